This design comes from an exercise in tuning for small area, a short achievable clock period and few clock cycles on the open sky130 flow, not from production work.
RTL that was checked went through simulation tests only; none was proved equivalent to the original.
The runs stand in the order in which they began. Some may have run side by side, so a run need not build on the results above it, and the first need not be the original design.
Some runs may be left out. An edit can pass the tests and still lose a function that they never use.
The RTL of runs 5 to 11, 14, 21 and 23 was laid out without a check of its function.
Power is estimated from default activity; no workload was simulated.

**flow/run.sh**
```bash
#!/bin/bash
# synth_recipe.tcl (not shown) runs the flow's synth.tcl, then flattens the netlist and writes it again
# the make line also repeats each setting of config.mk as NAME=value (left out here)
make -C /OpenROAD-flow-scripts/flow DESIGN_CONFIG=/design/flow/config.mk WORK_HOME=/design/flow/orfs CLKGATE_MAP_FILE= SYNTH_SCRIPT=/design/flow/synth_recipe.tcl finish
```
**flow/constraint.sdc**
```tcl
create_clock -name core_clock -period 12.0 [get_ports {CLK}]
set_input_delay 2.4000 -clock core_clock [delete_from_list [all_inputs] [get_ports {CLK}]]
set_output_delay 2.4000 -clock core_clock [all_outputs]
set_load 0.01 [all_outputs]
```
**flow/config.mk**
```make
export PLATFORM = sky130hd
export DESIGN_NAME = Processor
export DESIGN_NICKNAME = Processor
export VERILOG_FILES = /design/flow/design.v
export SDC_FILE = /design/flow/constraint.sdc
export NUM_CORES = 4
export LEC_CHECK = 0
export CAP_MARGIN = 20
export CORE_MARGIN = 2
export CORE_UTILIZATION = 40
export SLEW_MARGIN = 20
```
**flow/design.v**
```verilog
`default_nettype none 
module ALU (
    input [31:0] SrcAE,
    input [31:0] SrcBE,
    input [3:0] ALUControlE,
    output reg [31:0] ALUResultE,
    output reg ZeroE
);
    always @(*) begin
        ZeroE = 0;
        ALUResultE = 0;
            case (ALUControlE) 
                4'b0000 : ALUResultE = SrcAE + SrcBE;  
                4'b0001 : ALUResultE = SrcAE - SrcBE;  
                4'b0101 : ALUResultE = ($signed(SrcAE) < $signed(SrcBE)) ? 32'b1 : 32'b0;  
                4'b0100 : ALUResultE = ($unsigned(SrcAE) < $unsigned(SrcBE)) ? 32'b1 : 32'b0;  
                4'b0110 : ALUResultE = SrcAE ^ SrcBE;  
                4'b0011 : ALUResultE = SrcAE | SrcBE;  
                4'b0010 : ALUResultE = SrcAE & SrcBE;  
                4'b0111 : ALUResultE = SrcAE << SrcBE[4:0];  
                4'b1000 : ALUResultE = SrcAE >> SrcBE[4:0];  
                4'b1001 : ALUResultE = $signed(SrcAE) >>> SrcBE[4:0];  
                4'b1010 : ZeroE = (SrcAE == SrcBE) ? 1 : 0;  
                4'b1011 : ZeroE = (SrcAE != SrcBE) ? 1 : 0;  
                4'b1100 : ZeroE = ($signed(SrcAE) < $signed(SrcBE)) ? 1 : 0;  
                4'b1101 : ZeroE = ($signed(SrcAE) >= $signed(SrcBE)) ? 1 : 0;  
                4'b1110 : ZeroE = ($unsigned(SrcAE) < $unsigned(SrcBE)) ? 1 : 0;  
                4'b1111 : ZeroE = ($unsigned(SrcAE) >= $unsigned(SrcBE)) ? 1 : 0;  
                default : begin
                    ALUResultE = 32'b0;
                    ZeroE = 0;
                end
            endcase
    end
endmodule
`default_nettype none
module ALU_Decoder(
    input opcode_bit5,
    input [2:0] funct3,
    input funct7_bit5,
    input [1:0] ALUOp,
    output reg [3:0] ALUControlD
);
always @(*) begin
    case (ALUOp)
        2'b00 : ALUControlD = 4'b0000;  
        2'b01 : begin
                case (funct3)
                    3'b000: ALUControlD = 4'b1010;  
                    3'b001: ALUControlD = 4'b1011;  
                    3'b100: ALUControlD = 4'b1100;  
                    3'b101: ALUControlD = 4'b1101;  
                    3'b110: ALUControlD = 4'b1110;  
                    3'b111: ALUControlD = 4'b1111;  
                    default: ALUControlD = 4'b0000;  
                endcase
        end
        2'b10: begin
            case (funct3)
                3'b000: ALUControlD = (opcode_bit5 && funct7_bit5) ? 4'b0001 : 4'b0000;  
                3'b010: ALUControlD = 4'b0101;  
                3'b011: ALUControlD = 4'b0100;  
                3'b100: ALUControlD = 4'b0110;  
                3'b110: ALUControlD = 4'b0011;  
                3'b111: ALUControlD = 4'b0010;  
                3'b001: ALUControlD = 4'b0111;  
                3'b101: ALUControlD = funct7_bit5 ? 4'b1001 : 4'b1000;  
                default: ALUControlD = 4'b0000;
            endcase
        end
        default: ALUControlD = 4'b0000;
    endcase
end
endmodule
`default_nettype none
module Control_unit (
    input [6:0] opcode,
    input [4:0] Des_Reg,
    output reg RegWriteD,
    output reg [2:0] ImmSrcD,
    output reg ALUSrcD,
    output reg [1:0] ResultSrcD,
    output reg MemWriteD,
    output reg JumpD,
    output reg BranchD,
    output reg [1:0] ALUOp,
    output reg JalSrcD,
    output reg USrcD,
    output reg UOControlD
);
always @(*) begin
            RegWriteD  = 1'b0;
            ImmSrcD    = 3'b000;
            ALUSrcD    = 1'b0;
            ResultSrcD = 2'b00;
            MemWriteD  = 1'b0;
            BranchD    = 1'b0;
            ALUOp      = 2'b00;
            JumpD      = 1'b0;
            JalSrcD    = 1'b0;
            USrcD      = 1'b0;
            UOControlD = 1'b0;
    case (opcode)
        7'b0110011 : begin  
            RegWriteD = 1'b1;
            ALUSrcD = 0;
            MemWriteD = 0;
            ResultSrcD = 2'b00;
            BranchD = 0;
            ALUOp = 2'b10;
            JumpD = 0;
        end
        7'b0010011 : begin  
            RegWriteD = (Des_Reg != 5'b0) ? 1 : 0;   
            ImmSrcD = 3'b000;
            ALUSrcD = 1'b1;
            MemWriteD = 0;
            ResultSrcD = 2'b00;
            BranchD = 0;
            ALUOp = 2'b10;
            JumpD = 0;
            USrcD = 0;
        end
        7'b0000011 : begin  
            RegWriteD = 1'b1;
            ImmSrcD = 3'b000;
            ALUSrcD = 1'b1;
            MemWriteD = 0;
            ResultSrcD = 2'b01;
            BranchD = 0;
            ALUOp = 2'b00;
            JumpD = 0;
            USrcD = 0;
        end
        7'b0100011 : begin  
            RegWriteD = 1'b0;
            ImmSrcD = 3'b001;
            ALUSrcD = 1;
            MemWriteD = 1;
            BranchD = 0;
            ALUOp = 2'b00;
            JumpD = 0;
            USrcD = 0;
        end
        7'b1100011 : begin  
            RegWriteD = 1'b0;
            ImmSrcD = 3'b010;
            ALUSrcD = 0;
            MemWriteD = 0;
            BranchD = 1;
            ALUOp = 2'b01;
            JumpD = 0;
            JalSrcD = 0;
            USrcD = 0;
        end
        7'b1101111 : begin  
            RegWriteD = 1'b1;
            ImmSrcD = 3'b011;
            MemWriteD = 0;
            ResultSrcD = 2'b10;
            BranchD = 0;
            JumpD = 1;
            JalSrcD = 0;
            USrcD = 0;
        end
        7'b1100111 : begin  
            RegWriteD = 1'b1;
            ImmSrcD = 3'b000;
            MemWriteD = 0;
            ResultSrcD = 2'b10;
            BranchD = 0;
            JumpD = 1;
            JalSrcD = 1;
            USrcD = 0;
        end
        7'b0110111 : begin  
            RegWriteD = 1'b1;
            ImmSrcD = 3'b100;
            MemWriteD = 0;
            ResultSrcD = 2'b11;
            BranchD = 0;
            JumpD = 0;
            UOControlD = 1;
        end
        7'b0010111 : begin  
            RegWriteD = 1'b1;
            ImmSrcD = 3'b100;
            MemWriteD = 0;
            ResultSrcD = 2'b11;
            BranchD = 0;
            JumpD = 0;
            JalSrcD = 0;
            USrcD = 1;
            UOControlD = 0;
        end
        default : begin
            RegWriteD = 1'b0;
            ImmSrcD = 3'b000;
            ALUSrcD = 0;
            MemWriteD = 0;
            ResultSrcD = 2'b00;
            BranchD = 0;
            ALUOp = 2'b00;
            JumpD = 0;
            JalSrcD = 0;
            USrcD = 0;
            UOControlD = 0;
        end
    endcase
end
endmodule
`default_nettype none
module Decode_Reg (
    input reset,             
    input CLR,               
    input CLK,               
    input EN,                
    input [31:0] Instr,
    input [31:0] PCF,
    input [31:0] PCPlus4F,
    output reg [31:0] InstrD,
    output reg [31:0] PCD,
    output reg [31:0] PCPlus4D
);
always @(posedge CLK or posedge reset) begin
    if (reset) begin
        InstrD <= 32'b0;
        PCD <= 32'b0;
        PCPlus4D <= 32'b0;
    end
    else if (CLR) begin
        InstrD <= 32'b0;
        PCD <= 32'b0;
        PCPlus4D <= 32'b0;
    end
    else if (EN) begin
    InstrD <= Instr;
    PCD <= PCF;
    PCPlus4D <= PCPlus4F;
    end
end
endmodule
`default_nettype none
module Execute_Reg (
    input reset,             
    input CLR,               
    input CLK,               
    input ZeroE,
    input RegWriteD,
    input ALUSrcD,
    input [1:0] ResultSrcD,
    input MemWriteD,
    input JumpD,
    input BranchD,
    input [3:0] ALUControlD,
    input [31:0] RD1D,        
    input [31:0] RD2D,        
    input [31:0] PCD,
    input [31:0] PCPlus4D,
    input [4:0] Rs1D,
    input [4:0] Rs2D,
    input [4:0] RdD,
    input [31:0] ImmExtD,
    input JalSrcD,
    input USrcD,
    input UOControlD,
    output reg RegWriteE,
    output reg ALUSrcE,
    output reg [1:0] ResultSrcE,
    output reg MemWriteE,
    output reg JumpE,
    output reg BranchE,
    output reg [3:0] ALUControlE,
    output reg [31:0] RD1E,        
    output reg [31:0] RD2E,        
    output reg [31:0] PCE,
    output reg [31:0] PCPlus4E,
    output reg [4:0] Rs1E,
    output reg [4:0] Rs2E,
    output reg [4:0] RdE,
    output reg [31:0] ImmExtE,
    output reg JalSrcE,
    output reg USrcE,
    output reg UOControlE
);
always @(posedge CLK or posedge reset) begin
    if (reset) begin
        RegWriteE    <= 1'b0;
        ALUSrcE      <= 1'b0;
        ResultSrcE   <= 2'b00;
        MemWriteE    <= 1'b0;
        JumpE        <= 1'b0;
        BranchE      <= 1'b0;
        ALUControlE  <= 4'b0000;
        RD1E         <= 32'b0;
        RD2E         <= 32'b0;
        PCE          <= 32'b0;
        PCPlus4E     <= 32'b0;
        Rs1E         <= 5'b00000;
        Rs2E         <= 5'b00000;
        RdE          <= 5'b00000;
        ImmExtE      <= 32'b0;
        JalSrcE      <= 1'b0;
        USrcE        <= 1'b0;
        UOControlE   <= 1'b0;
    end
    else if (CLR) begin
        RegWriteE    <= 1'b0;
        ALUSrcE      <= 1'b0;
        ResultSrcE   <= 2'b00;
        MemWriteE    <= 1'b0;
        JumpE        <= 1'b0;
        BranchE      <= 1'b0;
        ALUControlE  <= 4'b0000;
        RD1E         <= 32'b0;
        RD2E         <= 32'b0;
        PCE          <= 32'b0;
        PCPlus4E     <= 32'b0;
        Rs1E         <= 5'b00000;
        Rs2E         <= 5'b00000;
        RdE          <= 5'b00000;
        ImmExtE      <= 32'b0;
        JalSrcE      <= 1'b0;
        USrcE        <= 1'b0;
        UOControlE   <= 1'b0;
    end 
    else begin
        RegWriteE <= RegWriteD;
        ResultSrcE <= ResultSrcD;
        MemWriteE <= MemWriteD;
        JumpE <= JumpD;
        BranchE <= BranchD;
        ALUControlE <= ALUControlD;
        ALUSrcE <= ALUSrcD;
        JalSrcE <= JalSrcD;
        USrcE <= USrcD;
        UOControlE <= UOControlD;
        RD1E <= RD1D;
        RD2E <= RD2D;
        PCE <= PCD;
        Rs1E <= Rs1D;
        Rs2E <= Rs2D;
        RdE <= RdD;
        ImmExtE <= ImmExtD;
        PCPlus4E <= PCPlus4D;
    end
end
endmodule
`default_nettype none
module Hazard_Unit(
    input  [4:0] Rs1E,
    input  [4:0] Rs2E,
    input  [4:0] RdE,
    input  [4:0] RdM,
    input  [4:0] RdW,
    input  [4:0] Rs1D,
    input  [4:0] Rs2D,
    input PCSrcE,
    input [1:0] ResultSrcE,
    input RegWriteM,
    input RegWriteW,
    output reg StallF,
    output reg StallD,
    output reg FlushD,
    output reg FlushE,
    output reg [1:0] ForwardAE,
    output reg [1:0] ForwardBE
);
    reg lwStall;
    always @(*) begin
        lwStall = (ResultSrcE == 2'b01) && ((Rs1D == RdE && Rs1D != 5'b0) || (Rs2D == RdE && Rs2D != 5'b0));
        StallF = lwStall;
        StallD = lwStall;
        FlushD = PCSrcE;
        FlushE = lwStall || PCSrcE;
        if ((Rs1E == RdM) && RegWriteM && (Rs1E != 5'b0))
            ForwardAE = 2'b10;   
        else if ((Rs1E == RdW) && RegWriteW && (Rs1E != 5'b0))
            ForwardAE = 2'b01;   
        else
            ForwardAE = 2'b00;   
        if ((Rs2E == RdM) && RegWriteM && (Rs2E != 5'b0))
            ForwardBE = 2'b10;   
        else if ((Rs2E == RdW) && RegWriteW && (Rs2E != 5'b0))
            ForwardBE = 2'b01;   
        else
            ForwardBE = 2'b00;   
    end
endmodule
`default_nettype none
module Mem_Reg (
    input CLK,               
    input reset,             
    input RegWriteE,
    input [1:0] ResultSrcE,
    input MemWriteE,
    input [31:0] PCPlus4E,
    input [4:0] RdE,
    input [31:0] UOutE,
    input [31:0] WriteDataE,
    input [31:0] ALUResultE,
    output reg RegWriteM,
    output reg [1:0] ResultSrcM,
    output reg MemWriteM,
    output reg [31:0] WriteDataM,       
    output reg [31:0] ALUResultM,       
    output reg [31:0] PCPlus4M,
    output reg [4:0] RdM,
    output reg [31:0] UOutM
);
always @(posedge CLK or posedge reset) begin
    if (reset) begin
        RegWriteM <= 0;
        ResultSrcM <= 0;
        MemWriteM <= 0;
        ALUResultM <= 0;
        WriteDataM <= 0;
        UOutM <= 0;
        RdM <= 0;
        PCPlus4M <= 0;
    end else begin
    RegWriteM <= RegWriteE;
    ResultSrcM <= ResultSrcE;
    MemWriteM <= MemWriteE;
    ALUResultM <= ALUResultE;
    WriteDataM <= WriteDataE;
    UOutM <= UOutE;
    RdM <= RdE;
    PCPlus4M <= PCPlus4E;
    end
end
endmodule
`default_nettype none
module PC (
    input wire CLK,                       
    input reset,                          
    input wire EN,                        
    input PCSrcE,
    output wire [31:0] PCFI,              
    input wire [31:0] PCTargetE,          
    input wire [31:0] PCPlus4F,           
    output reg [31:0] PCF                 
);
    assign PCFI = PCSrcE ? PCTargetE : PCPlus4F;
    always @(posedge CLK or posedge reset) begin
        if (reset)
            PCF <= 32'b0;             
        else if (EN)
            PCF <= PCFI;              
    end
endmodule
`default_nettype none
module Registers (
    input CLK,
    input [4:0] A1,            
    input [4:0] A2,              
    input [4:0] A3,              
    input WE3,                   
    input [31:0] WD3,            
    output [31:0] RD1,           
    output [31:0] RD2            
);
    reg [31:0] reg_file [1:15];
    assign RD1 = (A1[3:0] == 4'b0) ? 32'b0 : reg_file[A1[3:0]];
    assign RD2 = (A2[3:0] == 4'b0) ? 32'b0 : reg_file[A2[3:0]];
    always @(negedge CLK) begin
    if (WE3 && A3[3:0] != 0) begin
        reg_file[A3[3:0]] <= WD3;
    end
end
endmodule
`default_nettype none
module Writeback_Reg (
    input CLK,               
    input reset,             
    input RegWriteM,
    input [1:0] ResultSrcM,
    input [31:0] PCPlus4M,
    input [4:0] RdM,
    input [31:0] UOutM,
    input [31:0] ReadDataM,
    input [31:0] ALUResultM,
    output reg RegWriteW,
    output reg [1:0] ResultSrcW,
    output reg [31:0] ReadDataW,        
    output reg [31:0] ALUResultW,        
    output reg [31:0] PCPlus4W,
    output reg [4:0] RdW,
    output reg [31:0] UOutW
);
always @(posedge CLK or posedge reset) begin
    if (reset) begin
        RegWriteW <= 0;
        ResultSrcW <= 0;
        ALUResultW <= 0;
        ReadDataW <= 0;
        UOutW <= 0;
        RdW <= 0;
        PCPlus4W <= 0;
    end else begin
    RegWriteW <= RegWriteM;
    ResultSrcW <= ResultSrcM;
    ALUResultW <= ALUResultM;
    ReadDataW <= ReadDataM;
    UOutW <= UOutM;
    RdW <= RdM;
    PCPlus4W <= PCPlus4M;
    end
end
endmodule
`default_nettype none
module immediate (
    input wire [31:7] InstrD,
    input wire [2:0] ImmSrcD,
    output reg [31:0] ImmExtD
);
always @(*) begin
    case (ImmSrcD)
        3'b000 : ImmExtD = {{20{InstrD[31]}}, InstrD[31:20]};  
        3'b001 : ImmExtD = {{20{InstrD[31]}}, InstrD[31:25], InstrD[11:7]};  
        3'b010 : ImmExtD = {{20{InstrD[31]}}, InstrD[7], InstrD[30:25], InstrD[11:8], 1'b0};  
        3'b011 : ImmExtD = {{12{InstrD[31]}}, InstrD[19:12], InstrD[20], InstrD[30:21], 1'b0};  
        3'b100 : ImmExtD = {InstrD[31:12], 12'b0};  
        default : ImmExtD = 32'b0;
    endcase
end
endmodule
`default_nettype none
module Processor (
    input CLK,
    input reset,
    output [31:0] imem_addr,
    input  [31:0] imem_rdata,
    output [31:0] dmem_addr,
    output [31:0] dmem_wdata,
    output        dmem_we,
    output        dmem_re,
    input  [31:0] dmem_rdata
);
    wire StallF, StallD, FlushD, FlushE;
    wire [1:0] ForwardAE, ForwardBE;
    wire RegWriteD, RegWriteE, RegWriteM, RegWriteW;
    wire MemWriteD, MemWriteE;
    wire JumpD, JumpE;
    wire BranchD, BranchE;
    wire ALUSrcD, ALUSrcE;
    wire JalSrcD, JalSrcE;
    wire USrcD, USrcE;
    wire UOControlD, UOControlE;
    wire [1:0] ResultSrcD, ResultSrcE, ResultSrcM, ResultSrcW, ALUOp;
    wire [2:0] ImmSrcD;
    wire [3:0] ALUControlD, ALUControlE;
    wire PCSrcE;
    wire [31:0] PCFI, PCF, PCD, PCE, PCPlus4F, PCPlus4D, PCPlus4E, PCPlus4M, PCPlus4W;
    wire [31:0] Instr, InstrD;
    wire ZeroE;
    wire [31:0] RD1D, RD1E, RD2D, RD2E;
    wire [4:0] Rs1E, Rs2E, RdE, RdM, RdW;
    wire [31:0] ImmExtD, ImmExtE;
    wire [31:0] ALUResultE, ALUResultW;
    wire [31:0] ReadDataM, ReadDataW;
    wire [31:0] UOutM, UOutW;
    wire [31:0] ALUResultM; 
    wire MemWriteM;
    wire [31:0] WriteDataM;
    reg [31:0] SrcAE, SrcBE;
    reg [31:0] PCTargetE, UOutE, WriteDataE;
    reg [31:0] ResultW;
    reg [31:0] ResultM;
    PC pc_module (  
        .CLK(CLK),
        .reset(reset),
        .EN(~StallF),
        .PCFI(PCFI),
        .PCF(PCF),
        .PCTargetE(PCTargetE),
        .PCPlus4F(PCPlus4F),
        .PCSrcE(PCSrcE)
    );
    assign PCPlus4F = PCF + 4;
    assign imem_addr = PCF;
    assign Instr = imem_rdata;
    Decode_Reg decode_module(
        .reset(reset),
        .CLR(FlushD),
        .CLK(CLK),            
        .EN(~StallD),
        .Instr(Instr),
        .PCF(PCF),
        .PCPlus4F(PCPlus4F),
        .InstrD(InstrD),
        .PCD(PCD),
        .PCPlus4D(PCPlus4D)
);
    Hazard_Unit Hazard_module(
        .Rs1E(Rs1E),
        .Rs2E(Rs2E),
        .RdE(RdE),
        .RdM(RdM),
        .RdW(RdW),
        .Rs1D(InstrD[19:15]),
        .Rs2D(InstrD[24:20]),
        .PCSrcE(PCSrcE),
        .ResultSrcE(ResultSrcE),
        .RegWriteM(RegWriteM),
        .RegWriteW(RegWriteW),
        .StallF(StallF),
        .StallD(StallD),
        .FlushD(FlushD),
        .FlushE(FlushE),
        .ForwardAE(ForwardAE),
        .ForwardBE(ForwardBE)
    );
    Control_unit CU_module( 
        .opcode(InstrD[6:0]),
        .Des_Reg(InstrD[11:7]),
        .RegWriteD(RegWriteD),
        .ImmSrcD(ImmSrcD),
        .ALUSrcD(ALUSrcD),
        .ResultSrcD(ResultSrcD),
        .MemWriteD(MemWriteD),
        .JumpD(JumpD),
        .BranchD(BranchD),
        .ALUOp(ALUOp),
        .JalSrcD(JalSrcD),
        .USrcD(USrcD),
        .UOControlD(UOControlD)
    );
    ALU_Decoder ALUDecode_module(
        .opcode_bit5(InstrD[5]),
        .funct3(InstrD[14:12]),
        .funct7_bit5(InstrD[30]),
        .ALUOp(ALUOp),
        .ALUControlD(ALUControlD)
    );
    immediate immediate_module ( 
        .InstrD(InstrD[31:7]),
        .ImmSrcD(ImmSrcD),
        .ImmExtD(ImmExtD)
    );
    Registers register_module ( 
        .CLK(CLK),
        .A1(InstrD[19:15]),
        .A2(InstrD[24:20]),
        .A3(RdW),
        .WE3(RegWriteW),
        .WD3(ResultW),
        .RD1(RD1D),
        .RD2(RD2D)
    );
   Execute_Reg execute_module(
        .CLK(CLK),
        .reset(reset),
        .CLR(FlushE),
        .ZeroE(ZeroE),
        .RegWriteD(RegWriteD),
        .ALUSrcD(ALUSrcD),
        .ResultSrcD(ResultSrcD),
        .MemWriteD(MemWriteD),
        .JumpD(JumpD),
        .BranchD(BranchD),
        .ALUControlD(ALUControlD),
        .RD1D(RD1D),
        .RD2D(RD2D),
        .PCD(PCD),
        .PCPlus4D(PCPlus4D),
        .Rs1D(InstrD[19:15]),
        .Rs2D(InstrD[24:20]),
        .RdD(InstrD[11:7]),
        .ImmExtD(ImmExtD),
        .JalSrcD(JalSrcD),
        .USrcD(USrcD),
        .UOControlD(UOControlD),
        .RegWriteE(RegWriteE),
        .ALUSrcE(ALUSrcE),
        .ResultSrcE(ResultSrcE),
        .MemWriteE(MemWriteE),
        .JumpE(JumpE),
        .BranchE(BranchE),
        .ALUControlE(ALUControlE),
        .RD1E(RD1E),
        .RD2E(RD2E),
        .PCE(PCE),
        .PCPlus4E(PCPlus4E),
        .Rs1E(Rs1E),
        .Rs2E(Rs2E),
        .RdE(RdE),
        .ImmExtE(ImmExtE),
        .JalSrcE(JalSrcE),
        .USrcE(USrcE),
        .UOControlE(UOControlE)
   );
   assign PCSrcE = ((ZeroE && BranchE) || JumpE);
   reg [31:0] Imm, Add1, Add2;
   always @(*) begin 
        case (ForwardAE)
        2'b00 : SrcAE = RD1E;
        2'b01 : SrcAE = ResultW;
        2'b10 : SrcAE = ResultM;
        default : SrcAE = RD1E;
        endcase
        case (ForwardBE)
        2'b00 : WriteDataE = RD2E;
        2'b01 : WriteDataE = ResultW;
        2'b10 : WriteDataE = ResultM;
        default : WriteDataE = RD2E;
        endcase
        SrcBE = (ALUSrcE == 1) ? ImmExtE : WriteDataE;
        Add1 = (JalSrcE == 1) ? SrcAE : PCE;
        Add2 = (USrcE == 1) ? (ImmExtE) : ImmExtE;
        PCTargetE = Add1 + Add2;
        UOutE = (UOControlE == 1) ? (ImmExtE) : PCTargetE;
   end
    ALU ALU_module(   
        .SrcAE(SrcAE),
        .SrcBE(SrcBE),
        .ALUControlE(ALUControlE),
        .ALUResultE(ALUResultE),
        .ZeroE(ZeroE)
    );
    Mem_Reg Mem_module (
        .CLK(CLK),
        .reset(reset),
        .RegWriteE(RegWriteE),
        .ResultSrcE(ResultSrcE),
        .MemWriteE(MemWriteE),
        .PCPlus4E(PCPlus4E),
        .RdE(RdE),
        .UOutE(UOutE),
        .WriteDataE(WriteDataE),
        .ALUResultE(ALUResultE),
        .RegWriteM(RegWriteM),
        .ResultSrcM(ResultSrcM),
        .MemWriteM(MemWriteM),
        .WriteDataM(WriteDataM),
        .ALUResultM(ALUResultM),
        .PCPlus4M(PCPlus4M),
        .RdM(RdM),
        .UOutM(UOutM)
    );
    assign dmem_addr = ALUResultM;
    assign dmem_wdata = WriteDataM;
    assign dmem_we = MemWriteM;
    assign dmem_re = (ResultSrcM == 2'b01);
    assign ReadDataM = dmem_rdata;
    always @(*) begin
        case (ResultSrcM)
            2'b10 : ResultM = PCPlus4M;
            2'b11 : ResultM = UOutM;
            default : ResultM = ALUResultM;
        endcase
    end
    Writeback_Reg Writeback_module (
        .CLK(CLK),
        .reset(reset),
        .RegWriteM(RegWriteM),
        .ResultSrcM(ResultSrcM),
        .PCPlus4M(PCPlus4M),
        .RdM(RdM),
        .UOutM(UOutM),
        .ReadDataM(ReadDataM),
        .ALUResultM(ALUResultM),
        .RegWriteW(RegWriteW),
        .ResultSrcW(ResultSrcW),
        .ReadDataW(ReadDataW),
        .ALUResultW(ALUResultW),
        .PCPlus4W(PCPlus4W),
        .RdW(RdW),
        .UOutW(UOutW)
    );
    always @(*) begin
        case (ResultSrcW)
            2'b00 : ResultW = ALUResultW;
            2'b01 : ResultW = ReadDataW;
            2'b10 : ResultW = PCPlus4W;
            2'b11 : ResultW = UOutW;
        endcase
    end
endmodule
```
==> impl_metrics.env, run 1 <==
export IMPL_drc_errors=0
export IMPL_path_max_fanout=71
export IMPL_required_ns=12.55
export IMPL_clock_sinks=1065
export IMPL_slew_headroom=0.187
export IMPL_portBuffers=163
export IMPL_ys_seq_elements=1065
export IMPL_power_density_nw_per_um2=197
export IMPL_first_iter_violations=6192
export IMPL_synthesis_nets=4963
export IMPL_grt_antenna_before_repair=18
export IMPL_drt_pass1_iterations=8
export IMPL_fin_worst_skew_ns=0.0574
export IMPL_nets=5500
export IMPL_num_rows=136
export IMPL_finalHoldViolCount=0
export IMPL_p_clk_frac=0.340
export IMPL_grt_pass1_wl_um=312000
export IMPL_peakVddDrop_uv=143
export IMPL_drt_total_wl_um=221000
export IMPL_hp_class="flop to flop"
export IMPL_gr_total_overflow=0
export IMPL_htreeDepth=3
export IMPL_min_delay_start="execute_module.PCPlus4E[2]"
export IMPL_max_cap_viol_count=0
export IMPL_vias=44800
export IMPL_max_stage_delay_ns=0.93
export IMPL_largest_reg_flops=480
export IMPL_drive_gt1_frac=0.132
export IMPL_tns_ns=0
export IMPL_syn_area_per_cell_um2=11.6
export IMPL_status="finished clean"
export IMPL_synthFlopType="dfrtp_1"
export IMPL_cts_tree="built"
export IMPL_area_growth_pct=17.5
export IMPL_cp_startpoint="Writeback_module.ResultSrcW[0]"
export IMPL_synth_edf_count=480
export IMPL_die_h_um=376
export IMPL_gp_congestion=1.03
export IMPL_hpwl_um=150000
export IMPL_wl_per_cell_um=30.8
export IMPL_maxSlewViolCount=0
export IMPL_vias_per_cell=6.23
export IMPL_stdcell_count=7190
export IMPL_cp_cell_sequence="buf_4, mux4_2, nand3_1, a311oi_4, nor2_4, inv_2, ha_1, fa_1, nand2b_1, a21oi_1, o21a_1, o21ai_0, buf_4, o211a_1, a22oi_1, mux2i_1, o21ai_0, a41o_4, nand2b_4, buf_4, a2111oi_0"
export IMPL_p_comb_frac=0.250
export IMPL_start_util=0.403
export IMPL_p_sw_frac=0.369
export IMPL_grt_max_degree=174
export IMPL_rsz0062_at_grt="no"
export IMPL_grt_pass1_vias=42600
export IMPL_coreArea_um2=137000
export IMPL_period_minus_slack_ns=8.91
export IMPL_postCtsSetupBuffers=0
export IMPL_tightest_slew_ns=1.21
export IMPL_arrival_ns=9.46
export IMPL_crit_type="flop to flop"
export IMPL_critPathMostFrequentCell="buf_4"
export IMPL_ys_types=88
export IMPL_postCtsResizedCells=0
export IMPL_cts_root_buf="clkbuf_16"
export IMPL_cts_buffers=114
export IMPL_io_pins=164
export IMPL_yosysWarnings=12
export IMPL_setup_violations=0
export IMPL_seqPwrFrac=0.410
export IMPL_cp_top_family="compound AO/OA/AOI/OAI gates"
export IMPL_crit_path_end_kind="flop"
export IMPL_syn_cell_area_um2=55300
export IMPL_dieWidth_um=376
export IMPL_die_area_um2=141000
export IMPL_async_flop_share=0.549
export IMPL_start_kind="flop"
export IMPL_clk_latency_ns=0.77
export IMPL_seq_area_frac_synth=0.525
export IMPL_drtAntennaViolNets=0
export IMPL_clk_transition_reported_paths_ns=0.07
export IMPL_p_int_mw=8.08
export IMPL_slowest_stage="nand2b_4"
export IMPL_dp_cells=6496
export IMPL_grtUsageTotal=0.308
export IMPL_crit_buf_inv=4
export IMPL_r2r_start="Writeback_module.ResultSrcW[0]"
export IMPL_synthesis_instances=4760
export IMPL_hold_buffers=0
export IMPL_clockBufferDepth=3
export IMPL_fmax_ghz=0.112
export IMPL_p_switching_mw=4.72
export IMPL_power_leakage_nw=26.4
export IMPL_period_share=0.743
==> worst reg2reg max path, cell delays in order, from the launching register on <==
cell,delay (ns)
dfrtp_2,0.69
buf_4,0.38
mux4_2,0.55
nand3_1,0.26
a311oi_4,0.29
nor2_4,0.80
inv_2,0.63
ha_1,0.42
fa_1,0.48
nand2b_1,0.20
a21oi_1,0.18
o21a_1,0.18
o21ai_0,0.09
buf_4,0.18
o211a_1,0.34
a22oi_1,0.36
mux2i_1,0.12
o21ai_0,0.26
a41o_4,0.68
nand2b_4,1.00
buf_4,0.46
a2111oi_0,0.12
==> cell type report <==
cell class / count / area (µm²)
tap: 1794 / 2240
antenna: 6 / 15.0
inverter: 129 / 488
clock inverter: 538 / 2510
clock buffer: 151 / 3210
fill: 12300 / 72300
sequential: 1065 / 29100
multi-input combinational: 3205 / 24700
timing repair buffer: 302 / 2740
==> layout by cell type (no fill, tap or decap), drive strengths merged, types with 56 or more instances in the layout <==
cell and n:
and2 89, clkbuf 151, nand2 417, mux2 89, nor2 310, a2111oi 70, edfxtp 480, o22ai 56
xnor2 74, a211oi 125, nor3 67, o21ai 271, clkdlybuf4s50 163, nand3 95, dfrtp 585, mux4 201
inv 621, buf 139, mux2i 306, a21oi 338, ha 134
==> worst paths after layout <==
| path | end | slack, ns | cells past startpoint |
|---|---|---|---|
| setup / recovery | execute_module.RD2E[20] | 3.09 | 21 |
| hold / removal | Mem_module.PCPlus4M[2] | 0.32 | 0 |
| setup reg to reg | execute_module.RD2E[20] | 3.09 | 21 |
| hold reg to reg | Mem_module.PCPlus4M[2] | 0.32 | 0 |
| max in group asynchronous | decode_module.InstrD[4] | 7.73 | 4 |
| min in group asynchronous | Writeback_module.ReadDataW[15] | 2.08 | 2 |
==> metrics by stage <==
stage                     worst slack, ns   util  hold WS [ns]  power, mW  instance area (µm²)
after floorplan                      1.63      -         0.331       6.99                55300
after global placement               3.44  0.432         0.335       8.58                59300
after detailed placement             3.38  0.432         0.335       8.59                59300
after CTS                            3.36  0.473         0.332       12.7                65000
after global routing                 2.90  0.473         0.353       13.3                65000
final                                3.09  0.473         0.322       12.8                65000
==> power by group through the flow <==
stage / Combinational (mW) / Clock (mW) / Sequential [mW]
after floorplan: 1.83 / 0.237 / 4.93
after global placement: 3.07 / 0.237 / 5.28
after detailed placement: 3.08 / 0.237 / 5.27
after CTS: 3.10 / 4.36 / 5.22
after global routing: 3.39 / 4.64 / 5.28
final: 3.21 / 4.35 / 5.25
==> synthesized netlist by cell type (37+ instances only) <==
master	n	share of area
a21oi_1	338	0.031
mux2i_1	306	0.055
ha_1	134	0.030
dfrtp_1	585	0.26
o21ai_0	252	0.023
nand3_1	95	0.0086
buf_1	38	0.0026
clkbuf_1	288	0.020
edfxtp_1	480	0.26
a211oi_1	125	0.017
and2_1	89	0.010
o22ai_1	56	0.0063
a2111oi_0	70	0.011
inv_1	126	0.0086
mux4_2	201	0.082
xnor2_1	74	0.012
a31oi_1	41	0.0046
mux2_2	89	0.018
nor3_1	67	0.0061
nor2_1	308	0.021
nand2_1	417	0.028
o211ai_1	37	0.0050
nand2b_1	41	0.0046
==> layer usage <==
metal,vias up,share of wire,GRT usage
li1,19000,-,-
met1,22400,0.40,0.427
met2,2918,0.42,0.438
met3,525,0.13,0.100
met4,10,0.052,0.138
met5,-,0.00031,0
==> logic make-up after synthesis <==
family | Yosys count | share of synthesized area
AO/OA/AOI/OAI | 1227 | 0.144
AND/OR/NAND/NOR | 1150 | 0.0946
flip-flops | 1065 | 0.525
multiplexers | 596 | 0.155
buffers and inverters | 490 | 0.0343
adder cells (fa/ha/maj) | 137 | 0.0314
XOR/XNOR | 95 | 0.0150
Testbench counts, summed over its fixed seeds: cycles 131,165.
==> inputs of run 2 (changes only) <==
==> flow/design.v (replaced) <==
`default_nettype none
module Processor (
    input CLK,
    input reset,
    output [31:0] imem_addr,
    input  [31:0] imem_rdata,
    output [31:0] dmem_addr,
    output [31:0] dmem_wdata,
    output        dmem_we,
    output        dmem_re,
    input  [31:0] dmem_rdata
);
    reg [31:0] pc;
    wire [31:0] ins = imem_rdata;
    wire [6:0] op = ins[6:0];
    wire [2:0] f3 = ins[14:12];
    wire is_r    = (op == 7'b0110011);
    wire is_i    = (op == 7'b0010011);
    wire is_ld   = (op == 7'b0000011);
    wire is_st   = (op == 7'b0100011);
    wire is_br   = (op == 7'b1100011);
    wire is_jal  = (op == 7'b1101111);
    wire is_jalr = (op == 7'b1100111);
    wire is_lui  = (op == 7'b0110111);
    wire is_aui  = (op == 7'b0010111);
    reg [31:0] rf [1:15];
    wire [3:0] ra1 = ins[18:15];
    wire [3:0] ra2 = ins[23:20];
    wire [3:0] rd  = ins[10:7];
    wire [31:0] rs1 = (ra1 == 4'd0) ? 32'd0 : rf[ra1];
    wire [31:0] rs2 = (ra2 == 4'd0) ? 32'd0 : rf[ra2];
    wire [31:0] imm_i = {{20{ins[31]}}, ins[31:20]};
    wire [31:0] imm_s = {{20{ins[31]}}, ins[31:25], ins[11:7]};
    wire [31:0] imm_b = {{20{ins[31]}}, ins[7], ins[30:25], ins[11:8], 1'b0};
    wire [31:0] imm_j = {{12{ins[31]}}, ins[19:12], ins[20], ins[30:21], 1'b0};
    wire [31:0] imm_u = {ins[31:12], 12'b0};
    wire [31:0] srcb = is_r ? rs2 : imm_i;
    wire sub = is_r & ins[30];
    wire [31:0] sum = rs1 + (sub ? ~srcb : srcb) + {31'd0, sub};
    wire lt  = ($signed(rs1) < $signed(srcb));
    wire ltu = (rs1 < srcb);
    wire [31:0] sra = $signed(rs1) >>> srcb[4:0];
    reg [31:0] alu;
    always @(*) begin
        case (f3)
            3'b000: alu = sum;
            3'b001: alu = rs1 << srcb[4:0];
            3'b010: alu = {31'd0, lt};
            3'b011: alu = {31'd0, ltu};
            3'b100: alu = rs1 ^ srcb;
            3'b101: alu = ins[30] ? sra : (rs1 >> srcb[4:0]);
            3'b110: alu = rs1 | srcb;
            default: alu = rs1 & srcb;
        endcase
    end
    wire beq = (rs1 == rs2);
    wire blt = ($signed(rs1) < $signed(rs2));
    wire bltu = (rs1 < rs2);
    reg cond;
    always @(*) begin
        case (f3)
            3'b000: cond = beq;
            3'b001: cond = ~beq;
            3'b100: cond = blt;
            3'b101: cond = ~blt;
            3'b110: cond = bltu;
            3'b111: cond = ~bltu;
            default: cond = 1'b0;
        endcase
    end
    wire [31:0] pc4 = pc + 32'd4;
    wire [31:0] tgt = (is_jalr ? rs1 : pc) + (is_jalr ? imm_i : is_jal ? imm_j : imm_b);
    wire taken = is_jal | is_jalr | (is_br & cond);
    assign imem_addr = pc;
    assign dmem_addr = rs1 + (is_st ? imm_s : imm_i);
    assign dmem_wdata = rs2;
    assign dmem_we = is_st & ~reset;
    assign dmem_re = is_ld;
    reg [31:0] wd;
    always @(*) begin
        if (is_ld) wd = dmem_rdata;
        else if (is_jal | is_jalr) wd = pc4;
        else if (is_lui) wd = imm_u;
        else if (is_aui) wd = pc + imm_u;
        else wd = alu;
    end
    wire we = (is_r | is_i | is_ld | is_jal | is_jalr | is_lui | is_aui) && (rd != 4'd0);
    always @(posedge CLK) begin
        if (we) rf[rd] <= wd;
    end
    always @(posedge CLK or posedge reset) begin
        if (reset) pc <= 32'd0;
        else pc <= taken ? tgt : pc4;
    end
endmodule
==> run 2 against run 1 <==
  * Register-to-register slack better by 2.3 ns
  * Sequential share of layout area is 10 points lower
  * Critical path type is now input pin to primary output
  * Combinational power is 25% lower
  * Global-route usage is 0.12 points lower
  * Utilization is 1.2 points lower
  * Sequential power is 58% lower
  * Clock skew is 0.022 ns higher
  * Synthesized cell count is 25% lower
  * Critical path depth is 3 lower
  * Routed wire length is 30% lower
  * Non-clock buffer count is 1 higher
  * Highest routed layer unchanged
  * Setup slack worse by 2.3 ns
==> impl_metrics.env, run 2 <==
export IMPL_coreArea_um2=95300
export IMPL_layout_commonest_cell="edfxtp_1"
export IMPL_cts_root_buf="clkbuf_16"
export IMPL_synthesis_instances=3562
export IMPL_htreeDepth=2
export IMPL_dieWidth_um=315
export IMPL_tightest_slew_ns=1.22
export IMPL_synth_top_area_share=0.374
export IMPL_gp_congestion=1.03
export IMPL_fin_worst_skew_ns=0.0797
export IMPL_area_growth_pct=14.1
export IMPL_vias=32200
export IMPL_first_iter_violations=3831
export IMPL_drc_errors=0
export IMPL_synthFlopType="edfxtp_1"
export IMPL_synth_most_common_cell="edfxtp_1"
export IMPL_slew_headroom=0.184
export IMPL_yosysTopAreaCell="edfxtp_1"
export IMPL_syn_cell_area_um2=38600
export IMPL_gr_total_overflow=0
export IMPL_crit_type="input pin to primary output"
export IMPL_start_util=0.405
export IMPL_yosysWarnings=1
export IMPL_grt_antenna_before_repair=9
export IMPL_status="finished clean"
export IMPL_synthesis_nets=3873
export IMPL_wl_per_cell_um=31.0
export IMPL_seq_area_frac_synth=0.394
export IMPL_max_stage_delay_ns=0.57
export IMPL_synth_area_leaders="edfxtp_1 (37%), mux4_2 (11%), ha_1 (7.8%)"
export IMPL_final_cell_mix="edfxtp_1 (480), a21oi_1 (320), nor2_1 (285), ha_1 (241), nand2_1 (230)"
export IMPL_die_area_um2=98900
export IMPL_grtUsageTotal=0.306
export IMPL_drive_gt1_frac=0.154
export IMPL_period_minus_slack_ns=11.22
export IMPL_setup_violations=0
export IMPL_async_flop_share=0.0625
export IMPL_power_density_nw_per_um2=145
export IMPL_arrival_ns=8.82
export IMPL_hold_buffers=0
export IMPL_ys_types=86
export IMPL_rsz0062_at_grt="no"
export IMPL_path_max_fanout=45
export IMPL_holdWs_ns=0.675
export IMPL_vias_per_cell=6.43
export IMPL_fmax_ghz=0.0892
export IMPL_synthTopCellsByCount="edfxtp_1 (480), a21oi_1 (320), nor2_1 (301)"
export IMPL_critPathMostFrequentCell="a21oi_1"
export IMPL_tns_ns=0
export IMPL_drt_pass1_iterations=5
export IMPL_clockBufferDepth=3
export IMPL_cts_tree="built"
export IMPL_period_share=0.935
export IMPL_max_cap_viol_count=0
export IMPL_portBuffers=163
export IMPL_hp_class="flop to flop"
export IMPL_syn_area_per_cell_um2=10.8
export IMPL_cts_buffers=56
export IMPL_clk_latency_ns=0.69
export IMPL_die_h_um=315
export IMPL_crit_path_end_kind="primary output"
export IMPL_drt_total_wl_um=155000
export IMPL_nets=4007
export IMPL_start_kind="input pin"
export IMPL_slowest_stage="mux4_2"
export IMPL_grt_pass1_wl_um=220000
export IMPL_synth_edf_count=480
export IMPL_hpwl_um=110000
export IMPL_clock_sinks=512
export IMPL_peakVddDrop_uv=116
export IMPL_drtAntennaViolNets=0
export IMPL_ys_seq_elements=512
export IMPL_postCtsSetupBuffers=0
export IMPL_grt_pass1_vias=30700
export IMPL_io_pins=164
export IMPL_required_ns=9.60
export IMPL_maxSlewViolCount=0
export IMPL_cp_cell_sequence="clkbuf_8, mux4_2, mux2_2, a22oi_1, inv_1, ha_1, a21oi_1, o21bai_1, a21boi_0, o311ai_0, a21oi_1, o211ai_1, a211oi_1, o21ai_0, a31o_2, a21oi_1, xnor2_1, clkdlybuf4s50_1"
export IMPL_postCtsResizedCells=0
export IMPL_num_rows=113
export IMPL_largest_reg_flops=480
export IMPL_power_leakage_nw=16.3
export IMPL_clk_transition_reported_paths_ns=0.05
export IMPL_largest_registers="rf: 480 flops, pc: 32 flops"
export IMPL_grt_max_degree=90
export IMPL_finalHoldViolCount=0
-- run 2: cell types whose count changed after synthesis, sizes merged, moves of 44 or more --
cell     before  now
and2         89   29
nand2       417  230
o21ai       271  186
clkbuf      288  133
a21o         25   69
ha          134  241
dfrtp       585   32
a2111oi      70    4
mux2i       306  221
a211oi      125   62
-- run 2: logic make-up after synthesis --
family,share of synthesized area
AO/OA/AOI/OAI,0.164
XOR/XNOR,0.0347
adder cells (fa/ha/maj),0.0803
buffers and inverters,0.0384
flip-flops,0.394
multiplexers,0.191
AND/OR/NAND/NOR,0.0978
-- run 2: through the flow --
stage                      util  worst slack, ns  cells  area (µm²)  power, mW
after floorplan               -             2.51   3562       38600       3.67
after global placement    0.442            0.957   4903       42100       4.58
after detailed placement  0.442            0.810   4903       42100       4.58
after CTS                 0.462            0.788   5005       44000       6.36
after global routing      0.462            0.484   5005       44000       6.66
final                     0.462            0.784   5006       44000       6.39
-- run 2: per-layer routing --
layer  vias up  routed length [µm]  GRT usage
li1      14000                   -          -
met1     16100               62200      0.414
met2      1787               69700      0.478
met3       342               14800     0.0533
met4         2                8320      0.147
met5         -                  13          0
-- run 2: path summary, 6_finish.rpt --
path,startpoint,endpoint,slack [ns],cells after the start
worst max-delay path,imem_rdata[15],dmem_addr[31],0.78,18
worst min-delay path,pc[1],pc[1],0.67,1
worst max register to register,rf[12][2],rf[2][30],5.36,18
worst min register to register,pc[1],pc[1],0.67,1
max in group asynchronous,reset,pc[1],9.40,3
min in group asynchronous,reset,pc[29],2.21,3
-- run 2: final cells by class --
type | count | area [µm²]
clock buffer | 64 | 1430
multi-input combinational | 2697 | 22100
timing repair buffer | 303 | 2680
sequential | 512 | 15200
fill | 8833 | 51300
inverter | 126 | 475
antenna | 1 | 2.50
tap | 1265 | 1580
clock inverter | 38 | 484
-- run 2: power by group --
part | total (mW) | internal, mW | switching [mW]
Sequential | 2.19 | 2.07 | 0.117
Clock | 1.79 | 1.04 | 0.748
Combinational | 2.42 | 0.971 | 1.45
Total | 6.39 | 4.08 | 2.31
-- run 2: critical path: cells and delay by family --
family / cells / cell delay [ns]
AOI/OAI and AO/OA: 11 / 3.65
xor gates and xnor gates: 1 / 0.14
adders and majority gates: 1 / 0.40
buffers and inverters: 3 / 1.32
muxes: 2 / 0.85
Testbench counts for the RTL of run 2, summed over its fixed seeds: cycles 98,442.
==> inputs of run 3 (changes only) <==
==> flow/design.v (replaced) <==
`default_nettype none
module Processor (
    input CLK,
    input reset,
    output [31:0] imem_addr,
    input  [31:0] imem_rdata,
    output [31:0] dmem_addr,
    output [31:0] dmem_wdata,
    output        dmem_we,
    output        dmem_re,
    input  [31:0] dmem_rdata
);
    reg        we_e, st_e, ld_e, jalr_e, br_e;
    reg        pt_e;
    reg [3:0]  rd_e;
    reg [2:0]  f3_e;
    reg        sub_e, sra_e, useb_e, selalt_e;
    reg [31:0] a_e, b_e;
    reg [31:0] alt_e;      
    reg [11:0] imm_e;
    wire [31:0] immx_e = {{20{imm_e[11]}}, imm_e};
    wire [31:0] srcb = useb_e ? b_e : immx_e;
    wire [32:0] sum = {1'b0, a_e} + {1'b0, sub_e ? ~srcb : srcb} + {32'd0, sub_e};
    wire eq  = (sum[31:0] == 32'd0);
    wire ltu = ~sum[32];
    wire lt  = (a_e[31] ^ srcb[31]) ? a_e[31] : sum[31];
    wire left = ~f3_e[2];
    reg [31:0] a_rev;
    integer i;
    always @(*) for (i = 0; i < 32; i = i + 1) a_rev[i] = a_e[31 - i];
    wire [31:0] sh_in = left ? a_rev : a_e;
    wire fill = sra_e & a_e[31] & ~left;
    wire [63:0] sh_w = {{32{fill}}, sh_in} >> srcb[4:0];
    reg [31:0] sh_rev;
    always @(*) for (i = 0; i < 32; i = i + 1) sh_rev[i] = sh_w[31 - i];
    wire [31:0] shres = left ? sh_rev : sh_w[31:0];
    reg [31:0] alu;
    always @(*) begin
        case (f3_e)
            3'b000: alu = sum[31:0];
            3'b001: alu = shres;
            3'b010: alu = {31'd0, lt};
            3'b011: alu = {31'd0, ltu};
            3'b100: alu = a_e ^ srcb;
            3'b101: alu = shres;
            3'b110: alu = a_e | srcb;
            default: alu = a_e & srcb;
        endcase
    end
    wire [31:0] res_e = ld_e ? dmem_rdata : selalt_e ? alt_e : alu;
    reg cond;
    always @(*) begin
        case (f3_e)
            3'b000: cond = eq;
            3'b001: cond = ~eq;
            3'b100: cond = lt;
            3'b101: cond = ~lt;
            3'b110: cond = ltu;
            3'b111: cond = ~ltu;
            default: cond = 1'b0;
        endcase
    end
    wire mispred = br_e & (cond ^ pt_e);
    wire redirect = mispred | jalr_e;
    wire [31:0] rtgt = jalr_e ? sum[31:0] : alt_e;
    assign dmem_addr = sum[31:0];
    assign dmem_wdata = b_e;
    assign dmem_we = st_e;
    assign dmem_re = ld_e;
    reg [31:0] rf [1:15];
    always @(posedge CLK) begin
        if (we_e) rf[rd_e] <= res_e;
    end
    reg [31:0] pc;
    wire [31:0] ins = imem_rdata;
    wire [6:0] op = ins[6:0];
    wire [2:0] f3 = ins[14:12];
    wire is_r    = (op == 7'b0110011);
    wire is_i    = (op == 7'b0010011);
    wire is_ld   = (op == 7'b0000011);
    wire is_st   = (op == 7'b0100011);
    wire is_br   = (op == 7'b1100011);
    wire is_jal  = (op == 7'b1101111);
    wire is_jalr = (op == 7'b1100111);
    wire is_lui  = (op == 7'b0110111);
    wire is_aui  = (op == 7'b0010111);
    wire [3:0] ra1 = ins[18:15];
    wire [3:0] ra2 = ins[23:20];
    wire [3:0] rd  = ins[10:7];
    wire [31:0] rf1 = (ra1 == 4'd0) ? 32'd0 : rf[ra1];
    wire [31:0] rf2 = (ra2 == 4'd0) ? 32'd0 : rf[ra2];
    wire [31:0] rs1 = (we_e && rd_e == ra1) ? res_e : rf1;
    wire [31:0] rs2 = (we_e && rd_e == ra2) ? res_e : rf2;
    wire [31:0] imm_b = {{20{ins[31]}}, ins[7], ins[30:25], ins[11:8], 1'b0};
    wire [31:0] imm_j = {{12{ins[31]}}, ins[19:12], ins[20], ins[30:21], 1'b0};
    wire [31:0] imm_u = {ins[31:12], 12'b0};
    wire [31:0] pc4 = pc + 32'd4;
    wire [31:0] imm_t = ins[3] ? imm_j : ~ins[6] ? imm_u : imm_b;
    wire [31:0] tgt = pc + imm_t;
    wire pt = is_jal | (is_br & ins[31]);
    assign imem_addr = pc;
    always @(posedge CLK or posedge reset) begin
        if (reset) pc <= 32'd0;
        else if (redirect) pc <= rtgt;
        else if (pt) pc <= tgt;
        else pc <= pc4;
    end
    wire kill = redirect;    
    always @(posedge CLK or posedge reset) begin
        if (reset) begin
            we_e <= 1'b0; st_e <= 1'b0; ld_e <= 1'b0; jalr_e <= 1'b0; br_e <= 1'b0;
        end else begin
            we_e   <= ~kill & (is_r | is_i | is_ld | is_jal | is_jalr | is_lui | is_aui) & (rd != 4'd0);
            st_e   <= ~kill & is_st;
            ld_e   <= ~kill & is_ld;
            jalr_e <= ~kill & is_jalr;
            br_e   <= ~kill & is_br;
        end
    end
    always @(posedge CLK) begin
        pt_e     <= pt;
        rd_e     <= rd;
        f3_e     <= (is_r | is_i | is_br) ? f3 : 3'b000;
        sub_e    <= (is_r & ins[30] & (f3 == 3'b000)) | ((is_r | is_i) & (f3[2:1] == 2'b01)) | is_br;
        sra_e    <= ins[30];
        useb_e   <= is_r | is_br;
        selalt_e <= is_jal | is_jalr | is_lui | is_aui;
        a_e      <= rs1;
        b_e      <= rs2;
        imm_e    <= is_st ? {ins[31:25], ins[11:7]} : ins[31:20];
        alt_e    <= is_lui ? imm_u : (is_aui | (is_br & ~pt)) ? tgt : pc4;
    end
endmodule
==> run 3 against run 2 <==
  * Maximum frequency rose by 35%
  * Non-clock buffer count decreased by 34
  * Clock-buffer cell count up 29
  * Via count down 6.5%
==> impl_metrics.env, run 3 <==
export IMPL_slew_headroom=0.212
export IMPL_synthTopCellsByCount="edfxtp_1 (480), a21oi_1 (246), nand2_1 (246)"
export IMPL_hp_class="flop to flop"
export IMPL_synth_top_area_share=0.379
export IMPL_wl_per_cell_um=31.1
export IMPL_yosysTopAreaCell="edfxtp_1"
export IMPL_gr_total_overflow=0
export IMPL_drc_errors=0
export IMPL_p_clk_frac=0.307
export IMPL_cp_startpoint="useb_e"
export IMPL_syn_area_per_cell_um2=11.7
export IMPL_grt_pass1_wl_um=208000
export IMPL_synthFlopType="edfxtp_1"
export IMPL_portBuffers=163
export IMPL_vias=30100
export IMPL_finalPower_mw=7.47
export IMPL_cts_tree="built"
export IMPL_syn_cell_area_um2=38100
export IMPL_crit_cells=12
export IMPL_ys_seq_elements=636
export IMPL_dp_cells=4550
export IMPL_gp_congestion=1.01
export IMPL_arrival_ns=5.90
export IMPL_seq_area_frac_synth=0.466
export IMPL_fin_worst_skew_ns=0.0491
export IMPL_drt_pass1_iterations=6
export IMPL_num_fill_cells=8603
export IMPL_synth_most_common_cell="edfxtp_1"
export IMPL_max_cap_viol_count=0
export IMPL_p_int_mw=4.91
export IMPL_crit_buf_inv=3
export IMPL_required_ns=9.60
export IMPL_wl_met3_um=14200
export IMPL_p_comb_frac=0.302
export IMPL_synthesis_instances=3253
export IMPL_crit_path_end_kind="primary output"
export IMPL_stdcell_count=4686
export IMPL_nets=3555
export IMPL_clockBufferDepth=3
export IMPL_max_stage_delay_ns=0.96
export IMPL_die_area_um2=97700
export IMPL_htreeDepth=3
export IMPL_m1WireLength_um=58100
export IMPL_p_sw_frac=0.343
export IMPL_r2r_start="useb_e"
export IMPL_setup_violations=0
export IMPL_tightest_slew_ns=1.17
export IMPL_grt_pass1_vias=28700
export IMPL_r2r_cells=17
export IMPL_finalHoldViolCount=0
export IMPL_grt_max_degree=87
export IMPL_grt_antenna_before_repair=3
export IMPL_clk_transition_reported_paths_ns=0.06
export IMPL_slowest_stage="dfxtp_2"
export IMPL_cts_buffers=71
export IMPL_cts_root_buf="clkbuf_16"
export IMPL_synth_area_leaders="edfxtp_1 (38%), mux4_2 (13%), dfxtp_1 (6.3%)"
export IMPL_power_density_nw_per_um2=170
export IMPL_rsz0062_at_grt="no"
export IMPL_postCtsSetupBuffers=0
export IMPL_drtAntennaViolNets=0
export IMPL_crit_type="flop to primary output"
export IMPL_start_util=0.402
export IMPL_synthesis_nets=3449
export IMPL_fmax_ghz=0.121
export IMPL_top_layer_used="met5"
export IMPL_dieWidth_um=313
export IMPL_synth_edf_count=480
export IMPL_tns_ns=0
export IMPL_start_kind="flop"
export IMPL_yosysWarnings=1
export IMPL_critPathMostFrequentCell="o211ai_1"
export IMPL_io_pins=164
export IMPL_p_switching_mw=2.57
export IMPL_hpwl_um=99200
export IMPL_vias_per_cell=6.43
export IMPL_power_leakage_nw=15.8
export IMPL_clk_latency_ns=0.65
export IMPL_period_share=0.691
export IMPL_ys_types=89
export IMPL_period_minus_slack_ns=8.30
export IMPL_area_growth_pct=15.2
export IMPL_cp_top_family="compound AO/OA/AOI/OAI gates"
export IMPL_r2r_end="ld_e"
export IMPL_path_max_fanout=33
export IMPL_largest_reg_flops=480
export IMPL_rrSetupSlack_ns=5.16
export IMPL_postCtsResizedCells=0
export IMPL_final_cell_mix="edfxtp_1 (480), nand2_1 (246), a21oi_1 (246), nor2_1 (218), mux4_2 (216)"
export IMPL_hold_buffers=0
export IMPL_coreArea_um2=94700
export IMPL_maxSlewViolCount=0
export IMPL_cp_cell_sequence="mux2i_2, buf_4, xnor2_1, inv_1, fa_1, nor2b_1, o311a_1, o211ai_1, a211oi_1, o211ai_1, a21boi_0, clkdlybuf4s50_1"
export IMPL_layout_commonest_cell="edfxtp_1"
export IMPL_die_h_um=313
export IMPL_met2_length_um=65800
export IMPL_drive_gt1_frac=0.176
export IMPL_cp_endpoint="dmem_addr[28]"
export IMPL_num_rows=113
export IMPL_drt_total_wl_um=146000
export IMPL_status="finished clean"
export IMPL_seqPwrFrac=0.391
export IMPL_clock_sinks=636
export IMPL_first_iter_violations=4030
export IMPL_peakVddDrop_uv=117
export IMPL_grtUsageTotal=0.293
export IMPL_async_flop_share=0.0582
## run 3: cell count changes after synthesis, moves of 39 or more
cell | previous run | this run
o21ai_0 | 177 | 132
nor2_1 | 301 | 231
o22ai_1 | 20 | 59
buf_2 | 50 | 7
mux2i_1 | 220 | 142
clkbuf_1 | 133 | 183
nand2b_1 | 60 | 15
a21oi_1 | 320 | 246
dfxtp_1 | 0 | 119
a221o_1 | 4 | 69
ha_1 | 241 | 128
## run 3: cell families after synthesis
group                      Yosys count  share of synthesized area
AOI/OAI and AO/OA                  836                      0.148
xor gates and xnor gates           116                     0.0267
adders and majority gates          130                     0.0431
buffers and inverters              360                     0.0366
DFF                                636                      0.466
muxes                              451                      0.193
and+or+nand+nor                    724                     0.0868
## run 3: cell type report
type | instances | area (µm²) | share of cell area
clock buffers | 93 | 1950 | 0.0444
flip-flops and latches | 636 | 17700 | 0.404
clock inverters | 38 | 520 | 0.0119
multi-input cells | 2257 | 19200 | 0.437
well taps | 1265 | 1580 | 0.0361
repair buffers | 269 | 2440 | 0.0557
diodes | 4 | 10.0 | 0.000228
inverters | 124 | 465 | 0.0106
## run 3: worst min path at each step
stage	end	cells after the start	from
floorplan	pc[0]	2	alt_e[0]
global placement	alt_e[0]	1	pc[0]
detailed placement	pc[26]	2	alt_e[26]
CTS	pc[26]	2	alt_e[26]
global route	pc[26]	2	alt_e[26]
finish	pc[26]	2	alt_e[26]
## run 3: power by group through the flow
stage	clock [mW]	sequential (mW)	combinational, mW
2_1_floorplan	0	2.84	1.32
3_3_place_gp	0	2.96	2.21
3_5_place_dp	0	2.95	2.21
4_1_cts	2.31	2.91	2.22
5_1_grt	2.41	2.93	2.42
6_report	2.29	2.92	2.26
## run 3: worst register-to-register path, delay by kind of cell, from the launching register on
kind            cells  cell delay (ns)
flops               1             0.96
fa+ha+maj           1             0.40
buf+inv             2             0.46
simple gates        6             1.50
mux                 1             0.30
compound gates      6             2.91
xor+xnor            1             0.19
## run 3: stage by stage
stage | hold WS, ns | setup slack (ns) | cell area [µm²] | util
floorplan | 0.462 | 5.40 | 38100 | -
global placement | 0.513 | 4.59 | 41300 | 0.436
detailed placement | 0.507 | 4.52 | 41400 | 0.437
CTS | 0.480 | 3.84 | 43800 | 0.463
global route | 0.504 | 3.61 | 43900 | 0.463
finish | 0.468 | 3.70 | 43900 | 0.463
## run 3: routing by layer
layer | up-vias | GRT usage
met5 | - | 0
li1 | 12800 | -
met1 | 15100 | 0.391
met2 | 1820 | 0.455
met3 | 363 | 0.0618
met4 | 2 | 0.143
Testbench counts for the RTL of run 3, summed over its fixed seeds: cycles 108,335.
==> inputs of run 4 (changes only) <==
--- a/flow/config.mk
+++ b/flow/config.mk
@@ -10,2 +10,3 @@
 export CORE_UTILIZATION = 40
+export SETUP_SLACK_MARGIN = 5
 export SLEW_MARGIN = 20
==> run 4 against run 3 <==
  * Still clean on timing, DRC and antenna
  * Sequential cell count is the same
  * Register-to-register slack better by 0.76 ns
  * Utilization increased by 0.25 points
  * Sequential share of layout area decreased by 0.20 points
  * Maximum frequency increased by 19%
  * Setup slack improved by 1.3 ns
  * Clock skew down 0.0045 ns
  * Cell area rose by 0.53%
  * Sequential power about the same
  * First-iteration DRC count shrank 0.32%
  * Routed wire length grew 0.27%
  * Largest cell class unchanged
  * Largest power group unchanged
==> impl_metrics.env, run 4 <==
export IMPL_status="finished clean"
export IMPL_period_minus_slack_ns=6.97
export IMPL_vias_per_cell=6.42
export IMPL_required_ns=9.60
export IMPL_coreArea_um2=94700
export IMPL_largest_reg_flops=480
export IMPL_crit_type="flop to primary output"
export IMPL_grt_pass1_wl_um=208000
export IMPL_power_density_nw_per_um2=170
export IMPL_hpwl_um=99200
export IMPL_synth_compound_area_frac=0.148
export IMPL_power_leakage_nw=15.8
export IMPL_dp_cells=4550
export IMPL_max_cap_viol_count=0
export IMPL_synth_edf_count=480
export IMPL_dieWidth_um=313
export IMPL_critPathMostFrequentCell="nand2_1"
export IMPL_die_h_um=313
export IMPL_first_iter_violations=4017
export IMPL_peakVddDrop_uv=116
export IMPL_layout_commonest_cell="edfxtp_1"
export IMPL_crit_path_end_kind="primary output"
export IMPL_placed_area_um2=41400
export IMPL_wl_per_cell_um=31.1
export IMPL_finalHoldViolCount=0
export IMPL_synthesis_instances=3253
export IMPL_slowest_stage="clkdlybuf4s50_1"
export IMPL_r2r_end="ld_e"
export IMPL_grt_pass1_vias=28900
export IMPL_htreeDepth=3
export IMPL_drtAntennaViolNets=0
export IMPL_synth_most_common_cell="edfxtp_1"
export IMPL_min_delay_start="alt_e[26]"
export IMPL_hp_class="flop to flop"
export IMPL_die_area_um2=97700
export IMPL_cts_buffers=71
export IMPL_synth_xor_area_share=0.0267
export IMPL_fmax_ghz=0.143
export IMPL_clk_transition_reported_paths_ns=0.06
export IMPL_drive_gt1_frac=0.184
export IMPL_setup_violations=0
export IMPL_synthesis_nets=3449
export IMPL_yosysWarnings=1
export IMPL_period_share=0.581
export IMPL_tns_ns=0
export IMPL_num_rows=113
export IMPL_r2r_start="useb_e"
export IMPL_gp_congestion=1.01
export IMPL_synth_adder_area_share=0.0431
export IMPL_io_pins=164
export IMPL_stdcell_count=4694
export IMPL_clk_latency_ns=0.65
export IMPL_num_fill_cells=8600
export IMPL_drc_errors=0
export IMPL_cts_tree="built"
export IMPL_area_growth_pct=15.8
export IMPL_synth_area_leaders="edfxtp_1 (38%), mux4_2 (13%), dfxtp_1 (6.3%)"
export IMPL_drt_pass1_iterations=8
export IMPL_synthSimpleGateAreaFrac=0.0868
export IMPL_rsz0062_at_grt="yes"
export IMPL_muxShareOfSynthArea=0.193
export IMPL_syn_area_per_cell_um2=11.7
export IMPL_rrSetupSlack_ns=5.92
export IMPL_clock_sinks=636
export IMPL_clockBufferDepth=3
export IMPL_yosysTopAreaCell="edfxtp_1"
export IMPL_max_stage_delay_ns=0.68
export IMPL_grt_antenna_before_repair=3
export IMPL_hold_depth=2
export IMPL_gr_total_overflow=0
export IMPL_r2r_cells=17
export IMPL_arrival_ns=4.57
export IMPL_start_kind="flop"
export IMPL_nets=3562
export IMPL_syn_cell_area_um2=38100
export IMPL_cts_root_buf="clkbuf_16"
export IMPL_min_to="pc[26]"
export IMPL_synthFlopType="edfxtp_1"
export IMPL_grtUsageTotal=0.294
export IMPL_maxSlewViolCount=0
export IMPL_portBuffers=163
export IMPL_ys_seq_elements=636
export IMPL_drt_total_wl_um=146000
export IMPL_start_util=0.402
export IMPL_seq_area_frac_synth=0.466
export IMPL_final_cell_mix="edfxtp_1 (480), nand2_1 (246), a21oi_1 (240), mux4_2 (216), nor2_1 (215)"
export IMPL_synthTopCellsByCount="edfxtp_1 (480), a21oi_1 (246), nand2_1 (246)"
export IMPL_tightest_slew_ns=1.17
export IMPL_ys_types=89
export IMPL_path_max_fanout=16
export IMPL_cp_top_family="compound AO/OA/AOI/OAI gates"
export IMPL_synth_top_area_share=0.379
export IMPL_vias=30100
export IMPL_crit_buf_inv=3
export IMPL_synth_top_family_by_area="multiplexers"
export IMPL_slew_headroom=0.215
export IMPL_fin_worst_skew_ns=0.0446
export IMPL_grt_max_degree=87
export IMPL_holdWs_ns=0.472
export IMPL_finalPower_mw=7.50
export IMPL_async_flop_share=0.0582
export IMPL_final_cell_area_um2=44100
export IMPL_cp_cell_sequence="buf_12, buf_8, mux2i_2, xnor2_1, ha_1, a21oi_1, nand2_1, o2111ai_1, nand2_1, o21a_1, o211ai_1, clkdlybuf4s50_1"
-- run 4: cell counts after synthesis --
No cell type changed its count.
-- run 4: logic make-up after synthesis --
group	count (synthesis)
adders and majority gates	130
buffers and inverters	360
xor gates and xnor gates	116
and+or+nand+nor	724
muxes	451
DFF	636
AOI/OAI and AO/OA	836
-- run 4: layout make-up --
class                           count  area (µm²)  area share
Tap cell                         1265        1580      0.0359
Clock inverter                     38         520      0.0118
Timing Repair Buffer              276        2540      0.0577
Multi-Input combinational cell   2257       19300       0.437
Sequential cell                   636       17700       0.402
Inverter                          124         465      0.0106
Antenna cell                        5        12.5    0.000284
Clock buffer                       93        1950      0.0442
-- run 4: routing by layer --
metal / wire length (µm) / vias to the layer above / global-route usage / part of all wire
met5: 0 / - / 0 / 0
met4: 7570 / 0 / 0.143 / 0.052
li1: - / 12900 / - / -
met2: 66200 / 1777 / 0.456 / 0.45
met3: 14000 / 350 / 0.0646 / 0.096
met1: 58400 / 15200 / 0.391 / 0.40
-- run 4: worst max path at each step --
stage | from | endpoint | slack [ns] | cells after the start
after global routing | useb_e | dmem_addr[30] | 4.92 | 13
after floorplan | imem_rdata[20] | pc[28] | 5.40 | 16
final | useb_e | dmem_addr[24] | 5.03 | 12
after detailed placement | useb_e | dmem_addr[28] | 4.52 | 11
after CTS | useb_e | dmem_addr[30] | 5.00 | 12
after global placement | useb_e | dmem_addr[22] | 4.59 | 11
-- run 4: power by group --
group | internal [mW] | switching [mW] | total (mW)
combinational | 0.896 | 1.38 | 2.28
clock | 1.36 | 0.936 | 2.29
sequential | 2.67 | 0.256 | 2.92
total | 4.92 | 2.58 | 7.50
-- run 4: repair_timing --
item | 4_1_cts | 5_1_grt
resized for setup | 14 | 22
hold buffers | 0 | 0
buffers inserted | 4 | 3
pin swaps | 0 | 5
setup endpoints to repair | 24 | 11
gates cloned | 0 | 0
-- run 4: stage by stage --
stage               utilization  worst slack [ns]
floorplan                     -              5.40
CTS                       0.464              5.00
global placement          0.436              4.59
detailed placement        0.437              4.52
global route              0.465              4.92
finish                    0.466              5.03
-- run 4: worst min-delay path: stages (launching register included) --
cell	delay, ns
dfxtp_1	0.31
nand2_1	0.06
o221ai_1	0.09
==> inputs of run 5 (changes only) <==
--- a/flow/design.v
+++ b/flow/design.v
@@ -64,4 +64,5 @@
     wire redirect = mispred | jalr_e;
-    wire [31:0] rtgt = jalr_e ? sum[31:0] : alt_e;
-    assign dmem_addr = sum[31:0];
+    wire [31:0] addr = a_e + immx_e;
+    wire [31:0] rtgt = jalr_e ? addr : alt_e;
+    assign dmem_addr = addr;
     assign dmem_wdata = b_e;
==> flow/flow/run.sh (new file) <==
#!/bin/bash
export SETUP_SLACK_MARGIN=6
export BUFFER_PORTS_ARGS="-buffer_cell sky130_fd_sc_hd__buf_2"
bash standard.sh > standard.log 2>&1
==> flow/standard.sh (new file) <==
#!/bin/bash
# synth_recipe.tcl (not shown) runs the flow's synth.tcl, then flattens the netlist and writes it again
# the make line also repeats each setting of config.mk as NAME=value (left out here)
make -C /OpenROAD-flow-scripts/flow DESIGN_CONFIG=/design/flow/config.mk WORK_HOME=/design/flow/orfs CLKGATE_MAP_FILE= SYNTH_SCRIPT=/design/flow/synth_recipe.tcl "${@:-finish}"
--- a/flow/config.mk
+++ b/flow/config.mk
@@ -10,3 +10,2 @@
 export CORE_UTILIZATION = 40
-export SETUP_SLACK_MARGIN = 5
 export SLEW_MARGIN = 20
removed: flow/run.sh
==> run 5 against run 4 <==
  * Still clean
  * Global-route usage fell by 0.67 points
  * Utilization is 0.56 points lower
  * Sequential power about the same
  * Maximum frequency increased by 6.6%
  * Via count rose by 4.9%
  * Critical path depth up 4
  * Largest power group unchanged
==> impl_metrics.env, run 5 <==
export IMPL_synth_top_area_share=0.366
export IMPL_slew_headroom=0.226
export IMPL_gr_total_overflow=0
export IMPL_synthFlopType="edfxtp_1"
export IMPL_dp_cells=4735
export IMPL_finalHoldViolCount=0
export IMPL_wl_per_cell_um=30.4
export IMPL_cp_cell_sequence="ha_4, inv_2, fa_2, nor2b_1, o21ai_1, a21boi_2, or2_4, a311o_1, o211a_1, a31o_4, o41a_1, a31oi_4, o21bai_1, a21oi_2, xnor2_2, buf_2"
export IMPL_clk_latency_ns=0.63
export IMPL_area_growth_pct=14.5
export IMPL_die_area_um2=101000
export IMPL_setup_slack_ns=5.46
export IMPL_seq_area_frac_synth=0.450
export IMPL_ys_seq_elements=636
export IMPL_grtUsageTotal=0.287
export IMPL_clock_sinks=636
export IMPL_path_max_fanout=3
export IMPL_grt_pass1_vias=30200
export IMPL_layout_commonest_cell="edfxtp_1"
export IMPL_largest_reg_flops=480
export IMPL_peakVddDrop_uv=102
export IMPL_maxSlewViolCount=0
export IMPL_fin_worst_skew_ns=0.0252
export IMPL_portBuffers=163
export IMPL_synth_edf_count=480
export IMPL_grt_max_degree=96
export IMPL_place_ws_ns=5.20
export IMPL_htreeDepth=3
export IMPL_max_stage_delay_ns=0.38
export IMPL_slowest_stage="o41a_1"
export IMPL_start_kind="flop"
export IMPL_start_util=0.402
export IMPL_crit_type="flop to primary output"
export IMPL_placed_area_um2=41800
export IMPL_tightest_slew_ns=1.16
export IMPL_yosysTopAreaCell="edfxtp_1"
export IMPL_yosysWarnings=1
export IMPL_synthesis_nets=3671
export IMPL_num_fill_cells=8869
export IMPL_vias_per_cell=6.43
export IMPL_status="finished clean"
export IMPL_gp_congestion=0.999
export IMPL_synthTopCellsByCount="edfxtp_1 (480), a21oi_1 (265), nand2_1 (265)"
export IMPL_power_leakage_nw=16.7
export IMPL_cts_root_buf="clkbuf_16"
export IMPL_die_h_um=318
export IMPL_clk_transition_reported_paths_ns=0.06
export IMPL_drt_total_wl_um=149000
export IMPL_clockBufferDepth=3
export IMPL_async_flop_share=0.0582
export IMPL_syn_cell_area_um2=39400
export IMPL_arrival_ns=4.14
export IMPL_max_cap_viol_count=0
export IMPL_first_iter_violations=4351
export IMPL_power_density_nw_per_um2=166
export IMPL_drive_gt1_frac=0.237
export IMPL_hpwl_um=103000
export IMPL_period_share=0.545
export IMPL_final_cell_area_um2=45100
export IMPL_num_rows=115
export IMPL_cts_tree="built"
export IMPL_ys_types=97
export IMPL_grt_antenna_before_repair=4
export IMPL_hold_buffers=0
export IMPL_period_minus_slack_ns=6.54
export IMPL_tns_ns=0
export IMPL_synth_area_leaders="edfxtp_1 (37%), mux4_2 (13%), dfxtp_1 (6.1%)"
export IMPL_synth_most_common_cell="edfxtp_1"
export IMPL_cts_buffers=71
export IMPL_coreArea_um2=98000
export IMPL_setup_violations=0
export IMPL_synthesis_instances=3443
export IMPL_grt_pass1_wl_um=213000
export IMPL_rsz0062_at_grt="yes"
export IMPL_required_ns=9.60
export IMPL_io_pins=164
export IMPL_holdWs_ns=0.557
export IMPL_drtAntennaViolNets=0
export IMPL_dieWidth_um=318
export IMPL_vias=31600
export IMPL_crit_path_end_kind="primary output"
export IMPL_nets=3799
export IMPL_final_cell_mix="edfxtp_1 (480), nand2_1 (265), a21oi_1 (259), nor2_1 (228), mux4_2 (219)"
export IMPL_hp_class="flop to flop"
export IMPL_drc_errors=0
export IMPL_fmax_ghz=0.153
export IMPL_stdcell_count=4917
export IMPL_syn_area_per_cell_um2=11.4
export IMPL_drt_pass1_iterations=6
run 5: changes by cell type after synthesis, moves of 9 or more:
cell,delta
o21ai_0,+67
clkbuf_1,+10
a311o_1,-12
xnor2_1,+37
mux2_2,-11
nor4_1,-9
a21oi_1,+19
nand2_1,+19
ha_1,+31
o311ai_2,+18
inv_1,+18
nor2_1,+12
a22oi_1,-10
run 5: final cells by class:
class	instances	area, µm²	share of cell area
well taps	1287	1610	0.0357
diodes	1	2.50	0.0000555
repair buffers	301	1990	0.0442
clock inverters	46	526	0.0117
flip-flops and latches	636	17800	0.394
clock buffers	85	1890	0.0420
inverters	137	517	0.0115
multi-input cells	2424	20800	0.461
run 5: kinds of logic after synthesis:
family                   after synthesis  synth area share
AO/OA/AOI/OAI                        925             0.157
XOR/XNOR                             148            0.0329
adder cells (fa/ha/maj)              162            0.0521
buffers and inverters                384            0.0377
flip-flops                           636             0.450
multiplexers                         436             0.183
AND/OR/NAND/NOR                      752            0.0863
run 5: timing repair:
item / in CTS / in global routing
setup endpoints to repair: 85 / 66
pin swaps: 26 / 11
resized for setup: 61 / 43
setup buffers: 29 / 19
hold endpoints to repair: 0 / 0
cloned: 1 / 0
run 5: worst paths after layout:
check | start | end | slack (ns) | depth (start not counted)
max | imm_e[0] | dmem_addr[28] | 5.46 | 16
min | alt_e[3] | pc[3] | 0.56 | 2
max reg2reg | useb_e | pc[12] | 6.25 | 20
min reg2reg | alt_e[3] | pc[3] | 0.56 | 2
max in group asynchronous | reset | jalr_e | 9.71 | 3
min in group asynchronous | reset | pc[8] | 1.90 | 3
run 5: through the flow:
stage | utilization | total power [mW]
after floorplan | - | 4.23
after global placement | 0.426 | 5.11
after detailed placement | 0.426 | 5.12
after CTS | 0.456 | 7.40
after global routing | 0.460 | 7.76
final | 0.460 | 7.50
run 5: layer usage:
metal  GRT usage  part of all wire  up-vias
li1            -                 -    13500
met1       0.379              0.39    15900
met2       0.448              0.45     1883
met3      0.0604             0.098      352
met4       0.144             0.055        4
met5           0           0.00019        -
run 5: worst max-delay path: cells and delay by family, from the launching register on:
| family | cells | cell delay, ns |
|---|---|---|
| adder cells (fa/ha/maj) | 2 | 0.36 |
| AO/OA/AOI/OAI | 9 | 2.07 |
| AND/OR/NAND/NOR | 2 | 0.29 |
| flip-flops | 1 | 0.36 |
| buffers and inverters | 2 | 0.25 |
| XOR/XNOR | 1 | 0.20 |
run 5: where the power goes:
part / switching [mW] / internal (mW) / leakage, nW
clock: 0.938 / 1.32 / 1.19
combinational: 1.46 / 0.851 / 9.70
sequential: 0.275 / 2.66 / 5.76
==> inputs of run 6 (changes only) <==
==> flow/flow/run.sh (replaced) <==
#!/bin/bash
export SETUP_SLACK_MARGIN=7
export BUFFER_PORTS_ARGS="-buffer_cell sky130_fd_sc_hd__buf_2"
bash standard.sh > standard.log 2>&1
==> run 6 against run 5 <==
  * Non-clock buffer count increased by 124
  * Highest routed layer unchanged
  * Total power is 4.2% higher
  * Register-to-register slack better by 0.52 ns
  * Clock skew increased by 0.014 ns
  * Still clean on timing, DRC and antenna
==> impl_metrics.env, run 6 <==
export IMPL_grt_util_met3=0.0679
export IMPL_yosysWarnings=1
export IMPL_final_cell_mix="edfxtp_1 (480), nand2_1 (258), mux4_2 (219), a21oi_1 (216), nor2_1 (215)"
export IMPL_hp_class="flop to flop"
export IMPL_crit_path_end_kind="primary output"
export IMPL_final_cell_area_um2=48300
export IMPL_clk_transition_reported_paths_ns=0.06
export IMPL_vias_per_cell=6.46
export IMPL_drt_total_wl_um=155000
export IMPL_first_iter_violations=4120
export IMPL_synthesis_nets=3671
export IMPL_cts_buffers=70
export IMPL_rsz0062_at_grt="yes"
export IMPL_layout_commonest_cell="edfxtp_1"
export IMPL_muxShareOfSynthArea=0.183
export IMPL_seq_area_frac_synth=0.450
export IMPL_io_pins=164
export IMPL_cts_root_buf="clkbuf_16"
export IMPL_synth_area_leaders="edfxtp_1 (37%), mux4_2 (13%), dfxtp_1 (6.1%)"
export IMPL_async_flop_share=0.0582
export IMPL_path_max_fanout=6
export IMPL_tns_ns=0
export IMPL_period_share=0.544
export IMPL_fin_worst_skew_ns=0.0391
export IMPL_drc_errors=0
export IMPL_synthSimpleGateAreaFrac=0.0863
export IMPL_final_util=0.493
export IMPL_synthFlopType="edfxtp_1"
export IMPL_drt_pass1_iterations=8
export IMPL_ys_seq_elements=636
export IMPL_status="finished clean"
export IMPL_htreeDepth=3
export IMPL_yosysTopAreaCell="edfxtp_1"
export IMPL_tightest_slew_ns=1.21
export IMPL_max_cap_viol_count=0
export IMPL_die_area_um2=101000
export IMPL_wl_per_cell_um=30.7
export IMPL_power_leakage_nw=17.8
export IMPL_synth_top_area_share=0.366
export IMPL_dp_cells=4736
export IMPL_start_util=0.402
export IMPL_stdcell_count=5038
export IMPL_maxSlewViolCount=0
export IMPL_setup_slack_ns=5.47
export IMPL_num_rows=115
export IMPL_portBuffers=163
export IMPL_clock_sinks=636
export IMPL_syn_area_per_cell_um2=11.4
export IMPL_coreArea_um2=98000
export IMPL_dieWidth_um=318
export IMPL_cts_tree="built"
export IMPL_synth_compound_area_frac=0.157
export IMPL_hpwl_um=103000
export IMPL_grt_pass1_wl_um=218000
export IMPL_syn_cell_area_um2=39400
export IMPL_period_minus_slack_ns=6.53
export IMPL_use_met2=0.460
export IMPL_clockBufferDepth=3
export IMPL_setup_violations=0
export IMPL_fmax_ghz=0.153
export IMPL_die_h_um=318
export IMPL_synth_top_family_by_area="multiplexers"
export IMPL_synth_edf_count=480
export IMPL_power_density_nw_per_um2=162
export IMPL_num_fill_cells=8527
export IMPL_drtAntennaViolNets=0
export IMPL_largest_reg_flops=480
export IMPL_grt_max_degree=65
export IMPL_clk_latency_ns=0.62
export IMPL_placed_area_um2=41900
export IMPL_use_met1=0.377
export IMPL_busiest_layer="met2"
export IMPL_synth_xor_area_share=0.0329
export IMPL_drive_gt1_frac=0.317
export IMPL_slew_headroom=0.184
export IMPL_ys_types=97
export IMPL_grt_antenna_before_repair=4
export IMPL_synth_adder_area_share=0.0521
export IMPL_arrival_ns=4.13
export IMPL_place_ws_ns=5.16
export IMPL_required_ns=9.60
export IMPL_area_growth_pct=22.7
export IMPL_vias=32500
export IMPL_synth_most_common_cell="edfxtp_1"
export IMPL_grt_pass1_vias=31300
export IMPL_start_kind="flop"
export IMPL_finalHoldViolCount=0
export IMPL_synthesis_instances=3443
export IMPL_synthTopCellsByCount="edfxtp_1 (480), a21oi_1 (265), nand2_1 (265)"
export IMPL_gp_congestion=1.02
export IMPL_crit_type="flop to primary output"
export IMPL_gr_total_overflow=0
export IMPL_nets=3924
export IMPL_peakVddDrop_uv=84.8
export IMPL_grtUsageTotal=0.294
-- run 6: cell counts after synthesis --
Identical to the previous run, type by type.
-- run 6: report_power, final --
group	leakage (nW)	switching, mW	total, mW	internal, mW
combinational	11.0	1.62	2.75	1.14
clock	1.07	0.898	2.12	1.22
sequential	5.76	0.282	2.95	2.66
total	17.8	2.80	7.82	5.02
-- run 6: cell type report --
class	count	area, µm²	area share
timing repair buffer	425	3550	0.0734
tap	1287	1610	0.0333
antenna	1	2.50	0.0000518
multi-input combinational	2426	22600	0.468
sequential	636	17800	0.368
clock buffer	97	1940	0.0401
inverter	137	524	0.0109
clock inverter	29	290	0.00601
-- run 6: final timing paths --
kind	depth (start not counted)	start	slack [ns]	end
max reg2reg	25	useb_e	6.77	pc[18]
min reg2reg	2	alt_e[27]	0.53	pc[27]
min in group asynchronous	3	reset	1.92	pc[4]
max in group asynchronous	3	reset	9.66	jalr_e
max	16	a_e[2]	5.47	dmem_addr[30]
min	2	alt_e[27]	0.53	pc[27]
-- run 6: layer usage --
metal	routed length (µm)	vias to the layer above	part of all wire
met3	16100	458	0.10
met1	58400	16200	0.38
li1	-	13800	-
met2	69900	2025	0.45
met5	28	-	0.00018
met4	10100	4	0.065
-- run 6: stage by stage --
stage	power, mW	hold WS, ns
5_1_grt	8.08	0.551
3_3_place_gp	5.14	0.535
2_1_floorplan	4.27	0.461
3_5_place_dp	5.14	0.540
6_report	7.82	0.534
4_1_cts	7.52	0.535
-- run 6: what timing repair did --
action                     CTS  global route
hold buffers                 0             0
pin swaps                  112           101
setup endpoints to repair  614           342
gates cloned                12             5
hold endpoints to repair     0             0
setup buffers              107            51
resized for setup          318           186
-- run 6: cells by family after synthesis --
group / Yosys count
buffers and inverters: 384
flip-flops: 636
adder cells (fa/ha/maj): 162
AO/OA/AOI/OAI: 925
multiplexers: 436
XOR/XNOR: 148
AND/OR/NAND/NOR: 752
-- run 6: critical path: stages, from the launching register on --
cell	delay, ns
dfxtp_4	0.47
ha_4	0.25
nor2b_1	0.13
o21ai_2	0.14
a21boi_2	0.08
or2_4	0.24
a311o_1	0.37
o211a_1	0.28
a31o_4	0.25
o41a_1	0.38
a31oi_4	0.21
nor2_1	0.08
nor2_2	0.14
xor2_2	0.18
buf_6	0.14
inv_1	0.04
buf_2	0.13
==> inputs of run 7 (changes only) <==
--- a/flow/design.v
+++ b/flow/design.v
@@ -1,2 +1,27 @@
 `default_nettype none
+module skl_add #(parameter W = 32) (
+    input  [W-1:0] a,
+    input  [W-1:0] b,
+    input          cin,
+    output [W-1:0] s,
+    output         cout
+);
+    wire [W-1:0] g0 = a & b;
+    wire [W-1:0] p0 = a ^ b;
+    reg [W-1:0] g, p;
+    integer i, l;
+    always @(*) begin
+        g = g0;
+        p = p0;
+        g[0] = g0[0] | (p0[0] & cin);
+        for (l = 0; (1 << l) < W; l = l + 1)
+            for (i = W - 1; i >= 0; i = i - 1)
+                if (((i >> l) & 1) == 1) begin
+                    g[i] = g[i] | (p[i] & g[((i >> l) << l) - 1]);
+                    p[i] = p[i] & p[((i >> l) << l) - 1];
+                end
+    end
+    assign s = p0 ^ {g[W-2:0], cin};
+    assign cout = g[W-1];
+endmodule
 module Processor (
@@ -22,3 +47,4 @@
     wire [31:0] srcb = useb_e ? b_e : immx_e;
-    wire [32:0] sum = {1'b0, a_e} + {1'b0, sub_e ? ~srcb : srcb} + {32'd0, sub_e};
+    wire [32:0] sum;
+    skl_add #(32) u_sum (.a(a_e), .b(sub_e ? ~srcb : srcb), .cin(sub_e), .s(sum[31:0]), .cout(sum[32]));
     wire eq  = (sum[31:0] == 32'd0);
@@ -64,3 +90,5 @@
     wire redirect = mispred | jalr_e;
-    wire [31:0] addr = a_e + immx_e;
+    wire [31:0] addr;
+    wire addr_co;
+    skl_add #(32) u_addr (.a(a_e), .b(immx_e), .cin(1'b0), .s(addr), .cout(addr_co));
     wire [31:0] rtgt = jalr_e ? addr : alt_e;
@@ -90,4 +118,12 @@
     wire [3:0] rd  = ins[10:7];
-    wire [31:0] rf1 = (ra1 == 4'd0) ? 32'd0 : rf[ra1];
-    wire [31:0] rf2 = (ra2 == 4'd0) ? 32'd0 : rf[ra2];
+    reg [31:0] rf1, rf2;
+    integer k;
+    always @(*) begin
+        rf1 = 32'd0;
+        rf2 = 32'd0;
+        for (k = 1; k < 16; k = k + 1) begin
+            rf1 = rf1 | ({32{ra1 == k}} & rf[k]);
+            rf2 = rf2 | ({32{ra2 == k}} & rf[k]);
+        end
+    end
     wire [31:0] rs1 = (we_e && rd_e == ra1) ? res_e : rf1;
@@ -97,5 +133,10 @@
     wire [31:0] imm_u = {ins[31:12], 12'b0};
-    wire [31:0] pc4 = pc + 32'd4;
+    wire [31:0] pc4;
+    wire pc4_co;
+    skl_add #(30) u_pc4 (.a(pc[31:2]), .b(30'd1), .cin(1'b0), .s(pc4[31:2]), .cout(pc4_co));
+    assign pc4[1:0] = pc[1:0];
     wire [31:0] imm_t = ins[3] ? imm_j : ~ins[6] ? imm_u : imm_b;
-    wire [31:0] tgt = pc + imm_t;
+    wire [31:0] tgt;
+    wire tgt_co;
+    skl_add #(32) u_tgt (.a(pc), .b(imm_t), .cin(1'b0), .s(tgt), .cout(tgt_co));
     wire pt = is_jal | (is_br & ins[31]);
==> flow/run.sh (new file) <==
#!/bin/bash
# synth_recipe.tcl (not shown) runs the flow's synth.tcl, then flattens the netlist and writes it again
# the make line also repeats each setting of config.mk as NAME=value (left out here)
make -C /OpenROAD-flow-scripts/flow DESIGN_CONFIG=/design/flow/config.mk WORK_HOME=/design/flow/orfs CLKGATE_MAP_FILE= SYNTH_SCRIPT=/design/flow/synth_recipe.tcl finish
--- a/flow/config.mk
+++ b/flow/config.mk
@@ -10,2 +10,3 @@
 export CORE_UTILIZATION = 40
+export SETUP_SLACK_MARGIN = 5
 export SLEW_MARGIN = 20
removed: flow/flow/run.sh
removed: flow/standard.sh
==> run 7 against run 6 <==
  * Still clean
  * Worst hold slack got worse by 0.062 ns
  * Sequential share of layout area rose by 5.6 points
  * Register-to-register slack worse by 1.5 ns
  * Via count down 4.1%
  * Synthesized cell count shrank 1.5%
  * Cell area fell by 13%
  * Critical endpoint is now dmem_addr[31]
  * Largest cell class is now flip-flops and latches
==> impl_metrics.env, run 7 <==
export IMPL_htreeDepth=3
export IMPL_seq_area_frac_synth=0.492
export IMPL_gr_total_overflow=0
export IMPL_final_cell_mix="edfxtp_1 (480), a22oi_1 (302), nand2_1 (249), a21oi_1 (225), nor2_1 (164)"
export IMPL_synth_area_leaders="edfxtp_1 (40%), dfxtp_1 (6.6%), a22oi_1 (6.3%)"
export IMPL_hp_class="flop to flop"
export IMPL_cts_buffers=69
export IMPL_hpwl_um=95800
export IMPL_gp_congestion=1.00
export IMPL_max_cap_viol_count=0
export IMPL_grt_pass1_wl_um=217000
export IMPL_fin_worst_skew_ns=0.0345
export IMPL_cts_root_buf="clkbuf_16"
export IMPL_synth_edf_count=480
export IMPL_grt_max_degree=62
export IMPL_clockBufferDepth=3
export IMPL_largest_reg_flops=480
export IMPL_slew_headroom=0.223
export IMPL_nets=3743
export IMPL_setup_violations=0
export IMPL_period_share=0.572
export IMPL_clock_sinks=636
export IMPL_holdWs_ns=0.473
export IMPL_first_iter_violations=4983
export IMPL_wl_per_cell_um=32.6
export IMPL_synthFlopType="edfxtp_1"
export IMPL_arrival_ns=4.46
export IMPL_multi_input_area_um2=17300
export IMPL_max_stage_delay_ns=0.61
export IMPL_coreArea_um2=89600
export IMPL_slowest_stage="clkdlybuf4s50_1"
export IMPL_stdcell_count=4738
export IMPL_async_flop_share=0.0582
export IMPL_r2r_end="pc[30]"
export IMPL_maxSlewViolCount=0
export IMPL_crit_buf_inv=2
export IMPL_clk_transition_reported_paths_ns=0.06
export IMPL_num_fill_cells=8153
export IMPL_drc_errors=0
export IMPL_dieWidth_um=304
export IMPL_yosysTopAreaCell="edfxtp_1"
export IMPL_area_growth_pct=16.2
export IMPL_crit_cells=14
export IMPL_ys_types=79
export IMPL_peakVddDrop_uv=113
export IMPL_grt_antenna_before_repair=4
export IMPL_start_util=0.402
export IMPL_path_max_fanout=8
export IMPL_clk_latency_ns=0.64
export IMPL_register_area_um2=17700
export IMPL_synth_top_area_share=0.400
export IMPL_crit_type="flop to primary output"
export IMPL_fmax_ghz=0.146
export IMPL_tightest_slew_ns=1.16
export IMPL_finalHoldViolCount=0
export IMPL_die_area_um2=92500
export IMPL_vias=31200
export IMPL_crit_path_end_kind="primary output"
export IMPL_layout_commonest_cell="edfxtp_1"
export IMPL_yosysWarnings=3
export IMPL_vias_per_cell=6.59
export IMPL_num_rows=110
export IMPL_cts_tree="built"
export IMPL_syn_area_per_cell_um2=10.6
export IMPL_rsz0062_at_grt="no"
export IMPL_use_met2=0.505
export IMPL_rrSetupSlack_ns=5.22
export IMPL_cp_top_family="compound AO/OA/AOI/OAI gates"
export IMPL_drive_gt1_frac=0.100
export IMPL_power_leakage_nw=15.1
export IMPL_ys_seq_elements=636
export IMPL_synthesis_nets=3630
export IMPL_hold_buffers=0
export IMPL_synthesis_instances=3391
export IMPL_use_met1=0.404
export IMPL_portBuffers=163
export IMPL_synthTopCellsByCount="edfxtp_1 (480), a22oi_1 (302), nand2_1 (249)"
export IMPL_syn_cell_area_um2=36000
export IMPL_cp_cell_sequence="buf_4, ha_1, a21o_1, a21o_1, a21o_1, a21oi_2, a31oi_1, a221o_1, a31o_2, nand2_1, o21ai_1, a31o_2, xnor2_2, clkdlybuf4s50_1"
export IMPL_drt_pass1_iterations=9
export IMPL_min_delay_start="alt_e[29]"
export IMPL_busiest_layer="met2"
export IMPL_die_h_um=304
export IMPL_tns_ns=0
export IMPL_critPathMostFrequentCell="a21o_1"
export IMPL_min_to="pc[29]"
export IMPL_grt_pass1_vias=29800
export IMPL_grtUsageTotal=0.323
export IMPL_hold_depth=2
export IMPL_power_density_nw_per_um2=174
export IMPL_synth_most_common_cell="edfxtp_1"
export IMPL_drt_total_wl_um=154000
export IMPL_drtAntennaViolNets=0
export IMPL_required_ns=9.60
export IMPL_io_pins=164
export IMPL_start_kind="flop"
export IMPL_grt_util_met3=0.0860
export IMPL_status="finished clean"
export IMPL_dp_cells=4600
export IMPL_r2r_cells=21
export IMPL_r2r_start="sub_e"
export IMPL_period_minus_slack_ns=6.86
==> run 7: cell count changes after synthesis, moves of 54 or more <==
cell      change
a221o_1      -57
a222oi_1     +62
a22oi_1     +296
mux2_2       -54
mux4_2      -196
nand3_1      +87
nor3_1       +64
o21ai_0      -82
o22ai_1      -62
==> run 7: cell families after synthesis <==
logic type                 synth area share
AOI/OAI and AO/OA                     0.212
and+or+nand+nor                       0.107
DFF                                   0.492
buffers and inverters                0.0404
adders and majority gates            0.0630
muxes                                0.0520
xor gates and xnor gates             0.0330
==> run 7: metal layers <==
metal  vias up  part of all wire
li1      13300                 -
met1     14900              0.36
met2      2392              0.45
met3       533              0.13
met4         2             0.066
met5         -          0.000065
==> run 7: what timing repair did <==
| item | in CTS | in global routing |
|---|---|---|
| setup buffers | 1 | 7 |
| gates resized for setup | 13 | 13 |
| pin swaps | 0 | 1 |
| cloned | 0 | 1 |
| endpoints found under the setup margin | 44 | 24 |
==> run 7: stage by stage <==
stage                     power (mW)  setup WS [ns]  instance area [µm²]   util
after floorplan                 4.11           5.56                36000      -
after global placement          5.06           4.41                39400  0.439
after detailed placement        5.07           4.24                39400  0.439
after CTS                       7.23           5.03                41700  0.466
after global routing            7.54           5.01                41800  0.467
final                           7.29           5.14                41900  0.467
==> run 7: report_power, final <==
| group | switching, mW | total, mW | leakage [nW] | internal (mW) |
|---|---|---|---|---|
| clock network | 0.940 | 2.18 | 1.11 | 1.24 |
| registers | 0.237 | 2.92 | 5.74 | 2.68 |
| logic | 1.34 | 2.18 | 8.26 | 0.841 |
| total | 2.52 | 7.29 | 15.1 | 4.77 |
==> run 7: how the worst max path moves through the flow <==
stage	endpoint	start
floorplan	pc[30]	imem_rdata[6]
global placement	pc[30]	imem_rdata[6]
detailed placement	pc[15]	useb_e
CTS	pc[30]	imem_rdata[6]
global route	dmem_addr[31]	a_e[0]
finish	dmem_addr[31]	a_e[8]
==> run 7: worst reg2reg max path, cell delays in order, from the launching register on <==
cell,delay (ns)
dfxtp_2,1.10
a21oi_1,0.26
fa_1,0.51
nand2b_1,0.21
a211oi_1,0.42
o21ai_1,0.29
and2_1,0.26
inv_1,0.14
fa_1,0.47
nor2_1,0.11
nand4_1,0.10
nor2_1,0.09
and4_1,0.19
o221a_2,0.18
o2111ai_1,0.11
nor4_1,0.21
and4_1,0.33
mux2i_2,0.43
mux2i_4,0.33
buf_12,0.28
mux2_1,0.35
mux2_2,0.26
==> run 7: layout make-up <==
type	count	area share
diodes	2	0.000120
clock buffers	81	0.0428
clock inverters	46	0.0127
inverters	143	0.0128
multi-input cells	2383	0.413
flip-flops and latches	636	0.424
well taps	1176	0.0352
repair buffers	271	0.0592
==> inputs of run 8 (changes only) <==
==> flow/flow/run.sh (new file) <==
#!/bin/bash
export SETUP_SLACK_MARGIN=6
export BUFFER_PORTS_ARGS="-buffer_cell sky130_fd_sc_hd__buf_2"
bash standard.sh > standard.log 2>&1
==> flow/standard.sh (new file) <==
#!/bin/bash
# synth_recipe.tcl (not shown) runs the flow's synth.tcl, then flattens the netlist and writes it again
# the make line also repeats each setting of config.mk as NAME=value (left out here)
make -C /OpenROAD-flow-scripts/flow DESIGN_CONFIG=/design/flow/config.mk WORK_HOME=/design/flow/orfs CLKGATE_MAP_FILE= SYNTH_SCRIPT=/design/flow/synth_recipe.tcl "${@:-finish}"
--- a/flow/config.mk
+++ b/flow/config.mk
@@ -10,3 +10,2 @@
 export CORE_UTILIZATION = 40
-export SETUP_SLACK_MARGIN = 5
 export SLEW_MARGIN = 20
removed: flow/run.sh
==> run 8 against run 7 <==
  * Still clean on timing, DRC and antenna
  * Synthesized area stayed put
  * Cell area up 0.35%
  * Clock power hardly changed
  * Synthesized cell count stayed put
  * Maximum frequency is 13% higher
  * Critical path depth grew 10
  * Setup slack better by 0.81 ns
  * Die area did not move
  * Critical path type is now flop to flop
==> impl_metrics.env, run 8 <==
export IMPL_tightest_slew_ns=1.04
export IMPL_power_density_nw_per_um2=173
export IMPL_rsz0062_at_grt="yes"
export IMPL_slowest_stage="fa_1"
export IMPL_cts_root_buf="clkbuf_16"
export IMPL_arrival_ns=6.58
export IMPL_cp_top_family="multiplexers"
export IMPL_synthFlopType="edfxtp_1"
export IMPL_hp_class="flop to flop"
export IMPL_die_area_um2=92500
export IMPL_r2r_end="pc[10]"
export IMPL_synth_edf_count=480
export IMPL_setup_violations=0
export IMPL_largest_reg_flops=480
export IMPL_grt_pass1_wl_um=220000
export IMPL_tns_ns=0
export IMPL_holdWs_ns=0.467
export IMPL_final_cell_area_um2=42000
export IMPL_clk_transition_reported_paths_ns=0.06
export IMPL_area_growth_pct=16.6
export IMPL_drtAntennaViolNets=0
export IMPL_cp_endpoint="pc[10]"
export IMPL_syn_area_per_cell_um2=10.6
export IMPL_crit_type="flop to flop"
export IMPL_placed_area_um2=38500
export IMPL_r2r_start="useb_e"
export IMPL_cp_startpoint="useb_e"
export IMPL_stdcell_count=4773
export IMPL_start_kind="flop"
export IMPL_finalHoldViolCount=0
export IMPL_die_h_um=304
export IMPL_nets=3780
export IMPL_synth_area_leaders="edfxtp_1 (40%), dfxtp_1 (6.6%), a22oi_1 (6.3%)"
export IMPL_seq_area_frac_synth=0.492
export IMPL_period_minus_slack_ns=6.05
export IMPL_drive_gt1_frac=0.171
export IMPL_crit_cells=24
export IMPL_grtUsageTotal=0.326
export IMPL_synthesis_instances=3391
export IMPL_portBuffers=163
export IMPL_syn_cell_area_um2=36000
export IMPL_synthTopCellsByCount="edfxtp_1 (480), a22oi_1 (302), nand2_1 (249)"
export IMPL_num_rows=110
export IMPL_drt_total_wl_um=156000
export IMPL_cts_buffers=70
export IMPL_grt_antenna_before_repair=10
export IMPL_rrSetupSlack_ns=5.95
export IMPL_async_flop_share=0.0582
export IMPL_status="finished clean"
export IMPL_crit_path_end_kind="flop"
export IMPL_period_share=0.504
export IMPL_fmax_ghz=0.165
export IMPL_coreArea_um2=89600
export IMPL_dp_cells=4590
export IMPL_wl_per_cell_um=32.8
export IMPL_slew_headroom=0.306
export IMPL_crit_buf_inv=4
export IMPL_synthesis_nets=3630
export IMPL_start_util=0.402
export IMPL_clk_latency_ns=0.65
export IMPL_maxSlewViolCount=0
export IMPL_clockBufferDepth=3
export IMPL_r2r_cells=24
export IMPL_final_cell_mix="edfxtp_1 (480), a22oi_1 (302), nand2_1 (247), a21oi_1 (218), nor2_1 (166)"
export IMPL_grt_max_degree=62
export IMPL_gr_total_overflow=0
export IMPL_ys_seq_elements=636
export IMPL_finalPower_mw=7.25
export IMPL_yosysWarnings=3
export IMPL_vias=31800
export IMPL_io_pins=164
export IMPL_grt_pass1_vias=30300
export IMPL_first_iter_violations=5331
export IMPL_yosysTopAreaCell="edfxtp_1"
export IMPL_htreeDepth=3
export IMPL_clock_sinks=636
export IMPL_synth_top_area_share=0.400
export IMPL_vias_per_cell=6.67
export IMPL_max_stage_delay_ns=0.48
export IMPL_fin_worst_skew_ns=0.0514
export IMPL_ys_types=79
export IMPL_power_leakage_nw=15.5
export IMPL_cp_cell_sequence="buf_12, mux2i_4, buf_12, a21oi_1, fa_1, nand2b_2, a211oi_4, o21ai_4, and2_4, inv_1, fa_1, nor2_1, nand4_1, nor2_1, and4_1, o221a_2, o2111ai_1, nor4_1, and4_2, mux2i_4, mux2i_4, buf_12, mux2_2, mux2_2"
export IMPL_dieWidth_um=304
export IMPL_cts_tree="built"
export IMPL_drc_errors=0
export IMPL_max_cap_viol_count=0
export IMPL_peakVddDrop_uv=139
export IMPL_layout_commonest_cell="edfxtp_1"
export IMPL_path_max_fanout=8
export IMPL_drt_pass1_iterations=9
export IMPL_gp_congestion=1.01
export IMPL_hpwl_um=95700
export IMPL_synth_most_common_cell="edfxtp_1"
export IMPL_required_ns=12.54
run 8: cell counts after synthesis:
No cell type changed its count.
run 8: area by class of cell:
cell class | count | area [µm²]
Antenna cell | 2 | 5.00
Clock buffer | 99 | 1990
Clock inverter | 27 | 369
Tap cell | 1176 | 1470
Timing Repair Buffer | 308 | 2170
Inverter | 143 | 537
Fill cell | 8200 | 47600
Multi-Input combinational cell | 2382 | 17700
Sequential cell | 636 | 17800
run 8: worst min-delay path by stage:
stage	slack [ns]	cells after the start	end	from
floorplan	0.44	2	pc[3]	alt_e[3]
finish	0.47	2	pc[25]	alt_e[25]
CTS	0.48	2	pc[25]	alt_e[25]
detailed placement	0.47	2	pc[25]	alt_e[25]
global route	0.49	2	pc[12]	alt_e[12]
global placement	0.47	2	pc[12]	alt_e[12]
run 8: cell families after synthesis:
group | count (synthesis) | share of synthesized area
AOI/OAI and AO/OA | 1082 | 0.212
and+or+nand+nor | 838 | 0.107
DFF | 636 | 0.492
buffers and inverters | 373 | 0.0404
adders and majority gates | 173 | 0.0630
muxes | 155 | 0.0520
xor gates and xnor gates | 134 | 0.0330
run 8: where the power goes:
group / switching [mW] / total (mW) / internal, mW / leakage, nW
sequential: 0.245 / 2.93 / 2.69 / 5.75
combinational: 1.37 / 2.14 / 0.775 / 8.62
clock: 0.934 / 2.18 / 1.25 / 1.14
total: 2.55 / 7.25 / 4.71 / 15.5
run 8: routing by layer:
metal,share of wire,global-route usage,up-vias
li1,-,-,13400
met1,0.36,0.415,15400
met2,0.44,0.500,2461
met3,0.13,0.0810,561
met4,0.068,0.203,2
met5,0.000070,0.00207,-
run 8: what timing repair did:
action	4_1_cts	5_1_grt
hold buffers	0	0
pin swaps	21	9
buffers inserted	34	14
gates resized for setup	84	43
setup endpoints to repair	60	50
cloned	4	3
run 8: per-stage QoR:
stage | utilization | setup WS [ns]
2_1_floorplan | - | 5.94
3_3_place_gp | 0.429 | 4.60
3_5_place_dp | 0.430 | 4.50
4_1_cts | 0.464 | 5.99
5_1_grt | 0.469 | 5.84
6_report | 0.469 | 5.95
run 8: worst min-delay path, cell delays in order (launching register included):
cell and delay, ns:
dfxtp_1 0.31, nand2_1 0.05, a31oi_1 0.07
==> inputs of run 9 (changes only) <==
==> flow/flow/run.sh (replaced) <==
#!/bin/bash
export SETUP_SLACK_MARGIN=7
export BUFFER_PORTS_ARGS="-buffer_cell sky130_fd_sc_hd__buf_2"
bash standard.sh > standard.log 2>&1
==> run 9 against run 8 <==
  * Clock skew is 0.022 ns lower
  * Critical path type is now flop to primary output
  * Cell area rose by 4.0%
  * Combinational power is 11% higher
  * Utilization increased by 1.9 points
  * Clock-buffer cell count down 14
  * Synthesized cell count unchanged
==> impl_metrics.env, run 9 <==
export IMPL_dieWidth_um=304
export IMPL_crit_path_end_kind="primary output"
export IMPL_synth_most_common_cell="edfxtp_1"
export IMPL_status="finished clean"
export IMPL_hold_buffers=0
export IMPL_htreeDepth=3
export IMPL_hp_class="flop to flop"
export IMPL_dp_cells=4582
export IMPL_stdcell_count=4850
export IMPL_synthTopCellsByCount="edfxtp_1 (480), a22oi_1 (302), nand2_1 (249)"
export IMPL_p_int_mw=4.88
export IMPL_tightest_slew_ns=1.05
export IMPL_grt_pass1_vias=30900
export IMPL_portBuffers=163
export IMPL_power_density_nw_per_um2=172
export IMPL_num_rows=110
export IMPL_drt_pass1_iterations=10
export IMPL_crit_type="flop to primary output"
export IMPL_nets=3856
export IMPL_grt_antenna_before_repair=6
export IMPL_synth_top_area_share=0.400
export IMPL_period_share=0.505
export IMPL_clk_transition_reported_paths_ns=0.07
export IMPL_vias=32700
export IMPL_power_leakage_nw=16.1
export IMPL_synthFlopType="edfxtp_1"
export IMPL_wl_per_cell_um=32.7
export IMPL_grt_pass1_wl_um=223000
export IMPL_synthesis_nets=3630
export IMPL_num_fill_cells=7937
export IMPL_seqPwrFrac=0.393
export IMPL_gr_total_overflow=0
export IMPL_synth_area_leaders="edfxtp_1 (40%), dfxtp_1 (6.6%), a22oi_1 (6.3%)"
export IMPL_ys_types=79
export IMPL_final_cell_mix="edfxtp_1 (480), a22oi_1 (302), nand2_1 (237), a21oi_1 (198), buf_4 (166)"
export IMPL_drc_errors=0
export IMPL_drt_total_wl_um=158000
export IMPL_drtAntennaViolNets=0
export IMPL_syn_cell_area_um2=36000
export IMPL_fmax_ghz=0.165
export IMPL_finalPower_mw=7.52
export IMPL_first_iter_violations=5390
export IMPL_grtUsageTotal=0.330
export IMPL_layout_commonest_cell="edfxtp_1"
export IMPL_slew_headroom=0.295
export IMPL_hpwl_um=95100
export IMPL_peakVddDrop_uv=97.5
export IMPL_gp_congestion=1.01
export IMPL_largest_reg_flops=480
export IMPL_area_growth_pct=21.2
export IMPL_seq_area_frac_synth=0.492
export IMPL_cts_tree="built"
export IMPL_cts_buffers=69
export IMPL_required_ns=9.60
export IMPL_die_area_um2=92500
export IMPL_p_clk_frac=0.293
export IMPL_start_util=0.402
export IMPL_synth_edf_count=480
export IMPL_final_util=0.487
export IMPL_cts_root_buf="clkbuf_16"
export IMPL_die_h_um=304
export IMPL_holdWs_ns=0.501
export IMPL_max_cap_viol_count=0
export IMPL_grt_max_degree=62
export IMPL_multi_input_area_um2=18500
export IMPL_r2r_cells=29
export IMPL_finalHoldViolCount=0
export IMPL_register_area_um2=17800
export IMPL_vias_per_cell=6.74
export IMPL_drive_gt1_frac=0.221
export IMPL_path_max_fanout=3
export IMPL_synthesis_instances=3391
export IMPL_p_switching_mw=2.64
export IMPL_period_minus_slack_ns=6.06
export IMPL_p_comb_frac=0.315
export IMPL_io_pins=164
export IMPL_arrival_ns=3.66
export IMPL_rsz0062_at_grt="yes"
export IMPL_coreArea_um2=89600
export IMPL_clockBufferDepth=3
export IMPL_yosysWarnings=3
export IMPL_clock_sinks=636
export IMPL_syn_area_per_cell_um2=10.6
export IMPL_ys_seq_elements=636
export IMPL_hold_depth=2
export IMPL_setup_violations=0
export IMPL_start_kind="flop"
export IMPL_clk_latency_ns=0.63
export IMPL_fin_worst_skew_ns=0.0294
export IMPL_maxSlewViolCount=0
export IMPL_yosysTopAreaCell="edfxtp_1"
export IMPL_p_sw_frac=0.351
export IMPL_tns_ns=0
export IMPL_async_flop_share=0.0582
[run 9: cell counts after synthesis]
No cell type changed its count.
[run 9: worst max-delay path, cell delays in order (launching register included)]
cell	delay (ns)
dfxtp_4	0.39
ha_1	0.23
a21o_1	0.18
a21o_1	0.15
a21o_1	0.26
a21oi_4	0.25
a31oi_1	0.15
a221o_1	0.41
a31o_4	0.25
nand2_4	0.08
o21ai_4	0.07
a31o_4	0.25
xnor2_4	0.22
buf_6	0.14
[run 9: cell families (layout without fill, tap and decap cells)]
group	Yosys count	count (layout)	share of synthesized area
buffers and inverters	373	651	0.0404
xor gates and xnor gates	134	134	0.0330
muxes	155	156	0.0520
DFF	636	636	0.492
AOI/OAI and AO/OA	1082	1082	0.212
adders and majority gates	173	173	0.0630
and+or+nand+nor	838	840	0.107
other	0	2	0
[run 9: stage by stage]
stage | instance area (µm²) | setup WS [ns]
after global placement | 38600 | 4.20
final | 43700 | 5.94
after CTS | 43000 | 6.10
after detailed placement | 38600 | 4.06
after floorplan | 36300 | 6.49
after global routing | 43700 | 5.87
[run 9: routing by layer]
metal | track usage | wire length [µm]
met3 | 0.0938 | 21700
met1 | 0.407 | 55500
met4 | 0.211 | 12100
met2 | 0.508 | 69200
met5 | 0 | 10
[run 9: what timing repair did]
action	4_1_cts	5_1_grt
buffers inserted	95	30
cloned	14	1
endpoints found under the setup margin	619	272
pin swaps	82	44
gates resized for setup	226	89
[run 9: final timing paths]
kind,startpoint,to,slack (ns)
min in group asynchronous,reset,pc[9],1.89
setup / recovery,a_e[7],dmem_addr[31],5.94
max in group asynchronous,reset,ld_e,9.71
hold reg to reg,alt_e[12],pc[12],0.50
setup reg to reg,imm_e[11],ld_e,6.06
hold / removal,alt_e[12],pc[12],0.50
[run 9: power groups by stage]
stage / logic, mW / clock network, mW / registers (mW)
final: 2.37 / 2.20 / 2.95
after global routing: 2.52 / 2.30 / 2.95
after CTS: 2.18 / 2.21 / 2.94
after detailed placement: 1.98 / 0 / 2.98
after global placement: 1.97 / 0 / 2.99
after floorplan: 1.28 / 0 / 2.87
[run 9: cell type report]
type / count / area share
Antenna cell: 2 / 0.000115
Sequential cell: 636 / 0.408
Inverter: 143 / 0.0128
Clock buffer: 85 / 0.0416
Timing Repair inverter: 1 / 0.000143
Timing Repair Buffer: 381 / 0.0691
Tap cell: 1176 / 0.0337
Clock inverter: 41 / 0.0115
Multi-Input combinational cell: 2385 / 0.423
==> inputs of run 10 (changes only) <==
--- a/flow/design.v
+++ b/flow/design.v
@@ -41,4 +41,5 @@
     reg [2:0]  f3_e;
-    reg        sub_e, sra_e, useb_e, selalt_e;
-    reg [31:0] a_e, b_e;
+    reg        sub_e, sra_e, selalt_e;
+    reg [31:0] a_e;
+    reg [31:0] b_e;        
     reg [31:0] alt_e;      
@@ -46,8 +47,7 @@
     wire [31:0] immx_e = {{20{imm_e[11]}}, imm_e};
-    wire [31:0] srcb = useb_e ? b_e : immx_e;
     wire [32:0] sum;
-    skl_add #(32) u_sum (.a(a_e), .b(sub_e ? ~srcb : srcb), .cin(sub_e), .s(sum[31:0]), .cout(sum[32]));
-    wire eq  = (sum[31:0] == 32'd0);
+    skl_add #(32) u_sum (.a(a_e), .b(b_e), .cin(sub_e), .s(sum[31:0]), .cout(sum[32]));
+    wire eq  = &(a_e ^ b_e);
     wire ltu = ~sum[32];
-    wire lt  = (a_e[31] ^ srcb[31]) ? a_e[31] : sum[31];
+    wire lt  = (a_e[31] == b_e[31]) ? a_e[31] : sum[31];
     wire left = ~f3_e[2];
@@ -58,6 +58,14 @@
     wire fill = sra_e & a_e[31] & ~left;
-    wire [63:0] sh_w = {{32{fill}}, sh_in} >> srcb[4:0];
+    reg [31:0] sh_w;
+    always @(*) begin
+        sh_w = sh_in;
+        if (b_e[0]) sh_w = {{1{fill}}, sh_w[31:1]};
+        if (b_e[1]) sh_w = {{2{fill}}, sh_w[31:2]};
+        if (b_e[2]) sh_w = {{4{fill}}, sh_w[31:4]};
+        if (b_e[3]) sh_w = {{8{fill}}, sh_w[31:8]};
+        if (b_e[4]) sh_w = {{16{fill}}, sh_w[31:16]};
+    end
     reg [31:0] sh_rev;
     always @(*) for (i = 0; i < 32; i = i + 1) sh_rev[i] = sh_w[31 - i];
-    wire [31:0] shres = left ? sh_rev : sh_w[31:0];
+    wire [31:0] shres = left ? sh_rev : sh_w;
     reg [31:0] alu;
@@ -69,6 +77,6 @@
             3'b011: alu = {31'd0, ltu};
-            3'b100: alu = a_e ^ srcb;
+            3'b100: alu = a_e ^ b_e;
             3'b101: alu = shres;
-            3'b110: alu = a_e | srcb;
-            default: alu = a_e & srcb;
+            3'b110: alu = a_e | b_e;
+            default: alu = a_e & b_e;
         endcase
@@ -142,2 +150,4 @@
     wire pt = is_jal | (is_br & ins[31]);
+    wire sub_f = (is_r & ins[30] & (f3 == 3'b000)) | ((is_r | is_i) & (f3[2:1] == 2'b01)) | is_br;
+    wire [31:0] srcb_f = (is_r | is_br | is_st) ? rs2 : {{20{ins[31]}}, ins[31:20]};
     assign imem_addr = pc;
@@ -165,8 +175,7 @@
         f3_e     <= (is_r | is_i | is_br) ? f3 : 3'b000;
-        sub_e    <= (is_r & ins[30] & (f3 == 3'b000)) | ((is_r | is_i) & (f3[2:1] == 2'b01)) | is_br;
+        sub_e    <= sub_f;
         sra_e    <= ins[30];
-        useb_e   <= is_r | is_br;
         selalt_e <= is_jal | is_jalr | is_lui | is_aui;
         a_e      <= rs1;
-        b_e      <= rs2;
+        b_e      <= srcb_f ^ {32{sub_f}};
         imm_e    <= is_st ? {ins[31:25], ins[11:7]} : ins[31:20];
==> run 10 against run 9 <==
  * Die area increased by 2.4%
  * Utilization decreased by 1.2 points
  * Worst hold slack got worse by 0.028 ns
  * Clock-buffer cell count unchanged
  * Routed wire length increased by 7.6%
  * Critical path type unchanged
  * Still clean on timing, DRC and antenna
  * Register-to-register slack improved by 0.93 ns
  * Combinational power about the same
  * Global-route usage increased by 1.9 points
  * Clock skew increased by 0.0093 ns
  * Clock power about the same
==> impl_metrics.env, run 10 <==
export IMPL_vias=33700
export IMPL_coreArea_um2=91500
export IMPL_drtAntennaViolNets=0
export IMPL_tns_ns=0
export IMPL_clk_transition_reported_paths_ns=0.06
export IMPL_clock_sinks=635
export IMPL_fin_worst_skew_ns=0.0387
export IMPL_syn_cell_area_um2=36900
export IMPL_slew_headroom=0.244
export IMPL_async_flop_share=0.0583
export IMPL_r2r_end="b_e[4]"
export IMPL_fmax_ghz=0.171
export IMPL_placed_area_um2=39500
export IMPL_die_h_um=308
export IMPL_grt_max_degree=58
export IMPL_cts_buffers=71
export IMPL_drt_total_wl_um=170000
export IMPL_synth_most_common_cell="edfxtp_1"
export IMPL_power_density_nw_per_um2=172
export IMPL_arrival_ns=3.44
export IMPL_grt_pass1_vias=31800
export IMPL_crit_type="flop to primary output"
export IMPL_maxSlewViolCount=0
export IMPL_vias_per_cell=6.94
export IMPL_rrSetupSlack_ns=6.99
export IMPL_max_cap_viol_count=0
export IMPL_final_util=0.475
export IMPL_syn_area_per_cell_um2=10.8
export IMPL_clk_latency_ns=0.65
export IMPL_min_delay_start="alt_e[19]"
export IMPL_first_iter_violations=6018
export IMPL_tightest_slew_ns=1.12
export IMPL_yosysTopAreaCell="edfxtp_1"
export IMPL_cts_root_buf="clkbuf_16"
export IMPL_hold_depth=2
export IMPL_peakVddDrop_uv=96.8
export IMPL_min_to="pc[19]"
export IMPL_hp_class="flop to flop"
export IMPL_start_kind="flop"
export IMPL_hpwl_um=105000
export IMPL_drive_gt1_frac=0.217
export IMPL_rsz0062_at_grt="yes"
export IMPL_clockBufferDepth=3
export IMPL_period_share=0.487
export IMPL_gp_congestion=1.10
export IMPL_drc_errors=0
export IMPL_io_pins=164
export IMPL_drt_pass1_iterations=8
export IMPL_synthFlopType="edfxtp_1"
export IMPL_crit_path_end_kind="primary output"
export IMPL_portBuffers=163
export IMPL_dieWidth_um=308
export IMPL_num_rows=111
export IMPL_power_leakage_nw=15.8
export IMPL_wl_per_cell_um=35.1
export IMPL_area_growth_pct=17.8
export IMPL_grt_antenna_before_repair=5
export IMPL_finalHoldViolCount=0
export IMPL_start_util=0.403
export IMPL_grt_pass1_wl_um=236000
export IMPL_layout_commonest_cell="edfxtp_1"
export IMPL_period_minus_slack_ns=5.84
export IMPL_r2r_start="f3_e[2]"
export IMPL_synthesis_instances=3422
export IMPL_largest_reg_flops=480
export IMPL_diodes=0
export IMPL_seq_area_frac_synth=0.480
export IMPL_final_cell_mix="edfxtp_1 (480), a22oi_1 (294), nand2_1 (223), nor2_1 (181), buf_4 (166)"
export IMPL_cts_tree="built"
export IMPL_r2r_cells=14
export IMPL_grtUsageTotal=0.349
export IMPL_required_ns=9.60
export IMPL_final_cell_area_um2=43500
export IMPL_synthTopCellsByCount="edfxtp_1 (480), a22oi_1 (294), nand2_1 (224)"
export IMPL_ys_seq_elements=635
export IMPL_die_area_um2=94700
export IMPL_gr_total_overflow=0
export IMPL_yosysWarnings=3
export IMPL_synth_edf_count=480
export IMPL_synth_top_area_share=0.390
export IMPL_synth_area_leaders="edfxtp_1 (39%), dfxtp_1 (6.4%), a22oi_1 (6.0%)"
export IMPL_path_max_fanout=3
export IMPL_setup_violations=0
export IMPL_ys_types=90
export IMPL_htreeDepth=3
export IMPL_status="finished clean"
export IMPL_nets=3828
export IMPL_synthesis_nets=3632
export IMPL_hold_buffers=0
run 10: changes by cell type in the layout (fill, tap and decap cells not counted), moves of 17 or more:
cell | previous run | this run
a21oi_1 | 198 | 160
a221oi_1 | 49 | 66
nor2_1 | 157 | 181
nand3_1 | 131 | 114
nor3_1 | 86 | 63
ha_1 | 150 | 112
mux2i_1 | 88 | 65
mux2_2 | 24 | 45
and3_1 | 18 | 35
mux4_2 | 23 | 65
o31ai_1 | 1 | 20
o21ai_0 | 103 | 133
run 10: layout make-up:
cell class,count,area (µm²)
fill,8302,48000
multi-input combinational,2414,18900
sequential,635,17700
timing repair buffer,362,2540
clock buffer,85,1870
tap,1186,1480
inverter,134,507
clock inverter,40,450
run 10: how the worst max path moves through the flow:
| stage | to | depth (start not counted) | startpoint | slack (ns) |
|---|---|---|---|---|
| final | dmem_addr[23] | 14 | a_e[0] | 6.16 |
| after global routing | dmem_addr[23] | 14 | a_e[0] | 6.11 |
| after CTS | dmem_addr[23] | 13 | a_e[0] | 6.29 |
| after detailed placement | dmem_addr[31] | 13 | a_e[0] | 6.08 |
| after global placement | pc[23] | 14 | imem_rdata[3] | 6.25 |
| after floorplan | pc[21] | 14 | imem_rdata[3] | 6.78 |
run 10: power breakdown:
| group | total (mW) | switching, mW | leakage (nW) | internal, mW |
|---|---|---|---|---|
| registers | 2.92 | 0.253 | 5.74 | 2.66 |
| logic | 2.35 | 1.42 | 8.94 | 0.925 |
| clock network | 2.22 | 0.942 | 1.13 | 1.28 |
| total | 7.48 | 2.62 | 15.8 | 4.86 |
run 10: cell families (layout without fill, tap and decap cells):
group / after synthesis / in the layout / synth area share
muxes: 180 / 180 / 0.0725
adders and majority gates: 144 / 144 / 0.0519
buffers and inverters: 375 / 621 / 0.0404
and+or+nand+nor: 878 / 880 / 0.115
xor gates and xnor gates: 112 / 112 / 0.0266
AOI/OAI and AO/OA: 1098 / 1098 / 0.214
DFF: 635 / 635 / 0.480
run 10: critical path, cell delays in order (launching register included):
cell and delay, ns:
dfxtp_4 0.36, ha_4 0.12, inv_2 0.03, fa_2 0.37, nor2b_4 0.13, o211ai_1 0.13
nand3_1 0.16, nand4_1 0.19, a21o_1 0.25, a21oi_2 0.21, buf_4 0.15, o21ai_2 0.06
o21bai_2 0.16, xor2_2 0.28, buf_2 0.20
run 10: metal layers:
layer,share of wire,up-vias,track usage
met4,0.075,6,0.220
met3,0.13,630,0.0983
met5,0.00021,-,0
met2,0.44,2778,0.542
met1,0.35,16400,0.428
li1,-,13800,-
run 10: stage by stage:
| stage | power, mW | setup WS, ns | std cells | hold WS, ns |
|---|---|---|---|---|
| 2_1_floorplan | 4.14 | 6.78 | 3422 | 0.438 |
| 3_3_place_gp | 4.98 | 6.25 | 4645 | 0.465 |
| 3_5_place_dp | 4.99 | 6.08 | 4645 | 0.472 |
| 4_1_cts | 7.31 | 6.29 | 4826 | 0.476 |
| 5_1_grt | 7.72 | 6.11 | 4856 | 0.502 |
| 6_report | 7.48 | 6.16 | 4856 | 0.473 |
run 10: what timing repair did:
item                                    4_1_cts  5_1_grt
buffers inserted                             55       29
cloned                                        1        1
pin swaps                                    51       52
endpoints found under the setup margin       40      131
resized for setup                           124       73
==> inputs of run 11 (changes only) <==
==> flow/flow/run.sh (replaced) <==
#!/bin/bash
export SETUP_SLACK_MARGIN=6
export BUFFER_PORTS_ARGS="-buffer_cell sky130_fd_sc_hd__buf_2"
bash standard.sh > standard.log 2>&1
==> run 11 against run 10 <==
  * Total power decreased by 3.4%
  * Still clean on timing, DRC and antenna
  * Highest routed layer unchanged
  * Synthesized cell count unchanged
  * Die area unchanged
  * Final cell count decreased by 1.6%
==> impl_metrics.env, run 11 <==
export IMPL_period_minus_slack_ns=5.96
export IMPL_required_ns=9.60
export IMPL_placed_area_um2=39500
export IMPL_max_cap_viol_count=0
export IMPL_path_max_fanout=5
export IMPL_yosysWarnings=3
export IMPL_p_switching_mw=2.52
export IMPL_gp_congestion=1.04
export IMPL_crit_path_end_kind="primary output"
export IMPL_synthTopCellsByCount="edfxtp_1 (480), a22oi_1 (294), nand2_1 (224)"
export IMPL_start_kind="flop"
export IMPL_final_cell_area_um2=42100
export IMPL_start_util=0.403
export IMPL_finalHoldViolCount=0
export IMPL_vias=33100
export IMPL_synth_top_area_share=0.390
export IMPL_layout_commonest_cell="edfxtp_1"
export IMPL_crit_type="flop to primary output"
export IMPL_final_cell_mix="edfxtp_1 (480), a22oi_1 (294), nand2_1 (224), nor2_1 (190), a21oi_1 (175)"
export IMPL_seq_area_frac_synth=0.480
export IMPL_grt_antenna_before_repair=11
export IMPL_cts_tree="built"
export IMPL_drc_errors=0
export IMPL_clockBufferDepth=3
export IMPL_setup_violations=0
export IMPL_drive_gt1_frac=0.176
export IMPL_async_flop_share=0.0583
export IMPL_vias_per_cell=6.93
export IMPL_cts_root_buf="clkbuf_16"
export IMPL_slew_headroom=0.275
export IMPL_cp_cell_sequence="buf_8, ha_2, and4_2, and2_1, a221oi_4, o221ai_2, nor2_4, nor2b_4, a21o_1, xor2_1, buf_2"
export IMPL_grt_pass1_vias=31200
export IMPL_clk_latency_ns=0.66
export IMPL_portBuffers=163
export IMPL_p_comb_frac=0.291
export IMPL_p_sw_frac=0.348
export IMPL_tns_ns=0
export IMPL_status="finished clean"
export IMPL_max_stage_delay_ns=0.40
export IMPL_drtAntennaViolNets=0
export IMPL_arrival_ns=3.56
export IMPL_seqPwrFrac=0.404
export IMPL_wl_per_cell_um=34.5
export IMPL_grt_pass1_wl_um=231000
export IMPL_syn_area_per_cell_um2=10.8
export IMPL_die_h_um=308
export IMPL_die_area_um2=94700
export IMPL_first_iter_violations=5930
export IMPL_coreArea_um2=91500
export IMPL_p_clk_frac=0.305
export IMPL_cts_buffers=69
export IMPL_synthesis_instances=3422
export IMPL_synth_area_leaders="edfxtp_1 (39%), dfxtp_1 (6.4%), a22oi_1 (6.0%)"
export IMPL_yosysTopAreaCell="edfxtp_1"
export IMPL_fmax_ghz=0.168
export IMPL_power_leakage_nw=15.2
export IMPL_ys_seq_elements=635
export IMPL_synth_edf_count=480
export IMPL_htreeDepth=3
export IMPL_hpwl_um=102000
export IMPL_gr_total_overflow=0
export IMPL_period_share=0.497
export IMPL_maxSlewViolCount=0
export IMPL_syn_cell_area_um2=36900
export IMPL_fin_worst_skew_ns=0.0450
export IMPL_hp_class="flop to flop"
export IMPL_tightest_slew_ns=1.09
export IMPL_synth_most_common_cell="edfxtp_1"
export IMPL_drt_total_wl_um=165000
export IMPL_synthFlopType="edfxtp_1"
export IMPL_io_pins=164
export IMPL_area_growth_pct=14.1
export IMPL_dieWidth_um=308
export IMPL_peakVddDrop_uv=92.3
export IMPL_rsz0062_at_grt="yes"
export IMPL_drt_pass1_iterations=9
export IMPL_clk_transition_reported_paths_ns=0.06
export IMPL_largest_reg_flops=480
export IMPL_grt_max_degree=52
export IMPL_nets=3747
export IMPL_p_int_mw=4.71
export IMPL_num_rows=111
export IMPL_clock_sinks=635
export IMPL_ys_types=90
export IMPL_power_density_nw_per_um2=172
export IMPL_slowest_stage="xor2_1"
export IMPL_synthesis_nets=3632
export IMPL_grtUsageTotal=0.338
[run 11: power by group through the flow]
stage / Combinational (mW) / Sequential, mW / Clock [mW]
after floorplan: 1.27 / 2.85 / 0
after global placement: 1.99 / 2.95 / 0
after detailed placement: 2.00 / 2.95 / 0
after CTS: 2.02 / 2.91 / 2.22
after global routing: 2.24 / 2.92 / 2.32
final: 2.10 / 2.92 / 2.20
[run 11: layout make-up]
| cell class | count | area [µm²] |
|---|---|---|
| fill | 8400 | 49400 |
| sequential | 635 | 17700 |
| clock buffer | 90 | 1870 |
| multi-input combinational | 2412 | 18300 |
| timing repair buffer | 285 | 1760 |
| tap | 1186 | 1480 |
| inverter | 134 | 503 |
| clock inverter | 32 | 488 |
| antenna | 4 | 10.0 |
[run 11: kinds of logic after synthesis]
kind of cell | share of synthesized area
adder cells (fa/ha/maj) | 0.0519
buffers and inverters | 0.0404
AO/OA/AOI/OAI | 0.214
multiplexers | 0.0725
flip-flops | 0.480
XOR/XNOR | 0.0266
AND/OR/NAND/NOR | 0.115
[run 11: timing repair]
action	in CTS	in global routing
setup endpoints to repair	18	13
setup buffers	1	5
gates cloned	0	1
pin swaps	3	13
gates resized for setup	24	31
hold buffers	0	0
[run 11: metal layers]
layer	wire, µm	GRT usage	up-vias	part of all wire
met5	64	0	-	0.00039
met4	12600	0.217	10	0.076
met3	20600	0.0919	684	0.13
met2	72100	0.518	2693	0.44
met1	59300	0.422	16100	0.36
li1	-	-	13700	-
[run 11: through the flow]
stage / util / cells / setup WS [ns] / total power, mW / hold WS, ns
2_1_floorplan: - / 3422 / 6.35 / 4.12 / 0.438
3_3_place_gp: 0.431 / 4642 / 5.88 / 4.94 / 0.471
3_5_place_dp: 0.431 / 4644 / 5.85 / 4.96 / 0.481
4_1_cts: 0.458 / 4767 / 5.95 / 7.15 / 0.486
5_1_grt: 0.460 / 4774 / 5.97 / 7.48 / 0.513
6_report: 0.460 / 4778 / 6.04 / 7.23 / 0.479
[run 11: final timing paths]
path | from | end | slack, ns | cells past startpoint
hold / removal | alt_e[13] | pc[13] | 0.48 | 2
hold reg to reg | alt_e[13] | pc[13] | 0.48 | 2
setup / recovery | a_e[14] | dmem_addr[27] | 6.04 | 11
min in group asynchronous | reset | pc[2] | 1.88 | 3
setup reg to reg | b_e[1] | rf[2][16] | 6.61 | 12
max in group asynchronous | reset | we_e | 9.67 | 3
[run 11: critical path, delay by kind of cell, from the launching register on]
family | cells | cell delay, ns
fa+ha+maj | 1 | 0.31
flops | 1 | 0.39
buf+inv | 2 | 0.38
xor+xnor | 1 | 0.40
simple gates | 4 | 0.72
compound gates | 3 | 0.70
==> inputs of run 12 (changes only) <==
--- a/flow/design.v
+++ b/flow/design.v
@@ -45,4 +45,2 @@
     reg [31:0] alt_e;      
-    reg [11:0] imm_e;
-    wire [31:0] immx_e = {{20{imm_e[11]}}, imm_e};
     wire [32:0] sum;
@@ -98,8 +96,5 @@
     wire redirect = mispred | jalr_e;
-    wire [31:0] addr;
-    wire addr_co;
-    skl_add #(32) u_addr (.a(a_e), .b(immx_e), .cin(1'b0), .s(addr), .cout(addr_co));
-    wire [31:0] rtgt = jalr_e ? addr : alt_e;
-    assign dmem_addr = addr;
-    assign dmem_wdata = b_e;
+    wire [31:0] rtgt = jalr_e ? sum[31:0] : alt_e;
+    assign dmem_addr = sum[31:0];
+    assign dmem_wdata = alt_e;
     assign dmem_we = st_e;
@@ -151,3 +146,3 @@
     wire sub_f = (is_r & ins[30] & (f3 == 3'b000)) | ((is_r | is_i) & (f3[2:1] == 2'b01)) | is_br;
-    wire [31:0] srcb_f = (is_r | is_br | is_st) ? rs2 : {{20{ins[31]}}, ins[31:20]};
+    wire [31:0] srcb_f = (is_r | is_br) ? rs2 : {{20{ins[31]}}, ins[31:25], is_st ? ins[11:7] : ins[24:20]};
     assign imem_addr = pc;
@@ -180,4 +175,3 @@
         b_e      <= srcb_f ^ {32{sub_f}};
-        imm_e    <= is_st ? {ins[31:25], ins[11:7]} : ins[31:20];
-        alt_e    <= is_lui ? imm_u : (is_aui | (is_br & ~pt)) ? tgt : pc4;
+        alt_e    <= is_st ? rs2 : is_lui ? imm_u : (is_aui | (is_br & ~pt)) ? tgt : pc4;
     end
==> run 12 against run 11 <==
  * Critical path depth fell by 2
  * Combinational power rose by about 20%
  * Die area barely moved
  * Critical endpoint is now dmem_addr[23]
==> impl_metrics.env, run 12 <==
export IMPL_status="finished clean"
export IMPL_finalHoldViolCount=0
export IMPL_r2r_start="b_e[0]"
export IMPL_synth_area_leaders="edfxtp_1 (39%), a22oi_1 (6.3%), dfxtp_1 (5.8%)"
export IMPL_htreeDepth=3
export IMPL_clockBufferDepth=3
export IMPL_drc_errors=0
export IMPL_hp_class="flop to flop"
export IMPL_io_pins=164
export IMPL_grt_max_degree=69
export IMPL_tns_ns=0
export IMPL_area_growth_pct=13.5
export IMPL_power_density_nw_per_um2=182
export IMPL_drt_pass1_iterations=10
export IMPL_first_iter_violations=6995
export IMPL_wl_per_cell_um=36.0
export IMPL_yosysTopAreaCell="edfxtp_1"
export IMPL_slowest_stage="dfxtp_2"
export IMPL_ys_seq_elements=624
export IMPL_vias_per_cell=7.19
export IMPL_power_leakage_nw=14.9
export IMPL_gr_total_overflow=0
export IMPL_cts_root_buf="clkbuf_16"
export IMPL_hpwl_um=111000
export IMPL_r2r_cells=10
export IMPL_async_flop_share=0.0593
export IMPL_grtUsageTotal=0.353
export IMPL_vias=34500
export IMPL_largest_reg_flops=480
export IMPL_portBuffers=163
export IMPL_coreArea_um2=91500
export IMPL_cp_cell_sequence="inv_1, ha_1, and4_1, and2_1, o211a_1, a211o_1, o41ai_4, xnor2_2, buf_2"
export IMPL_max_cap_viol_count=0
export IMPL_clk_latency_ns=0.64
export IMPL_clock_sinks=624
export IMPL_cts_tree="built"
export IMPL_stdcell_count=4798
export IMPL_syn_area_per_cell_um2=10.7
export IMPL_seq_area_frac_synth=0.473
export IMPL_crit_path_end_kind="primary output"
export IMPL_tightest_slew_ns=1.26
export IMPL_start_util=0.404
export IMPL_clk_transition_reported_paths_ns=0.06
export IMPL_synthTopCellsByCount="edfxtp_1 (480), a22oi_1 (310), nand2_1 (227)"
export IMPL_grt_pass1_wl_um=240000
export IMPL_dieWidth_um=308
export IMPL_hold_buffers=0
export IMPL_cp_endpoint="dmem_addr[23]"
export IMPL_drt_total_wl_um=173000
export IMPL_drtAntennaViolNets=0
export IMPL_start_kind="flop"
export IMPL_grt_antenna_before_repair=9
export IMPL_final_cell_mix="edfxtp_1 (480), a22oi_1 (310), nand2_1 (227), nor2_1 (175), buf_2 (163)"
export IMPL_cts_buffers=69
export IMPL_holdWs_ns=0.541
export IMPL_max_stage_delay_ns=0.66
export IMPL_ys_types=104
export IMPL_yosysWarnings=3
export IMPL_dp_cells=4657
export IMPL_layout_commonest_cell="edfxtp_1"
export IMPL_period_share=0.498
export IMPL_maxSlewViolCount=0
export IMPL_grt_pass1_vias=32200
export IMPL_nets=3724
export IMPL_cp_startpoint="a_e[16]"
export IMPL_crit_type="flop to primary output"
export IMPL_synth_top_area_share=0.390
export IMPL_die_h_um=308
export IMPL_synthesis_instances=3458
export IMPL_peakVddDrop_uv=111
export IMPL_slew_headroom=0.156
export IMPL_synth_edf_count=480
export IMPL_fin_worst_skew_ns=0.0522
export IMPL_synthesis_nets=3633
export IMPL_synthFlopType="edfxtp_1"
export IMPL_period_minus_slack_ns=5.97
export IMPL_num_rows=111
export IMPL_syn_cell_area_um2=36900
export IMPL_rrSetupSlack_ns=6.41
export IMPL_required_ns=9.60
export IMPL_synth_most_common_cell="edfxtp_1"
export IMPL_drive_gt1_frac=0.178
export IMPL_gp_congestion=1.08
export IMPL_rsz0062_at_grt="no"
export IMPL_setup_violations=0
export IMPL_path_max_fanout=9
export IMPL_r2r_end="b_e[19]"
export IMPL_die_area_um2=94800
export IMPL_fmax_ghz=0.167
export IMPL_arrival_ns=3.57
[run 12: cell types whose count changed after synthesis, sizes merged, moves of 20 or more]
| cell | change |
|---|---|
| o211ai | +27 |
| and2 | +20 |
| ha | -30 |
| nor2 | -25 |
| mux2i | -29 |
| a21oi | -21 |
[run 12: power breakdown]
| part | leakage (nW) | switching (mW) | internal, mW |
|---|---|---|---|
| sequential | 5.65 | 0.310 | 2.67 |
| clock | 1.10 | 0.930 | 1.18 |
| combinational | 8.14 | 1.65 | 0.883 |
| total | 14.9 | 2.89 | 4.74 |
[run 12: per-stage QoR]
stage	util	total power, mW	setup WS (ns)	instance area [µm²]
global placement	0.430	5.38	5.78	39300
floorplan	-	4.30	6.15	36900
finish	0.458	7.63	6.03	41900
CTS	0.456	7.50	6.00	41800
detailed placement	0.430	5.38	5.71	39300
global route	0.458	7.83	6.00	41900
[run 12: cell type report]
class,count,area (µm²)
Timing Repair Buffer,285,1810
Inverter,124,473
Fill cell,8499,49600
Clock buffer,83,1810
Clock inverter,44,429
Antenna cell,7,17.5
Tap cell,1186,1480
Timing Repair inverter,1,5.00
Sequential cell,624,17500
Multi-Input combinational cell,2444,18400
[run 12: logic make-up after synthesis]
group,after synthesis,synth area share
AOI/OAI and AO/OA,1142,0.227
xor gates and xnor gates,104,0.0247
adders and majority gates,109,0.0390
buffers and inverters,390,0.0441
DFF,624,0.473
muxes,150,0.0655
and+or+nand+nor,939,0.126
[run 12: worst min-delay path by stage]
stage / start / endpoint / slack (ns) / depth (start not counted)
2_1_floorplan: alt_e[2] / pc[2] / 0.52 / 2
3_3_place_gp: pc[0] / alt_e[0] / 0.54 / 2
3_5_place_dp: pc[0] / alt_e[0] / 0.53 / 2
4_1_cts: alt_e[2] / pc[2] / 0.54 / 2
5_1_grt: alt_e[7] / pc[7] / 0.56 / 2
6_report: alt_e[2] / pc[2] / 0.54 / 2
[run 12: what timing repair did]
| item | in CTS | in global routing |
|---|---|---|
| resized for setup | 44 | 27 |
| pin swaps | 4 | 6 |
| setup buffers | 3 | 2 |
| gates cloned | 2 | 0 |
| setup endpoints to repair | 28 | 19 |
[run 12: layer usage]
metal	up-vias	track usage	part of all wire	wire [µm]
met1	16600	0.449	0.35	61200
met4	2	0.223	0.075	13000
met3	786	0.112	0.15	26100
li1	13900	-	-	-
met2	3255	0.518	0.42	72500
met5	-	0	0.000087	15
[run 12: worst max-delay path, delay by kind of cell (launching register included)]
family	cells	cell delay, ns
AO/OA/AOI/OAI	3	0.80
flip-flops	1	0.66
AND/OR/NAND/NOR	2	0.55
adder cells (fa/ha/maj)	1	0.39
buffers and inverters	2	0.31
XOR/XNOR	1	0.25
Testbench counts for the RTL of run 12, summed over its fixed seeds: cycles 108,335.
==> inputs of run 13 (changes only) <==
==> flow/flow/run.sh (replaced) <==
#!/bin/bash
export SETUP_SLACK_MARGIN=6.5
export BUFFER_PORTS_ARGS="-buffer_cell sky130_fd_sc_hd__buf_2"
bash standard.sh > standard.log 2>&1
--- a/flow/config.mk
+++ b/flow/config.mk
@@ -10,2 +10,3 @@
 export CORE_UTILIZATION = 40
+export CTS_BUF_LIST = sky130_fd_sc_hd__clkbuf_8
 export SLEW_MARGIN = 20
==> run 13 against run 12 <==
  * Still clean on timing, DRC and antenna
  * Critical endpoint is now dmem_addr[17]
  * Sequential cell count is the same
  * Largest cell class unchanged
  * Largest power group unchanged
  * Clock power shrank 6%
  * Clock skew shrank 0.0058 ns
  * Worst hold slack gained 0.023 ns
  * Combinational power grew 12%
  * Die area is the same
==> impl_metrics.env, run 13 <==
export IMPL_status="finished clean"
export IMPL_synth_edf_count=480
export IMPL_async_flop_share=0.0593
export IMPL_grt_pass1_wl_um=252000
export IMPL_htreeDepth=3
export IMPL_finalHoldViolCount=0
export IMPL_ys_types=104
export IMPL_clock_sinks=624
export IMPL_slew_headroom=0.147
export IMPL_fmax_ghz=0.170
export IMPL_drtAntennaViolNets=0
export IMPL_setup_violations=0
export IMPL_placed_area_um2=39400
export IMPL_rsz0062_at_grt="yes"
export IMPL_crit_path_end_kind="primary output"
export IMPL_drive_gt1_frac=0.230
export IMPL_gr_total_overflow=0
export IMPL_die_area_um2=94800
export IMPL_final_cell_area_um2=43500
export IMPL_drc_errors=0
export IMPL_area_growth_pct=17.9
export IMPL_synthesis_nets=3633
export IMPL_drt_total_wl_um=182000
export IMPL_crit_buf_inv=3
export IMPL_slowest_stage="fa_2"
export IMPL_peakVddDrop_uv=98.0
export IMPL_first_iter_violations=6738
export IMPL_min_delay_start="alt_e[8]"
export IMPL_dieWidth_um=308
export IMPL_portBuffers=163
export IMPL_hold_buffers=0
export IMPL_gp_congestion=1.10
export IMPL_largest_reg_flops=480
export IMPL_hpwl_um=115000
export IMPL_cts_buffers=100
export IMPL_cts_root_buf="clkbuf_8"
export IMPL_seq_area_frac_synth=0.473
export IMPL_path_max_fanout=5
export IMPL_tightest_slew_ns=1.28
export IMPL_synthTopCellsByCount="edfxtp_1 (480), a22oi_1 (310), nand2_1 (227)"
export IMPL_setup_slack_ns=6.12
export IMPL_yosysTopAreaCell="edfxtp_1"
export IMPL_die_h_um=308
export IMPL_arrival_ns=3.48
export IMPL_clockBufferDepth=3
export IMPL_start_util=0.404
export IMPL_synth_most_common_cell="edfxtp_1"
export IMPL_grt_pass1_vias=33300
export IMPL_synthesis_instances=3458
export IMPL_period_share=0.490
export IMPL_cp_startpoint="a_e[0]"
export IMPL_synthFlopType="edfxtp_1"
export IMPL_max_cap_viol_count=0
export IMPL_io_pins=164
export IMPL_num_rows=111
export IMPL_grt_antenna_before_repair=19
export IMPL_cp_cell_sequence="fa_2, fa_2, nand3_4, a21oi_4, o21ai_4, buf_6, buf_6, nand2_8, fa_2, xor2_4, buf_2"
export IMPL_synth_area_leaders="edfxtp_1 (39%), a22oi_1 (6.3%), dfxtp_1 (5.8%)"
export IMPL_hp_class="flop to flop"
export IMPL_clk_transition_reported_paths_ns=0.06
export IMPL_power_leakage_nw=15.7
export IMPL_drt_pass1_iterations=9
export IMPL_coreArea_um2=91500
export IMPL_vias=35500
export IMPL_yosysWarnings=3
export IMPL_ys_seq_elements=624
export IMPL_period_minus_slack_ns=5.88
export IMPL_place_ws_ns=5.94
export IMPL_layout_commonest_cell="edfxtp_1"
export IMPL_grtUsageTotal=0.373
export IMPL_syn_area_per_cell_um2=10.7
export IMPL_maxSlewViolCount=0
export IMPL_cp_top_family="adder cells"
export IMPL_r2r_start="f3_e[2]"
export IMPL_crit_type="flop to primary output"
export IMPL_power_density_nw_per_um2=179
export IMPL_required_ns=9.60
export IMPL_clk_latency_ns=0.76
export IMPL_vias_per_cell=7.17
export IMPL_synth_top_area_share=0.390
export IMPL_nets=3842
export IMPL_final_cell_mix="edfxtp_1 (480), a22oi_1 (310), nand2_1 (226), buf_4 (184), nor2_1 (169)"
export IMPL_final_util=0.476
export IMPL_cts_tree="built"
export IMPL_wl_per_cell_um=36.8
export IMPL_critPathMostFrequentCell="fa_2"
export IMPL_tns_ns=0
export IMPL_syn_cell_area_um2=36900
export IMPL_max_stage_delay_ns=0.39
export IMPL_start_kind="flop"
export IMPL_fin_worst_skew_ns=0.0464
export IMPL_grt_max_degree=68
## run 13: cell counts after synthesis
Identical to the previous run, type by type.
## run 13: path summary, 6_finish.rpt
path	to	cells past startpoint	slack [ns]
max	dmem_addr[17]	11	6.12
max in group asynchronous	ld_e	3	9.71
min	pc[8]	2	0.56
min reg2reg	pc[8]	2	0.56
max reg2reg	b_e[4]	9	6.52
min in group asynchronous	pc[16]	3	1.81
## run 13: metal layers
layer | vias up | share of wire | track usage
li1 | 14200 | - | -
met1 | 17100 | 0.35 | 0.472
met2 | 3385 | 0.41 | 0.542
met3 | 820 | 0.15 | 0.123
met4 | 16 | 0.083 | 0.250
met5 | - | 0.00057 | 0
## run 13: power breakdown
| part | total [mW] | switching, mW | internal, mW |
|---|---|---|---|
| clock network | 1.98 | 0.928 | 1.06 |
| logic | 2.83 | 1.77 | 1.06 |
| registers | 2.97 | 0.295 | 2.67 |
## run 13: worst reg2reg max path, cell delays in order (launching register included)
cell	delay, ns
dfxtp_2	0.68
buf_4	0.74
nand3_1	0.69
mux2_2	0.50
mux4_2	0.51
o221a_1	0.35
o221ai_4	0.62
o22ai_1	0.35
a21oi_1	0.34
xnor2_1	0.50
## run 13: area by class of cell
class | count | area (µm²)
Inverter | 124 | 473
Clock buffer | 111 | 1530
Multi-Input combinational cell | 2444 | 19100
Timing Repair Buffer | 373 | 2720
Fill cell | 8484 | 48000
Antenna cell | 7 | 17.5
Clock inverter | 78 | 609
Tap cell | 1186 | 1480
Sequential cell | 624 | 17600
## run 13: logic make-up (layout without fill, tap and decap cells)
logic type / after synthesis / count (layout) / synth area share
AOI/OAI and AO/OA: 1142 / 1142 / 0.227
and+or+nand+nor: 939 / 939 / 0.126
DFF: 624 / 624 / 0.473
buffers and inverters: 390 / 686 / 0.0441
muxes: 150 / 150 / 0.0655
adders and majority gates: 109 / 109 / 0.0390
xor gates and xnor gates: 104 / 104 / 0.0247
other: 0 / 7 / 0
## run 13: metrics by stage
step                cells  power (mW)  hold slack (ns)
floorplan            3458        4.31            0.518
global placement     4661        5.39            0.553
detailed placement   4661        5.40            0.558
CTS                  4920        7.59            0.568
global route         4943        7.99            0.618
finish               4947        7.78            0.564
## run 13: timing repair
action	4_1_cts	5_1_grt
pin swaps	38	19
gates cloned	6	0
setup endpoints to repair	31	48
buffers inserted	64	20
resized for setup	223	32
==> inputs of run 14 (changes only) <==
--- a/flow/design.v
+++ b/flow/design.v
@@ -131,3 +131,4 @@
     end
-    wire [31:0] rs1 = (we_e && rd_e == ra1) ? res_e : rf1;
+    wire hit1 = we_e && rd_e == ra1;
+    wire [31:0] rs1 = hit1 ? res_e : rf1;
     wire [31:0] rs2 = (we_e && rd_e == ra2) ? res_e : rf2;
@@ -140,7 +141,11 @@
     assign pc4[1:0] = pc[1:0];
-    wire [31:0] imm_t = ins[3] ? imm_j : ~ins[6] ? imm_u : imm_b;
+    wire jalr_f = is_jalr & (~hit1 | selalt_e);
+    wire [31:0] rs1_j = hit1 ? alt_e : rf1;
+    wire jfmt = ins[6] & ~ins[3] & ins[2];      
+    wire [31:0] imm_i = {{20{ins[31]}}, ins[31:20]};
+    wire [31:0] imm_t = ins[3] ? imm_j : ~ins[6] ? imm_u : ins[2] ? imm_i : imm_b;
     wire [31:0] tgt;
     wire tgt_co;
-    skl_add #(32) u_tgt (.a(pc), .b(imm_t), .cin(1'b0), .s(tgt), .cout(tgt_co));
-    wire pt = is_jal | (is_br & ins[31]);
+    skl_add #(32) u_tgt (.a(jfmt ? rs1_j : pc), .b(imm_t), .cin(1'b0), .s(tgt), .cout(tgt_co));
+    wire pt = is_jal | (is_br & ins[31]) | jalr_f;
     wire sub_f = (is_r & ins[30] & (f3 == 3'b000)) | ((is_r | is_i) & (f3[2:1] == 2'b01)) | is_br;
@@ -162,3 +167,3 @@
             ld_e   <= ~kill & is_ld;
-            jalr_e <= ~kill & is_jalr;
+            jalr_e <= ~kill & is_jalr & ~jalr_f;
             br_e   <= ~kill & is_br;
--- a/flow/config.mk
+++ b/flow/config.mk
@@ -10,3 +10,2 @@
 export CORE_UTILIZATION = 40
-export CTS_BUF_LIST = sky130_fd_sc_hd__clkbuf_8
 export SLEW_MARGIN = 20
==> run 14 against run 13 <==
  * Critical path depth rose by 11
  * Worst hold slack better by 0.039 ns
  * Largest cell class unchanged
  * Highest routed layer unchanged
  * Register-to-register slack improved by 0.02 ns
  * Sequential cell count stayed put
  * Utilization is 2.2 points higher
  * Synthesized cell count down 0.67%
  * Clock-buffer cell count decreased by 23
  * Die area down 2.8%
  * Synthesized area decreased by 2.8%
  * Global-route usage is 0.67 points higher
  * Combinational power down 4%
==> impl_metrics.env, run 14 <==
export IMPL_drive_gt1_frac=0.242
export IMPL_arrival_ns=6.64
export IMPL_min_delay_start="alt_e[12]"
export IMPL_layout_commonest_cell="edfxtp_1"
export IMPL_drt_total_wl_um=181000
export IMPL_rrSetupSlack_ns=6.54
export IMPL_max_stage_delay_ns=0.42
export IMPL_setup_slack_ns=5.90
export IMPL_tns_ns=0
export IMPL_power_leakage_nw=16.0
export IMPL_hpwl_um=116000
export IMPL_clk_transition_reported_paths_ns=0.06
export IMPL_synthFlopType="edfxtp_1"
export IMPL_dp_cells=4613
export IMPL_fmax_ghz=0.164
export IMPL_grt_pass1_wl_um=247000
export IMPL_peakVddDrop_uv=122
export IMPL_drtAntennaViolNets=0
export IMPL_synth_top_area_share=0.402
export IMPL_die_area_um2=92100
export IMPL_syn_cell_area_um2=35900
export IMPL_m1WireLength_um=64000
export IMPL_met2_length_um=74200
export IMPL_drt_pass1_iterations=8
export IMPL_clk_latency_ns=0.63
export IMPL_io_pins=164
export IMPL_dieWidth_um=304
export IMPL_yosysTopAreaCell="edfxtp_1"
export IMPL_crit_path_end_kind="flop"
export IMPL_r2r_end="b_e[15]"
export IMPL_coreArea_um2=88600
export IMPL_max_cap_viol_count=0
export IMPL_tightest_slew_ns=1.33
export IMPL_cp_cell_sequence="buf_16, nand2b_4, buf_12, nor2_4, buf_6, buf_4, a22oi_1, nand4_1, nor3_4, buf_12, o31ai_2, ha_1, a21o_1, a21o_1, a221o_1, a21oi_2, nand2_1, nor2_4, o21bai_1, xor2_1, a22oi_1, o211ai_1"
export IMPL_final_cell_mix="edfxtp_1 (480), a22oi_1 (315), nand2_1 (293), buf_4 (200), nor2_1 (153)"
export IMPL_start_util=0.405
export IMPL_synthTopCellsByCount="edfxtp_1 (480), a22oi_1 (318), nand2_1 (299)"
export IMPL_synth_area_leaders="edfxtp_1 (40%), a22oi_1 (6.7%), dfxtp_1 (6.0%)"
export IMPL_clock_sinks=624
export IMPL_rsz0062_at_grt="yes"
export IMPL_num_fill_cells=7978
export IMPL_status="finished clean"
export IMPL_cts_root_buf="clkbuf_16"
export IMPL_grtUsageTotal=0.380
export IMPL_synthesis_nets=3611
export IMPL_hold_depth=2
export IMPL_area_growth_pct=22.8
export IMPL_synth_edf_count=480
export IMPL_ys_seq_elements=624
export IMPL_crit_type="input pin to flop"
export IMPL_first_iter_violations=7127
export IMPL_start_kind="input pin"
export IMPL_die_h_um=304
export IMPL_vias=34700
export IMPL_async_flop_share=0.0593
export IMPL_gr_total_overflow=0
export IMPL_register_area_um2=17500
export IMPL_multi_input_area_um2=18700
export IMPL_required_ns=12.54
export IMPL_setup_violations=0
export IMPL_min_to="pc[12]"
export IMPL_htreeDepth=3
export IMPL_power_density_nw_per_um2=178
export IMPL_syn_area_per_cell_um2=10.4
export IMPL_synthesis_instances=3435
export IMPL_grt_max_degree=57
export IMPL_path_max_fanout=8
export IMPL_gp_congestion=1.04
export IMPL_period_minus_slack_ns=6.10
export IMPL_portBuffers=163
export IMPL_r2r_cells=12
export IMPL_slew_headroom=0.104
export IMPL_drc_errors=0
export IMPL_maxSlewViolCount=0
export IMPL_vias_per_cell=7.07
export IMPL_largest_reg_flops=480
export IMPL_grt_pass1_vias=31900
export IMPL_period_share=0.508
export IMPL_clockBufferDepth=3
export IMPL_synth_most_common_cell="edfxtp_1"
export IMPL_top_layer_used="met5"
export IMPL_wl_per_cell_um=36.8
export IMPL_fin_worst_skew_ns=0.0266
export IMPL_yosysWarnings=3
export IMPL_seq_area_frac_synth=0.487
export IMPL_nets=3853
export IMPL_stdcell_count=4906
export IMPL_place_ws_ns=4.30
export IMPL_wl_met3_um=26100
export IMPL_final_util=0.497
export IMPL_cts_tree="built"
export IMPL_finalHoldViolCount=0
export IMPL_grt_antenna_before_repair=8
export IMPL_r2r_start="f3_e[2]"
export IMPL_num_rows=109
export IMPL_hp_class="flop to flop"
export IMPL_cts_buffers=67
export IMPL_hold_buffers=0
export IMPL_finalPower_mw=7.86
export IMPL_slowest_stage="a221o_1"
export IMPL_ys_types=89
## run 14: cell types whose count changed after synthesis, moves of 14 or more
cell	before	now
nand2_1	227	299
mux2_2	41	26
and2_1	34	16
mux2i_1	37	66
o21ai_0	118	150
and3_1	46	28
inv_1	120	135
o22ai_1	17	31
mux4_2	61	39
o21ai_1	21	3
## run 14: power breakdown
part	leakage (nW)	internal [mW]	switching, mW
clock	1.10	1.25	0.926
combinational	9.30	1.05	1.67
sequential	5.65	2.63	0.336
total	16.0	4.93	2.94
## run 14: per-layer routing
| layer | GRT usage | vias up |
|---|---|---|
| li1 | - | 13900 |
| met1 | 0.485 | 16800 |
| met2 | 0.546 | 3226 |
| met3 | 0.124 | 794 |
| met4 | 0.259 | 6 |
| met5 | 0.00776 | - |
## run 14: repair_timing
action / 4_1_cts / 5_1_grt
endpoints found under the setup margin: 108 / 99
gates cloned: 5 / 2
buffers inserted: 92 / 60
resized for setup: 256 / 139
pin swaps: 88 / 125
## run 14: logic make-up after synthesis
| kind of cell | count (synthesis) | share of synthesized area |
|---|---|---|
| AOI/OAI and AO/OA | 1135 | 0.229 |
| xor gates and xnor gates | 110 | 0.0268 |
| adders and majority gates | 110 | 0.0406 |
| buffers and inverters | 395 | 0.0434 |
| DFF | 624 | 0.487 |
| muxes | 131 | 0.0510 |
| and+or+nand+nor | 930 | 0.121 |
## run 14: metrics by stage
stage	hold slack, ns	area (µm²)
final	0.603	44100
after global routing	0.603	44100
after CTS	0.567	42800
after detailed placement	0.553	38500
after global placement	0.561	38400
after floorplan	0.507	36300
## run 14: how the worst max path moves through the flow
stage,endpoint,cells past startpoint,slack (ns),start
floorplan,alt_e[23],20,6.05,imem_rdata[15]
global placement,alt_e[23],18,4.46,imem_rdata[16]
detailed placement,alt_e[23],18,4.30,imem_rdata[16]
CTS,alt_e[31],20,6.09,imem_rdata[17]
global route,pc[29],23,5.85,imem_rdata[18]
finish,pc[29],22,5.90,imem_rdata[17]
## run 14: area by class of cell
type	instances	area share
Sequential cell	624	0.398
Clock inverter	34	0.0102
Clock buffer	88	0.0407
Multi-Input combinational cell	2416	0.423
Timing Repair Buffer	429	0.0824
Antenna cell	11	0.000624
Inverter	139	0.0122
Tap cell	1165	0.0331
## run 14: worst max-delay path: cells and delay by family
kind	cells	cell delay [ns]
adder cells (fa/ha/maj)	1	0.38
XOR/XNOR	1	0.27
AND/OR/NAND/NOR	6	1.01
AO/OA/AOI/OAI	9	1.84
buffers and inverters	5	0.70
==> inputs of run 15 (changes only) <==
--- a/flow/design.v
+++ b/flow/design.v
@@ -131,4 +131,3 @@
     end
-    wire hit1 = we_e && rd_e == ra1;
-    wire [31:0] rs1 = hit1 ? res_e : rf1;
+    wire [31:0] rs1 = (we_e && rd_e == ra1) ? res_e : rf1;
     wire [31:0] rs2 = (we_e && rd_e == ra2) ? res_e : rf2;
@@ -141,11 +140,7 @@
     assign pc4[1:0] = pc[1:0];
-    wire jalr_f = is_jalr & (~hit1 | selalt_e);
-    wire [31:0] rs1_j = hit1 ? alt_e : rf1;
-    wire jfmt = ins[6] & ~ins[3] & ins[2];      
-    wire [31:0] imm_i = {{20{ins[31]}}, ins[31:20]};
-    wire [31:0] imm_t = ins[3] ? imm_j : ~ins[6] ? imm_u : ins[2] ? imm_i : imm_b;
+    wire [31:0] imm_t = ins[3] ? imm_j : ~ins[6] ? imm_u : imm_b;
     wire [31:0] tgt;
     wire tgt_co;
-    skl_add #(32) u_tgt (.a(jfmt ? rs1_j : pc), .b(imm_t), .cin(1'b0), .s(tgt), .cout(tgt_co));
-    wire pt = is_jal | (is_br & ins[31]) | jalr_f;
+    skl_add #(32) u_tgt (.a(pc), .b(imm_t), .cin(1'b0), .s(tgt), .cout(tgt_co));
+    wire pt = is_jal | (is_br & ins[31]);
     wire sub_f = (is_r & ins[30] & (f3 == 3'b000)) | ((is_r | is_i) & (f3[2:1] == 2'b01)) | is_br;
@@ -167,3 +162,3 @@
             ld_e   <= ~kill & is_ld;
-            jalr_e <= ~kill & is_jalr & ~jalr_f;
+            jalr_e <= ~kill & is_jalr;
             br_e   <= ~kill & is_br;
==> run 15 against run 14 <==
  * Still clean
  * Largest cell class unchanged
  * Total power rose by 1.8%
  * Clock-buffer cell count rose by 2
  * Maximum frequency increased by 6.9%
  * Clock skew rose by 0.021 ns
  * Synthesized cell count up 0.67%
  * Routed wire length shrank 0.21%
  * Die area grew 2.9%
  * Critical path type is now flop to primary output
  * Setup slack better by 0.40 ns
  * Combinational power about the same
  * Sequential share of layout area grew 0.73 points
  * Cell area shrank 1.6%
==> impl_metrics.env, run 15 <==
export IMPL_status="finished clean"
export IMPL_required_ns=9.60
export IMPL_power_leakage_nw=15.4
export IMPL_crit_path_end_kind="primary output"
export IMPL_drt_total_wl_um=180000
export IMPL_start_util=0.404
export IMPL_peakVddDrop_uv=108
export IMPL_seqPwrFrac=0.371
export IMPL_synth_top_area_share=0.390
export IMPL_crit_type="flop to primary output"
export IMPL_period_minus_slack_ns=5.70
export IMPL_rsz0062_at_grt="yes"
export IMPL_critPathMostFrequentCell="fa_2"
export IMPL_nets=3784
export IMPL_yosysTopAreaCell="edfxtp_1"
export IMPL_num_rows=111
export IMPL_vias_per_cell=7.21
export IMPL_finalPower_mw=8.01
export IMPL_hp_class="flop to flop"
export IMPL_clockBufferDepth=3
export IMPL_drt_pass1_iterations=10
export IMPL_synth_area_leaders="edfxtp_1 (39%), a22oi_1 (6.3%), dfxtp_1 (5.8%)"
export IMPL_p_comb_frac=0.343
export IMPL_clk_transition_reported_paths_ns=0.06
export IMPL_syn_cell_area_um2=36900
export IMPL_tns_ns=0
export IMPL_grt_max_degree=68
export IMPL_final_cell_mix="edfxtp_1 (480), a22oi_1 (309), nand2_1 (226), nor2_1 (171)"
export IMPL_drive_gt1_frac=0.211
export IMPL_layout_commonest_cell="edfxtp_1"
export IMPL_cp_cell_sequence="fa_2, fa_2, nand3_4, a21oi_4, o21ai_4, a21oi_1, or2_2, nor2_1, xnor2_1, buf_2"
export IMPL_slew_headroom=0.166
export IMPL_seq_area_frac_synth=0.473
export IMPL_grtUsageTotal=0.369
export IMPL_grt_pass1_vias=32500
export IMPL_tightest_slew_ns=1.24
export IMPL_gp_congestion=1.10
export IMPL_fmax_ghz=0.175
export IMPL_synth_most_common_cell="edfxtp_1"
export IMPL_htreeDepth=3
export IMPL_area_growth_pct=17.5
export IMPL_setup_violations=0
export IMPL_p_clk_frac=0.285
export IMPL_r2r_start="f3_e[2]"
export IMPL_cts_tree="built"
export IMPL_finalHoldViolCount=0
export IMPL_p_int_mw=5.04
export IMPL_hold_buffers=0
export IMPL_synth_edf_count=480
export IMPL_final_util=0.474
export IMPL_ys_seq_elements=624
export IMPL_synthFlopType="edfxtp_1"
export IMPL_hpwl_um=115000
export IMPL_max_stage_delay_ns=0.39
export IMPL_rrSetupSlack_ns=6.55
export IMPL_grt_pass1_wl_um=248000
export IMPL_io_pins=164
export IMPL_async_flop_share=0.0593
export IMPL_die_area_um2=94800
export IMPL_cts_root_buf="clkbuf_16"
export IMPL_die_h_um=308
export IMPL_synthTopCellsByCount="edfxtp_1 (480), a22oi_1 (310), nand2_1 (227)"
export IMPL_clk_latency_ns=0.65
export IMPL_cp_startpoint="a_e[0]"
export IMPL_p_sw_frac=0.370
export IMPL_dieWidth_um=308
export IMPL_drc_errors=0
export IMPL_coreArea_um2=91500
export IMPL_wl_per_cell_um=37.1
export IMPL_synthesis_nets=3633
export IMPL_crit_buf_inv=1
export IMPL_clock_sinks=624
export IMPL_min_delay_start="alt_e[8]"
export IMPL_grt_antenna_before_repair=12
export IMPL_cts_buffers=68
export IMPL_portBuffers=163
export IMPL_slowest_stage="fa_2"
export IMPL_synthesis_instances=3458
export IMPL_gr_total_overflow=0
export IMPL_cp_top_family="adder cells"
export IMPL_fin_worst_skew_ns=0.0474
export IMPL_first_iter_violations=6424
export IMPL_max_cap_viol_count=0
export IMPL_arrival_ns=3.30
export IMPL_maxSlewViolCount=0
export IMPL_largest_reg_flops=480
export IMPL_drtAntennaViolNets=0
export IMPL_p_switching_mw=2.96
export IMPL_power_density_nw_per_um2=185
export IMPL_path_max_fanout=5
export IMPL_vias=35000
export IMPL_ys_types=104
export IMPL_yosysWarnings=3
export IMPL_period_share=0.475
export IMPL_start_kind="flop"
export IMPL_syn_area_per_cell_um2=10.7
-- run 15: stage by stage --
step	area, µm²	std cells	hold WS (ns)	worst slack, ns
floorplan	37000	3458	0.518	6.52
global placement	39400	4661	0.553	5.96
detailed placement	39400	4661	0.558	5.94
CTS	43000	4831	0.567	6.19
global route	43400	4849	0.616	6.24
finish	43400	4854	0.561	6.30
-- run 15: path summary, 6_finish.rpt --
| kind | to | cells after the start |
|---|---|---|
| setup / recovery | dmem_addr[19] | 10 |
| hold / removal | pc[8] | 2 |
| setup reg to reg | b_e[4] | 9 |
| hold reg to reg | pc[8] | 2 |
| max in group asynchronous | ld_e | 3 |
| min in group asynchronous | pc[9] | 3 |
-- run 15: final cells by class --
type	count	area, µm²
fillers	8405	48100
flip-flops and latches	624	17600
repair buffers	346	2500
clock buffers	90	1830
inverters	124	473
multi-input cells	2445	18900
clock inverters	34	592
well taps	1186	1480
diodes	5	12.5
-- run 15: metal layers --
metal | track usage | wire, µm | up-vias
li1 | - | - | 14000
met1 | 0.473 | 64600 | 17000
met2 | 0.539 | 75000 | 3244
met3 | 0.113 | 25800 | 758
met4 | 0.239 | 14600 | 8
met5 | 0 | 50 | -
-- run 15: cells by family after synthesis --
logic type / after synthesis / synth area share
multiplexers: 150 / 0.0655
adder cells (fa/ha/maj): 109 / 0.0390
XOR/XNOR: 104 / 0.0247
flip-flops: 624 / 0.473
AO/OA/AOI/OAI: 1142 / 0.227
buffers and inverters: 390 / 0.0441
AND/OR/NAND/NOR: 939 / 0.126
-- run 15: power by group through the flow --
stage / clock, mW / sequential [mW] / combinational (mW)
3_3_place_gp: 0 / 3.00 / 2.40
6_report: 2.28 / 2.97 / 2.75
3_5_place_dp: 0 / 2.99 / 2.41
4_1_cts: 2.29 / 2.95 / 2.58
5_1_grt: 2.37 / 2.96 / 2.87
2_1_floorplan: 0 / 2.89 / 1.42
-- run 15: worst register-to-register path, stage by stage (launching register included) --
cell	delay, ns
dfxtp_2	0.70
buf_4	0.74
nand3_1	0.67
mux2_2	0.50
mux4_2	0.50
o221a_1	0.33
o221ai_2	0.82
o22ai_1	0.41
a21oi_1	0.35
xnor2_1	0.27
-- run 15: timing repair --
item	CTS	global route
buffers inserted	40	16
gates resized for setup	157	53
pin swaps	27	15
cloned	6	2
setup endpoints to repair	30	46
Testbench counts for the RTL of run 15, summed over its fixed seeds: cycles 108,335.
==> inputs of run 16 (changes only) <==
==> flow/flow/run.sh (replaced) <==
#!/bin/bash
export SETUP_SLACK_MARGIN=7
export BUFFER_PORTS_ARGS="-buffer_cell sky130_fd_sc_hd__buf_2"
bash standard.sh > standard.log 2>&1
==> run 16 against run 15 <==
  * Still clean on timing, DRC and antenna
  * Clock skew fell by 0.013 ns
  * Routed wire length fell by 1.7%
  * Synthesized cell count stayed put
  * Sequential share of layout area fell by 0.57 points
  * Cell area up 1.5%
  * Critical path depth is 1 lower
  * Final cell count is 0.74% higher
  * Die area did not move
  * Combinational power up 6%
  * Global-route usage fell by 0.74 points
  * Sequential power hardly changed
  * Critical path type unchanged
  * Largest cell class unchanged
==> impl_metrics.env, run 16 <==
export IMPL_r2r_end="a_e[14]"
export IMPL_clock_sinks=624
export IMPL_crit_type="flop to primary output"
export IMPL_clk_transition_reported_paths_ns=0.07
export IMPL_num_fill_cells=8290
export IMPL_synthesis_nets=3633
export IMPL_min_delay_start="alt_e[27]"
export IMPL_synthFlopType="edfxtp_1"
export IMPL_final_cell_area_um2=44000
export IMPL_maxSlewViolCount=0
export IMPL_multi_input_area_um2=19300
export IMPL_max_cap_viol_count=0
export IMPL_synth_edf_count=480
export IMPL_r2r_cells=12
export IMPL_placed_area_um2=39500
export IMPL_path_max_fanout=5
export IMPL_slew_headroom=0.161
export IMPL_peakVddDrop_uv=101
export IMPL_area_growth_pct=19.2
export IMPL_largest_reg_flops=480
export IMPL_required_ns=9.60
export IMPL_grt_pass1_vias=32500
export IMPL_grt_max_degree=51
export IMPL_hp_class="flop to flop"
export IMPL_synthTopCellsByCount="edfxtp_1 (480), a22oi_1 (310), nand2_1 (227)"
export IMPL_power_density_nw_per_um2=182
export IMPL_crit_path_end_kind="primary output"
export IMPL_cts_buffers=67
export IMPL_grt_pass1_wl_um=245000
export IMPL_drc_errors=0
export IMPL_first_iter_violations=7190
export IMPL_fmax_ghz=0.176
export IMPL_drt_total_wl_um=177000
export IMPL_period_share=0.473
export IMPL_tightest_slew_ns=1.24
export IMPL_busiest_layer="met2"
export IMPL_async_flop_share=0.0593
export IMPL_yosysWarnings=3
export IMPL_synth_top_area_share=0.390
export IMPL_portBuffers=163
export IMPL_start_kind="flop"
export IMPL_clockBufferDepth=3
export IMPL_use_met2=0.529
export IMPL_drtAntennaViolNets=0
export IMPL_syn_cell_area_um2=36900
export IMPL_wl_per_cell_um=36.2
export IMPL_ys_seq_elements=624
export IMPL_period_minus_slack_ns=5.68
export IMPL_dieWidth_um=308
export IMPL_grt_util_met3=0.110
export IMPL_power_leakage_nw=15.7
export IMPL_cts_root_buf="clkbuf_16"
export IMPL_vias=35400
export IMPL_synth_area_leaders="edfxtp_1 (39%), a22oi_1 (6.3%), dfxtp_1 (5.8%)"
export IMPL_io_pins=164
export IMPL_layout_commonest_cell="edfxtp_1"
export IMPL_finalPower_mw=8.00
export IMPL_final_util=0.481
export IMPL_grt_antenna_before_repair=12
export IMPL_r2r_start="f3_e[2]"
export IMPL_fin_worst_skew_ns=0.0349
export IMPL_register_area_um2=17600
export IMPL_die_h_um=308
export IMPL_ys_types=104
export IMPL_num_rows=111
export IMPL_synthesis_instances=3458
export IMPL_rsz0062_at_grt="yes"
export IMPL_final_cell_mix="edfxtp_1 (480), a22oi_1 (309), nand2_1 (222), buf_4 (197), nor2_1 (168)"
export IMPL_drt_pass1_iterations=9
export IMPL_status="finished clean"
export IMPL_grtUsageTotal=0.361
export IMPL_clk_latency_ns=0.65
export IMPL_nets=3825
export IMPL_drive_gt1_frac=0.232
export IMPL_seq_area_frac_synth=0.473
export IMPL_syn_area_per_cell_um2=10.7
export IMPL_gr_total_overflow=0
export IMPL_min_to="pc[27]"
export IMPL_use_met1=0.470
export IMPL_cts_tree="built"
export IMPL_gp_congestion=1.11
export IMPL_htreeDepth=3
export IMPL_synth_most_common_cell="edfxtp_1"
export IMPL_tns_ns=0
export IMPL_hpwl_um=113000
export IMPL_arrival_ns=3.28
export IMPL_yosysTopAreaCell="edfxtp_1"
export IMPL_rrSetupSlack_ns=6.98
export IMPL_setup_violations=0
export IMPL_die_area_um2=94800
export IMPL_finalHoldViolCount=0
export IMPL_start_util=0.404
export IMPL_coreArea_um2=91500
export IMPL_vias_per_cell=7.24
export IMPL_hold_depth=2
[run 16: cell type report]
class                   instances  area share
diodes                          4    0.000227
clock buffers                  84      0.0405
clock inverters                35     0.00935
inverters                     124      0.0110
multi-input cells            2445       0.439
flip-flops and latches        624       0.399
well taps                    1186      0.0337
repair buffers                388      0.0671
[run 16: worst max path at each step]
stage | from | endpoint | slack (ns)
after floorplan | imem_rdata[6] | pc[25] | 6.58
after global placement | imem_rdata[3] | alt_e[3] | 6.18
after detailed placement | imem_rdata[6] | pc[31] | 6.12
after CTS | a_e[0] | dmem_addr[23] | 6.31
after global routing | a_e[0] | dmem_addr[30] | 6.28
final | a_e[0] | dmem_addr[17] | 6.32
[run 16: layer usage]
metal / wire length [µm] / share of wire
met2: 73700 / 0.42
met1: 62800 / 0.35
met4: 13800 / 0.078
met3: 26800 / 0.15
met5: 41 / 0.00023
[run 16: logic make-up (layout without fill, tap and decap cells)]
family,after synthesis,after routing,synth area share
other cells,0,4,0
xor+xnor,104,104,0.0247
mux,150,150,0.0655
fa+ha+maj,109,109,0.0390
compound gates,1142,1142,0.227
buf+inv,390,631,0.0441
flops,624,624,0.473
simple gates,939,940,0.126
[run 16: repair_timing]
| item | in CTS | in global routing |
|---|---|---|
| pin swaps | 45 | 46 |
| gates resized for setup | 209 | 83 |
| hold buffers | 0 | 0 |
| buffers inserted | 55 | 38 |
| cloned | 9 | 1 |
| endpoints found under the setup margin | 103 | 74 |
[run 16: report_power, final]
group / switching (mW) / internal, mW / total, mW
registers: 0.287 / 2.67 / 2.96
clock network: 0.932 / 1.20 / 2.13
logic: 1.79 / 1.12 / 2.91
[run 16: per-stage QoR]
stage               setup slack, ns  hold slack [ns]  std cells
global route                   6.28            0.575       4886
CTS                            6.31            0.555       4847
global placement               6.18            0.544       4664
finish                         6.32            0.564       4890
detailed placement             6.12            0.548       4664
floorplan                      6.58            0.518       3458
[run 16: worst max-delay path: stages, from the launching register on]
cell and delay (ns):
dfxtp_4 0.37, fa_2 0.41, fa_2 0.38, nand3_4 0.11
a21oi_4 0.09, o21ai_4 0.25, nand2_2 0.15, fa_2 0.39
xor2_2 0.28, buf_2 0.21
==> inputs of run 17 (changes only) <==
--- a/flow/design.v
+++ b/flow/design.v
@@ -42,2 +42,3 @@
     reg        sub_e, sra_e, selalt_e;
+    reg [7:0]  op_e;       
     reg [31:0] a_e;
@@ -50,34 +51,23 @@
     wire lt  = (a_e[31] == b_e[31]) ? a_e[31] : sum[31];
-    wire left = ~f3_e[2];
-    reg [31:0] a_rev;
-    integer i;
-    always @(*) for (i = 0; i < 32; i = i + 1) a_rev[i] = a_e[31 - i];
-    wire [31:0] sh_in = left ? a_rev : a_e;
-    wire fill = sra_e & a_e[31] & ~left;
-    reg [31:0] sh_w;
+    wire fill = sra_e & a_e[31];
+    reg [31:0] shl, shr;
     always @(*) begin
-        sh_w = sh_in;
-        if (b_e[0]) sh_w = {{1{fill}}, sh_w[31:1]};
-        if (b_e[1]) sh_w = {{2{fill}}, sh_w[31:2]};
-        if (b_e[2]) sh_w = {{4{fill}}, sh_w[31:4]};
-        if (b_e[3]) sh_w = {{8{fill}}, sh_w[31:8]};
-        if (b_e[4]) sh_w = {{16{fill}}, sh_w[31:16]};
+        shl = a_e;
+        if (b_e[0]) shl = {shl[30:0], 1'b0};
+        if (b_e[1]) shl = {shl[29:0], 2'b0};
+        if (b_e[2]) shl = {shl[27:0], 4'b0};
+        if (b_e[3]) shl = {shl[23:0], 8'b0};
+        if (b_e[4]) shl = {shl[15:0], 16'b0};
+        shr = a_e;
+        if (b_e[0]) shr = {{1{fill}}, shr[31:1]};
+        if (b_e[1]) shr = {{2{fill}}, shr[31:2]};
+        if (b_e[2]) shr = {{4{fill}}, shr[31:4]};
+        if (b_e[3]) shr = {{8{fill}}, shr[31:8]};
+        if (b_e[4]) shr = {{16{fill}}, shr[31:16]};
     end
-    reg [31:0] sh_rev;
-    always @(*) for (i = 0; i < 32; i = i + 1) sh_rev[i] = sh_w[31 - i];
-    wire [31:0] shres = left ? sh_rev : sh_w;
-    reg [31:0] alu;
-    always @(*) begin
-        case (f3_e)
-            3'b000: alu = sum[31:0];
-            3'b001: alu = shres;
-            3'b010: alu = {31'd0, lt};
-            3'b011: alu = {31'd0, ltu};
-            3'b100: alu = a_e ^ b_e;
-            3'b101: alu = shres;
-            3'b110: alu = a_e | b_e;
-            default: alu = a_e & b_e;
-        endcase
-    end
-    wire [31:0] res_e = ld_e ? dmem_rdata : selalt_e ? alt_e : alu;
+    wire [31:0] res_e = ({32{ld_e}} & dmem_rdata) | ({32{selalt_e}} & alt_e)
+                      | ({32{op_e[0]}} & sum[31:0]) | ({32{op_e[1]}} & shl)
+                      | {31'd0, (op_e[2] & lt) | (op_e[3] & ltu)}
+                      | ({32{op_e[4]}} & (a_e ^ b_e)) | ({32{op_e[5]}} & shr)
+                      | ({32{op_e[6]}} & (a_e | b_e)) | ({32{op_e[7]}} & (a_e & b_e));
     reg cond;
@@ -173,2 +163,3 @@
         selalt_e <= is_jal | is_jalr | is_lui | is_aui;
+        op_e     <= (is_r | is_i) ? (8'd1 << f3) : 8'd0;
         a_e      <= rs1;
==> flow/flow/run.sh (replaced) <==
#!/bin/bash
export SETUP_SLACK_MARGIN=6.5
export BUFFER_PORTS_ARGS="-buffer_cell sky130_fd_sc_hd__buf_2"
bash standard.sh > standard.log 2>&1
==> run 17 against run 16 <==
  * Still clean
  * Utilization fell by 0.98 points
  * Die area fell by 4.0%
  * Via count fell by 8.5%
  * Total power is 14% lower
  * Sequential share of layout area grew 2.8 points
  * Clock power increased by 5%
  * First-iteration DRC count down 8.2%
  * Critical endpoint is now dmem_addr[26]
==> impl_metrics.env, run 17 <==
export IMPL_num_fill_cells=8112
export IMPL_vias_per_cell=6.97
export IMPL_yosysTopAreaCell="edfxtp_1"
export IMPL_gr_total_overflow=0
export IMPL_cp_cell_sequence="inv_1, ha_1, nand4_1, a21oi_4, o21bai_4, a21oi_4, nor2_4, o211ai_1, nor2_2, xnor2_2, buf_2"
export IMPL_clk_transition_reported_paths_ns=0.06
export IMPL_yosysWarnings=3
export IMPL_cts_buffers=71
export IMPL_crit_type="flop to primary output"
export IMPL_max_stage_delay_ns=0.54
export IMPL_syn_cell_area_um2=35500
export IMPL_p_comb_frac=0.274
export IMPL_async_flop_share=0.0585
export IMPL_grt_pass1_vias=30400
export IMPL_ys_seq_elements=632
export IMPL_clockBufferDepth=3
export IMPL_drc_errors=0
export IMPL_period_minus_slack_ns=5.79
export IMPL_start_util=0.402
export IMPL_path_max_fanout=10
export IMPL_dieWidth_um=302
export IMPL_htreeDepth=3
export IMPL_power_leakage_nw=15.3
export IMPL_grt_max_degree=69
export IMPL_largest_reg_flops=480
export IMPL_p_sw_frac=0.346
export IMPL_grtUsageTotal=0.344
export IMPL_place_ws_ns=5.73
export IMPL_hp_class="flop to flop"
export IMPL_seqPwrFrac=0.401
export IMPL_fin_worst_skew_ns=0.0351
export IMPL_die_area_um2=91000
export IMPL_first_iter_violations=6597
export IMPL_setup_slack_ns=6.21
export IMPL_power_density_nw_per_um2=166
export IMPL_p_switching_mw=2.38
export IMPL_drive_gt1_frac=0.203
export IMPL_io_pins=164
export IMPL_drt_total_wl_um=161000
export IMPL_drtAntennaViolNets=0
export IMPL_required_ns=9.60
export IMPL_rsz0062_at_grt="yes"
export IMPL_synthTopCellsByCount="edfxtp_1 (480), a22oi_1 (322), nor2_1 (249)"
export IMPL_tightest_slew_ns=1.25
export IMPL_gp_congestion=1.01
export IMPL_drt_pass1_iterations=11
export IMPL_max_cap_viol_count=0
export IMPL_slowest_stage="dfxtp_2"
export IMPL_synthesis_nets=3449
export IMPL_hpwl_um=100000
export IMPL_fmax_ghz=0.173
export IMPL_ys_types=89
export IMPL_grt_pass1_wl_um=224000
export IMPL_area_growth_pct=17.1
export IMPL_grt_antenna_before_repair=8
export IMPL_nets=3602
export IMPL_period_share=0.482
export IMPL_portBuffers=163
export IMPL_synth_area_leaders="edfxtp_1 (41%), a22oi_1 (6.8%), dfxtp_1 (6.5%)"
export IMPL_vias=32400
export IMPL_status="finished clean"
export IMPL_num_rows=109
export IMPL_register_area_um2=17700
export IMPL_tns_ns=0
export IMPL_start_kind="flop"
export IMPL_critPathMostFrequentCell="a21oi_4"
export IMPL_die_h_um=302
export IMPL_clock_sinks=632
export IMPL_layout_commonest_cell="edfxtp_1"
export IMPL_p_clk_frac=0.325
export IMPL_slew_headroom=0.158
export IMPL_wl_per_cell_um=34.7
export IMPL_finalHoldViolCount=0
export IMPL_synth_edf_count=480
export IMPL_peakVddDrop_uv=151
export IMPL_arrival_ns=3.39
export IMPL_cts_tree="built"
export IMPL_p_int_mw=4.50
export IMPL_multi_input_area_um2=17300
export IMPL_synthFlopType="edfxtp_1"
export IMPL_maxSlewViolCount=0
export IMPL_synth_top_area_share=0.407
export IMPL_synth_most_common_cell="edfxtp_1"
export IMPL_crit_path_end_kind="primary output"
export IMPL_coreArea_um2=88100
export IMPL_synthesis_instances=3273
export IMPL_syn_area_per_cell_um2=10.8
export IMPL_clk_latency_ns=0.65
export IMPL_final_cell_mix="edfxtp_1 (480), a22oi_1 (321), nand2_1 (242), nor2_1 (210), buf_2 (159)"
export IMPL_setup_violations=0
export IMPL_cts_root_buf="clkbuf_16"
export IMPL_seq_area_frac_synth=0.498
==> run 17: changes by cell type after synthesis, moves of 13 or more <==
cell      previous run  this run
o31ai_1             24         6
and3_1              46        17
o211ai_1            45        26
nor2_1             196       249
a21o_1              26        39
o21ai_1             21         7
mux2_2              41        16
and2_1              34        16
a222oi_1            66        80
nand4_1             66        43
mux2i_1             37        55
a211oi_1            30        15
a22o_1              65        48
nand2_1            227       243
==> run 17: path summary, 6_finish.rpt <==
path	start	endpoint	slack [ns]	cells after the start
max	a_e[7]	dmem_addr[26]	6.21	11
min	alt_e[8]	pc[8]	0.54	2
max reg2reg	b_e[0]	b_e[2]	6.50	12
min reg2reg	alt_e[8]	pc[8]	0.54	2
max in group asynchronous	reset	pc[16]	9.66	3
min in group asynchronous	reset	br_e	1.89	3
==> run 17: what timing repair did <==
item,in CTS,in global routing
gates cloned,0,2
endpoints found under the setup margin,35,50
pin swaps,23,25
resized for setup,151,47
hold buffers,0,0
buffers inserted,41,29
hold endpoints to repair,0,0
==> run 17: worst max-delay path: cells and delay by family, from the launching register on <==
kind,cells,cell delay [ns]
compound gates,4,0.93
flops,1,0.54
fa+ha+maj,1,0.40
simple gates,3,0.34
buf+inv,2,0.28
xor+xnor,1,0.25
==> run 17: logic make-up after synthesis <==
family / after synthesis / share of synthesized area
buf+inv: 359 / 0.0413
simple gates: 898 / 0.117
mux: 138 / 0.0649
flops: 632 / 0.498
xor+xnor: 110 / 0.0272
fa+ha+maj: 110 / 0.0409
compound gates: 1026 / 0.211
==> run 17: power by group through the flow <==
stage / Sequential [mW] / Clock, mW / Combinational (mW)
floorplan: 2.67 / 0 / 1.02
global placement: 2.79 / 0 / 1.63
detailed placement: 2.79 / 0 / 1.64
CTS: 2.74 / 2.25 / 1.77
global route: 2.75 / 2.34 / 1.99
finish: 2.76 / 2.24 / 1.88
==> run 17: metal layers <==
| metal | track usage | part of all wire | wire (µm) | vias to the layer above |
|---|---|---|---|---|
| met5 | 0 | 0.00023 | 37 | - |
| met4 | 0.192 | 0.065 | 10600 | 6 |
| met3 | 0.0957 | 0.14 | 23000 | 657 |
| met2 | 0.519 | 0.43 | 69800 | 2935 |
| met1 | 0.446 | 0.36 | 58100 | 15700 |
| li1 | - | - | - | 13100 |
==> run 17: layout make-up <==
type,instances,area share
antenna,2,0.000121
inverter,114,0.0103
tap,1165,0.0351
clock buffer,84,0.0455
sequential,632,0.427
clock inverter,46,0.0117
multi-input combinational,2282,0.418
timing repair buffer,325,0.0523
==> run 17: through the flow <==
stage | hold WS [ns] | instances | power, mW | area (µm²) | util
CTS | 0.537 | 4617 | 6.75 | 41000 | 0.465
detailed placement | 0.537 | 4446 | 4.43 | 37700 | 0.428
finish | 0.543 | 4650 | 6.88 | 41500 | 0.471
global route | 0.555 | 4648 | 7.08 | 41500 | 0.471
global placement | 0.524 | 4445 | 4.43 | 37700 | 0.428
floorplan | 0.499 | 3273 | 3.69 | 35500 | -
Testbench counts for the RTL of run 17, summed over its fixed seeds: cycles 108,335.
==> inputs of run 18 (changes only) <==
--- a/flow/config.mk
+++ b/flow/config.mk
@@ -10,2 +10,3 @@
 export CORE_UTILIZATION = 40
+export PLACE_DENSITY = 0.75
 export SLEW_MARGIN = 20
==> run 18 against run 17 <==
  * Critical path type unchanged
  * Clock skew shrank 0.0057 ns
  * Synthesized cell count stayed put
  * Combinational power barely moved
  * Still clean
  * Largest power group unchanged
==> impl_metrics.env, run 18 <==
export IMPL_status="finished clean"
export IMPL_synth_area_leaders="edfxtp_1 (41%), a22oi_1 (6.8%), dfxtp_1 (6.5%)"
export IMPL_syn_cell_area_um2=35500
export IMPL_synthSimpleGateAreaFrac=0.117
export IMPL_r2r_start="a_e[0]"
export IMPL_hp_class="flop to flop"
export IMPL_max_cap_viol_count=0
export IMPL_drt_total_wl_um=157000
export IMPL_gr_total_overflow=0
export IMPL_synthesis_instances=3273
export IMPL_drtAntennaViolNets=0
export IMPL_drc_errors=0
export IMPL_fin_worst_skew_ns=0.0294
export IMPL_drt_pass1_iterations=13
export IMPL_coreArea_um2=88100
export IMPL_synth_compound_area_frac=0.211
export IMPL_synth_most_common_cell="edfxtp_1"
export IMPL_tns_ns=0
export IMPL_power_density_nw_per_um2=166
export IMPL_grt_pass1_wl_um=220000
export IMPL_clock_sinks=632
export IMPL_gp_congestion=1.05
export IMPL_clk_transition_reported_paths_ns=0.06
export IMPL_fmax_ghz=0.173
export IMPL_htreeDepth=3
export IMPL_synthFlopType="edfxtp_1"
export IMPL_vias_per_cell=7.10
export IMPL_nets=3605
export IMPL_slew_headroom=0.157
export IMPL_period_share=0.482
export IMPL_start_kind="flop"
export IMPL_hold_depth=2
export IMPL_clockBufferDepth=3
export IMPL_min_to="pc[8]"
export IMPL_syn_area_per_cell_um2=10.8
export IMPL_dieWidth_um=302
export IMPL_synth_top_family_by_area="compound AO/OA/AOI/OAI gates"
export IMPL_slowest_stage="dfxtp_2"
export IMPL_wl_per_cell_um=33.7
export IMPL_area_growth_pct=16.9
export IMPL_grt_max_degree=69
export IMPL_clk_latency_ns=0.63
export IMPL_crit_buf_inv=3
export IMPL_cts_root_buf="clkbuf_16"
export IMPL_layout_commonest_cell="edfxtp_1"
export IMPL_final_cell_mix="edfxtp_1 (480), a22oi_1 (321), nand2_1 (243), nor2_1 (210), buf_4 (161)"
export IMPL_cp_top_family="compound AO/OA/AOI/OAI gates"
export IMPL_cts_tree="built"
export IMPL_synth_adder_area_share=0.0409
export IMPL_finalPower_mw=6.86
export IMPL_setup_violations=0
export IMPL_synth_xor_area_share=0.0272
export IMPL_seq_area_frac_synth=0.498
export IMPL_finalHoldViolCount=0
export IMPL_synthesis_nets=3449
export IMPL_muxShareOfSynthArea=0.0649
export IMPL_synth_top_area_share=0.407
export IMPL_required_ns=9.60
export IMPL_grtUsageTotal=0.334
export IMPL_hpwl_um=98100
export IMPL_cts_buffers=68
export IMPL_first_iter_violations=6639
export IMPL_portBuffers=163
export IMPL_period_minus_slack_ns=5.78
export IMPL_final_cell_area_um2=41400
export IMPL_yosysWarnings=3
export IMPL_maxSlewViolCount=0
export IMPL_yosysTopAreaCell="edfxtp_1"
export IMPL_synthTopCellsByCount="edfxtp_1 (480), a22oi_1 (322), nor2_1 (249)"
export IMPL_io_pins=164
export IMPL_arrival_ns=3.38
export IMPL_crit_path_end_kind="primary output"
export IMPL_r2r_end="b_e[17]"
export IMPL_async_flop_share=0.0585
export IMPL_rsz0062_at_grt="yes"
export IMPL_synth_edf_count=480
export IMPL_num_rows=109
export IMPL_ys_seq_elements=632
export IMPL_start_util=0.402
export IMPL_peakVddDrop_uv=148
export IMPL_vias=33000
export IMPL_drive_gt1_frac=0.204
export IMPL_die_area_um2=91000
export IMPL_grt_pass1_vias=30600
export IMPL_r2r_cells=16
export IMPL_num_fill_cells=7938
export IMPL_cp_cell_sequence="inv_1, ha_1, nand4_1, a21oi_4, o21bai_4, a21o_1, a21boi_2, buf_4, nor2_2, xnor2_2, buf_2"
export IMPL_hold_buffers=0
export IMPL_ys_types=89
export IMPL_tightest_slew_ns=1.25
export IMPL_crit_type="flop to primary output"
export IMPL_max_stage_delay_ns=0.54
export IMPL_largest_reg_flops=480
export IMPL_grt_antenna_before_repair=5
export IMPL_power_leakage_nw=15.3
export IMPL_placed_area_um2=37700
export IMPL_min_delay_start="alt_e[8]"
export IMPL_rrSetupSlack_ns=6.65
export IMPL_path_max_fanout=10
export IMPL_die_h_um=302
run 18: worst max-delay path by stage:
| stage | startpoint | end | slack (ns) | cells past startpoint |
|---|---|---|---|---|
| floorplan | imem_rdata[3] | pc[27] | 6.43 | 15 |
| global placement | imem_rdata[3] | pc[27] | 5.82 | 14 |
| detailed placement | imem_rdata[3] | alt_e[31] | 5.78 | 13 |
| CTS | b_e[0] | dmem_addr[22] | 6.35 | 12 |
| global route | a_e[0] | dmem_addr[11] | 6.24 | 14 |
| finish | a_e[7] | dmem_addr[21] | 6.22 | 11 |
run 18: final cells by class:
cell class | count | area (µm²) | area share
Antenna cell | 3 | 7.51 | 0.000181
Clock buffer | 82 | 1830 | 0.0440
Clock inverter | 42 | 513 | 0.0124
Inverter | 114 | 428 | 0.0103
Multi-Input combinational cell | 2282 | 17300 | 0.418
Sequential cell | 632 | 17700 | 0.428
Tap cell | 1165 | 1460 | 0.0352
Timing Repair Buffer | 331 | 2150 | 0.0518
run 18: cell families (layout without fill, tap and decap cells):
logic type               count (synthesis)  after routing
AO/OA/AOI/OAI                         1026           1026
AND/OR/NAND/NOR                        898            898
flip-flops                             632            632
buffers and inverters                  359            569
multiplexers                           138            138
adder cells (fa/ha/maj)                110            110
XOR/XNOR                               110            110
other                                    0              3
run 18: repair_timing:
action / CTS / global route
buffers inserted: 51 / 29
endpoints found under the hold margin: 0 / 0
endpoints found under the setup margin: 29 / 37
resized for setup: 152 / 48
pin swaps: 31 / 25
run 18: where the power goes:
group	switching, mW	total [mW]	internal, mW
clock	0.931	2.21	1.28
sequential	0.299	2.77	2.47
combinational	1.13	1.89	0.759
run 18: worst reg2reg max path: cells and delay by family, from the launching register on:
kind            cells  cell delay [ns]
buf+inv             3             0.37
fa+ha+maj           3             1.01
flops               1             0.35
simple gates        3             1.11
compound gates      5             1.96
xor+xnor            2             0.39
run 18: through the flow:
stage          setup WS, ns  hold WS (ns)  std cells   util
3_5_place_dp           5.78         0.541       4444  0.428
5_1_grt                6.24         0.577       4648  0.470
3_3_place_gp           5.82         0.523       4444  0.428
6_report               6.22         0.543       4651  0.470
4_1_cts                6.35         0.539       4619  0.465
2_1_floorplan          6.43         0.499       3273      -
run 18: layer usage:
layer	GRT usage	share of wire	vias to the layer above
met2	0.480	0.41	3467
met3	0.126	0.17	780
met5	0	0.00043	-
met1	0.423	0.34	15700
met4	0.212	0.079	4
li1	-	-	13100
==> inputs of run 19 (changes only) <==
==> flow/flow/run.sh (replaced) <==
#!/bin/bash
export SETUP_SLACK_MARGIN=6
export BUFFER_PORTS_ARGS="-buffer_cell sky130_fd_sc_hd__buf_2"
bash standard.sh > standard.log 2>&1
==> run 19 against run 18 <==
  * Still clean
  * First-iteration DRC count increased by 3.0%
  * Routed wire length decreased by 0.48%
  * Critical path depth decreased by 2
  * Global-route usage about the same
  * Utilization decreased by 1.3 points
  * Cell area decreased by 2.7%
  * Sequential cell count unchanged
  * Synthesized cell count unchanged
  * Worst hold slack got worse by 0.020 ns
  * Total power decreased by 3.3%
  * Critical endpoint is now dmem_addr[9]
==> impl_metrics.env, run 19 <==
export IMPL_status="finished clean"
export IMPL_num_rows=109
export IMPL_htreeDepth=3
export IMPL_p_sw_frac=0.345
export IMPL_yosysWarnings=3
export IMPL_finalPower_mw=6.64
export IMPL_async_flop_share=0.0585
export IMPL_hold_buffers=0
export IMPL_slew_headroom=0.0997
export IMPL_layout_commonest_cell="edfxtp_1"
export IMPL_synthesis_nets=3449
export IMPL_cp_cell_sequence="buf_4, inv_1, ha_1, a211oi_2, o21bai_2, or2_2, fa_1, xor2_1, buf_2"
export IMPL_cp_top_family="adder cells"
export IMPL_p_int_mw=4.34
export IMPL_synthTopCellsByCount="edfxtp_1 (480), a22oi_1 (322), nor2_1 (249)"
export IMPL_grt_antenna_before_repair=7
export IMPL_die_h_um=302
export IMPL_synthFlopType="edfxtp_1"
export IMPL_holdWs_ns=0.523
export IMPL_gp_congestion=1.00
export IMPL_tns_ns=0
export IMPL_drc_errors=0
export IMPL_coreArea_um2=88100
export IMPL_peakVddDrop_uv=159
export IMPL_yosysTopAreaCell="edfxtp_1"
export IMPL_seqPwrFrac=0.413
export IMPL_nets=3541
export IMPL_ys_seq_elements=632
export IMPL_multi_input_area_um2=16900
export IMPL_wl_met3_um=25500
export IMPL_clk_latency_ns=0.65
export IMPL_dieWidth_um=302
export IMPL_drtAntennaViolNets=0
export IMPL_p_clk_frac=0.324
export IMPL_drt_pass1_iterations=13
export IMPL_slowest_stage="xor2_1"
export IMPL_crit_type="flop to primary output"
export IMPL_portBuffers=163
export IMPL_rsz0062_at_grt="yes"
export IMPL_crit_path_end_kind="primary output"
export IMPL_grt_pass1_wl_um=218000
export IMPL_required_ns=9.60
export IMPL_final_cell_area_um2=40300
export IMPL_max_cap_viol_count=0
export IMPL_ys_types=89
export IMPL_clk_transition_reported_paths_ns=0.06
export IMPL_fmax_ghz=0.168
export IMPL_syn_cell_area_um2=35500
export IMPL_seq_area_frac_synth=0.498
export IMPL_max_stage_delay_ns=0.53
export IMPL_setup_violations=0
export IMPL_place_ws_ns=5.84
export IMPL_cts_buffers=68
export IMPL_area_growth_pct=13.7
export IMPL_grt_max_degree=68
export IMPL_num_fill_cells=8037
export IMPL_maxSlewViolCount=0
export IMPL_start_util=0.402
export IMPL_vias=31900
export IMPL_dp_cells=4449
export IMPL_power_leakage_nw=14.8
export IMPL_grtUsageTotal=0.334
export IMPL_wl_per_cell_um=34.0
export IMPL_path_max_fanout=10
export IMPL_grt_pass1_vias=30200
export IMPL_top_layer_used="met5"
export IMPL_hpwl_um=99000
export IMPL_io_pins=164
export IMPL_drive_gt1_frac=0.167
export IMPL_setup_slack_ns=6.05
export IMPL_gr_total_overflow=0
export IMPL_finalHoldViolCount=0
export IMPL_arrival_ns=3.55
export IMPL_m1WireLength_um=54600
export IMPL_synth_edf_count=480
export IMPL_period_minus_slack_ns=5.95
export IMPL_hp_class="flop to flop"
export IMPL_drt_total_wl_um=156000
export IMPL_stdcell_count=4587
export IMPL_clockBufferDepth=3
export IMPL_first_iter_violations=6837
export IMPL_tightest_slew_ns=1.34
export IMPL_clock_sinks=632
export IMPL_power_density_nw_per_um2=165
export IMPL_placed_area_um2=37700
export IMPL_fin_worst_skew_ns=0.0327
export IMPL_final_cell_mix="edfxtp_1 (480), a22oi_1 (321), nand2_1 (243), nor2_1 (219), buf_2 (162)"
export IMPL_synth_top_area_share=0.407
export IMPL_met2_length_um=65100
export IMPL_p_switching_mw=2.29
export IMPL_synth_most_common_cell="edfxtp_1"
export IMPL_register_area_um2=17700
export IMPL_synthesis_instances=3273
export IMPL_die_area_um2=91000
export IMPL_final_util=0.458
export IMPL_period_share=0.496
export IMPL_start_kind="flop"
export IMPL_largest_reg_flops=480
export IMPL_vias_per_cell=6.96
export IMPL_cts_tree="built"
export IMPL_synth_area_leaders="edfxtp_1 (41%), a22oi_1 (6.8%), dfxtp_1 (6.5%)"
export IMPL_syn_area_per_cell_um2=10.8
export IMPL_cts_root_buf="clkbuf_16"
export IMPL_crit_buf_inv=3
export IMPL_p_comb_frac=0.262
[run 19: timing repair]
action | CTS | global route
pin swaps | 4 | 4
setup buffers | 7 | 4
gates resized for setup | 23 | 40
endpoints found under the hold margin | 0 | 0
gates cloned | 0 | 0
setup endpoints to repair | 23 | 19
[run 19: cell families (layout without fill, tap and decap cells)]
| kind of cell | Yosys count | count (layout) | share of synthesized area |
|---|---|---|---|
| AO/OA/AOI/OAI | 1026 | 1026 | 0.211 |
| other | 0 | 2 | 0 |
| XOR/XNOR | 110 | 110 | 0.0272 |
| buffers and inverters | 359 | 506 | 0.0413 |
| multiplexers | 138 | 138 | 0.0649 |
| AND/OR/NAND/NOR | 898 | 898 | 0.117 |
| flip-flops | 632 | 632 | 0.498 |
| adder cells (fa/ha/maj) | 110 | 110 | 0.0409 |
[run 19: worst paths after layout]
check,start,endpoint,slack (ns),depth (start not counted)
max reg2reg,b_e[0],alt_e[15],6.06,11
min,alt_e[8],pc[8],0.52,2
min reg2reg,alt_e[8],pc[8],0.52,2
max in group asynchronous,reset,pc[27],9.68,3
max,a_e[5],dmem_addr[9],6.05,9
min in group asynchronous,reset,st_e,1.90,3
[run 19: area by class of cell]
type / count / share of cell area
Sequential cell: 632 / 0.439
Inverter: 114 / 0.0106
Timing Repair Buffer: 267 / 0.0401
Antenna cell: 2 / 0.000124
Multi-Input combinational cell: 2282 / 0.418
Clock inverter: 42 / 0.0121
Clock buffer: 83 / 0.0441
Tap cell: 1165 / 0.0362
[run 19: per-layer routing]
layer / GRT usage / up-vias
met2: 0.483 / 3016
met5: 0.00155 / -
met1: 0.424 / 15200
met3: 0.134 / 683
li1: - / 13000
met4: 0.193 / 8
[run 19: power groups by stage]
stage | clock [mW] | combinational [mW] | sequential [mW]
CTS | 2.16 | 1.67 | 2.73
global route | 2.24 | 1.86 | 2.74
detailed placement | 0 | 1.65 | 2.78
floorplan | 0 | 1.02 | 2.67
global placement | 0 | 1.63 | 2.78
finish | 2.15 | 1.74 | 2.74
[run 19: worst min-delay path, cell delays in order (launching register included)]
cell and delay, ns:
dfxtp_1 0.34, nand2_1 0.07, a31oi_1 0.07
==> inputs of run 20 (changes only) <==
==> flow/flow/run.sh (replaced) <==
#!/bin/bash
export SETUP_SLACK_MARGIN=7
export BUFFER_PORTS_ARGS="-buffer_cell sky130_fd_sc_hd__buf_2"
bash standard.sh > standard.log 2>&1
--- a/flow/config.mk
+++ b/flow/config.mk
@@ -10,3 +10,2 @@
 export CORE_UTILIZATION = 40
-export PLACE_DENSITY = 0.75
 export SLEW_MARGIN = 20
==> run 20 against run 19 <==
  * Synthesized area stayed put
  * Largest cell class unchanged
  * Sequential power hardly changed
  * Final cell count is 2.4% higher
  * First-iteration DRC count is 3.6% lower
  * Non-clock buffer count is 101 higher
  * Die area stayed put
  * Maximum frequency is 6.0% higher
  * Synthesized cell count stayed put
  * Still clean
  * Worst hold slack worse by 0.0099 ns
  * Critical path type unchanged
  * Cell area is 5.0% higher
  * Register-to-register slack better by 0.97 ns
==> impl_metrics.env, run 20 <==
export IMPL_period_share=0.468
export IMPL_slew_headroom=0.134
export IMPL_fmax_ghz=0.178
export IMPL_drive_gt1_frac=0.229
export IMPL_finalPower_mw=6.95
export IMPL_cts_tree="built"
export IMPL_holdWs_ns=0.513
export IMPL_tns_ns=0
export IMPL_synthTopCellsByCount="edfxtp_1 (480), a22oi_1 (322), nor2_1 (249)"
export IMPL_grt_pass1_vias=30600
export IMPL_status="finished clean"
export IMPL_hpwl_um=101000
export IMPL_largest_reg_flops=480
export IMPL_synthFlopType="edfxtp_1"
export IMPL_drc_errors=0
export IMPL_p_clk_frac=0.314
export IMPL_crit_path_end_kind="primary output"
export IMPL_syn_area_per_cell_um2=10.8
export IMPL_power_leakage_nw=15.6
export IMPL_setup_violations=0
export IMPL_portBuffers=163
export IMPL_hp_class="flop to flop"
export IMPL_htreeDepth=3
export IMPL_arrival_ns=3.22
export IMPL_clk_latency_ns=0.64
export IMPL_place_ws_ns=5.64
export IMPL_die_h_um=302
export IMPL_rsz0062_at_grt="yes"
export IMPL_nets=3645
export IMPL_num_rows=109
export IMPL_layout_commonest_cell="edfxtp_1"
export IMPL_period_minus_slack_ns=5.62
export IMPL_synth_edf_count=480
export IMPL_vias_per_cell=6.97
export IMPL_synthesis_instances=3273
export IMPL_drtAntennaViolNets=0
export IMPL_synth_most_common_cell="edfxtp_1"
export IMPL_placed_area_um2=37800
export IMPL_clockBufferDepth=3
export IMPL_stdcell_count=4696
export IMPL_path_max_fanout=5
export IMPL_area_growth_pct=19.3
export IMPL_fin_worst_skew_ns=0.0416
export IMPL_drt_total_wl_um=162000
export IMPL_tightest_slew_ns=1.29
export IMPL_start_util=0.402
export IMPL_async_flop_share=0.0585
export IMPL_grt_max_degree=69
export IMPL_first_iter_violations=6593
export IMPL_max_cap_viol_count=0
export IMPL_synthesis_nets=3449
export IMPL_crit_type="flop to primary output"
export IMPL_clock_sinks=632
export IMPL_die_area_um2=91000
export IMPL_finalHoldViolCount=0
export IMPL_gr_total_overflow=0
export IMPL_ys_types=89
export IMPL_yosysWarnings=3
export IMPL_final_cell_area_um2=42300
export IMPL_synth_top_area_share=0.407
export IMPL_syn_cell_area_um2=35500
export IMPL_gp_congestion=1.06
export IMPL_wl_per_cell_um=34.6
export IMPL_coreArea_um2=88100
export IMPL_clk_transition_reported_paths_ns=0.06
export IMPL_dieWidth_um=302
export IMPL_p_comb_frac=0.289
export IMPL_start_kind="flop"
export IMPL_setup_slack_ns=6.38
export IMPL_p_int_mw=4.54
export IMPL_io_pins=164
export IMPL_peakVddDrop_uv=151
export IMPL_p_sw_frac=0.346
export IMPL_cts_root_buf="clkbuf_16"
export IMPL_required_ns=9.60
export IMPL_power_density_nw_per_um2=164
export IMPL_final_cell_mix="edfxtp_1 (480), a22oi_1 (320), nand2_1 (239), nor2_1 (211), buf_4 (187)"
export IMPL_final_util=0.480
export IMPL_vias=32700
export IMPL_p_switching_mw=2.40
export IMPL_seq_area_frac_synth=0.498
export IMPL_ys_seq_elements=632
export IMPL_drt_pass1_iterations=9
export IMPL_grt_antenna_before_repair=7
export IMPL_dp_cells=4446
export IMPL_yosysTopAreaCell="edfxtp_1"
export IMPL_grt_pass1_wl_um=226000
export IMPL_cts_buffers=70
export IMPL_maxSlewViolCount=0
export IMPL_grtUsageTotal=0.346
export IMPL_synth_area_leaders="edfxtp_1 (41%), a22oi_1 (6.8%), dfxtp_1 (6.5%)"
export IMPL_seqPwrFrac=0.397
-- run 20: worst max-delay path, stage by stage (launching register included) --
cell and delay (ns):
dfxtp_2 0.45, inv_1 0.09, ha_1 0.37, a21oi_2 0.27, a21oi_4 0.12, o21bai_4 0.27, a21boi_2 0.11, o21ai_2 0.19
nand2b_1 0.16, a21oi_2 0.19, xnor2_2 0.12, buf_4 0.16, buf_6 0.11
-- run 20: routing by layer --
layer,up-vias,routed length [µm],global-route usage
met5,-,37,0
met4,6,10500,0.194
met3,627,24700,0.105
met2,3025,69200,0.512
met1,15800,58100,0.452
li1,13200,-,-
-- run 20: cells by family (layout without fill, tap and decap cells) --
kind of cell             Yosys count  count (layout)  synth area share
other                              0               5                 0
flip-flops                       632             632             0.498
AND/OR/NAND/NOR                  898             899             0.117
buffers and inverters            359             611            0.0413
multiplexers                     138             138            0.0649
AO/OA/AOI/OAI                   1026            1026             0.211
adder cells (fa/ha/maj)          110             110            0.0409
XOR/XNOR                         110             110            0.0272
-- run 20: repair_timing --
| action | 4_1_cts | 5_1_grt |
|---|---|---|
| gates resized for setup | 210 | 71 |
| hold buffers | 0 | 0 |
| cloned | 3 | 2 |
| pin swaps | 39 | 48 |
| buffers inserted | 76 | 35 |
| endpoints found under the setup margin | 93 | 118 |
-- run 20: worst paths after layout --
path / startpoint / end / slack (ns) / cells after the start
max: b_e[3] / dmem_addr[19] / 6.38 / 12
min: alt_e[8] / pc[8] / 0.51 / 2
max reg2reg: b_e[0] / b_e[30] / 7.03 / 14
min reg2reg: alt_e[8] / pc[8] / 0.51 / 2
max in group asynchronous: reset / pc[22] / 9.69 / 3
min in group asynchronous: reset / st_e / 1.89 / 3
-- run 20: area by class of cell --
cell class	count	area (µm²)
clock inverters	47	485
multi-input cells	2283	17700
repair buffers	368	2600
clock buffers	82	1850
flip-flops and latches	632	17800
diodes	5	12.5
inverters	114	432
well taps	1165	1460
fillers	7980	45800
-- run 20: power by group through the flow --
stage / Combinational (mW) / Clock [mW] / Sequential, mW
global route: 2.13 / 2.28 / 2.75
global placement: 1.64 / 0 / 2.79
CTS: 1.84 / 2.19 / 2.73
finish: 2.01 / 2.18 / 2.76
floorplan: 1.05 / 0 / 2.67
detailed placement: 1.65 / 0 / 2.78
==> inputs of run 21 (changes only) <==
--- a/flow/design.v
+++ b/flow/design.v
@@ -86,4 +86,15 @@
     wire redirect = mispred | jalr_e;
-    wire [31:0] rtgt = jalr_e ? sum[31:0] : alt_e;
-    assign dmem_addr = sum[31:0];
+    wire [11:0] alo;
+    wire alo_c;
+    skl_add #(12) u_alo (.a(a_e[11:0]), .b(b_e[11:0]), .cin(1'b0), .s(alo), .cout(alo_c));
+    wire [19:0] ahi = a_e[31:12];
+    wire [19:0] ahi_p, ahi_m;
+    wire ahi_pc, ahi_mc;
+    skl_add #(20) u_ahp (.a(ahi), .b(20'd0), .cin(1'b1), .s(ahi_p), .cout(ahi_pc));
+    skl_add #(20) u_ahm (.a(ahi), .b(20'hfffff), .cin(1'b0), .s(ahi_m), .cout(ahi_mc));
+    wire a_up = alo_c & ~b_e[11];
+    wire a_dn = ~alo_c & b_e[11];
+    wire [31:0] addr = {({20{a_up}} & ahi_p) | ({20{a_dn}} & ahi_m) | ({20{~(a_up | a_dn)}} & ahi), alo};
+    wire [31:0] rtgt = jalr_e ? addr : alt_e;
+    assign dmem_addr = addr;
     assign dmem_wdata = alt_e;
==> run 21 against run 20 <==
  * Sequential share of layout area fell by 0.80 points
  * Combinational power rose by 5%
  * Clock-buffer cell count rose by 11
==> impl_metrics.env, run 21 <==
export IMPL_status="finished clean"
export IMPL_crit_type="flop to primary output"
export IMPL_max_cap_viol_count=0
export IMPL_grtUsageTotal=0.352
export IMPL_num_rows=110
export IMPL_fin_worst_skew_ns=0.0472
export IMPL_hpwl_um=106000
export IMPL_period_share=0.504
export IMPL_finalPower_mw=7.02
export IMPL_grt_pass1_wl_um=235000
export IMPL_period_minus_slack_ns=6.05
export IMPL_seq_area_frac_synth=0.487
export IMPL_area_growth_pct=18.6
export IMPL_r2r_start="a_e[9]"
export IMPL_min_delay_start="alt_e[15]"
export IMPL_crit_buf_inv=2
export IMPL_ys_types=89
export IMPL_required_ns=9.60
export IMPL_drc_errors=0
export IMPL_first_iter_violations=6472
export IMPL_coreArea_um2=89900
export IMPL_fmax_ghz=0.165
export IMPL_hp_class="flop to flop"
export IMPL_async_flop_share=0.0585
export IMPL_hold_depth=2
export IMPL_cts_tree="built"
export IMPL_die_h_um=305
export IMPL_largest_reg_flops=480
export IMPL_grt_antenna_before_repair=11
export IMPL_portBuffers=163
export IMPL_placed_area_um2=39200
export IMPL_final_cell_mix="edfxtp_1 (480), a22oi_1 (325), nand2_1 (226), nor2_1 (178), buf_4 (178)"
export IMPL_synthFlopType="edfxtp_1"
export IMPL_wl_per_cell_um=35.5
export IMPL_cp_startpoint="b_e[0]"
export IMPL_slowest_stage="dfxtp_4"
export IMPL_layout_commonest_cell="edfxtp_1"
export IMPL_htreeDepth=3
export IMPL_grt_max_degree=57
export IMPL_cp_top_family="compound AO/OA/AOI/OAI gates"
export IMPL_die_area_um2=92900
export IMPL_drt_pass1_iterations=6
export IMPL_cp_cell_sequence="ha_4, fa_2, a21o_1, a21o_1, a41o_1, a21oi_2, nor2_1, or2_4, ha_4, buf_6, a21oi_1, a31oi_4, buf_2"
export IMPL_tns_ns=0
export IMPL_power_leakage_nw=15.6
export IMPL_rsz0062_at_grt="yes"
export IMPL_start_kind="flop"
export IMPL_yosysTopAreaCell="edfxtp_1"
export IMPL_gp_congestion=1.03
export IMPL_crit_cells=13
export IMPL_setup_violations=0
export IMPL_synthesis_nets=3556
export IMPL_peakVddDrop_uv=88.5
export IMPL_drive_gt1_frac=0.220
export IMPL_vias=33500
export IMPL_synth_most_common_cell="edfxtp_1"
export IMPL_synthTopCellsByCount="edfxtp_1 (480), a22oi_1 (330), nand2_1 (228)"
export IMPL_maxSlewViolCount=0
export IMPL_dp_cells=4554
export IMPL_vias_per_cell=7.02
export IMPL_synthesis_instances=3364
export IMPL_power_density_nw_per_um2=164
export IMPL_r2r_end="b_e[17]"
export IMPL_rrSetupSlack_ns=6.80
export IMPL_syn_cell_area_um2=36200
export IMPL_clock_sinks=632
export IMPL_stdcell_count=4768
export IMPL_finalHoldViolCount=0
export IMPL_crit_path_end_kind="primary output"
export IMPL_clk_transition_reported_paths_ns=0.05
export IMPL_synth_edf_count=480
export IMPL_io_pins=164
export IMPL_dieWidth_um=305
export IMPL_cts_root_buf="clkbuf_16"
export IMPL_start_util=0.403
export IMPL_cts_buffers=71
export IMPL_ys_seq_elements=632
export IMPL_final_cell_area_um2=42900
export IMPL_grt_pass1_vias=31600
export IMPL_final_util=0.477
export IMPL_synth_top_area_share=0.398
export IMPL_gr_total_overflow=0
export IMPL_yosysWarnings=5
export IMPL_place_ws_ns=5.79
export IMPL_drtAntennaViolNets=0
export IMPL_min_to="pc[15]"
export IMPL_max_stage_delay_ns=0.37
export IMPL_drt_total_wl_um=169000
export IMPL_r2r_cells=16
export IMPL_clk_latency_ns=0.64
export IMPL_syn_area_per_cell_um2=10.8
export IMPL_setup_slack_ns=5.95
export IMPL_holdWs_ns=0.570
export IMPL_nets=3725
export IMPL_arrival_ns=3.65
export IMPL_synth_area_leaders="edfxtp_1 (40%), a22oi_1 (6.8%), dfxtp_1 (6.4%)"
export IMPL_tightest_slew_ns=1.20
export IMPL_slew_headroom=0.203
export IMPL_clockBufferDepth=3
export IMPL_path_max_fanout=9
==> run 21: logic make-up after synthesis <==
family | after synthesis | synth area share
adders and majority gates | 126 | 0.0465
DFF | 632 | 0.487
muxes | 157 | 0.0706
AOI/OAI and AO/OA | 1080 | 0.215
xor gates and xnor gates | 104 | 0.0252
buffers and inverters | 394 | 0.0415
and+or+nand+nor | 871 | 0.114
==> run 21: where the power goes <==
part	leakage, nW	total [mW]	internal (mW)	switching, mW
clock	1.10	2.14	1.21	0.928
combinational	8.70	2.11	0.872	1.24
sequential	5.79	2.76	2.47	0.291
==> run 21: per-layer routing <==
| layer | global-route usage | wire [µm] | up-vias | part of all wire |
|---|---|---|---|---|
| met5 | 0 | 112 | - | 0.00066 |
| met4 | 0.229 | 12800 | 14 | 0.075 |
| met3 | 0.0942 | 23000 | 691 | 0.14 |
| met2 | 0.523 | 72100 | 2938 | 0.43 |
| met1 | 0.453 | 61300 | 16200 | 0.36 |
| li1 | - | - | 13600 | - |
==> run 21: worst register-to-register path, cell delays in order, from the launching register on <==
cell,delay [ns]
dfxtp_1,0.30
buf_4,0.24
inv_1,0.08
ha_1,0.43
a21oi_1,0.22
o21ai_2,0.17
a221oi_2,0.82
and2_1,0.27
inv_1,0.07
fa_1,0.39
a21oi_1,0.18
a21oi_1,0.11
a211oi_1,0.46
nand3_2,0.45
o21ai_1,0.53
o21ai_0,0.19
xor2_1,0.18
==> run 21: repair_timing <==
item                                    CTS  global route
hold endpoints to repair                  0             0
pin swaps                                28            41
gates resized for setup                 103            71
cloned                                    3             0
hold buffers                              0             0
endpoints found under the setup margin   73            75
setup buffers                            49            30
==> run 21: worst max path at each step <==
stage | to | slack (ns)
6_report | dmem_addr[18] | 5.95
5_1_grt | dmem_addr[24] | 5.90
4_1_cts | dmem_addr[24] | 6.00
3_5_place_dp | alt_e[31] | 5.79
3_3_place_gp | dmem_addr[31] | 5.79
2_1_floorplan | alt_e[31] | 6.55
==> run 21: cell type report <==
class | instances | area (µm²)
antenna | 6 | 15.0
clock buffer | 93 | 1900
clock inverter | 33 | 368
fill | 8185 | 47000
inverter | 127 | 518
multi-input combinational | 2338 | 18400
sequential | 632 | 17700
tap | 1176 | 1470
timing repair buffer | 363 | 2580
==> inputs of run 22 (changes only) <==
--- a/flow/design.v
+++ b/flow/design.v
@@ -86,15 +86,4 @@
     wire redirect = mispred | jalr_e;
-    wire [11:0] alo;
-    wire alo_c;
-    skl_add #(12) u_alo (.a(a_e[11:0]), .b(b_e[11:0]), .cin(1'b0), .s(alo), .cout(alo_c));
-    wire [19:0] ahi = a_e[31:12];
-    wire [19:0] ahi_p, ahi_m;
-    wire ahi_pc, ahi_mc;
-    skl_add #(20) u_ahp (.a(ahi), .b(20'd0), .cin(1'b1), .s(ahi_p), .cout(ahi_pc));
-    skl_add #(20) u_ahm (.a(ahi), .b(20'hfffff), .cin(1'b0), .s(ahi_m), .cout(ahi_mc));
-    wire a_up = alo_c & ~b_e[11];
-    wire a_dn = ~alo_c & b_e[11];
-    wire [31:0] addr = {({20{a_up}} & ahi_p) | ({20{a_dn}} & ahi_m) | ({20{~(a_up | a_dn)}} & ahi), alo};
-    wire [31:0] rtgt = jalr_e ? addr : alt_e;
-    assign dmem_addr = addr;
+    wire [31:0] rtgt = jalr_e ? sum[31:0] : alt_e;
+    assign dmem_addr = sum[31:0];
     assign dmem_wdata = alt_e;
--- a/flow/config.mk
+++ b/flow/config.mk
@@ -10,2 +10,3 @@
 export CORE_UTILIZATION = 40
+export PLACE_DENSITY = 0.75
 export SLEW_MARGIN = 20
==> run 22 against run 21 <==
  * Still clean
  * Maximum frequency is 6.1% higher
  * Register-to-register slack better by 0.11 ns
  * Cell area decreased by 3.5%
  * Final cell count shrank 2.7%
  * Highest routed layer unchanged
==> impl_metrics.env, run 22 <==
export IMPL_finalHoldViolCount=0
export IMPL_setup_slack_ns=6.30
export IMPL_vias=32900
export IMPL_power_leakage_nw=15.2
export IMPL_layout_commonest_cell="edfxtp_1"
export IMPL_io_pins=164
export IMPL_area_growth_pct=16.8
export IMPL_path_max_fanout=6
export IMPL_syn_area_per_cell_um2=10.8
export IMPL_drtAntennaViolNets=0
export IMPL_die_area_um2=91000
export IMPL_wl_per_cell_um=33.6
export IMPL_cts_root_buf="clkbuf_16"
export IMPL_num_rows=109
export IMPL_largest_reg_flops=480
export IMPL_grt_pass1_vias=30700
export IMPL_portBuffers=163
export IMPL_arrival_ns=3.30
export IMPL_required_ns=9.60
export IMPL_synth_edf_count=480
export IMPL_die_h_um=302
export IMPL_slew_headroom=0.209
export IMPL_crit_type="flop to primary output"
export IMPL_drc_errors=0
export IMPL_first_iter_violations=6936
export IMPL_clk_latency_ns=0.67
export IMPL_setup_violations=0
export IMPL_drt_total_wl_um=156000
export IMPL_synth_area_leaders="edfxtp_1 (41%), a22oi_1 (6.8%), dfxtp_1 (6.5%)"
export IMPL_crit_path_end_kind="primary output"
export IMPL_synthFlopType="edfxtp_1"
export IMPL_syn_cell_area_um2=35500
export IMPL_gp_congestion=1.08
export IMPL_clockBufferDepth=3
export IMPL_max_cap_viol_count=0
export IMPL_async_flop_share=0.0585
export IMPL_drive_gt1_frac=0.210
export IMPL_grt_antenna_before_repair=9
export IMPL_start_util=0.402
export IMPL_gr_total_overflow=0
export IMPL_ys_seq_elements=632
export IMPL_synthTopCellsByCount="edfxtp_1 (480), a22oi_1 (322), nor2_1 (249)"
export IMPL_peakVddDrop_uv=168
export IMPL_start_kind="flop"
export IMPL_synth_top_area_share=0.407
export IMPL_fin_worst_skew_ns=0.0509
export IMPL_finalPower_mw=6.72
export IMPL_tns_ns=0
export IMPL_period_minus_slack_ns=5.70
export IMPL_hp_class="flop to flop"
export IMPL_rsz0062_at_grt="yes"
export IMPL_tightest_slew_ns=1.19
export IMPL_cts_buffers=61
export IMPL_yosysTopAreaCell="edfxtp_1"
export IMPL_cts_tree="built"
export IMPL_ys_types=89
export IMPL_maxSlewViolCount=0
export IMPL_coreArea_um2=88100
export IMPL_final_cell_area_um2=41400
export IMPL_nets=3592
export IMPL_clock_sinks=632
export IMPL_grtUsageTotal=0.328
export IMPL_seq_area_frac_synth=0.498
export IMPL_synth_most_common_cell="edfxtp_1"
export IMPL_clk_transition_reported_paths_ns=0.07
export IMPL_dieWidth_um=302
export IMPL_grt_pass1_wl_um=218000
export IMPL_synthesis_instances=3273
export IMPL_vias_per_cell=7.10
export IMPL_placed_area_um2=37800
export IMPL_grt_max_degree=68
export IMPL_yosysWarnings=3
export IMPL_htreeDepth=2
export IMPL_hpwl_um=97700
export IMPL_drt_pass1_iterations=13
export IMPL_hold_buffers=0
export IMPL_final_cell_mix="edfxtp_1 (480), a22oi_1 (321), nand2_1 (241), nor2_1 (211), buf_2 (151)"
export IMPL_fmax_ghz=0.175
export IMPL_power_density_nw_per_um2=162
export IMPL_synthesis_nets=3449
export IMPL_place_ws_ns=6.20
export IMPL_num_fill_cells=7937
export IMPL_status="finished clean"
export IMPL_period_share=0.475
-- run 22: power breakdown --
group          total, mW  switching [mW]  leakage (nW)  internal (mW)
sequential          2.76           0.293          5.85           2.47
combinational       1.98            1.17          8.36          0.807
clock               1.98           0.860          1.00           1.12
-- run 22: worst paths after layout --
kind / from / depth (start not counted) / slack [ns] / to
setup / recovery: b_e[0] / 12 / 6.30 / dmem_addr[22]
hold / removal: alt_e[24] / 2 / 0.56 / pc[24]
setup reg to reg: b_e[3] / 15 / 6.91 / b_e[8]
hold reg to reg: alt_e[24] / 2 / 0.56 / pc[24]
max in group asynchronous: reset / 3 / 9.66 / pc[18]
min in group asynchronous: reset / 3 / 1.89 / pc[9]
-- run 22: cells by family (layout without fill, tap and decap cells) --
group / after synthesis / after routing / synth area share
AOI/OAI and AO/OA: 1026 / 1026 / 0.211
xor gates and xnor gates: 110 / 110 / 0.0272
adders and majority gates: 110 / 110 / 0.0409
buffers and inverters: 359 / 552 / 0.0413
DFF: 632 / 632 / 0.498
muxes: 138 / 138 / 0.0649
other: 0 / 5 / 0
and+or+nand+nor: 898 / 899 / 0.117
-- run 22: critical path, cell delays in order, from the launching register on --
cell	delay, ns
dfxtp_4	0.41
fa_2	0.22
inv_2	0.04
fa_2	0.34
nand3b_1	0.23
a21oi_4	0.28
o21bai_4	0.17
a21o_4	0.27
a21boi_4	0.18
o21a_1	0.14
nor2_2	0.05
xnor2_2	0.17
buf_2	0.17
-- run 22: metal layers --
metal  global-route usage  part of all wire
met5                    0           0.00044
met4                0.202             0.081
met3                0.135              0.17
met2                0.478              0.41
met1                0.406              0.33
-- run 22: layout make-up --
| type | count | area, µm² | area share |
|---|---|---|---|
| Clock buffer | 77 | 1630 | 0.0393 |
| Timing Repair Buffer | 324 | 2190 | 0.0530 |
| Tap cell | 1165 | 1460 | 0.0352 |
| Multi-Input combinational cell | 2283 | 17500 | 0.423 |
| Antenna cell | 5 | 12.5 | 0.000302 |
| Clock inverter | 37 | 432 | 0.0104 |
| Inverter | 114 | 428 | 0.0103 |
| Sequential cell | 632 | 17700 | 0.428 |
-- run 22: what timing repair did --
action / CTS / global route
gates cloned: 0 / 3
setup endpoints to repair: 49 / 96
setup buffers: 40 / 35
pin swaps: 27 / 51
resized for setup: 144 / 95
-- run 22: through the flow --
step,hold WS [ns],util,cells
after floorplan,0.499,-,3273
after global placement,0.539,0.429,4440
after detailed placement,0.555,0.429,4440
after CTS,0.559,0.461,4594
after global routing,0.583,0.470,4632
final,0.561,0.470,4637
Testbench counts for the RTL of run 22, summed over its fixed seeds: cycles 108,335.
==> inputs of run 23 (changes only) <==
--- a/flow/design.v
+++ b/flow/design.v
@@ -86,4 +86,7 @@
     wire redirect = mispred | jalr_e;
-    wire [31:0] rtgt = jalr_e ? sum[31:0] : alt_e;
-    assign dmem_addr = sum[31:0];
+    wire [31:0] addr;
+    wire addr_c;
+    skl_add #(32) u_addr (.a(a_e), .b(b_e), .cin(1'b0), .s(addr), .cout(addr_c));
+    wire [31:0] rtgt = jalr_e ? addr : alt_e;
+    assign dmem_addr = addr;
     assign dmem_wdata = alt_e;
==> run 23 against run 22 <==
  * Sequential share of layout area shrank 1.5 points
  * First-iteration DRC count grew 4.3%
  * Synthesized cell count grew 0.79%
  * Cell area grew 3.6%
  * Via count grew 2.8%
  * Still clean
  * Utilization grew 1.5 points
  * Worst hold slack gained 0.032 ns
  * Setup slack lost 0.10 ns
  * Critical path depth is the same
  * Maximum frequency shrank 1.8%
  * Clock skew shrank 0.020 ns
==> impl_metrics.env, run 23 <==
export IMPL_status="finished clean"
export IMPL_finalHoldViolCount=0
export IMPL_ys_seq_elements=632
export IMPL_cts_tree="built"
export IMPL_grt_max_degree=58
export IMPL_gr_total_overflow=0
export IMPL_period_share=0.484
export IMPL_fin_worst_skew_ns=0.0306
export IMPL_synth_area_leaders="edfxtp_1 (40%), dfxtp_1 (6.4%), a22oi_1 (6.3%)"
export IMPL_syn_area_per_cell_um2=10.8
export IMPL_crit_type="flop to primary output"
export IMPL_hpwl_um=98700
export IMPL_fmax_ghz=0.172
export IMPL_wl_per_cell_um=34.2
export IMPL_path_max_fanout=4
export IMPL_htreeDepth=3
export IMPL_slew_headroom=0.272
export IMPL_drt_pass1_iterations=10
export IMPL_layout_commonest_cell="edfxtp_1"
export IMPL_rsz0062_at_grt="yes"
export IMPL_power_leakage_nw=15.8
export IMPL_drc_errors=0
export IMPL_power_density_nw_per_um2=165
export IMPL_drtAntennaViolNets=0
export IMPL_num_fill_cells=7715
export IMPL_die_area_um2=91900
export IMPL_synth_edf_count=480
export IMPL_synth_most_common_cell="edfxtp_1"
export IMPL_cts_buffers=66
export IMPL_drt_total_wl_um=162000
export IMPL_async_flop_share=0.0585
export IMPL_peakVddDrop_uv=92.9
export IMPL_max_cap_viol_count=0
export IMPL_grt_antenna_before_repair=11
export IMPL_area_growth_pct=19.9
export IMPL_final_util=0.485
export IMPL_crit_path_end_kind="primary output"
export IMPL_cts_root_buf="clkbuf_16"
export IMPL_synthTopCellsByCount="edfxtp_1 (480), a22oi_1 (302), nand2_1 (216)"
export IMPL_maxSlewViolCount=0
export IMPL_clock_sinks=632
export IMPL_num_rows=109
export IMPL_tns_ns=0
export IMPL_synthesis_nets=3480
export IMPL_dieWidth_um=303
export IMPL_gp_congestion=1.07
export IMPL_finalPower_mw=7.07
export IMPL_largest_reg_flops=480
export IMPL_required_ns=9.60
export IMPL_vias=33900
export IMPL_final_cell_mix="edfxtp_1 (480), a22oi_1 (302), nand2_1 (210), buf_4 (199), nor2_1 (173)"
export IMPL_start_util=0.404
export IMPL_stdcell_count=4725
export IMPL_ys_types=89
export IMPL_yosysWarnings=3
export IMPL_start_kind="flop"
export IMPL_synthFlopType="edfxtp_1"
export IMPL_hp_class="flop to flop"
export IMPL_nets=3688
export IMPL_portBuffers=163
export IMPL_grtUsageTotal=0.340
export IMPL_vias_per_cell=7.17
export IMPL_setup_violations=0
export IMPL_coreArea_um2=88500
export IMPL_rrSetupSlack_ns=6.99
export IMPL_drive_gt1_frac=0.237
export IMPL_synthesis_instances=3299
export IMPL_grt_pass1_vias=31600
export IMPL_synth_top_area_share=0.403
export IMPL_syn_cell_area_um2=35800
export IMPL_clk_transition_reported_paths_ns=0.07
export IMPL_period_minus_slack_ns=5.81
export IMPL_arrival_ns=3.41
export IMPL_yosysTopAreaCell="edfxtp_1"
export IMPL_holdWs_ns=0.593
export IMPL_seq_area_frac_synth=0.493
export IMPL_clockBufferDepth=3
export IMPL_first_iter_violations=7236
export IMPL_grt_pass1_wl_um=226000
export IMPL_clk_latency_ns=0.63
export IMPL_dp_cells=4472
export IMPL_die_h_um=303
export IMPL_tightest_slew_ns=1.09
export IMPL_io_pins=164
[run 23: cell count changes in the layout (fill, tap and decap cells not counted), sizes merged, moves of 15 or more]
cell   delta
a21oi    +41
inv      +18
buf      +57
a22oi    -20
o21ai    +18
xnor2    +15
mux2     +17
nor2     -42
nand2    -25
[run 23: worst max-delay path, cell delays in order (launching register included)]
cell and delay, ns:
dfxtp_4 0.39, ha_4 0.18, fa_2 0.37, a21oi_4 0.17
o21bai_4 0.13, a211oi_4 0.31, o21ai_4 0.12, a21oi_2 0.21
o21ai_2 0.11, a211oi_2 0.21, nor2_1 0.08, xor2_1 0.32
buf_2 0.20
[run 23: kinds of logic after synthesis]
kind of cell / Yosys count / share of synthesized area
XOR/XNOR: 125 / 0.0306
adder cells (fa/ha/maj): 115 / 0.0434
multiplexers: 162 / 0.0686
AO/OA/AOI/OAI: 1059 / 0.213
AND/OR/NAND/NOR: 818 / 0.108
buffers and inverters: 388 / 0.0443
flip-flops: 632 / 0.493
[run 23: cell type report]
class	instances	area, µm²	area share
antenna	2	5.00	0.000117
clock buffer	78	1740	0.0405
clock inverter	41	413	0.00963
inverter	135	548	0.0128
multi-input combinational	2279	18100	0.421
sequential	632	17700	0.414
tap	1165	1460	0.0340
timing repair buffer	392	2920	0.0681
timing repair inverter	1	16.3	0.000379
[run 23: report_power, final]
part           internal (mW)  switching (mW)  total [mW]
Clock                   1.14           0.914        2.06
Sequential              2.48           0.305        2.78
Combinational          0.937            1.30        2.23
[run 23: through the flow]
step                      setup WS [ns]  instance area [µm²]
final                              6.19                42900
after global routing               6.15                42900
after CTS                          6.30                42000
after detailed placement           5.65                38200
after global placement             5.69                38200
after floorplan                    6.75                36000
[run 23: per-layer routing]
metal / track usage / part of all wire / vias up
li1: - / - / 13300
met1: 0.427 / 0.33 / 15900
met2: 0.489 / 0.41 / 3740
met3: 0.127 / 0.17 / 913
met4: 0.228 / 0.085 / 6
met5: 0 / 0.00026 / -
[run 23: worst paths after layout]
check                       start  cells after the start       endpoint
max in group asynchronous   reset                      3         pc[21]
hold / removal              pc[0]                      2       alt_e[0]
min in group asynchronous   reset                      3          pc[8]
hold reg to reg             pc[0]                      2       alt_e[0]
setup / recovery           b_e[0]                     12  dmem_addr[29]
setup reg to reg           b_e[0]                     11         b_e[6]
[run 23: repair_timing]
action	CTS	global route
cloned	7	0
setup endpoints to repair	137	82
gates resized for setup	184	115
setup buffers	81	42
pin swaps	44	42
hold buffers	0	0

==> port drivers added, routing unchanged <==
The flow's constraints put no driver on any port. The routed layouts listed below were extracted and timed again, unchanged, in two steps.
Step 1: set_driving_cell puts a clkbuf_16 on CLK and a buf_2 on each other input, an assumption about the parent block.
Step 2, shift: input delay + t, output delay - t, t = (earliest + latest rising clock arrival at the registers) / 2. This alone moves slack from input paths to output paths.
a / b / c = ideal / step 1 / step 2; a / b = the first two.
| run | shift t [ns] | setup slack, ns | worst setup path at the end | latest minus earliest clock arrival (ns) | worst register clock-pin slew, ns |
|---|---|---|---|---|---|
| run 2 | 0.716 | 0.784 / 0.731 / 0.731 | input to output | 0.080 / 0.079 | 0.07 / 0.07 |
| run 3 | 0.700 | 3.704 / 3.629 / 4.328 | register to output | 0.049 / 0.049 | 0.06 / 0.06 |
| run 4 | 0.700 | 5.031 / 4.956 / 4.802 | input to register | 0.044 / 0.045 | 0.06 / 0.06 |
| run 5 | 0.692 | 5.461 / 5.388 / 5.543 | input to register | 0.026 / 0.026 | 0.07 / 0.07 |
| run 6 | 0.678 | 5.474 / 5.400 / 5.996 | input to register | 0.039 / 0.040 | 0.07 / 0.07 |
| run 7 | 0.694 | 5.140 / 5.072 / 4.689 | input to register | 0.034 / 0.035 | 0.06 / 0.06 |
| run 8 | 0.686 | 5.953 / 5.913 / 5.507 | input to register | 0.057 / 0.057 | 0.08 / 0.08 |
| run 9 | 0.693 | 5.937 / 5.864 / 6.056 | register to register | 0.030 / 0.030 | 0.07 / 0.07 |
| run 10 | 0.701 | 6.157 / 6.084 / 6.357 | input to register | 0.039 / 0.039 | 0.08 / 0.08 |
| run 11 | 0.700 | 6.040 / 5.975 / 5.760 | input to register | 0.049 / 0.050 | 0.07 / 0.07 |
| run 12 | 0.684 | 6.026 / 5.959 / 5.692 | input to register | 0.052 / 0.052 | 0.07 / 0.07 |
| run 13 | 0.811 | 6.125 / 6.055 / 5.859 | input to register | 0.047 / 0.046 | 0.09 / 0.09 |
| run 14 | 0.693 | 5.902 / 5.909 / 5.217 | input to register | 0.031 / 0.031 | 0.07 / 0.07 |
| run 15 | 0.695 | 6.298 / 6.232 / 5.987 | input to register | 0.047 / 0.047 | 0.07 / 0.07 |
| run 16 | 0.696 | 6.320 / 6.255 / 6.340 | input to register | 0.035 / 0.036 | 0.07 / 0.07 |
| run 17 | 0.700 | 6.214 / 6.143 / 6.026 | input to register | 0.035 / 0.035 | 0.08 / 0.08 |
| run 18 | 0.691 | 6.220 / 6.147 / 5.939 | input to register | 0.030 / 0.029 | 0.07 / 0.07 |
| run 19 | 0.697 | 6.047 / 5.980 / 5.781 | input to register | 0.033 / 0.033 | 0.07 / 0.07 |
| run 20 | 0.682 | 6.382 / 6.316 / 6.321 | input to register | 0.042 / 0.042 | 0.08 / 0.08 |
| run 21 | 0.688 | 5.949 / 5.881 / 6.347 | input to register | 0.047 / 0.047 | 0.07 / 0.07 |
| run 22 | 0.716 | 6.299 / 6.231 / 6.296 | input to register | 0.051 / 0.051 | 0.07 / 0.07 |
| run 23 | 0.684 | 6.194 / 6.125 / 6.277 | input to register | 0.036 / 0.036 | 0.07 / 0.07 |
After both steps every run listed still meets setup and hold. The setup slack of run 14, which loses most, moves by +0.007 ns with the drivers and by -0.685 ns with both steps.
